This design comes from an exercise in tuning for small area and a short achievable clock period on the open sky130 flow, not from production work.
Where RTL was checked, it was by simulation tests only, not by an equivalence proof against the original.
Runs are listed by start time; runs that overlapped did not see each other's results, and the first one shown may already differ from the original design.
The series may have gaps, and a smaller design here may also do less where the tests do not look.
Function not checked in runs 2, 4 to 6 and 13: the RTL went through the layout flow alone.

`design.v`:
```
module ConvolutionModule (
    input [199:0] matrix_a,      
    input [199:0] matrix_b,      
    input [1:0] matrix_size,     
    output reg signed [15:0] result_out
);
    function [7:0] get_pixel;
        input [199:0] matrix;
        input [4:0] index;
        begin
            get_pixel = matrix[(index*8) +: 8];
        end
    endfunction
    function signed [7:0] get_kernel;
        input [199:0] matrix;
        input [4:0] index;
        begin
            get_kernel = matrix[(index*8) +: 8];
        end
    endfunction
    function [4:0] get_index;
        input [2:0] row;
        input [2:0] col;
        begin
            get_index = row * 5 + col;  
        end
    endfunction
    function is_valid_coord;
        input [2:0] row;
        input [2:0] col;
        input [1:0] size;
        begin
            case (size)
                2'b00: is_valid_coord = (row < 2) && (col < 2);  
                2'b01: is_valid_coord = (row < 3) && (col < 3);  
                2'b10: is_valid_coord = (row < 4) && (col < 4);  
                2'b11: is_valid_coord = (row < 5) && (col < 5);  
                default: is_valid_coord = 0;
            endcase
        end
    endfunction
    function signed [15:0] optimized_convolution;
        input [199:0] pixels;
        input [199:0] kernel;
        input [1:0] size;
        reg signed [19:0] sum;  
        reg [7:0] pixel_val;
        reg signed [7:0] kernel_val;
        reg [2:0] row, col;
        reg [4:0] idx;
        begin
            sum = 20'sb0;
            for (row = 0; row < 5; row = row + 1) begin
                for (col = 0; col < 5; col = col + 1) begin
                    if (is_valid_coord(row, col, size)) begin
                        idx = get_index(row, col);
                        pixel_val = get_pixel(pixels, idx);
                        kernel_val = get_kernel(kernel, idx);
                        sum = sum + ($signed({1'b0, pixel_val}) * kernel_val);
                    end
                end
            end
            if (sum > 20'sd32767) 
                optimized_convolution = 16'sd32767;
            else if (sum < -20'sd32768)
                optimized_convolution = -16'sd32768;
            else
                optimized_convolution = sum[15:0];
        end
    endfunction
    always @(*) begin
        result_out = optimized_convolution(matrix_a, matrix_b, matrix_size);
    end
endmodule
module sqrt (
    input  wire [31:0] in,
    output reg  [15:0] out   
);
    integer i;
    reg [15:0] x;
    reg [31:0] temp;
    always @(*) begin
        x = 16'h0;
        for (i = 15; i >= 0; i = i - 1) begin
            temp = (x | (1 << i));
            if ((temp * temp) <= in) begin
                x = temp;
            end
        end
        out = x;
    end
endmodule
module Coprocessor (
    input [2:0] op_code,                     
    input [1:0] matrix_size,                 
    input [199:0] matrix_a,                  
    input [199:0] matrix_b,                  
    input [199:0] matrix_c,                  
    output reg process_Done,                
    output reg [199:0] result_final                                  
);
    wire signed [15:0] conv_gx, conv_gy;
    wire signed [15:0] conv_laplacian;
    ConvolutionModule conv_gx_unit (
        .matrix_a(matrix_a),
        .matrix_b(matrix_b),
        .matrix_size(matrix_size),
        .result_out(conv_gx)
    );
    ConvolutionModule conv_gy_unit (
        .matrix_a(matrix_a),
        .matrix_b(matrix_c),
        .matrix_size(matrix_size),
        .result_out(conv_gy)
    );
    ConvolutionModule conv_laplacian_unit (
        .matrix_a(matrix_a),
        .matrix_b(matrix_b),
        .matrix_size(matrix_size),
        .result_out(conv_laplacian)
    );
    wire signed [31:0] gx_squared, gy_squared, sum_squares;
    wire signed [15:0] sqrt_result;
    wire [7:0] saturated_result_gradient, saturated_result_laplacian;
    assign gx_squared = conv_gx * conv_gx;
    assign gy_squared = conv_gy * conv_gy; 
    assign sum_squares = gx_squared + gy_squared;
    sqrt sqrt_unit (
        .in(sum_squares),
        .out(sqrt_result)           
    );
    assign saturated_result_gradient = (sqrt_result > 16'd255) ? 8'd255 : 
                                      (sqrt_result < 16'd0) ? 8'd0 : 
                                      sqrt_result[7:0];
    assign saturated_result_laplacian = (conv_laplacian > 16'sd255) ? 8'd255 : 
                                       (conv_laplacian < -16'sd255) ? 8'd0 :
                                       (conv_laplacian < 16'sd0) ? 8'd0 :
                                       conv_laplacian[7:0];
    always @(*) begin
        case (op_code)
            3'b110: begin  
                result_final = {192'b0, saturated_result_laplacian};   
                process_Done = 1'b1;                     
            end
            3'b111: begin  
                result_final = {192'b0, saturated_result_gradient};   
                process_Done = 1'b1;                     
            end
            default: begin 
                result_final = 200'b0;
                process_Done = 1'b0;
            end
        endcase
    end
endmodule
module FilterPipe (
    input  wire         clk,
    input  wire         rst,
    input  wire         in_valid,
    input  wire [2:0]   op_code,
    input  wire [1:0]   matrix_size,
    input  wire [199:0] matrix_a,
    input  wire [199:0] matrix_b,
    input  wire [199:0] matrix_c,
    output reg          out_valid,
    output reg  [7:0]   result
);
    reg         v_r;
    reg [2:0]   op_r;
    reg [1:0]   size_r;
    reg [199:0] a_r, b_r, c_r;
    wire [199:0] result_final;
    wire         done;
    Coprocessor core (
        .op_code(op_r),
        .matrix_size(size_r),
        .matrix_a(a_r),
        .matrix_b(b_r),
        .matrix_c(c_r),
        .process_Done(done),
        .result_final(result_final)
    );
    always @(posedge clk) begin
        if (rst) begin
            v_r       <= 1'b0;
            out_valid <= 1'b0;
        end else begin
            v_r       <= in_valid;
            out_valid <= v_r;
        end
        op_r   <= op_code;
        size_r <= matrix_size;
        a_r    <= matrix_a;
        b_r    <= matrix_b;
        c_r    <= matrix_c;
        result <= result_final[7:0];
    end
endmodule
```
`constraint.sdc`:
```
create_clock -name core_clock -period 190.0 [get_ports {clk}]
set_input_delay 38.0000 -clock core_clock [delete_from_list [all_inputs] [get_ports {clk}]]
set_output_delay 38.0000 -clock core_clock [all_outputs]
set_load 0.01 [all_outputs]
```
`run.sh`:
```
#!/bin/bash
# synth_recipe.tcl (not shown) runs the flow's synth.tcl, then flattens the netlist and writes it again
# the make line also repeats each setting of config.mk as NAME=value (left out here)
make -C /OpenROAD-flow-scripts/flow DESIGN_CONFIG=/design/flow/config.mk WORK_HOME=/design/flow/orfs CLKGATE_MAP_FILE= SYNTH_SCRIPT=/design/flow/synth_recipe.tcl finish
```
`config.mk`:
```
export PLATFORM = sky130hd
export DESIGN_NAME = FilterPipe
export DESIGN_NICKNAME = FilterPipe
export VERILOG_FILES = /design/flow/design.v
export SDC_FILE = /design/flow/constraint.sdc
export NUM_CORES = 8
export LEC_CHECK = 0
export CAP_MARGIN = 20
export CORE_MARGIN = 2
export CORE_UTILIZATION = 40
export PLACE_DENSITY_LB_ADDON = 0.1
export SLEW_MARGIN = 20
```
==> impl_metrics.tcl, run 1 <==
set metrics [dict create \
    busiest_layer "met2" \
    setup_ws_ns 10.43 \
    drt_iter0_drc 9358 \
    reg2reg_to "result[4]" \
    hp-class "flip-flop to flip-flop" \
    path_delay_family "adder cells" \
    fin_setup_tns_ns 0 \
    rr_startpoint "a_r[3]" \
    boundaryPins 617 \
    crit_path_max_incr_delay_ns 0.74 \
    cts_tree "done" \
    die_y_microns 728 \
    finClkSkew_ns 0.132 \
    clk_latency_ns 0.94 \
    grt_first_pass_wirelength_mm 1060 \
    grt_pass1_vias 166000 \
    drive_above_1_share_pct 2.88 \
    reg2reg_depth 695 \
    netlist_area_sq_um 210000 \
    grt_setup_unrepaired "no" \
    max_freq_mhz 5.57 \
    track_usage_pct 26.8 \
    synthDominantCellAreaShare_pct 33.1 \
    coreArea_sq_um 522000 \
    relSlewSlack_pct 18.5 \
    syn_inst 23400 \
    pre_cts_slack_ns 7.88 \
    portBuffers 616 \
    wl_per_cell_microns 22.7 \
    synth_edf_count 0 \
    status "no timing/DRC/antenna violations" \
    grt_max_degree 110 \
    dr_total_vias 157000 \
    fin_crit_sh_pct 94.5 \
    required_ns 190.67 \
    seq_area_frac_synth_pct 5.87 \
    cts_root_buf "clkbuf_16" \
    use_met3_pct 2.87 \
    yosys.cell_count.top_type "inv_1" \
    ys_top_cells_by_area "fa_1 (33%), ha_1 (24%), inv_1 (9.3%)" \
    cp_num_cells 695 \
    clk_path_buf_depth 4 \
    numCtsBuffers 102 \
    hold_viol 0 \
    crit_top_cell "fa_1" \
    cts_sinks 615 \
    clk_pin_slew_ns 0.06 \
    setup_viol 0 \
    synthToLayoutAreaGrowth_pct 9.31 \
    min_from "v_r" \
    crit_path_end "result[4]" \
    dr.pass1.iters 9 \
    ys_seq_elements 615 \
    drv_slew 0 \
    ys_types 92 \
    drtAntennaViolNets 0 \
    die_w_microns 728 \
    viasPerCell 5.07 \
    cap_violations 0 \
    crit_type "flip-flop to flip-flop" \
    slowest_stage "fa_1" \
    post-dp-hpwl_mm 604 \
    drc_errors 0 \
    initial_core_util_pct 40.2 \
    holdPathStages 1 \
    worstSetupStartpoint "a_r[3]" \
    path_buf_inv 111 \
    yosysTopAreaCell "fa_1" \
    wirelength_mm 704 \
    dieArea_sq_um 530000 \
    end_kind "flip-flop" \
    ys_warn_count 4 \
    synthTopCellsByCount "inv_1 (5187), ha_1 (3962), fa_1 (3466)" \
    place_congestion 0.921 \
    min_to "out_valid" \
    antenna_found_initial 84 \
    cp.arrival_ns 180.24 \
    grtUsageMet1_pct 38.0 \
    syn_area_per_cell_sq_um 8.97 \
    async_flop_share_pct 0 \
    min_period_ns 179.57 \
    overflow 0 \
    path_max_fanout 27 \
    r2r_slack_ns 10.43 \
    h-tree-depth 3 \
    tightestPinTransition_ns 1.21 \
    layout.nets 32000 \
    start_kind "flip-flop" \
    num_rows 265 \
    synth_flop_cell "dfxtp_1" \
    use_met2_pct 43.2 \
]
-- layout make-up --
| cell class | count | area, sq um |
|---|---|---|
| fillers | 52000 | 292000 |
| multi-input cells | 17100 | 177000 |
| inverters | 5212 | 19600 |
| flip-flops and latches | 615 | 12300 |
| well taps | 6942 | 8690 |
| repair buffers | 896 | 8330 |
| clock buffers | 111 | 2650 |
| clock inverters | 72 | 847 |
| diodes | 73 | 183 |
-- placed cells by master, fill, tap and decap left out, types with 19 or more instances in the layout --
cell             synthesis  routed
inv_1                 5187    5185
ha_1                  3962    3962
fa_1                  3466    3466
nand2_1               1814    1812
and2_1                1801    1801
a21oi_1                929     917
nor2_1                 857     848
xnor2_1                765     758
o21ai_0                717     706
clkdlybuf4s50_1          0     616
dfxtp_1                615     605
a21o_1                 512     512
nand2b_1               422     422
xor2_1                 309     307
buf_4                    1     274
o21bai_1               193     193
nor3_1                 123     122
nor2b_1                121     120
o21a_1                 107     107
nand3_1                103     103
clkbuf_16                0     103
a21boi_0               102     101
diode_2                  0      73
a211oi_1                72      72
mux2_2                  69      69
nand4_1                 61      61
o31ai_1                 66      61
or3_1                   57      57
and3_1                  50      50
a31oi_1                 41      41
or2_2                   32      32
o211ai_1                22      22
a31o_2                  21      21
nor4_1                  21      21
inv_6                    0      19
nor3b_1                 19      19
mux2i_1                 19      19
-- stage by stage --
step,hold WS (ns),utilization [%],cells,area (sq um)
floorplan,0.414,-,23400,210000
global placement,0.421,43.2,30800,225000
detailed placement,0.436,43.2,30800,225000
CTS,0.452,43.9,31000,229000
global route,0.461,43.9,31000,229000
finish,0.441,43.9,31100,229000
-- logic make-up (layout without fill, tap and decap cells) --
| logic type | Yosys count | in the layout | share of synthesized area [%] |
|---|---|---|---|
| compound gates | 2993 | 2993 | 8.91 |
| xor+xnor | 1090 | 1090 | 4.65 |
| fa+ha+maj | 7428 | 7428 | 56.7 |
| buf+inv | 5624 | 6291 | 10.1 |
| flops | 615 | 615 | 5.87 |
| mux | 89 | 89 | 0.472 |
| other cells | 0 | 73 | 0 |
| simple gates | 5537 | 5537 | 13.3 |
-- per-layer routing --
layer / up-vias / wire length [microns]
li1: 74400 / -
met1: 78900 / 330000
met4: 22 / 22900
met2: 3434 / 317000
met5: - / 152
met3: 631 / 34100
-- flip-flops by register name (all words and copies together), names as in the netlist --
signal	flops
b_r	200
op_r	3
v_r	1
a_r	200
size_r	2
c_r	200
result	8
out_valid	1
-- timing repair --
item / in CTS / in global routing
resized for setup: 0 / 36
hold buffers: 0 / 0
setup endpoints to repair: 0 / 7
setup buffers: 0 / 2
Power of run 1 is not shown: the default activity estimate is doubtful for this run.
==> run 2: too many edits to list; what changed since run 1 <==
design.v: 198 -> 5278 lines; modules unchanged: 0
  ConvFront: new, 4712 lines, shown in part
  ConvBack: new, 215 lines
  FA: new, 4 lines
  HA: new, 4 lines
  sqrt: edited, 18 -> 233 lines
  Coprocessor: edited, 63 -> 32 lines
  Magnitudes: new, 22 lines
  FilterPipe: edited, 43 -> 56 lines
  removed: ConvolutionModule
==> module ConvFront as of run 2, first 61 of 4712 lines <==
module ConvFront (
    input  wire [199:0] am,    
    input  wire [199:0] k,     
    output wire [93:0]  p
);
  wire t0 = ~(am[0] & k[0]);
  wire t1 = ~(am[0] & k[1]);
  wire t2 = ~(am[0] & k[2]);
  wire t3 = ~(am[0] & k[3]);
  wire t4 = ~(am[0] & k[4]);
  wire t5 = ~(am[0] & k[5]);
  wire t6 = ~(am[0] & k[6]);
  wire t7 = ~(am[0] & k[7]);
  wire t8 = ~(am[1] & k[0]);
  wire t9 = ~(am[1] & k[1]);
  wire t10 = ~(am[1] & k[2]);
  wire t11 = ~(am[1] & k[3]);
  wire t12 = ~(am[1] & k[4]);
  wire t13 = ~(am[1] & k[5]);
  wire t14 = ~(am[1] & k[6]);
  wire t15 = ~(am[1] & k[7]);
  wire t16 = ~(am[2] & k[0]);
  wire t17 = ~(am[2] & k[1]);
  wire t18 = ~(am[2] & k[2]);
  wire t19 = ~(am[2] & k[3]);
  wire t20 = ~(am[2] & k[4]);
  wire t21 = ~(am[2] & k[5]);
  wire t22 = ~(am[2] & k[6]);
  wire t23 = ~(am[2] & k[7]);
  wire t24 = ~(am[3] & k[0]);
  wire t25 = ~(am[3] & k[1]);
  wire t26 = ~(am[3] & k[2]);
  wire t27 = ~(am[3] & k[3]);
  wire t28 = ~(am[3] & k[4]);
  wire t29 = ~(am[3] & k[5]);
  wire t30 = ~(am[3] & k[6]);
  wire t31 = ~(am[3] & k[7]);
  wire t32 = ~(am[4] & k[0]);
  wire t33 = ~(am[4] & k[1]);
  wire t34 = ~(am[4] & k[2]);
  wire t35 = ~(am[4] & k[3]);
  wire t36 = ~(am[4] & k[4]);
  wire t37 = ~(am[4] & k[5]);
  wire t38 = ~(am[4] & k[6]);
  wire t39 = ~(am[4] & k[7]);
  wire t40 = ~(am[5] & k[0]);
  wire t41 = ~(am[5] & k[1]);
  wire t42 = ~(am[5] & k[2]);
  wire t43 = ~(am[5] & k[3]);
  wire t44 = ~(am[5] & k[4]);
  wire t45 = ~(am[5] & k[5]);
  wire t46 = ~(am[5] & k[6]);
  wire t47 = ~(am[5] & k[7]);
  wire t48 = ~(am[6] & k[0]);
  wire t49 = ~(am[6] & k[1]);
  wire t50 = ~(am[6] & k[2]);
  wire t51 = ~(am[6] & k[3]);
  wire t52 = ~(am[6] & k[4]);
  wire t53 = ~(am[6] & k[5]);
  wire t54 = ~(am[6] & k[6]);
  wire t55 = ~(am[6] & k[7]);
==> module ConvBack as of run 2 <==
module ConvBack (
    input  wire [93:0] p,
    output wire [19:0]  s      
);
  wire u0, u1;
  FA u_u0 (.a(p[88]), .b(p[89]), .c(p[90]), .s(u0), .co(u1));
  wire u2, u3;
  FA u_u2 (.a(p[91]), .b(p[92]), .c(u1), .s(u2), .co(u3));
  wire u4 = ~p[75];
  wire u5 = ~p[76];
  wire u6 = ~p[77];
  wire u7 = ~p[78];
  wire u8 = ~p[79];
  wire u9 = ~p[80];
  wire u10 = ~p[81];
  wire u11 = ~p[82];
  wire u12 = ~p[83];
  wire u13 = ~p[84];
  wire u14 = ~p[85];
  wire u15 = ~p[86];
  wire u16 = ~p[87];
  wire u17 = ~u0;
  wire u18 = ~u2;
  wire u19 = ~p[93];
  wire u20 = ~u3;
  wire u21 = ~(p[1] ^ p[2]);
  wire u22 = p[1] | p[2];
  wire u23 = ~(p[3] ^ u22);
  wire u24 = p[3] | u22;
  wire u25, u26;
  FA u_u25 (.a(p[4]), .b(p[5]), .c(u24), .s(u25), .co(u26));
  wire u27, u28;
  FA u_u27 (.a(p[6]), .b(p[7]), .c(u26), .s(u27), .co(u28));
  wire u29 = ~(p[8] ^ p[9]);
  wire u30 = p[8] | p[9];
  wire u31, u32;
  FA u_u31 (.a(p[10]), .b(u29), .c(u28), .s(u31), .co(u32));
  wire u33 = ~(p[11] ^ p[12]);
  wire u34 = p[11] | p[12];
  wire u35, u36;
  FA u_u35 (.a(p[13]), .b(p[14]), .c(u30), .s(u35), .co(u36));
  wire u37, u38;
  FA u_u37 (.a(u33), .b(u35), .c(u32), .s(u37), .co(u38));
  wire u39, u40;
  FA u_u39 (.a(p[15]), .b(p[16]), .c(p[17]), .s(u39), .co(u40));
  wire u41, u42;
  FA u_u41 (.a(p[18]), .b(p[19]), .c(p[20]), .s(u41), .co(u42));
  wire u43, u44;
  FA u_u43 (.a(u4), .b(u34), .c(u39), .s(u43), .co(u44));
  wire u45, u46;
  FA u_u45 (.a(u41), .b(u36), .c(u43), .s(u45), .co(u46));
  wire u47, u48;
  HA u_u47 (.a(u45), .b(u38), .s(u47), .co(u48));
  wire u49 = ~(p[21] ^ p[22]);
  wire u50 = p[21] | p[22];
  wire u51, u52;
  FA u_u51 (.a(p[23]), .b(p[24]), .c(p[25]), .s(u51), .co(u52));
  wire u53, u54;
  FA u_u53 (.a(p[26]), .b(u5), .c(u40), .s(u53), .co(u54));
  wire u55, u56;
  FA u_u55 (.a(u42), .b(u49), .c(u51), .s(u55), .co(u56));
  wire u57, u58;
  FA u_u57 (.a(u44), .b(u53), .c(u55), .s(u57), .co(u58));
  wire u59, u60;
  FA u_u59 (.a(u46), .b(u57), .c(u48), .s(u59), .co(u60));
  wire u61, u62;
  FA u_u61 (.a(p[27]), .b(p[28]), .c(p[29]), .s(u61), .co(u62));
  wire u63, u64;
  FA u_u63 (.a(p[30]), .b(p[31]), .c(p[32]), .s(u63), .co(u64));
  wire u65, u66;
  FA u_u65 (.a(u6), .b(u50), .c(u52), .s(u65), .co(u66));
  wire u67, u68;
  FA u_u67 (.a(u61), .b(u63), .c(u54), .s(u67), .co(u68));
  wire u69, u70;
  FA u_u69 (.a(u56), .b(u65), .c(u67), .s(u69), .co(u70));
  wire u71, u72;
  FA u_u71 (.a(u58), .b(u69), .c(u60), .s(u71), .co(u72));
  wire u73, u74;
  FA u_u73 (.a(p[33]), .b(p[34]), .c(p[35]), .s(u73), .co(u74));
  wire u75, u76;
  FA u_u75 (.a(p[36]), .b(p[37]), .c(p[38]), .s(u75), .co(u76));
  wire u77, u78;
  FA u_u77 (.a(p[39]), .b(u7), .c(u8), .s(u77), .co(u78));
  wire u79, u80;
  FA u_u79 (.a(u62), .b(u64), .c(u73), .s(u79), .co(u80));
  wire u81, u82;
  FA u_u81 (.a(u75), .b(u77), .c(u66), .s(u81), .co(u82));
  wire u83, u84;
  FA u_u83 (.a(u79), .b(u68), .c(u81), .s(u83), .co(u84));
  wire u85, u86;
  FA u_u85 (.a(u70), .b(u83), .c(u72), .s(u85), .co(u86));
  wire u87 = ~u85;
  wire u88, u89;
  FA u_u88 (.a(p[40]), .b(p[41]), .c(p[42]), .s(u88), .co(u89));
  wire u90, u91;
  FA u_u90 (.a(p[43]), .b(p[44]), .c(p[45]), .s(u90), .co(u91));
  wire u92, u93;
  FA u_u92 (.a(p[46]), .b(u9), .c(u74), .s(u92), .co(u93));
  wire u94, u95;
  FA u_u94 (.a(u76), .b(u78), .c(u88), .s(u94), .co(u95));
  wire u96, u97;
  FA u_u96 (.a(u90), .b(u80), .c(u92), .s(u96), .co(u97));
  wire u98, u99;
  FA u_u98 (.a(u94), .b(u82), .c(u96), .s(u98), .co(u99));
  wire u100, u101;
  FA u_u100 (.a(u84), .b(u98), .c(u86), .s(u100), .co(u101));
  wire u102, u103;
  HA u_u102 (.a(u85), .b(u100), .s(u102), .co(u103));
  wire u104, u105;
  FA u_u104 (.a(p[47]), .b(p[48]), .c(p[49]), .s(u104), .co(u105));
  wire u106, u107;
  FA u_u106 (.a(p[50]), .b(p[51]), .c(p[52]), .s(u106), .co(u107));
  wire u108, u109;
  FA u_u108 (.a(p[53]), .b(u10), .c(u11), .s(u108), .co(u109));
  wire u110, u111;
  FA u_u110 (.a(u89), .b(u91), .c(u104), .s(u110), .co(u111));
  wire u112, u113;
  FA u_u112 (.a(u106), .b(u108), .c(u93), .s(u112), .co(u113));
  wire u114, u115;
  FA u_u114 (.a(u95), .b(u110), .c(u97), .s(u114), .co(u115));
  wire u116, u117;
  FA u_u116 (.a(u112), .b(u114), .c(u99), .s(u116), .co(u117));
  wire u118, u119;
  FA u_u118 (.a(u116), .b(u101), .c(u103), .s(u118), .co(u119));
  wire u120 = ~(p[54] ^ p[55]);
  wire u121 = p[54] | p[55];
  wire u122, u123;
  FA u_u122 (.a(p[56]), .b(p[57]), .c(p[58]), .s(u122), .co(u123));
  wire u124, u125;
  FA u_u124 (.a(p[59]), .b(u12), .c(u13), .s(u124), .co(u125));
  wire u126, u127;
  FA u_u126 (.a(u105), .b(u107), .c(u109), .s(u126), .co(u127));
  wire u128, u129;
  FA u_u128 (.a(u120), .b(u122), .c(u124), .s(u128), .co(u129));
  wire u130, u131;
  FA u_u130 (.a(u111), .b(u126), .c(u128), .s(u130), .co(u131));
  wire u132, u133;
  FA u_u132 (.a(u113), .b(u130), .c(u115), .s(u132), .co(u133));
  wire u134, u135;
  FA u_u134 (.a(u117), .b(u132), .c(u119), .s(u134), .co(u135));
  wire u136, u137;
  FA u_u136 (.a(p[60]), .b(p[61]), .c(p[62]), .s(u136), .co(u137));
  wire u138, u139;
  FA u_u138 (.a(p[63]), .b(p[64]), .c(u14), .s(u138), .co(u139));
  wire u140, u141;
  FA u_u140 (.a(u15), .b(u121), .c(u123), .s(u140), .co(u141));
  wire u142, u143;
  FA u_u142 (.a(u125), .b(u136), .c(u138), .s(u142), .co(u143));
  wire u144, u145;
  FA u_u144 (.a(u127), .b(u129), .c(u140), .s(u144), .co(u145));
  wire u146, u147;
  FA u_u146 (.a(u142), .b(u131), .c(u144), .s(u146), .co(u147));
  wire u148, u149;
  FA u_u148 (.a(u146), .b(u133), .c(u135), .s(u148), .co(u149));
  wire u150, u151;
  FA u_u150 (.a(p[65]), .b(p[66]), .c(p[67]), .s(u150), .co(u151));
  wire u152, u153;
  FA u_u152 (.a(p[68]), .b(p[69]), .c(u16), .s(u152), .co(u153));
  wire u154, u155;
  FA u_u154 (.a(u137), .b(u139), .c(u150), .s(u154), .co(u155));
  wire u156, u157;
  FA u_u156 (.a(u152), .b(u141), .c(u143), .s(u156), .co(u157));
  wire u158, u159;
  FA u_u158 (.a(u154), .b(u145), .c(u156), .s(u158), .co(u159));
  wire u160, u161;
  FA u_u160 (.a(u147), .b(u158), .c(u149), .s(u160), .co(u161));
  wire u162 = ~u160;
  wire u163, u164;
  FA u_u163 (.a(p[70]), .b(p[71]), .c(p[72]), .s(u163), .co(u164));
  wire u165, u166;
  FA u_u165 (.a(u17), .b(u151), .c(u153), .s(u165), .co(u166));
  wire u167, u168;
  FA u_u167 (.a(u163), .b(u155), .c(u165), .s(u167), .co(u168));
  wire u169, u170;
  FA u_u169 (.a(u157), .b(u167), .c(u159), .s(u169), .co(u170));
  wire u171, u172;
  FA u_u171 (.a(u169), .b(u161), .c(u160), .s(u171), .co(u172));
  wire u173 = ~u171;
  wire u174, u175;
  FA u_u174 (.a(p[73]), .b(p[74]), .c(u18), .s(u174), .co(u175));
  wire u176, u177;
  FA u_u176 (.a(u164), .b(u174), .c(u166), .s(u176), .co(u177));
  wire u178, u179;
  FA u_u178 (.a(u168), .b(u176), .c(u170), .s(u178), .co(u179));
  wire u180, u181;
  FA u_u180 (.a(u178), .b(u172), .c(u171), .s(u180), .co(u181));
  wire u182 = ~u180;
  wire u183, u184;
  FA u_u183 (.a(u19), .b(u20), .c(u175), .s(u183), .co(u184));
  wire u185, u186;
  FA u_u185 (.a(u183), .b(u177), .c(u179), .s(u185), .co(u186));
  wire u187, u188;
  FA u_u187 (.a(u185), .b(u181), .c(u180), .s(u187), .co(u188));
  wire u189 = u184 ^ u186 ^ u188;
  assign s[0] = ~p[0];
  assign s[1] = ~u21;
  assign s[2] = ~u23;
  assign s[3] = ~u25;
  assign s[4] = ~u27;
  assign s[5] = ~u31;
  assign s[6] = ~u37;
  assign s[7] = ~u47;
  assign s[8] = ~u59;
  assign s[9] = ~u71;
  assign s[10] = ~u87;
  assign s[11] = ~u102;
  assign s[12] = ~u118;
  assign s[13] = ~u134;
  assign s[14] = ~u148;
  assign s[15] = ~u162;
  assign s[16] = ~u173;
  assign s[17] = ~u182;
  assign s[18] = ~u187;
  assign s[19] = ~u189;
endmodule
==> module FA as of run 2 <==
module FA (input wire a, input wire b, input wire c, output wire s, output wire co);
    assign s  = a ^ b ^ c;
    assign co = (a & b) | (a & c) | (b & c);
endmodule
==> module HA as of run 2 <==
module HA (input wire a, input wire b, output wire s, output wire co);
    assign s  = a ^ b;
    assign co = a & b;
endmodule
==> module sqrt as of run 2 <==
module sqrt (
    input  wire [7:0] x,
    input  wire [7:0] y,
    output wire [7:0] out
);
  wire q0 = x[0] & x[1];
  wire q1 = x[0] & x[2];
  wire q2 = x[0] & x[3];
  wire q3 = x[0] & x[4];
  wire q4 = x[0] & x[5];
  wire q5 = x[0] & x[6];
  wire q6 = x[0] & x[7];
  wire q7 = x[1] & x[2];
  wire q8 = x[1] & x[3];
  wire q9 = x[1] & x[4];
  wire q10 = x[1] & x[5];
  wire q11 = x[1] & x[6];
  wire q12 = x[1] & x[7];
  wire q13 = x[2] & x[3];
  wire q14 = x[2] & x[4];
  wire q15 = x[2] & x[5];
  wire q16 = x[2] & x[6];
  wire q17 = x[2] & x[7];
  wire q18 = x[3] & x[4];
  wire q19 = x[3] & x[5];
  wire q20 = x[3] & x[6];
  wire q21 = x[3] & x[7];
  wire q22 = x[4] & x[5];
  wire q23 = x[4] & x[6];
  wire q24 = x[4] & x[7];
  wire q25 = x[5] & x[6];
  wire q26 = x[5] & x[7];
  wire q27 = x[6] & x[7];
  wire q28 = y[0] & y[1];
  wire q29 = y[0] & y[2];
  wire q30 = y[0] & y[3];
  wire q31 = y[0] & y[4];
  wire q32 = y[0] & y[5];
  wire q33 = y[0] & y[6];
  wire q34 = y[0] & y[7];
  wire q35 = y[1] & y[2];
  wire q36 = y[1] & y[3];
  wire q37 = y[1] & y[4];
  wire q38 = y[1] & y[5];
  wire q39 = y[1] & y[6];
  wire q40 = y[1] & y[7];
  wire q41 = y[2] & y[3];
  wire q42 = y[2] & y[4];
  wire q43 = y[2] & y[5];
  wire q44 = y[2] & y[6];
  wire q45 = y[2] & y[7];
  wire q46 = y[3] & y[4];
  wire q47 = y[3] & y[5];
  wire q48 = y[3] & y[6];
  wire q49 = y[3] & y[7];
  wire q50 = y[4] & y[5];
  wire q51 = y[4] & y[6];
  wire q52 = y[4] & y[7];
  wire q53 = y[5] & y[6];
  wire q54 = y[5] & y[7];
  wire q55 = y[6] & y[7];
  wire q56, q57;
  HA u_q56 (.a(x[0]), .b(y[0]), .s(q56), .co(q57));
  wire q58, q59;
  FA u_q58 (.a(q0), .b(x[1]), .c(q28), .s(q58), .co(q59));
  wire q60, q61;
  HA u_q60 (.a(y[1]), .b(q58), .s(q60), .co(q61));
  wire q62, q63;
  FA u_q62 (.a(q1), .b(q29), .c(q59), .s(q62), .co(q63));
  wire q64, q65;
  HA u_q64 (.a(q61), .b(q62), .s(q64), .co(q65));
  wire q66, q67;
  FA u_q66 (.a(q2), .b(q7), .c(x[2]), .s(q66), .co(q67));
  wire q68, q69;
  FA u_q68 (.a(q30), .b(q35), .c(y[2]), .s(q68), .co(q69));
  wire q70, q71;
  FA u_q70 (.a(q66), .b(q68), .c(q63), .s(q70), .co(q71));
  wire q72, q73;
  HA u_q72 (.a(q65), .b(q70), .s(q72), .co(q73));
  wire q74, q75;
  FA u_q74 (.a(q3), .b(q8), .c(q31), .s(q74), .co(q75));
  wire q76, q77;
  FA u_q76 (.a(q36), .b(q67), .c(q69), .s(q76), .co(q77));
  wire q78, q79;
  FA u_q78 (.a(q74), .b(q76), .c(q71), .s(q78), .co(q79));
  wire q80, q81;
  HA u_q80 (.a(q73), .b(q78), .s(q80), .co(q81));
  wire q82, q83;
  FA u_q82 (.a(q4), .b(q9), .c(q13), .s(q82), .co(q83));
  wire q84, q85;
  FA u_q84 (.a(x[3]), .b(q32), .c(q37), .s(q84), .co(q85));
  wire q86, q87;
  FA u_q86 (.a(q41), .b(y[3]), .c(q75), .s(q86), .co(q87));
  wire q88, q89;
  FA u_q88 (.a(q82), .b(q84), .c(q77), .s(q88), .co(q89));
  wire q90, q91;
  FA u_q90 (.a(q86), .b(q88), .c(q79), .s(q90), .co(q91));
  wire q92, q93;
  HA u_q92 (.a(q81), .b(q90), .s(q92), .co(q93));
  wire q94, q95;
  FA u_q94 (.a(q5), .b(q10), .c(q14), .s(q94), .co(q95));
  wire q96, q97;
  FA u_q96 (.a(q33), .b(q38), .c(q42), .s(q96), .co(q97));
  wire q98, q99;
  FA u_q98 (.a(q83), .b(q85), .c(q94), .s(q98), .co(q99));
  wire q100, q101;
  FA u_q100 (.a(q96), .b(q87), .c(q98), .s(q100), .co(q101));
  wire q102, q103;
  FA u_q102 (.a(q89), .b(q100), .c(q91), .s(q102), .co(q103));
  wire q104, q105;
  HA u_q104 (.a(q93), .b(q102), .s(q104), .co(q105));
  wire q106, q107;
  FA u_q106 (.a(q6), .b(q11), .c(q15), .s(q106), .co(q107));
  wire q108, q109;
  FA u_q108 (.a(q18), .b(x[4]), .c(q34), .s(q108), .co(q109));
  wire q110, q111;
  FA u_q110 (.a(q39), .b(q43), .c(q46), .s(q110), .co(q111));
  wire q112, q113;
  FA u_q112 (.a(y[4]), .b(q95), .c(q97), .s(q112), .co(q113));
  wire q114, q115;
  FA u_q114 (.a(q106), .b(q108), .c(q110), .s(q114), .co(q115));
  wire q116, q117;
  FA u_q116 (.a(q99), .b(q112), .c(q114), .s(q116), .co(q117));
  wire q118, q119;
  FA u_q118 (.a(q101), .b(q116), .c(q103), .s(q118), .co(q119));
  wire q120, q121;
  HA u_q120 (.a(q105), .b(q118), .s(q120), .co(q121));
  wire q122, q123;
  FA u_q122 (.a(q12), .b(q16), .c(q19), .s(q122), .co(q123));
  wire q124, q125;
  FA u_q124 (.a(q40), .b(q44), .c(q47), .s(q124), .co(q125));
  wire q126, q127;
  FA u_q126 (.a(q107), .b(q109), .c(q111), .s(q126), .co(q127));
  wire q128, q129;
  FA u_q128 (.a(q122), .b(q124), .c(q113), .s(q128), .co(q129));
  wire q130, q131;
  FA u_q130 (.a(q115), .b(q126), .c(q128), .s(q130), .co(q131));
  wire q132, q133;
  FA u_q132 (.a(q117), .b(q130), .c(q119), .s(q132), .co(q133));
  wire q134, q135;
  HA u_q134 (.a(q121), .b(q132), .s(q134), .co(q135));
  wire q136, q137;
  FA u_q136 (.a(q17), .b(q20), .c(q22), .s(q136), .co(q137));
  wire q138, q139;
  FA u_q138 (.a(x[5]), .b(q45), .c(q48), .s(q138), .co(q139));
  wire q140, q141;
  FA u_q140 (.a(q50), .b(y[5]), .c(q123), .s(q140), .co(q141));
  wire q142, q143;
  FA u_q142 (.a(q125), .b(q136), .c(q138), .s(q142), .co(q143));
  wire q144, q145;
  FA u_q144 (.a(q127), .b(q140), .c(q142), .s(q144), .co(q145));
  wire q146, q147;
  FA u_q146 (.a(q129), .b(q144), .c(q131), .s(q146), .co(q147));
  wire q148, q149;
  FA u_q148 (.a(q146), .b(q133), .c(q135), .s(q148), .co(q149));
  wire q150, q151;
  FA u_q150 (.a(q21), .b(q23), .c(q49), .s(q150), .co(q151));
  wire q152, q153;
  FA u_q152 (.a(q51), .b(q137), .c(q139), .s(q152), .co(q153));
  wire q154, q155;
  FA u_q154 (.a(q150), .b(q141), .c(q143), .s(q154), .co(q155));
  wire q156, q157;
  FA u_q156 (.a(q152), .b(q145), .c(q154), .s(q156), .co(q157));
  wire q158, q159;
  FA u_q158 (.a(q156), .b(q147), .c(q149), .s(q158), .co(q159));
  wire q160, q161;
  FA u_q160 (.a(q24), .b(q25), .c(x[6]), .s(q160), .co(q161));
  wire q162, q163;
  FA u_q162 (.a(q52), .b(q53), .c(y[6]), .s(q162), .co(q163));
  wire q164, q165;
  FA u_q164 (.a(q151), .b(q160), .c(q162), .s(q164), .co(q165));
  wire q166, q167;
  FA u_q166 (.a(q153), .b(q164), .c(q155), .s(q166), .co(q167));
  wire q168, q169;
  FA u_q168 (.a(q166), .b(q157), .c(q159), .s(q168), .co(q169));
  wire q170, q171;
  FA u_q170 (.a(q26), .b(q54), .c(q161), .s(q170), .co(q171));
  wire q172, q173;
  FA u_q172 (.a(q163), .b(q165), .c(q170), .s(q172), .co(q173));
  wire q174, q175;
  FA u_q174 (.a(q172), .b(q167), .c(q169), .s(q174), .co(q175));
  wire q176, q177;
  FA u_q176 (.a(q27), .b(x[7]), .c(q55), .s(q176), .co(q177));
  wire q178, q179;
  FA u_q178 (.a(y[7]), .b(q176), .c(q171), .s(q178), .co(q179));
  wire q180, q181;
  FA u_q180 (.a(q173), .b(q178), .c(q175), .s(q180), .co(q181));
  wire q182, q183;
  FA u_q182 (.a(q177), .b(q179), .c(q181), .s(q182), .co(q183));
  wire q184 = q183;
  wire [16:0] ss = {q184, q182, q180, q174, q168, q158, q148, q134, q120, q104, q92, q80, q72, q64, q60, q57, q56};
  wire [0:0] r0 = 1'b0;
  wire [2:0] ri1 = {1'b0, ss[15:14]};
  wire [2:0] tr1 = {1'b0, 2'b01};
  wire [2:0] df1 = ri1 - tr1;
  wire ge1 = ~df1[2];
  wire [1:0] rm1 = ge1 ? df1[1:0] : ri1[1:0];
  wire [3:0] ri2 = {rm1, ss[13:12]};
  wire [3:0] tr2 = {1'b0, ge1, 2'b01};
  wire [3:0] df2 = ri2 - tr2;
  wire ge2 = ~df2[3];
  wire [2:0] rm2 = ge2 ? df2[2:0] : ri2[2:0];
  wire [4:0] ri3 = {rm2, ss[11:10]};
  wire [4:0] tr3 = {1'b0, ge1, ge2, 2'b01};
  wire [4:0] df3 = ri3 - tr3;
  wire ge3 = ~df3[4];
  wire [3:0] rm3 = ge3 ? df3[3:0] : ri3[3:0];
  wire [5:0] ri4 = {rm3, ss[9:8]};
  wire [5:0] tr4 = {1'b0, ge1, ge2, ge3, 2'b01};
  wire [5:0] df4 = ri4 - tr4;
  wire ge4 = ~df4[5];
  wire [4:0] rm4 = ge4 ? df4[4:0] : ri4[4:0];
  wire [6:0] ri5 = {rm4, ss[7:6]};
  wire [6:0] tr5 = {1'b0, ge1, ge2, ge3, ge4, 2'b01};
  wire [6:0] df5 = ri5 - tr5;
  wire ge5 = ~df5[6];
  wire [5:0] rm5 = ge5 ? df5[5:0] : ri5[5:0];
  wire [7:0] ri6 = {rm5, ss[5:4]};
  wire [7:0] tr6 = {1'b0, ge1, ge2, ge3, ge4, ge5, 2'b01};
  wire [7:0] df6 = ri6 - tr6;
  wire ge6 = ~df6[7];
  wire [6:0] rm6 = ge6 ? df6[6:0] : ri6[6:0];
  wire [8:0] ri7 = {rm6, ss[3:2]};
  wire [8:0] tr7 = {1'b0, ge1, ge2, ge3, ge4, ge5, ge6, 2'b01};
  wire [8:0] df7 = ri7 - tr7;
  wire ge7 = ~df7[8];
  wire [7:0] rm7 = ge7 ? df7[7:0] : ri7[7:0];
  wire [9:0] ri8 = {rm7, ss[1:0]};
  wire [9:0] tr8 = {1'b0, ge1, ge2, ge3, ge4, ge5, ge6, ge7, 2'b01};
  wire [9:0] df8 = ri8 - tr8;
  wire ge8 = ~df8[9];
  assign out = ss[16] ? 8'd255 : {ge1, ge2, ge3, ge4, ge5, ge6, ge7, ge8};
endmodule
==> module Coprocessor as of run 2 <==
module Coprocessor (
    input  wire [1:0]   matrix_size,
    input  wire [199:0] matrix_a,
    input  wire [199:0] matrix_b,
    input  wire [199:0] matrix_c,
    output wire [93:0]   pb,
    output wire [93:0]   pc
);
    wire m2 = matrix_size[1] | matrix_size[0];
    wire m3 = matrix_size[1];
    wire m4 = matrix_size[1] & matrix_size[0];
    wire [199:0] am;
    genvar e;
    generate
        for (e = 0; e < 25; e = e + 1) begin : g_mask
            localparam integer R = e / 5;
            localparam integer C = e % 5;
            localparam integer MX = (R > C) ? R : C;
            if (MX <= 1) begin : g_all
                assign am[8*e +: 8] = matrix_a[8*e +: 8];
            end else if (MX == 2) begin : g_2
                assign am[8*e +: 8] = matrix_a[8*e +: 8] & {8{m2}};
            end else if (MX == 3) begin : g_3
                assign am[8*e +: 8] = matrix_a[8*e +: 8] & {8{m3}};
            end else begin : g_4
                assign am[8*e +: 8] = matrix_a[8*e +: 8] & {8{m4}};
            end
        end
    endgenerate
    ConvFront conv_b (.am(am), .k(matrix_b), .p(pb));
    ConvFront conv_c (.am(am), .k(matrix_c), .p(pc));
endmodule
==> module Magnitudes as of run 2 <==
module Magnitudes (
    input  wire [93:0]   pb,
    input  wire [93:0]   pc,
    output wire [7:0]   ax,       
    output wire [7:0]   ay,       
    output wire         satx,     
    output wire         saty,     
    output wire         negx      
);
    wire [19:0] sb, sc;
    ConvBack sum_b (.p(pb), .s(sb));
    ConvBack sum_c (.p(pc), .s(sc));
    wire bx_hi0 = ~|sb[19:8];
    wire bx_hi1 = &sb[19:8];
    wire by_hi0 = ~|sc[19:8];
    wire by_hi1 = &sc[19:8];
    assign negx = sb[19];
    assign satx = ~(bx_hi0 | (bx_hi1 & |sb[7:0]));
    assign saty = ~(by_hi0 | (by_hi1 & |sc[7:0]));
    assign ax = sb[19] ? (~sb[7:0] + 8'd1) : sb[7:0];
    assign ay = sc[19] ? (~sc[7:0] + 8'd1) : sc[7:0];
endmodule
==> module FilterPipe as of run 2 <==
module FilterPipe (
    input  wire         clk,
    input  wire         rst,
    input  wire         in_valid,
    input  wire [2:0]   op_code,
    input  wire [1:0]   matrix_size,
    input  wire [199:0] matrix_a,
    input  wire [199:0] matrix_b,
    input  wire [199:0] matrix_c,
    output reg          out_valid,
    output reg  [7:0]   result
);
    wire [93:0] pb, pc;
    Coprocessor core (
        .matrix_size(matrix_size), .matrix_a(matrix_a), .matrix_b(matrix_b),
        .matrix_c(matrix_c), .pb(pb), .pc(pc)
    );
    reg         v_r;
    reg [2:0]   op_r;
    reg [93:0] pb_r, pc_r;
    always @(posedge clk) begin
        if (rst) v_r <= 1'b0;
        else     v_r <= in_valid;
        op_r <= op_code;
        pb_r <= pb;
        pc_r <= pc;
    end
    wire [7:0] ax, ay;
    wire       satx, saty, negx;
    Magnitudes mag (
        .pb(pb_r), .pc(pc_r),
        .ax(ax), .ay(ay), .satx(satx), .saty(saty), .negx(negx)
    );
    reg        v_m, satx_m, saty_m, negx_m, is6_m, is7_m;
    reg [7:0]  ax_m, ay_m;
    always @(posedge clk) begin
        if (rst) v_m <= 1'b0;
        else     v_m <= v_r;
        satx_m <= satx;
        saty_m <= saty;
        negx_m <= negx;
        is6_m  <= (op_r == 3'd6);
        is7_m  <= (op_r == 3'd7);
        ax_m   <= ax;
        ay_m   <= ay;
    end
    wire [7:0] grad;
    sqrt sqrt_unit (.x(ax_m), .y(ay_m), .out(grad));
    wire [7:0] grad_s = (satx_m | saty_m) ? 8'd255 : grad;
    wire [7:0] lap    = negx_m ? 8'd0 : (satx_m ? 8'd255 : ax_m);
    always @(posedge clk) begin
        if (rst) out_valid <= 1'b0;
        else     out_valid <= v_m;
        result <= is6_m ? lap : (is7_m ? grad_s : 8'd0);
    end
endmodule
--- a/config.mk
+++ b/config.mk
@@ -6,4 +6,5 @@
 export NUM_CORES = 8
 export LEC_CHECK = 0
+export ABC_AREA = 1
 export CAP_MARGIN = 20
 export CORE_MARGIN = 2
@@ -11,2 +12,3 @@
 export PLACE_DENSITY_LB_ADDON = 0.1
 export SLEW_MARGIN = 20
+export SYNTH_HIERARCHICAL = 1
==> run 2 against run 1 <==
Net effect:
- maximum frequency increased to 4.0 times the previous value
- core utilization decreased by 2.6 points
- setup slack improved by 130 ns
- final cell count decreased by 62%
- routed wire length decreased by 21%
- critical path type is now input pin to flip-flop
==> impl_metrics.tcl, run 2 <==
set metrics [dict create \
    status "no timing/DRC/antenna violations" \
    clk_pin_slew_ns 0.06 \
    boundaryPins 617 \
    cp.arrival_ns 45.94 \
    async_flop_share_pct 0 \
    overflow 0 \
    dr.pass1.iters 8 \
    synthMuxAreaShare_pct 0 \
    netlist_area_sq_um 97000 \
    setup_viol 0 \
    yosysTopAreaCell "fa_1" \
    synth_edf_count 0 \
    grt_first_pass_wirelength_mm 727 \
    required_ns 190.50 \
    portBuffers 616 \
    synthToLayoutAreaGrowth_pct 2.53 \
    hp-class "flip-flop to flip-flop" \
    hold_viol 0 \
    crit_type "input pin to flip-flop" \
    cts_sinks 223 \
    end_kind "flip-flop" \
    syn_inst 8816 \
    ys_seq_elements 223 \
    drtAntennaViolNets 0 \
    fillers 23200 \
    track_usage_pct 45.7 \
    synthXorXnorAreaFrac_pct 0.190 \
    drt_iter0_drc 11200 \
    seq_area_frac_synth_pct 4.60 \
    ys_types 35 \
    grt_max_degree 45 \
    fin_crit_sh_pct 23.9 \
    layout_common_cells "nand2_1 (3468), fa_1 (3219), clkdlybuf4s50_1 (613), inv_1 (442), dfxtp_1 (223)" \
    grt_setup_unrepaired "no" \
    utilization_pct 41.3 \
    fin_setup_tns_ns 0 \
    die_w_microns 496 \
    synthDominantCellAreaShare_pct 66.4 \
    wl_per_cell_microns 47.3 \
    top_regs "pb_r (94), pc_r (94)" \
    syn_area_per_cell_sq_um 11.0 \
    numCtsBuffers 37 \
    worstSetupStartpoint "matrix_size[0]" \
    place_congestion 1.08 \
    viasPerCell 6.01 \
    coreArea_sq_um 241000 \
    cts_root_buf "clkbuf_16" \
    regArea_sq_um 4460 \
    synth_top_family_by_area "adder cells" \
    finClkSkew_ns 0.0476 \
    cts-resized-gates 0 \
    post_cts_buffers 0 \
    initial_core_util_pct 40.3 \
    ys_top_cells_by_area "fa_1 (66%), nand2_1 (13%), buf_6 (9.3%)" \
    grt_pass1_vias 74000 \
    post-dp-hpwl_mm 490 \
    cap_violations 0 \
    cts_hold_buf 0 \
    rr_startpoint "ax_m[1]" \
    drc_errors 0 \
    ys_warn_count 7 \
    layout.nets 12500 \
    synth_flop_cell "dfxtp_1" \
    wirelength_mm 559 \
    synth-simple-area-share_pct 15.2 \
    clk_latency_ns 0.66 \
    die_y_microns 496 \
    drv_slew 0 \
    synthTopCellsByCount "nand2_1 (3469), fa_1 (3219), buf_6 (803)" \
    min_period_ns 45.44 \
    dr_total_vias 71100 \
    yosys.cell_count.top_type "nand2_1" \
    drive_above_1_share_pct 4.93 \
    cts_tree "done" \
    clk_path_buf_depth 3 \
    h-tree-depth 2 \
    synth-compound-area-share_pct 0.280 \
    relSlewSlack_pct 14.8 \
    max_freq_mhz 22.0 \
    final_common_cell "nand2_1" \
    path_max_fanout 44 \
    multi_input_area_sq_um 80700 \
    dieArea_sq_um 247000 \
    tightestPinTransition_ns 1.27 \
    min_from "v_m" \
    start_kind "input pin" \
    synthAdderAreaFrac_pct 67.1 \
    antenna_found_initial 51 \
    num_rows 180 \
]
==> run 2: cell types whose count changed in the layout (fill, tap and decap cells not counted), sizes merged, moves of 512 or more <==
| cell | before | now |
|---|---|---|
| inv | 5226 | 458 |
| ha | 3962 | 52 |
| nand2 | 1814 | 3537 |
| a21o | 512 | 0 |
| and2 | 1802 | 0 |
| a21oi | 937 | 9 |
| nor2 | 864 | 161 |
| o21ai | 722 | 33 |
| xnor2 | 767 | 6 |
==> run 2: cell type report <==
type                       instances  share of cell area [%]
antenna                           18                  0.0453
multi-input combinational       7124                    81.1
sequential                       223                    4.49
clock buffer                      46                    1.04
timing repair buffer             753                    7.25
inverter                         451                    1.70
tap                             3185                    4.01
clock inverter                    22                   0.352
==> run 2: path summary, 6_finish.rpt <==
| check | slack [ns] | depth (start not counted) | endpoint |
|---|---|---|---|
| setup / recovery | 144.56 | 15 | pb_r[38] |
| hold / removal | 0.40 | 2 | out_valid |
| setup reg to reg | 173.65 | 70 | result[0] |
| hold reg to reg | 0.40 | 2 | out_valid |
==> run 2: Yosys stat by module, one instance, submodules excluded <==
module       cell area (sq um)  cells  copies in the design  flip-flops and latches
FA                        20.0      1                  3219                       0
sqrt                      2530    466                     1                       0
FilterPipe                4750    295                     1                     223
ConvBack                   328     69                     2                       0
Magnitudes                 631    142                     1                       0
ConvFront                11300   2094                     2                       0
HA                        12.5      1                    13                       0
Coprocessor               1350    355                     1                       0
==> run 2: layer usage <==
metal	GRT usage (%)	routed length [microns]	vias to the layer above
li1	-	-	24800
met1	63.3	225000	39300
met2	59.1	212000	6020
met3	28.1	102000	901
met4	12.3	19600	42
met5	0.772	525	-
==> run 2: kinds of logic after synthesis <==
group / count (synthesis)
AOI/OAI and AO/OA: 46
and+or+nand+nor: 3786
DFF: 223
xor gates and xnor gates: 21
adders and majority gates: 3271
buffers and inverters: 1469
==> run 2: per-stage QoR <==
step | area, sq um | std cells | worst slack [ns] | hold WS (ns)
after floorplan | 97000 | 8816 | 147.09 | 0.356
after global placement | 98000 | 11700 | 144.25 | 0.391
after detailed placement | 98000 | 11700 | 144.20 | 0.398
after CTS | 99400 | 11800 | 144.89 | 0.396
after global routing | 99500 | 11800 | 144.63 | 0.406
final | 99500 | 11800 | 144.56 | 0.396
==> run 2: worst max-delay path: stages <==
cell,delay [ns]
clkdlybuf4s50_1,0.57
nand2_4,0.25
buf_4,0.38
buf_4,0.46
nor2_2,0.65
buf_4,0.40
nand2_1,0.15
fa_1,0.58
fa_1,0.54
fa_1,0.78
fa_1,0.97
fa_1,0.52
fa_1,0.44
fa_1,0.63
fa_1,0.44
Power of run 2 is not shown: default switching activity piles up to over one toggle a cycle in this logic, so the estimate is an artifact.
==> run 3: too many edits to list; what changed since run 2 <==
design.v: 5278 -> 5168 lines; modules unchanged: 3
  ConvolutionModule: new, 4828 lines, shown in part
  Coprocessor: edited, 32 -> 45 lines
  FilterPipe: edited, 56 -> 54 lines
  removed: ConvFront, ConvBack, Magnitudes
==> module ConvolutionModule as of run 3, first 61 of 4828 lines <==
module ConvolutionModule (
    input  wire [199:0] am,    
    input  wire [199:0] k,     
    output wire [19:0]  s      
);
  wire t0 = ~(am[0] & k[0]);
  wire t1 = ~(am[0] & k[1]);
  wire t2 = ~(am[0] & k[2]);
  wire t3 = ~(am[0] & k[3]);
  wire t4 = ~(am[0] & k[4]);
  wire t5 = ~(am[0] & k[5]);
  wire t6 = ~(am[0] & k[6]);
  wire t7 = ~(am[0] & k[7]);
  wire t8 = ~(am[1] & k[0]);
  wire t9 = ~(am[1] & k[1]);
  wire t10 = ~(am[1] & k[2]);
  wire t11 = ~(am[1] & k[3]);
  wire t12 = ~(am[1] & k[4]);
  wire t13 = ~(am[1] & k[5]);
  wire t14 = ~(am[1] & k[6]);
  wire t15 = ~(am[1] & k[7]);
  wire t16 = ~(am[2] & k[0]);
  wire t17 = ~(am[2] & k[1]);
  wire t18 = ~(am[2] & k[2]);
  wire t19 = ~(am[2] & k[3]);
  wire t20 = ~(am[2] & k[4]);
  wire t21 = ~(am[2] & k[5]);
  wire t22 = ~(am[2] & k[6]);
  wire t23 = ~(am[2] & k[7]);
  wire t24 = ~(am[3] & k[0]);
  wire t25 = ~(am[3] & k[1]);
  wire t26 = ~(am[3] & k[2]);
  wire t27 = ~(am[3] & k[3]);
  wire t28 = ~(am[3] & k[4]);
  wire t29 = ~(am[3] & k[5]);
  wire t30 = ~(am[3] & k[6]);
  wire t31 = ~(am[3] & k[7]);
  wire t32 = ~(am[4] & k[0]);
  wire t33 = ~(am[4] & k[1]);
  wire t34 = ~(am[4] & k[2]);
  wire t35 = ~(am[4] & k[3]);
  wire t36 = ~(am[4] & k[4]);
  wire t37 = ~(am[4] & k[5]);
  wire t38 = ~(am[4] & k[6]);
  wire t39 = ~(am[4] & k[7]);
  wire t40 = ~(am[5] & k[0]);
  wire t41 = ~(am[5] & k[1]);
  wire t42 = ~(am[5] & k[2]);
  wire t43 = ~(am[5] & k[3]);
  wire t44 = ~(am[5] & k[4]);
  wire t45 = ~(am[5] & k[5]);
  wire t46 = ~(am[5] & k[6]);
  wire t47 = ~(am[5] & k[7]);
  wire t48 = ~(am[6] & k[0]);
  wire t49 = ~(am[6] & k[1]);
  wire t50 = ~(am[6] & k[2]);
  wire t51 = ~(am[6] & k[3]);
  wire t52 = ~(am[6] & k[4]);
  wire t53 = ~(am[6] & k[5]);
  wire t54 = ~(am[6] & k[6]);
  wire t55 = ~(am[6] & k[7]);
==> module Coprocessor, changes in run 3 <==
@@ -4,6 +4,9 @@
     input  wire [199:0] matrix_b,
     input  wire [199:0] matrix_c,
-    output wire [93:0]   pb,
-    output wire [93:0]   pc
+    output wire [7:0]   ax,       
+    output wire [7:0]   ay,       
+    output wire         satx,     
+    output wire         saty,     
+    output wire         negx      
 );
     wire m2 = matrix_size[1] | matrix_size[0];
@@ -28,5 +31,15 @@
         end
     endgenerate
-    ConvFront conv_b (.am(am), .k(matrix_b), .p(pb));
-    ConvFront conv_c (.am(am), .k(matrix_c), .p(pc));
+    wire [19:0] sb, sc;
+    ConvolutionModule conv_b (.am(am), .k(matrix_b), .s(sb));
+    ConvolutionModule conv_c (.am(am), .k(matrix_c), .s(sc));
+    wire bx_hi0 = ~|sb[19:8];
+    wire bx_hi1 = &sb[19:8];
+    wire by_hi0 = ~|sc[19:8];
+    wire by_hi1 = &sc[19:8];
+    assign negx = sb[19];
+    assign satx = ~(bx_hi0 | (bx_hi1 & |sb[7:0]));
+    assign saty = ~(by_hi0 | (by_hi1 & |sc[7:0]));
+    assign ax = sb[19] ? (~sb[7:0] + 8'd1) : sb[7:0];
+    assign ay = sc[19] ? (~sc[7:0] + 8'd1) : sc[7:0];
 endmodule
==> module FilterPipe, changes in run 3 <==
@@ -11,23 +11,21 @@
     output reg  [7:0]   result
 );
-    wire [93:0] pb, pc;
-    Coprocessor core (
-        .matrix_size(matrix_size), .matrix_a(matrix_a), .matrix_b(matrix_b),
-        .matrix_c(matrix_c), .pb(pb), .pc(pc)
-    );
     reg         v_r;
     reg [2:0]   op_r;
-    reg [93:0] pb_r, pc_r;
+    reg [1:0]   size_r;
+    reg [199:0] a_r, b_r, c_r;
     always @(posedge clk) begin
         if (rst) v_r <= 1'b0;
         else     v_r <= in_valid;
-        op_r <= op_code;
-        pb_r <= pb;
-        pc_r <= pc;
+        op_r   <= op_code;
+        size_r <= matrix_size;
+        a_r    <= matrix_a;
+        b_r    <= matrix_b;
+        c_r    <= matrix_c;
     end
     wire [7:0] ax, ay;
     wire       satx, saty, negx;
-    Magnitudes mag (
-        .pb(pb_r), .pc(pc_r),
+    Coprocessor core (
+        .matrix_size(size_r), .matrix_a(a_r), .matrix_b(b_r), .matrix_c(c_r),
         .ax(ax), .ay(ay), .satx(satx), .saty(saty), .negx(negx)
     );
==> run 3 against run 2 <==
Net effect:
- largest cell class unchanged
- design area grew 9.8%
- first-iteration DRC count grew 3.0%
- non-clock buffer count grew 83
- maximum frequency grew 15%
- setup slack gained 5.9 ns
- synthesized cell count grew 2.7%
- synthesized area grew 2.0%
- highest routed layer unchanged
- final cell count grew 5.1%
- still clean
- via count grew 3.6%
- critical endpoint is now result[5]
==> impl_metrics.tcl, run 3 <==
set metrics [dict create \
    path_max_fanout 1 \
    post_cts_buffers 0 \
    synthAdderAreaFrac_pct 65.8 \
    async_flop_share_pct 0 \
    cts_tree "done" \
    post-dp-hpwl_mm 496 \
    synth-simple-area-share_pct 14.8 \
    seq_area_frac_synth_pct 12.9 \
    end_kind "output port" \
    coreArea_sq_um 246000 \
    synthXorXnorAreaFrac_pct 0.186 \
    netlist_area_sq_um 98900 \
    synthDominantCellAreaShare_pct 65.1 \
    syn_area_per_cell_sq_um 10.9 \
    synthMuxAreaShare_pct 0 \
    path_buf_inv 1 \
    synthToLayoutAreaGrowth_pct 10.4 \
    die_y_microns 501 \
    num_rows 182 \
    drtAntennaViolNets 0 \
    min_period_ns 39.58 \
    route.met2.wl_mm 218 \
    grt_max_degree 46 \
    finClkSkew_ns 0.0599 \
    initial_core_util_pct 40.2 \
    crit_type "flip-flop to output port" \
    relSlewSlack_pct 33.6 \
    numCtsBuffers 71 \
    track_usage_pct 46.0 \
    ys_warn_count 7 \
    fin_crit_sh_pct 20.8 \
    path_cells "clkdlybuf4s50_1" \
    layout_common_cells "nand2_1 (3498), fa_1 (3219), dfxtp_1 (635), clkdlybuf4s50_1 (616), inv_1 (456)" \
    status "no timing/DRC/antenna violations" \
    setup_viol 0 \
    path_delay_family "buffers and inverters" \
    dr_total_vias 73600 \
    antenna_found_initial 41 \
    drive_above_1_share_pct 5.18 \
    grt_pass1_vias 77300 \
    portBuffers 616 \
    cts_root_buf "clkbuf_16" \
    clk_pin_slew_ns 0.06 \
    syn_inst 9054 \
    final_common_cell "nand2_1" \
    required_ns 152.00 \
    ys_seq_elements 637 \
    drv_slew 0 \
    max_freq_mhz 25.3 \
    clk_latency_ns 0.77 \
    top_layer "met5" \
    dieArea_sq_um 251000 \
    top_regs "a_r (200), b_r (200), c_r (200)" \
    cp.arrival_ns 1.58 \
    yosysTopAreaCell "fa_1" \
    place_congestion 1.08 \
    cts_sinks 637 \
    cts_hold_buf 0 \
    viasPerCell 5.92 \
    yosys.cell_count.top_type "nand2_1" \
    cap_violations 0 \
    hold_viol 0 \
    synthTopCellsByCount "nand2_1 (3499), fa_1 (3219), buf_2 (793)" \
    tightestPinTransition_ns 0.996 \
    grt_setup_unrepaired "no" \
    boundaryPins 617 \
    hp-class "flip-flop to flip-flop" \
    synth-compound-area-share_pct 0.274 \
    layout.nets 13000 \
    synth_top_family_by_area "adder cells" \
    wl_met1_mm 224 \
    die_w_microns 501 \
    synth_flop_cell "dfxtp_1" \
    wl_per_cell_microns 45.8 \
    ys_top_cells_by_area "fa_1 (65%), nand2_1 (13%), dfxtp_1 (13%)" \
    crit_path_max_incr_delay_ns 0.53 \
    overflow 0 \
    slowest_stage "clkdlybuf4s50_1" \
    synth_edf_count 0 \
    dr.pass1.iters 8 \
    cts-resized-gates 0 \
    met3_length_mm 99.3 \
    grt_first_pass_wirelength_mm 745 \
    wirelength_mm 569 \
    ys_types 36 \
    drt_iter0_drc 11600 \
    clk_path_buf_depth 3 \
    start_kind "flip-flop" \
    fin_setup_tns_ns 0 \
    h-tree-depth 3 \
    drc_errors 0 \
]
==> run 3: cell types whose count changed in the layout (fill, tap and decap cells not counted), moves of 6 or more <==
cell       change
nand2_2       -30
inv_1         +14
clkinv_2       +6
nor2_2        -23
nor2_1        +50
clkbuf_8      +12
buf_4         +85
nor2_4        -27
clkbuf_16     +33
clkbuf_1       +9
nand2_1       +30
dfxtp_1      +412
==> run 3: final cells by class <==
class | instances | area (sq um)
Sequential cell | 637 | 12800
Fill cell | 23000 | 137000
Inverter | 463 | 1740
Tap cell | 3220 | 4030
Antenna cell | 20 | 50.0
Clock inverter | 29 | 370
Multi-Input combinational cell | 7124 | 80400
Clock buffer | 100 | 2060
Timing Repair Buffer | 836 | 7820
==> run 3: final timing paths <==
| check | cells past startpoint | slack, ns | startpoint | end |
|---|---|---|---|---|
| min reg2reg | 2 | 0.40 | v_m | out_valid |
| max reg2reg | 45 | 171.35 | size_r[1] | saty_m |
| max | 1 | 150.42 | result[5] | result[5] |
| min | 2 | 0.40 | v_m | out_valid |
==> run 3: modules after synthesis (local to each module, per instance) <==
module / flip-flops and latches / cell area (sq um)
FilterPipe: 637 / 13000
ConvolutionModule: 0 / 8390
sqrt: 0 / 2530
Coprocessor: 0 / 1970
FA: 0 / 20.0
HA: 0 / 12.5
==> run 3: through the flow <==
stage	instances	setup slack (ns)	util, %	cell area (sq um)	hold WS, ns
floorplan	9054	151.67	-	98900	0.388
global placement	12300	151.18	43.4	107000	0.407
detailed placement	12300	151.15	43.4	107000	0.398
CTS	12400	150.35	44.4	109000	0.408
global route	12400	150.36	44.4	109000	0.424
finish	12400	150.42	44.4	109000	0.403
==> run 3: cells by family after synthesis <==
family,count (synthesis)
flip-flops,637
XOR/XNOR,21
AND/OR/NAND/NOR,3786
AO/OA/AOI/OAI,46
buffers and inverters,1293
adder cells (fa/ha/maj),3271
==> run 3: per-layer routing <==
metal / global-route usage (%) / vias up
met5: 0.752 / -
met1: 62.1 / 39900
met3: 26.9 / 1059
met2: 60.3 / 6260
li1: - / 26300
met4: 16.2 / 40
Power of run 3 is left out for the same reason.
==> run 4, diff against run 3 <==
--- a/design.v
+++ b/design.v
@@ -4840,242 +4840,364 @@
     output wire [7:0] out
 );
-  wire q0 = x[0] & x[1];
-  wire q1 = x[0] & x[2];
-  wire q2 = x[0] & x[3];
-  wire q3 = x[0] & x[4];
-  wire q4 = x[0] & x[5];
-  wire q5 = x[0] & x[6];
-  wire q6 = x[0] & x[7];
-  wire q7 = x[1] & x[2];
-  wire q8 = x[1] & x[3];
-  wire q9 = x[1] & x[4];
-  wire q10 = x[1] & x[5];
-  wire q11 = x[1] & x[6];
-  wire q12 = x[1] & x[7];
-  wire q13 = x[2] & x[3];
-  wire q14 = x[2] & x[4];
-  wire q15 = x[2] & x[5];
-  wire q16 = x[2] & x[6];
-  wire q17 = x[2] & x[7];
-  wire q18 = x[3] & x[4];
-  wire q19 = x[3] & x[5];
-  wire q20 = x[3] & x[6];
-  wire q21 = x[3] & x[7];
-  wire q22 = x[4] & x[5];
-  wire q23 = x[4] & x[6];
-  wire q24 = x[4] & x[7];
-  wire q25 = x[5] & x[6];
-  wire q26 = x[5] & x[7];
-  wire q27 = x[6] & x[7];
-  wire q28 = y[0] & y[1];
-  wire q29 = y[0] & y[2];
-  wire q30 = y[0] & y[3];
-  wire q31 = y[0] & y[4];
-  wire q32 = y[0] & y[5];
-  wire q33 = y[0] & y[6];
-  wire q34 = y[0] & y[7];
-  wire q35 = y[1] & y[2];
-  wire q36 = y[1] & y[3];
-  wire q37 = y[1] & y[4];
-  wire q38 = y[1] & y[5];
-  wire q39 = y[1] & y[6];
-  wire q40 = y[1] & y[7];
-  wire q41 = y[2] & y[3];
-  wire q42 = y[2] & y[4];
-  wire q43 = y[2] & y[5];
-  wire q44 = y[2] & y[6];
-  wire q45 = y[2] & y[7];
-  wire q46 = y[3] & y[4];
-  wire q47 = y[3] & y[5];
-  wire q48 = y[3] & y[6];
-  wire q49 = y[3] & y[7];
-  wire q50 = y[4] & y[5];
-  wire q51 = y[4] & y[6];
-  wire q52 = y[4] & y[7];
-  wire q53 = y[5] & y[6];
-  wire q54 = y[5] & y[7];
-  wire q55 = y[6] & y[7];
-  wire q56, q57;
-  HA u_q56 (.a(x[0]), .b(y[0]), .s(q56), .co(q57));
-  wire q58, q59;
-  FA u_q58 (.a(q0), .b(x[1]), .c(q28), .s(q58), .co(q59));
-  wire q60, q61;
-  HA u_q60 (.a(y[1]), .b(q58), .s(q60), .co(q61));
-  wire q62, q63;
-  FA u_q62 (.a(q1), .b(q29), .c(q59), .s(q62), .co(q63));
-  wire q64, q65;
-  HA u_q64 (.a(q61), .b(q62), .s(q64), .co(q65));
-  wire q66, q67;
-  FA u_q66 (.a(q2), .b(q7), .c(x[2]), .s(q66), .co(q67));
-  wire q68, q69;
-  FA u_q68 (.a(q30), .b(q35), .c(y[2]), .s(q68), .co(q69));
-  wire q70, q71;
-  FA u_q70 (.a(q66), .b(q68), .c(q63), .s(q70), .co(q71));
-  wire q72, q73;
-  HA u_q72 (.a(q65), .b(q70), .s(q72), .co(q73));
-  wire q74, q75;
-  FA u_q74 (.a(q3), .b(q8), .c(q31), .s(q74), .co(q75));
+  wire q0 = ~x[0];
+  wire q1 = ~(x[0] & x[1]);
+  wire q2 = ~(x[0] & x[2]);
+  wire q3 = ~(x[0] & x[3]);
+  wire q4 = ~(x[0] & x[4]);
+  wire q5 = ~(x[0] & x[5]);
+  wire q6 = ~(x[0] & x[6]);
+  wire q7 = ~(x[0] & x[7]);
+  wire q8 = ~x[1];
+  wire q9 = ~(x[1] & x[2]);
+  wire q10 = ~(x[1] & x[3]);
+  wire q11 = ~(x[1] & x[4]);
+  wire q12 = ~(x[1] & x[5]);
+  wire q13 = ~(x[1] & x[6]);
+  wire q14 = ~(x[1] & x[7]);
+  wire q15 = ~x[2];
+  wire q16 = ~(x[2] & x[3]);
+  wire q17 = ~(x[2] & x[4]);
+  wire q18 = ~(x[2] & x[5]);
+  wire q19 = ~(x[2] & x[6]);
+  wire q20 = ~(x[2] & x[7]);
+  wire q21 = ~x[3];
+  wire q22 = ~(x[3] & x[4]);
+  wire q23 = ~(x[3] & x[5]);
+  wire q24 = ~(x[3] & x[6]);
+  wire q25 = ~(x[3] & x[7]);
+  wire q26 = ~x[4];
+  wire q27 = ~(x[4] & x[5]);
+  wire q28 = ~(x[4] & x[6]);
+  wire q29 = ~(x[4] & x[7]);
+  wire q30 = ~x[5];
+  wire q31 = ~(x[5] & x[6]);
+  wire q32 = ~(x[5] & x[7]);
+  wire q33 = ~x[6];
+  wire q34 = ~(x[6] & x[7]);
+  wire q35 = ~x[7];
+  wire q36 = ~y[0];
+  wire q37 = ~(y[0] & y[1]);
+  wire q38 = ~(y[0] & y[2]);
+  wire q39 = ~(y[0] & y[3]);
+  wire q40 = ~(y[0] & y[4]);
+  wire q41 = ~(y[0] & y[5]);
+  wire q42 = ~(y[0] & y[6]);
+  wire q43 = ~(y[0] & y[7]);
+  wire q44 = ~y[1];
+  wire q45 = ~(y[1] & y[2]);
+  wire q46 = ~(y[1] & y[3]);
+  wire q47 = ~(y[1] & y[4]);
+  wire q48 = ~(y[1] & y[5]);
+  wire q49 = ~(y[1] & y[6]);
+  wire q50 = ~(y[1] & y[7]);
+  wire q51 = ~y[2];
+  wire q52 = ~(y[2] & y[3]);
+  wire q53 = ~(y[2] & y[4]);
+  wire q54 = ~(y[2] & y[5]);
+  wire q55 = ~(y[2] & y[6]);
+  wire q56 = ~(y[2] & y[7]);
+  wire q57 = ~y[3];
+  wire q58 = ~(y[3] & y[4]);
+  wire q59 = ~(y[3] & y[5]);
+  wire q60 = ~(y[3] & y[6]);
+  wire q61 = ~(y[3] & y[7]);
+  wire q62 = ~y[4];
+  wire q63 = ~(y[4] & y[5]);
+  wire q64 = ~(y[4] & y[6]);
+  wire q65 = ~(y[4] & y[7]);
+  wire q66 = ~y[5];
+  wire q67 = ~(y[5] & y[6]);
+  wire q68 = ~(y[5] & y[7]);
+  wire q69 = ~y[6];
+  wire q70 = ~(y[6] & y[7]);
+  wire q71 = ~y[7];
+  wire q72 = ~(q0 ^ q36);
+  wire q73 = q0 | q36;
+  wire q74 = ~(q1 ^ q8);
+  wire q75 = q1 | q8;
   wire q76, q77;
-  FA u_q76 (.a(q36), .b(q67), .c(q69), .s(q76), .co(q77));
-  wire q78, q79;
-  FA u_q78 (.a(q74), .b(q76), .c(q71), .s(q78), .co(q79));
+  FA u_q76 (.a(q37), .b(q44), .c(q74), .s(q76), .co(q77));
+  wire q78 = ~(q2 ^ q38);
+  wire q79 = q2 | q38;
   wire q80, q81;
-  HA u_q80 (.a(q73), .b(q78), .s(q80), .co(q81));
-  wire q82, q83;
-  FA u_q82 (.a(q4), .b(q9), .c(q13), .s(q82), .co(q83));
+  FA u_q80 (.a(q75), .b(q78), .c(q77), .s(q80), .co(q81));
+  wire q82 = ~(q3 ^ q9);
+  wire q83 = q3 | q9;
   wire q84, q85;
-  FA u_q84 (.a(x[3]), .b(q32), .c(q37), .s(q84), .co(q85));
+  FA u_q84 (.a(q15), .b(q39), .c(q45), .s(q84), .co(q85));
   wire q86, q87;
-  FA u_q86 (.a(q41), .b(y[3]), .c(q75), .s(q86), .co(q87));
+  FA u_q86 (.a(q51), .b(q79), .c(q82), .s(q86), .co(q87));
   wire q88, q89;
-  FA u_q88 (.a(q82), .b(q84), .c(q77), .s(q88), .co(q89));
-  wire q90, q91;
-  FA u_q90 (.a(q86), .b(q88), .c(q79), .s(q90), .co(q91));
+  FA u_q88 (.a(q84), .b(q86), .c(q81), .s(q88), .co(q89));
+  wire q90 = ~(q4 ^ q10);
+  wire q91 = q4 | q10;
   wire q92, q93;
-  HA u_q92 (.a(q81), .b(q90), .s(q92), .co(q93));
+  FA u_q92 (.a(q40), .b(q46), .c(q83), .s(q92), .co(q93));
   wire q94, q95;
-  FA u_q94 (.a(q5), .b(q10), .c(q14), .s(q94), .co(q95));
+  FA u_q94 (.a(q85), .b(q90), .c(q87), .s(q94), .co(q95));
   wire q96, q97;
-  FA u_q96 (.a(q33), .b(q38), .c(q42), .s(q96), .co(q97));
-  wire q98, q99;
-  FA u_q98 (.a(q83), .b(q85), .c(q94), .s(q98), .co(q99));
+  FA u_q96 (.a(q92), .b(q94), .c(q89), .s(q96), .co(q97));
+  wire q98 = ~(q5 ^ q11);
+  wire q99 = q5 | q11;
   wire q100, q101;
-  FA u_q100 (.a(q96), .b(q87), .c(q98), .s(q100), .co(q101));
+  FA u_q100 (.a(q16), .b(q21), .c(q41), .s(q100), .co(q101));
   wire q102, q103;
-  FA u_q102 (.a(q89), .b(q100), .c(q91), .s(q102), .co(q103));
+  FA u_q102 (.a(q47), .b(q52), .c(q57), .s(q102), .co(q103));
   wire q104, q105;
-  HA u_q104 (.a(q93), .b(q102), .s(q104), .co(q105));
+  FA u_q104 (.a(q91), .b(q98), .c(q100), .s(q104), .co(q105));
   wire q106, q107;
-  FA u_q106 (.a(q6), .b(q11), .c(q15), .s(q106), .co(q107));
+  FA u_q106 (.a(q102), .b(q93), .c(q104), .s(q106), .co(q107));
   wire q108, q109;
-  FA u_q108 (.a(q18), .b(x[4]), .c(q34), .s(q108), .co(q109));
-  wire q110, q111;
-  FA u_q110 (.a(q39), .b(q43), .c(q46), .s(q110), .co(q111));
+  FA u_q108 (.a(q95), .b(q106), .c(q97), .s(q108), .co(q109));
+  wire q110 = ~(q6 ^ q12);
+  wire q111 = q6 | q12;
   wire q112, q113;
-  FA u_q112 (.a(y[4]), .b(q95), .c(q97), .s(q112), .co(q113));
+  FA u_q112 (.a(q17), .b(q42), .c(q48), .s(q112), .co(q113));
   wire q114, q115;
-  FA u_q114 (.a(q106), .b(q108), .c(q110), .s(q114), .co(q115));
+  FA u_q114 (.a(q53), .b(q99), .c(q101), .s(q114), .co(q115));
   wire q116, q117;
-  FA u_q116 (.a(q99), .b(q112), .c(q114), .s(q116), .co(q117));
+  FA u_q116 (.a(q103), .b(q110), .c(q112), .s(q116), .co(q117));
   wire q118, q119;
-  FA u_q118 (.a(q101), .b(q116), .c(q103), .s(q118), .co(q119));
+  FA u_q118 (.a(q105), .b(q114), .c(q116), .s(q118), .co(q119));
   wire q120, q121;
-  HA u_q120 (.a(q105), .b(q118), .s(q120), .co(q121));
-  wire q122, q123;
-  FA u_q122 (.a(q12), .b(q16), .c(q19), .s(q122), .co(q123));
+  FA u_q120 (.a(q107), .b(q118), .c(q109), .s(q120), .co(q121));
+  wire q122 = ~(q7 ^ q13);
+  wire q123 = q7 | q13;
   wire q124, q125;
-  FA u_q124 (.a(q40), .b(q44), .c(q47), .s(q124), .co(q125));
+  FA u_q124 (.a(q18), .b(q22), .c(q26), .s(q124), .co(q125));
   wire q126, q127;
-  FA u_q126 (.a(q107), .b(q109), .c(q111), .s(q126), .co(q127));
+  FA u_q126 (.a(q43), .b(q49), .c(q54), .s(q126), .co(q127));
   wire q128, q129;
-  FA u_q128 (.a(q122), .b(q124), .c(q113), .s(q128), .co(q129));
+  FA u_q128 (.a(q58), .b(q62), .c(q111), .s(q128), .co(q129));
   wire q130, q131;
-  FA u_q130 (.a(q115), .b(q126), .c(q128), .s(q130), .co(q131));
+  FA u_q130 (.a(q113), .b(q122), .c(q124), .s(q130), .co(q131));
   wire q132, q133;
-  FA u_q132 (.a(q117), .b(q130), .c(q119), .s(q132), .co(q133));
+  FA u_q132 (.a(q126), .b(q115), .c(q117), .s(q132), .co(q133));
   wire q134, q135;
-  HA u_q134 (.a(q121), .b(q132), .s(q134), .co(q135));
+  FA u_q134 (.a(q128), .b(q130), .c(q119), .s(q134), .co(q135));
   wire q136, q137;
-  FA u_q136 (.a(q17), .b(q20), .c(q22), .s(q136), .co(q137));
-  wire q138, q139;
-  FA u_q138 (.a(x[5]), .b(q45), .c(q48), .s(q138), .co(q139));
+  FA u_q136 (.a(q132), .b(q134), .c(q121), .s(q136), .co(q137));
+  wire q138 = ~(q14 ^ q19);
+  wire q139 = q14 | q19;
   wire q140, q141;
-  FA u_q140 (.a(q50), .b(y[5]), .c(q123), .s(q140), .co(q141));
+  FA u_q140 (.a(q23), .b(q50), .c(q55), .s(q140), .co(q141));
   wire q142, q143;
-  FA u_q142 (.a(q125), .b(q136), .c(q138), .s(q142), .co(q143));
+  FA u_q142 (.a(q59), .b(q123), .c(q125), .s(q142), .co(q143));
   wire q144, q145;
-  FA u_q144 (.a(q127), .b(q140), .c(q142), .s(q144), .co(q145));
+  FA u_q144 (.a(q127), .b(q138), .c(q140), .s(q144), .co(q145));
   wire q146, q147;
-  FA u_q146 (.a(q129), .b(q144), .c(q131), .s(q146), .co(q147));
+  FA u_q146 (.a(q129), .b(q131), .c(q142), .s(q146), .co(q147));
   wire q148, q149;
-  FA u_q148 (.a(q146), .b(q133), .c(q135), .s(q148), .co(q149));
+  FA u_q148 (.a(q144), .b(q133), .c(q146), .s(q148), .co(q149));
   wire q150, q151;
-  FA u_q150 (.a(q21), .b(q23), .c(q49), .s(q150), .co(q151));
+  FA u_q150 (.a(q135), .b(q148), .c(q137), .s(q150), .co(q151));
   wire q152, q153;
-  FA u_q152 (.a(q51), .b(q137), .c(q139), .s(q152), .co(q153));
+  FA u_q152 (.a(q20), .b(q24), .c(q27), .s(q152), .co(q153));
   wire q154, q155;
-  FA u_q154 (.a(q150), .b(q141), .c(q143), .s(q154), .co(q155));
+  FA u_q154 (.a(q30), .b(q56), .c(q60), .s(q154), .co(q155));
   wire q156, q157;
-  FA u_q156 (.a(q152), .b(q145), .c(q154), .s(q156), .co(q157));
+  FA u_q156 (.a(q63), .b(q66), .c(q139), .s(q156), .co(q157));
   wire q158, q159;
-  FA u_q158 (.a(q156), .b(q147), .c(q149), .s(q158), .co(q159));
+  FA u_q158 (.a(q141), .b(q152), .c(q154), .s(q158), .co(q159));
   wire q160, q161;
-  FA u_q160 (.a(q24), .b(q25), .c(x[6]), .s(q160), .co(q161));
+  FA u_q160 (.a(q143), .b(q145), .c(q156), .s(q160), .co(q161));
   wire q162, q163;
-  FA u_q162 (.a(q52), .b(q53), .c(y[6]), .s(q162), .co(q163));
+  FA u_q162 (.a(q158), .b(q147), .c(q160), .s(q162), .co(q163));
   wire q164, q165;
-  FA u_q164 (.a(q151), .b(q160), .c(q162), .s(q164), .co(q165));
+  FA u_q164 (.a(q149), .b(q162), .c(q151), .s(q164), .co(q165));
   wire q166, q167;
-  FA u_q166 (.a(q153), .b(q164), .c(q155), .s(q166), .co(q167));
+  FA u_q166 (.a(q25), .b(q28), .c(q61), .s(q166), .co(q167));
   wire q168, q169;
-  FA u_q168 (.a(q166), .b(q157), .c(q159), .s(q168), .co(q169));
+  FA u_q168 (.a(q64), .b(q153), .c(q155), .s(q168), .co(q169));
   wire q170, q171;
-  FA u_q170 (.a(q26), .b(q54), .c(q161), .s(q170), .co(q171));
+  FA u_q170 (.a(q166), .b(q157), .c(q159), .s(q170), .co(q171));
   wire q172, q173;
-  FA u_q172 (.a(q163), .b(q165), .c(q170), .s(q172), .co(q173));
+  FA u_q172 (.a(q168), .b(q161), .c(q170), .s(q172), .co(q173));
   wire q174, q175;
-  FA u_q174 (.a(q172), .b(q167), .c(q169), .s(q174), .co(q175));
+  FA u_q174 (.a(q163), .b(q172), .c(q165), .s(q174), .co(q175));
   wire q176, q177;
-  FA u_q176 (.a(q27), .b(x[7]), .c(q55), .s(q176), .co(q177));
+  FA u_q176 (.a(q29), .b(q31), .c(q33), .s(q176), .co(q177));
   wire q178, q179;
-  FA u_q178 (.a(y[7]), .b(q176), .c(q171), .s(q178), .co(q179));
+  FA u_q178 (.a(q65), .b(q67), .c(q69), .s(q178), .co(q179));
   wire q180, q181;
-  FA u_q180 (.a(q173), .b(q178), .c(q175), .s(q180), .co(q181));
+  FA u_q180 (.a(q167), .b(q176), .c(q178), .s(q180), .co(q181));
   wire q182, q183;
-  FA u_q182 (.a(q177), .b(q179), .c(q181), .s(q182), .co(q183));
-  wire q184 = q183;
-  wire [16:0] ss = {q184, q182, q180, q174, q168, q158, q148, q134, q120, q104, q92, q80, q72, q64, q60, q57, q56};
-  wire [0:0] r0 = 1'b0;
-  wire [2:0] ri1 = {1'b0, ss[15:14]};
-  wire [2:0] tr1 = {1'b0, 2'b01};
-  wire [2:0] df1 = ri1 - tr1;
-  wire ge1 = ~df1[2];
-  wire [1:0] rm1 = ge1 ? df1[1:0] : ri1[1:0];
-  wire [3:0] ri2 = {rm1, ss[13:12]};
-  wire [3:0] tr2 = {1'b0, ge1, 2'b01};
-  wire [3:0] df2 = ri2 - tr2;
-  wire ge2 = ~df2[3];
-  wire [2:0] rm2 = ge2 ? df2[2:0] : ri2[2:0];
-  wire [4:0] ri3 = {rm2, ss[11:10]};
-  wire [4:0] tr3 = {1'b0, ge1, ge2, 2'b01};
-  wire [4:0] df3 = ri3 - tr3;
-  wire ge3 = ~df3[4];
-  wire [3:0] rm3 = ge3 ? df3[3:0] : ri3[3:0];
-  wire [5:0] ri4 = {rm3, ss[9:8]};
-  wire [5:0] tr4 = {1'b0, ge1, ge2, ge3, 2'b01};
-  wire [5:0] df4 = ri4 - tr4;
-  wire ge4 = ~df4[5];
-  wire [4:0] rm4 = ge4 ? df4[4:0] : ri4[4:0];
-  wire [6:0] ri5 = {rm4, ss[7:6]};
-  wire [6:0] tr5 = {1'b0, ge1, ge2, ge3, ge4, 2'b01};
-  wire [6:0] df5 = ri5 - tr5;
-  wire ge5 = ~df5[6];
-  wire [5:0] rm5 = ge5 ? df5[5:0] : ri5[5:0];
-  wire [7:0] ri6 = {rm5, ss[5:4]};
-  wire [7:0] tr6 = {1'b0, ge1, ge2, ge3, ge4, ge5, 2'b01};
-  wire [7:0] df6 = ri6 - tr6;
-  wire ge6 = ~df6[7];
-  wire [6:0] rm6 = ge6 ? df6[6:0] : ri6[6:0];
-  wire [8:0] ri7 = {rm6, ss[3:2]};
-  wire [8:0] tr7 = {1'b0, ge1, ge2, ge3, ge4, ge5, ge6, 2'b01};
-  wire [8:0] df7 = ri7 - tr7;
-  wire ge7 = ~df7[8];
-  wire [7:0] rm7 = ge7 ? df7[7:0] : ri7[7:0];
-  wire [9:0] ri8 = {rm7, ss[1:0]};
-  wire [9:0] tr8 = {1'b0, ge1, ge2, ge3, ge4, ge5, ge6, ge7, 2'b01};
-  wire [9:0] df8 = ri8 - tr8;
-  wire ge8 = ~df8[9];
-  assign out = ss[16] ? 8'd255 : {ge1, ge2, ge3, ge4, ge5, ge6, ge7, ge8};
+  FA u_q182 (.a(q169), .b(q180), .c(q171), .s(q182), .co(q183));
+  wire q184, q185;
+  FA u_q184 (.a(q182), .b(q173), .c(q175), .s(q184), .co(q185));
+  wire q186, q187;
+  FA u_q186 (.a(q32), .b(q68), .c(q177), .s(q186), .co(q187));
+  wire q188, q189;
+  FA u_q188 (.a(q179), .b(q181), .c(q186), .s(q188), .co(q189));
+  wire q190, q191;
+  FA u_q190 (.a(q188), .b(q183), .c(q185), .s(q190), .co(q191));
+  wire q192, q193;
+  FA u_q192 (.a(q34), .b(q35), .c(q70), .s(q192), .co(q193));
+  wire q194, q195;
+  FA u_q194 (.a(q71), .b(q192), .c(q187), .s(q194), .co(q195));
+  wire q196, q197;
+  FA u_q196 (.a(q189), .b(q194), .c(q191), .s(q196), .co(q197));
+  wire q198, q199;
+  FA u_q198 (.a(q193), .b(q195), .c(q197), .s(q198), .co(q199));
+  wire q200 = q199;
+  wire [16:0] ss = ~{q200, q198, q196, q190, q184, q174, q164, q150, q136, q120, q108, q96, q88, q80, q76, q73, q72};
+  wire q201 = ~ss[14];
+  wire q202 = ~(ss[15] ^ ss[14]);
+  wire q203 = ss[15] | ss[14];
+  wire q204 = ~q203;
+  wire q205 = ~q204;
+  wire q206 = q205 ? q201 : ss[14];
+  wire q207 = q205 ? q202 : ss[15];
+  wire q208 = ~ss[12];
+  wire q209 = ~(ss[13] ^ ss[12]);
+  wire q210 = ss[13] | ss[12];
+  wire q211, q212;
+  FA u_q211 (.a(q206), .b(q204), .c(q210), .s(q211), .co(q212));
+  wire q213 = ~(q207 ^ q212);
+  wire q214 = ~q213;
+  wire q215 = q214 ? q208 : ss[12];
+  wire q216 = q214 ? q209 : ss[13];
+  wire q217 = q214 ? q211 : q206;
+  wire q218 = ~ss[10];
+  wire q219 = ~(ss[11] ^ ss[10]);
+  wire q220 = ss[11] | ss[10];
+  wire q221, q222;
+  FA u_q221 (.a(q215), .b(q213), .c(q220), .s(q221), .co(q222));
+  wire q223, q224;
+  FA u_q223 (.a(q216), .b(q204), .c(q222), .s(q223), .co(q224));
+  wire q225 = ~(q217 ^ q224);
+  wire q226 = ~q225;
+  wire q227 = q226 ? q218 : ss[10];
+  wire q228 = q226 ? q219 : ss[11];
+  wire q229 = q226 ? q221 : q215;
+  wire q230 = q226 ? q223 : q216;
+  wire q231 = ~ss[8];
+  wire q232 = ~(ss[9] ^ ss[8]);
+  wire q233 = ss[9] | ss[8];
+  wire q234, q235;
+  FA u_q234 (.a(q227), .b(q225), .c(q233), .s(q234), .co(q235));
+  wire q236, q237;
+  FA u_q236 (.a(q228), .b(q213), .c(q235), .s(q236), .co(q237));
+  wire q238, q239;
+  FA u_q238 (.a(q229), .b(q204), .c(q237), .s(q238), .co(q239));
+  wire q240 = ~(q230 ^ q239);
+  wire q241 = ~q240;
+  wire q242 = q241 ? q231 : ss[8];
+  wire q243 = q241 ? q232 : ss[9];
+  wire q244 = q241 ? q234 : q227;
+  wire q245 = q241 ? q236 : q228;
+  wire q246 = q241 ? q238 : q229;
+  wire q247 = ~ss[6];
+  wire q248 = ~(ss[7] ^ ss[6]);
+  wire q249 = ss[7] | ss[6];
+  wire q250, q251;
+  FA u_q250 (.a(q242), .b(q240), .c(q249), .s(q250), .co(q251));
+  wire q252, q253;
+  FA u_q252 (.a(q243), .b(q225), .c(q251), .s(q252), .co(q253));
+  wire q254, q255;
+  FA u_q254 (.a(q244), .b(q213), .c(q253), .s(q254), .co(q255));
+  wire q256, q257;
+  FA u_q256 (.a(q245), .b(q204), .c(q255), .s(q256), .co(q257));
+  wire q258 = ~(q246 ^ q257);
+  wire q259 = ~q258;
+  wire q260 = q259 ? q247 : ss[6];
+  wire q261 = q259 ? q248 : ss[7];
+  wire q262 = q259 ? q250 : q242;
+  wire q263 = q259 ? q252 : q243;
+  wire q264 = q259 ? q254 : q244;
+  wire q265 = q259 ? q256 : q245;
+  wire q266 = ~ss[4];
+  wire q267 = ~(ss[5] ^ ss[4]);
+  wire q268 = ss[5] | ss[4];
+  wire q269, q270;
+  FA u_q269 (.a(q260), .b(q258), .c(q268), .s(q269), .co(q270));
+  wire q271, q272;
+  FA u_q271 (.a(q261), .b(q240), .c(q270), .s(q271), .co(q272));
+  wire q273, q274;
+  FA u_q273 (.a(q262), .b(q225), .c(q272), .s(q273), .co(q274));
+  wire q275, q276;
+  FA u_q275 (.a(q263), .b(q213), .c(q274), .s(q275), .co(q276));
+  wire q277, q278;
+  FA u_q277 (.a(q264), .b(q204), .c(q276), .s(q277), .co(q278));
+  wire q279 = ~(q265 ^ q278);
+  wire q280 = ~q279;
+  wire q281 = q280 ? q266 : ss[4];
+  wire q282 = q280 ? q267 : ss[5];
+  wire q283 = q280 ? q269 : q260;
+  wire q284 = q280 ? q271 : q261;
+  wire q285 = q280 ? q273 : q262;
+  wire q286 = q280 ? q275 : q263;
+  wire q287 = q280 ? q277 : q264;
+  wire q288 = ~ss[2];
+  wire q289 = ~(ss[3] ^ ss[2]);
+  wire q290 = ss[3] | ss[2];
+  wire q291, q292;
+  FA u_q291 (.a(q281), .b(q279), .c(q290), .s(q291), .co(q292));
+  wire q293, q294;
+  FA u_q293 (.a(q282), .b(q258), .c(q292), .s(q293), .co(q294));
+  wire q295, q296;
+  FA u_q295 (.a(q283), .b(q240), .c(q294), .s(q295), .co(q296));
+  wire q297, q298;
+  FA u_q297 (.a(q284), .b(q225), .c(q296), .s(q297), .co(q298));
+  wire q299, q300;
+  FA u_q299 (.a(q285), .b(q213), .c(q298), .s(q299), .co(q300));
+  wire q301, q302;
+  FA u_q301 (.a(q286), .b(q204), .c(q300), .s(q301), .co(q302));
+  wire q303 = ~(q287 ^ q302);
+  wire q304 = ~q303;
+  wire q305 = q304 ? q288 : ss[2];
+  wire q306 = q304 ? q289 : ss[3];
+  wire q307 = q304 ? q291 : q281;
+  wire q308 = q304 ? q293 : q282;
+  wire q309 = q304 ? q295 : q283;
+  wire q310 = q304 ? q297 : q284;
+  wire q311 = q304 ? q299 : q285;
+  wire q312 = q304 ? q301 : q286;
+  wire q313 = ~ss[0];
+  wire q314 = ~(ss[1] ^ ss[0]);
+  wire q315 = ss[1] | ss[0];
+  wire q316 = (q305 & q303) | (q305 & q315) | (q303 & q315);
+  wire q317 = (q306 & q279) | (q306 & q316) | (q279 & q316);
+  wire q318 = (q307 & q258) | (q307 & q317) | (q258 & q317);
+  wire q319 = (q308 & q240) | (q308 & q318) | (q240 & q318);
+  wire q320 = (q309 & q225) | (q309 & q319) | (q225 & q319);
+  wire q321 = (q310 & q213) | (q310 & q320) | (q213 & q320);
+  wire q322 = (q311 & q204) | (q311 & q321) | (q204 & q321);
+  wire q323 = ~(q312 ^ q322);
+  wire q324 = ~q323;
+  assign out = ss[16] ? 8'd255 : {q205, q214, q226, q241, q259, q280, q304, q324};
 endmodule
 module Coprocessor (
+    input  wire         is6,        
+    input  wire         is7,        
+    input  wire [199:0] am,         
+    input  wire [199:0] matrix_b,
+    input  wire [199:0] matrix_c,
+    output wire [7:0]   result
+);
+    wire [19:0] sb, sc;
+    ConvolutionModule conv_b (.am(am), .k(matrix_b), .s(sb));
+    ConvolutionModule conv_c (.am(am), .k(matrix_c), .s(sc));
+    wire satx = ~(~|sb[19:8] | (&sb[19:8] & |sb[7:0]));
+    wire saty = ~(~|sc[19:8] | (&sc[19:8] & |sc[7:0]));
+    wire [7:0] ax = sb[19] ? (~sb[7:0] + 8'd1) : sb[7:0];
+    wire [7:0] ay = sc[19] ? (~sc[7:0] + 8'd1) : sc[7:0];
+    wire [7:0] grad;
+    sqrt sqrt_unit (.x(ax), .y(ay), .out(grad));
+    wire [7:0] grad_s = (satx | saty) ? 8'd255 : grad;
+    wire [7:0] lap    = sb[19] ? 8'd0 : (satx ? 8'd255 : sb[7:0]);
+    assign result = is6 ? lap : (is7 ? grad_s : 8'd0);
+endmodule
+module FilterPipe (
+    input  wire         clk,
+    input  wire         rst,
+    input  wire         in_valid,
+    input  wire [2:0]   op_code,
     input  wire [1:0]   matrix_size,
     input  wire [199:0] matrix_a,
     input  wire [199:0] matrix_b,
     input  wire [199:0] matrix_c,
-    output wire [7:0]   ax,       
-    output wire [7:0]   ay,       
-    output wire         satx,     
-    output wire         saty,     
-    output wire         negx      
+    output reg          out_valid,
+    output reg  [7:0]   result
 );
     wire m2 = matrix_size[1] | matrix_size[0];
@@ -5100,69 +5222,24 @@
         end
     endgenerate
-    wire [19:0] sb, sc;
-    ConvolutionModule conv_b (.am(am), .k(matrix_b), .s(sb));
-    ConvolutionModule conv_c (.am(am), .k(matrix_c), .s(sc));
-    wire bx_hi0 = ~|sb[19:8];
-    wire bx_hi1 = &sb[19:8];
-    wire by_hi0 = ~|sc[19:8];
-    wire by_hi1 = &sc[19:8];
-    assign negx = sb[19];
-    assign satx = ~(bx_hi0 | (bx_hi1 & |sb[7:0]));
-    assign saty = ~(by_hi0 | (by_hi1 & |sc[7:0]));
-    assign ax = sb[19] ? (~sb[7:0] + 8'd1) : sb[7:0];
-    assign ay = sc[19] ? (~sc[7:0] + 8'd1) : sc[7:0];
-endmodule
-module FilterPipe (
-    input  wire         clk,
-    input  wire         rst,
-    input  wire         in_valid,
-    input  wire [2:0]   op_code,
-    input  wire [1:0]   matrix_size,
-    input  wire [199:0] matrix_a,
-    input  wire [199:0] matrix_b,
-    input  wire [199:0] matrix_c,
-    output reg          out_valid,
-    output reg  [7:0]   result
-);
-    reg         v_r;
-    reg [2:0]   op_r;
-    reg [1:0]   size_r;
+    reg         v_r, is6_r, is7_r;
     reg [199:0] a_r, b_r, c_r;
     always @(posedge clk) begin
         if (rst) v_r <= 1'b0;
         else     v_r <= in_valid;
-        op_r   <= op_code;
-        size_r <= matrix_size;
-        a_r    <= matrix_a;
-        b_r    <= matrix_b;
-        c_r    <= matrix_c;
+        is6_r <= (op_code == 3'd6);
+        is7_r <= (op_code == 3'd7);
+        a_r   <= am;
+        b_r   <= matrix_b;
+        c_r   <= matrix_c;
     end
-    wire [7:0] ax, ay;
-    wire       satx, saty, negx;
+    wire [7:0] res;
     Coprocessor core (
-        .matrix_size(size_r), .matrix_a(a_r), .matrix_b(b_r), .matrix_c(c_r),
-        .ax(ax), .ay(ay), .satx(satx), .saty(saty), .negx(negx)
+        .is6(is6_r), .is7(is7_r), .am(a_r), .matrix_b(b_r), .matrix_c(c_r),
+        .result(res)
     );
-    reg        v_m, satx_m, saty_m, negx_m, is6_m, is7_m;
-    reg [7:0]  ax_m, ay_m;
-    always @(posedge clk) begin
-        if (rst) v_m <= 1'b0;
-        else     v_m <= v_r;
-        satx_m <= satx;
-        saty_m <= saty;
-        negx_m <= negx;
-        is6_m  <= (op_r == 3'd6);
-        is7_m  <= (op_r == 3'd7);
-        ax_m   <= ax;
-        ay_m   <= ay;
-    end
-    wire [7:0] grad;
-    sqrt sqrt_unit (.x(ax_m), .y(ay_m), .out(grad));
-    wire [7:0] grad_s = (satx_m | saty_m) ? 8'd255 : grad;
-    wire [7:0] lap    = negx_m ? 8'd0 : (satx_m ? 8'd255 : ax_m);
     always @(posedge clk) begin
         if (rst) out_valid <= 1'b0;
-        else     out_valid <= v_m;
-        result <= is6_m ? lap : (is7_m ? grad_s : 8'd0);
+        else     out_valid <= v_r;
+        result <= res;
     end
 endmodule
--- a/config.mk
+++ b/config.mk
@@ -6,5 +6,4 @@
 export NUM_CORES = 8
 export LEC_CHECK = 0
-export ABC_AREA = 1
 export CAP_MARGIN = 20
 export CORE_MARGIN = 2
==> run 4 against run 3 <==
Net effect:
- still clean
- clock skew decreased by 0.014 ns
- final cell count decreased by 4.8%
- critical path type unchanged
- design area decreased by 1.8%
- sequential share of layout area decreased by 0.21 points
==> impl_metrics.tcl, run 4 <==
set metrics [dict create \
    track_usage_pct 46.3 \
    fin_setup_tns_ns 0 \
    cts_tree "done" \
    yosysTopAreaCell "fa_1" \
    drt_iter0_drc 11400 \
    top_regs "a_r (200), b_r (200), c_r (200)" \
    cts_root_buf "clkbuf_16" \
    layout.nets 12400 \
    r2r_slack_ns 151.01 \
    place_congestion 1.14 \
    antenna_found_initial 42 \
    synthTopCellsByCount "nand2_1 (3259), fa_1 (3240), dfxtp_1 (612)" \
    synth_flop_cell "dfxtp_1" \
    start_kind "flip-flop" \
    ys_seq_elements 612 \
    fin_crit_sh_pct 20.8 \
    hold_viol 0 \
    final_common_cell "nand2_1" \
    grt_max_degree 95 \
    grtUsageMet1_pct 64.6 \
    use_met3_pct 28.6 \
    initial_core_util_pct 40.1 \
    required_ns 152.00 \
    hp-class "flip-flop to flip-flop" \
    cap_violations 0 \
    boundaryPins 617 \
    min_from "v_r" \
    holdPathStages 1 \
    wl_per_cell_microns 47.8 \
    synthToLayoutAreaGrowth_pct 10.2 \
    finClkSkew_ns 0.0457 \
    cts-resized-gates 0 \
    netlist_area_sq_um 97300 \
    synth_edf_count 0 \
    relSlewSlack_pct 20.9 \
    die_y_microns 497 \
    h-tree-depth 3 \
    dr.pass1.iters 8 \
    crit_path_max_incr_delay_ns 0.53 \
    viasPerCell 6.09 \
    cp.arrival_ns 1.61 \
    coreArea_sq_um 243000 \
    syn_area_per_cell_sq_um 11.4 \
    ys_warn_count 7 \
    path_delay_family "buffers and inverters" \
    rr_startpoint "a_r[48]" \
    final_area_sq_um 107000 \
    dr_total_vias 72000 \
    path_max_fanout 1 \
    busiest_layer "met1" \
    setup_viol 0 \
    wirelength_mm 566 \
    overflow 0 \
    fillers 22700 \
    synthDominantCellAreaShare_pct 66.7 \
    layout_common_cells "nand2_1 (3259), fa_1 (3240), clkdlybuf4s50_1 (614), dfxtp_1 (572), buf_4 (193)" \
    clk_path_buf_depth 3 \
    status "no timing/DRC/antenna violations" \
    drv_slew 0 \
    post-dp-hpwl_mm 481 \
    multi_input_area_sq_um 80300 \
    syn_inst 8506 \
    clk_pin_slew_ns 0.05 \
    cts_sinks 612 \
    yosys.cell_count.top_type "nand2_1" \
    tightestPinTransition_ns 1.19 \
    post_cts_buffers 0 \
    clk_latency_ns 0.76 \
    grt_setup_unrepaired "no" \
    ys_top_cells_by_area "fa_1 (67%), dfxtp_1 (13%), nand2_1 (13%)" \
    use_met2_pct 57.4 \
    min_to "out_valid" \
    place_area_sq_um 105000 \
    grt_first_pass_wirelength_mm 742 \
    ys_types 72 \
    path_buf_inv 1 \
    dieArea_sq_um 247000 \
    reg2reg_to "result[0]" \
    slowest_stage "clkdlybuf4s50_1" \
    num_rows 181 \
    crit_type "flip-flop to output port" \
    portBuffers 616 \
    max_freq_mhz 25.2 \
    async_flop_share_pct 0 \
    end_kind "output port" \
    min_period_ns 39.61 \
    die_w_microns 497 \
    path_cells "clkdlybuf4s50_1" \
    regArea_sq_um 12300 \
    grt_pass1_vias 76500 \
    drc_errors 0 \
    reg2reg_depth 99 \
    cts_hold_buf 0 \
    seq_area_frac_synth_pct 12.6 \
    drive_above_1_share_pct 4.35 \
    drtAntennaViolNets 0 \
    numCtsBuffers 71 \
]
-- run 4: worst register-to-register path, delay by kind of cell (launching register included) --
family | cells | cell delay, ns
flip-flops | 1 | 1.10
adder cells (fa/ha/maj) | 60 | 27.73
buffers and inverters | 9 | 2.03
XOR/XNOR | 6 | 2.48
multiplexers | 1 | 0.11
AND/OR/NAND/NOR | 10 | 2.38
AO/OA/AOI/OAI | 13 | 3.04
-- run 4: worst max path at each step --
stage | startpoint | end | slack (ns) | cells after the start
after floorplan | matrix_size[0] | a_r[100] | 151.43 | 3
after global placement | matrix_size[1] | a_r[154] | 150.21 | 3
after detailed placement | matrix_size[1] | a_r[154] | 150.16 | 3
after CTS | out_valid | out_valid | 150.32 | 1
after global routing | a_r[48] | result[0] | 149.70 | 99
final | out_valid | out_valid | 150.39 | 1
-- run 4: area by class of cell --
cell class | count | area share (%)
Clock buffer | 98 | 1.92
Tap cell | 3202 | 3.74
Clock inverter | 28 | 0.300
Inverter | 134 | 0.469
Sequential cell | 612 | 11.5
Timing Repair Buffer | 809 | 7.11
Multi-Input combinational cell | 6923 | 74.9
Antenna cell | 23 | 0.0537
-- run 4: stage by stage --
stage,util [%],instances,hold WS [ns],setup slack [ns]
final,44.2,11800,0.432,150.39
after global placement,43.2,11700,0.444,150.21
after CTS,44.2,11800,0.438,150.32
after floorplan,-,8506,0.414,151.43
after global routing,44.2,11800,0.456,149.70
after detailed placement,43.2,11700,0.425,150.16
-- run 4: layer usage --
layer | vias up | part of all wire, % | routed length, microns
li1 | 25100 | - | -
met2 | 6282 | 37 | 208000
met1 | 39600 | 40 | 228000
met3 | 952 | 18 | 103000
met4 | 38 | 4.5 | 25700
met5 | - | 0.13 | 755
-- run 4: modules after synthesis (local to each module, per instance) --
module / cell area [sq um] / flip-flops and latches / times used / cells inside
ConvolutionModule: 8290 / 0 / 2 / 2046
Coprocessor: 601 / 0 / 1 / 88
FA: 20.0 / 0 / 3240 / 1
FilterPipe: 13600 / 612 / 1 / 814
HA: 12.5 / 0 / 4 / 1
sqrt: 1650 / 0 / 1 / 268
-- run 4: logic make-up after synthesis --
logic type	synth area share [%]
and+or+nand+nor	14.2
adders and majority gates	67.1
buffers and inverters	4.87
DFF	12.6
AOI/OAI and AO/OA	0.818
xor gates and xnor gates	0.265
muxes	0.204
Power of run 4 is left out for the same reason.
==> run 5, diff against run 4 <==
==> flow/run.sh (new file) <==
#!/bin/bash
# The standard layout (standard.sh: ORFS synthesis to finish), with the
# port buffers that global placement inserts made sky130_fd_sc_hd__buf_1 cells
# instead of the cell buffer_ports picks by default.
set -euo pipefail
export BUFFER_PORTS_ARGS="-buffer_cell sky130_fd_sc_hd__buf_1"
bash standard.sh finish > standard.log 2>&1
==> standard.sh (new file) <==
#!/bin/bash
# synth_recipe.tcl (not shown) runs the flow's synth.tcl, then flattens the netlist and writes it again
# the make line also repeats each setting of config.mk as NAME=value (left out here)
make -C /OpenROAD-flow-scripts/flow DESIGN_CONFIG=/design/flow/config.mk WORK_HOME=/design/flow/orfs CLKGATE_MAP_FILE= SYNTH_SCRIPT=/design/flow/synth_recipe.tcl "${@:-finish}"
removed: run.sh
==> run 5 against run 4 <==
Net effect:
- critical path type unchanged
- still clean
- clock skew fell by 0.017 ns
- global-route usage fell by 2.4 points
- flip-flop and latch count did not move
==> impl_metrics.tcl, run 5 <==
set metrics [dict create \
    status "no timing/DRC/antenna violations" \
    clk_pin_slew_ns 0.06 \
    path_cells "buf_1" \
    h-tree-depth 3 \
    cts_tree "done" \
    post-dp-hpwl_mm 459 \
    cp.arrival_ns 1.23 \
    async_flop_share_pct 0 \
    relSlewSlack_pct 15.4 \
    netlist_area_sq_um 97300 \
    min_period_ns 39.23 \
    synth_flop_cell "dfxtp_1" \
    ys_warn_count 7 \
    path_max_fanout 1 \
    viasPerCell 6.05 \
    finClkSkew_ns 0.0289 \
    layout.nets 12400 \
    synthTopCellsByCount "nand2_1 (3259), fa_1 (3240), dfxtp_1 (612)" \
    grt_setup_unrepaired "no" \
    drt_iter0_drc 10700 \
    max_freq_mhz 25.5 \
    ys_top_cells_by_area "fa_1 (67%), dfxtp_1 (13%), nand2_1 (13%)" \
    path_delay_family "flip-flops" \
    wirelength_mm 537 \
    coreArea_sq_um 243000 \
    start_kind "flip-flop" \
    die_y_microns 497 \
    die_w_microns 497 \
    syn_inst 8506 \
    grt_first_pass_wirelength_mm 709 \
    boundaryPins 617 \
    cap_violations 0 \
    synthDominantCellAreaShare_pct 66.7 \
    crit_type "flip-flop to output port" \
    syn_area_per_cell_sq_um 11.4 \
    dieArea_sq_um 247000 \
    drtAntennaViolNets 0 \
    place_congestion 1.07 \
    drc_errors 0 \
    hp-class "flip-flop to flip-flop" \
    portBuffers 616 \
    tightestPinTransition_ns 1.27 \
    grt_max_degree 79 \
    required_ns 152.00 \
    cts-resized-gates 0 \
    utilization_pct 42.6 \
    drv_slew 0 \
    top_regs "a_r (200), b_r (200), c_r (200)" \
    hold_viol 0 \
    initial_core_util_pct 40.1 \
    antenna_found_initial 42 \
    synth_edf_count 0 \
    cts_root_buf "clkbuf_16" \
    grt_pass1_vias 76500 \
    wl_per_cell_microns 45.4 \
    ys_types 72 \
    dr_total_vias 71600 \
    dr.pass1.iters 6 \
    clk_path_buf_depth 3 \
    cts_hold_buf 0 \
    yosysTopAreaCell "fa_1" \
    layout_common_cells "nand2_1 (3259), fa_1 (3240), buf_1 (614), dfxtp_1 (587), buf_4 (203)" \
    end_kind "output port" \
    path_buf_inv 1 \
    fin_setup_tns_ns 0 \
    overflow 0 \
    numCtsBuffers 69 \
    cts_sinks 612 \
    seq_area_frac_synth_pct 12.6 \
    yosys.cell_count.top_type "nand2_1" \
    setup_viol 0 \
    slowest_stage "dfxtp_1" \
    drive_above_1_share_pct 4.25 \
    post_cts_buffers 0 \
    ys_seq_elements 612 \
    num_rows 181 \
    track_usage_pct 43.9 \
    crit_path_max_incr_delay_ns 0.33 \
    clk_latency_ns 0.75 \
    fin_crit_sh_pct 20.6 \
    final_common_cell "nand2_1" \
    synthToLayoutAreaGrowth_pct 6.20 \
]
run 5: final timing paths:
| kind | to | slack, ns | cells after the start | start |
|---|---|---|---|---|
| max | result[0] | 150.77 | 1 | result[0] |
| min | out_valid | 0.46 | 1 | v_r |
| max reg2reg | result[0] | 150.78 | 94 | a_r[48] |
| min reg2reg | out_valid | 0.46 | 1 | v_r |
run 5: cells by family (layout without fill, tap and decap cells):
group | Yosys count | count (layout) | share of synthesized area [%]
fa+ha+maj | 3271 | 3271 | 67.1
simple gates | 3505 | 3505 | 14.2
mux | 18 | 18 | 0.204
xor+xnor | 23 | 23 | 0.265
buf+inv | 971 | 1077 | 4.87
flops | 612 | 612 | 12.6
compound gates | 106 | 106 | 0.818
other cells | 0 | 18 | 0
run 5: layout make-up:
class	instances	area, sq um
Sequential cell	612	12300
Multi-Input combinational cell	6923	80300
Inverter	134	503
Clock buffer	94	1970
Clock inverter	30	349
Antenna cell	18	45.0
Fill cell	23000	139000
Tap cell	3202	4010
Timing Repair Buffer	819	3840
run 5: per-module statistics from Yosys (local to each module, per instance):
module / cell area, sq um / copies in the design
HA: 12.5 / 4
ConvolutionModule: 8290 / 2
sqrt: 1650 / 1
FilterPipe: 13600 / 1
Coprocessor: 601 / 1
FA: 20.0 / 3240
run 5: routing by layer:
layer	vias up	global-route usage, %	part of all wire, %
met3	953	25.4	18
met1	39300	61.1	40
met5	-	0.772	0.094
met4	38	15.7	4.5
met2	6192	55.7	38
li1	25100	-	-
run 5: stage by stage:
stage	cell area (sq um)	setup WS [ns]	cells	hold WS, ns
finish	103000	150.77	11800	0.461
global route	103000	149.92	11800	0.480
CTS	103000	150.73	11800	0.474
detailed placement	101000	150.16	11700	0.466
global placement	101000	150.19	11700	0.470
floorplan	97300	151.43	8506	0.414
Power of run 5 is left out for the same reason.
==> run 6: too many edits to list; what changed since run 5 <==
design.v: 5245 -> 5396 lines; modules unchanged: 3
  ConvolutionModule: edited, 4828 -> 4299 lines, shown in part
  AOI22: new, 3 lines
  AOI222: new, 4 lines
  Coprocessor: edited, 21 -> 21 lines
  Triple: new, 655 lines
  FilterPipe: edited, 55 -> 73 lines
==> module ConvolutionModule as of run 6, first 42 of 4299 lines <==
module ConvolutionModule (
    input  wire [199:0] am,    
    input  wire [249:0] t,     
    input  wire [199:0] k,     
    output wire [19:0]  s      
);
  wire t0 = k[0] & ~k[1];
  wire t1 = ~k[0] & k[1];
  wire t2 = k[0] & k[1];
  wire t3 = ~(am[0] & k[0]);
  wire t4;
  AOI222 u_t4 (.a1(t0), .a2(am[1]), .b1(t1), .b2(am[0]), .c1(t2), .c2(t[1]), .y(t4));
  wire t5;
  AOI222 u_t5 (.a1(t0), .a2(am[2]), .b1(t1), .b2(am[1]), .c1(t2), .c2(t[2]), .y(t5));
  wire t6;
  AOI222 u_t6 (.a1(t0), .a2(am[3]), .b1(t1), .b2(am[2]), .c1(t2), .c2(t[3]), .y(t6));
  wire t7;
  AOI222 u_t7 (.a1(t0), .a2(am[4]), .b1(t1), .b2(am[3]), .c1(t2), .c2(t[4]), .y(t7));
  wire t8;
  AOI222 u_t8 (.a1(t0), .a2(am[5]), .b1(t1), .b2(am[4]), .c1(t2), .c2(t[5]), .y(t8));
  wire t9;
  AOI222 u_t9 (.a1(t0), .a2(am[6]), .b1(t1), .b2(am[5]), .c1(t2), .c2(t[6]), .y(t9));
  wire t10;
  AOI222 u_t10 (.a1(t0), .a2(am[7]), .b1(t1), .b2(am[6]), .c1(t2), .c2(t[7]), .y(t10));
  wire t11;
  AOI222 u_t11 (.a1(t0), .a2(1'b0), .b1(t1), .b2(am[7]), .c1(t2), .c2(t[8]), .y(t11));
  wire t12 = ~(t2 & t[9]);
  wire t13 = k[2] & ~k[3];
  wire t14 = ~k[2] & k[3];
  wire t15 = k[2] & k[3];
  wire t16 = ~(am[0] & k[2]);
  wire t17;
  AOI222 u_t17 (.a1(t13), .a2(am[1]), .b1(t14), .b2(am[0]), .c1(t15), .c2(t[1]), .y(t17));
  wire t18;
  AOI222 u_t18 (.a1(t13), .a2(am[2]), .b1(t14), .b2(am[1]), .c1(t15), .c2(t[2]), .y(t18));
  wire t19;
  AOI222 u_t19 (.a1(t13), .a2(am[3]), .b1(t14), .b2(am[2]), .c1(t15), .c2(t[3]), .y(t19));
  wire t20;
  AOI222 u_t20 (.a1(t13), .a2(am[4]), .b1(t14), .b2(am[3]), .c1(t15), .c2(t[4]), .y(t20));
  wire t21;
  AOI222 u_t21 (.a1(t13), .a2(am[5]), .b1(t14), .b2(am[4]), .c1(t15), .c2(t[5]), .y(t21));
  wire t22;
==> module AOI22 as of run 6 <==
module AOI22 (input wire a1, input wire a2, input wire b1, input wire b2, output wire y);
    assign y = ~((a1 & a2) | (b1 & b2));
endmodule
==> module AOI222 as of run 6 <==
module AOI222 (input wire a1, input wire a2, input wire b1, input wire b2,
               input wire c1, input wire c2, output wire y);
    assign y = ~((a1 & a2) | (b1 & b2) | (c1 & c2));
endmodule
==> module Coprocessor as of run 6 <==
module Coprocessor (
    input  wire [199:0] am,         
    input  wire [199:0] matrix_b,
    input  wire [199:0] matrix_c,
    output wire [7:0]   ax,         
    output wire [7:0]   ay,         
    output wire         satx,       
    output wire         saty,       
    output wire         negx        
);
    wire [249:0] t;
    Triple triple (.am(am), .t(t));
    wire [19:0] sb, sc;
    ConvolutionModule conv_b (.am(am), .t(t), .k(matrix_b), .s(sb));
    ConvolutionModule conv_c (.am(am), .t(t), .k(matrix_c), .s(sc));
    assign satx = ~(~|sb[19:8] | (&sb[19:8] & |sb[7:0]));
    assign saty = ~(~|sc[19:8] | (&sc[19:8] & |sc[7:0]));
    assign negx = sb[19];
    assign ax = sb[19] ? (~sb[7:0] + 8'd1) : sb[7:0];
    assign ay = sc[19] ? (~sc[7:0] + 8'd1) : sc[7:0];
endmodule
==> module Triple as of run 6 <==
module Triple (
    input  wire [199:0] am,
    output wire [249:0] t
);
  wire r0, r1;
  HA u_r0 (.a(am[1]), .b(am[0]), .s(r0), .co(r1));
  wire r2, r3;
  FA u_r2 (.a(am[2]), .b(am[1]), .c(r1), .s(r2), .co(r3));
  wire r4, r5;
  FA u_r4 (.a(am[3]), .b(am[2]), .c(r3), .s(r4), .co(r5));
  wire r6, r7;
  FA u_r6 (.a(am[4]), .b(am[3]), .c(r5), .s(r6), .co(r7));
  wire r8, r9;
  FA u_r8 (.a(am[5]), .b(am[4]), .c(r7), .s(r8), .co(r9));
  wire r10, r11;
  FA u_r10 (.a(am[6]), .b(am[5]), .c(r9), .s(r10), .co(r11));
  wire r12, r13;
  FA u_r12 (.a(am[7]), .b(am[6]), .c(r11), .s(r12), .co(r13));
  wire r14, r15;
  HA u_r14 (.a(am[7]), .b(r13), .s(r14), .co(r15));
  wire r16, r17;
  HA u_r16 (.a(am[9]), .b(am[8]), .s(r16), .co(r17));
  wire r18, r19;
  FA u_r18 (.a(am[10]), .b(am[9]), .c(r17), .s(r18), .co(r19));
  wire r20, r21;
  FA u_r20 (.a(am[11]), .b(am[10]), .c(r19), .s(r20), .co(r21));
  wire r22, r23;
  FA u_r22 (.a(am[12]), .b(am[11]), .c(r21), .s(r22), .co(r23));
  wire r24, r25;
  FA u_r24 (.a(am[13]), .b(am[12]), .c(r23), .s(r24), .co(r25));
  wire r26, r27;
  FA u_r26 (.a(am[14]), .b(am[13]), .c(r25), .s(r26), .co(r27));
  wire r28, r29;
  FA u_r28 (.a(am[15]), .b(am[14]), .c(r27), .s(r28), .co(r29));
  wire r30, r31;
  HA u_r30 (.a(am[15]), .b(r29), .s(r30), .co(r31));
  wire r32, r33;
  HA u_r32 (.a(am[17]), .b(am[16]), .s(r32), .co(r33));
  wire r34, r35;
  FA u_r34 (.a(am[18]), .b(am[17]), .c(r33), .s(r34), .co(r35));
  wire r36, r37;
  FA u_r36 (.a(am[19]), .b(am[18]), .c(r35), .s(r36), .co(r37));
  wire r38, r39;
  FA u_r38 (.a(am[20]), .b(am[19]), .c(r37), .s(r38), .co(r39));
  wire r40, r41;
  FA u_r40 (.a(am[21]), .b(am[20]), .c(r39), .s(r40), .co(r41));
  wire r42, r43;
  FA u_r42 (.a(am[22]), .b(am[21]), .c(r41), .s(r42), .co(r43));
  wire r44, r45;
  FA u_r44 (.a(am[23]), .b(am[22]), .c(r43), .s(r44), .co(r45));
  wire r46, r47;
  HA u_r46 (.a(am[23]), .b(r45), .s(r46), .co(r47));
  wire r48, r49;
  HA u_r48 (.a(am[25]), .b(am[24]), .s(r48), .co(r49));
  wire r50, r51;
  FA u_r50 (.a(am[26]), .b(am[25]), .c(r49), .s(r50), .co(r51));
  wire r52, r53;
  FA u_r52 (.a(am[27]), .b(am[26]), .c(r51), .s(r52), .co(r53));
  wire r54, r55;
  FA u_r54 (.a(am[28]), .b(am[27]), .c(r53), .s(r54), .co(r55));
  wire r56, r57;
  FA u_r56 (.a(am[29]), .b(am[28]), .c(r55), .s(r56), .co(r57));
  wire r58, r59;
  FA u_r58 (.a(am[30]), .b(am[29]), .c(r57), .s(r58), .co(r59));
  wire r60, r61;
  FA u_r60 (.a(am[31]), .b(am[30]), .c(r59), .s(r60), .co(r61));
  wire r62, r63;
  HA u_r62 (.a(am[31]), .b(r61), .s(r62), .co(r63));
  wire r64, r65;
  HA u_r64 (.a(am[33]), .b(am[32]), .s(r64), .co(r65));
  wire r66, r67;
  FA u_r66 (.a(am[34]), .b(am[33]), .c(r65), .s(r66), .co(r67));
  wire r68, r69;
  FA u_r68 (.a(am[35]), .b(am[34]), .c(r67), .s(r68), .co(r69));
  wire r70, r71;
  FA u_r70 (.a(am[36]), .b(am[35]), .c(r69), .s(r70), .co(r71));
  wire r72, r73;
  FA u_r72 (.a(am[37]), .b(am[36]), .c(r71), .s(r72), .co(r73));
  wire r74, r75;
  FA u_r74 (.a(am[38]), .b(am[37]), .c(r73), .s(r74), .co(r75));
  wire r76, r77;
  FA u_r76 (.a(am[39]), .b(am[38]), .c(r75), .s(r76), .co(r77));
  wire r78, r79;
  HA u_r78 (.a(am[39]), .b(r77), .s(r78), .co(r79));
  wire r80, r81;
  HA u_r80 (.a(am[41]), .b(am[40]), .s(r80), .co(r81));
  wire r82, r83;
  FA u_r82 (.a(am[42]), .b(am[41]), .c(r81), .s(r82), .co(r83));
  wire r84, r85;
  FA u_r84 (.a(am[43]), .b(am[42]), .c(r83), .s(r84), .co(r85));
  wire r86, r87;
  FA u_r86 (.a(am[44]), .b(am[43]), .c(r85), .s(r86), .co(r87));
  wire r88, r89;
  FA u_r88 (.a(am[45]), .b(am[44]), .c(r87), .s(r88), .co(r89));
  wire r90, r91;
  FA u_r90 (.a(am[46]), .b(am[45]), .c(r89), .s(r90), .co(r91));
  wire r92, r93;
  FA u_r92 (.a(am[47]), .b(am[46]), .c(r91), .s(r92), .co(r93));
  wire r94, r95;
  HA u_r94 (.a(am[47]), .b(r93), .s(r94), .co(r95));
  wire r96, r97;
  HA u_r96 (.a(am[49]), .b(am[48]), .s(r96), .co(r97));
  wire r98, r99;
  FA u_r98 (.a(am[50]), .b(am[49]), .c(r97), .s(r98), .co(r99));
  wire r100, r101;
  FA u_r100 (.a(am[51]), .b(am[50]), .c(r99), .s(r100), .co(r101));
  wire r102, r103;
  FA u_r102 (.a(am[52]), .b(am[51]), .c(r101), .s(r102), .co(r103));
  wire r104, r105;
  FA u_r104 (.a(am[53]), .b(am[52]), .c(r103), .s(r104), .co(r105));
  wire r106, r107;
  FA u_r106 (.a(am[54]), .b(am[53]), .c(r105), .s(r106), .co(r107));
  wire r108, r109;
  FA u_r108 (.a(am[55]), .b(am[54]), .c(r107), .s(r108), .co(r109));
  wire r110, r111;
  HA u_r110 (.a(am[55]), .b(r109), .s(r110), .co(r111));
  wire r112, r113;
  HA u_r112 (.a(am[57]), .b(am[56]), .s(r112), .co(r113));
  wire r114, r115;
  FA u_r114 (.a(am[58]), .b(am[57]), .c(r113), .s(r114), .co(r115));
  wire r116, r117;
  FA u_r116 (.a(am[59]), .b(am[58]), .c(r115), .s(r116), .co(r117));
  wire r118, r119;
  FA u_r118 (.a(am[60]), .b(am[59]), .c(r117), .s(r118), .co(r119));
  wire r120, r121;
  FA u_r120 (.a(am[61]), .b(am[60]), .c(r119), .s(r120), .co(r121));
  wire r122, r123;
  FA u_r122 (.a(am[62]), .b(am[61]), .c(r121), .s(r122), .co(r123));
  wire r124, r125;
  FA u_r124 (.a(am[63]), .b(am[62]), .c(r123), .s(r124), .co(r125));
  wire r126, r127;
  HA u_r126 (.a(am[63]), .b(r125), .s(r126), .co(r127));
  wire r128, r129;
  HA u_r128 (.a(am[65]), .b(am[64]), .s(r128), .co(r129));
  wire r130, r131;
  FA u_r130 (.a(am[66]), .b(am[65]), .c(r129), .s(r130), .co(r131));
  wire r132, r133;
  FA u_r132 (.a(am[67]), .b(am[66]), .c(r131), .s(r132), .co(r133));
  wire r134, r135;
  FA u_r134 (.a(am[68]), .b(am[67]), .c(r133), .s(r134), .co(r135));
  wire r136, r137;
  FA u_r136 (.a(am[69]), .b(am[68]), .c(r135), .s(r136), .co(r137));
  wire r138, r139;
  FA u_r138 (.a(am[70]), .b(am[69]), .c(r137), .s(r138), .co(r139));
  wire r140, r141;
  FA u_r140 (.a(am[71]), .b(am[70]), .c(r139), .s(r140), .co(r141));
  wire r142, r143;
  HA u_r142 (.a(am[71]), .b(r141), .s(r142), .co(r143));
  wire r144, r145;
  HA u_r144 (.a(am[73]), .b(am[72]), .s(r144), .co(r145));
  wire r146, r147;
  FA u_r146 (.a(am[74]), .b(am[73]), .c(r145), .s(r146), .co(r147));
  wire r148, r149;
  FA u_r148 (.a(am[75]), .b(am[74]), .c(r147), .s(r148), .co(r149));
  wire r150, r151;
  FA u_r150 (.a(am[76]), .b(am[75]), .c(r149), .s(r150), .co(r151));
  wire r152, r153;
  FA u_r152 (.a(am[77]), .b(am[76]), .c(r151), .s(r152), .co(r153));
  wire r154, r155;
  FA u_r154 (.a(am[78]), .b(am[77]), .c(r153), .s(r154), .co(r155));
  wire r156, r157;
  FA u_r156 (.a(am[79]), .b(am[78]), .c(r155), .s(r156), .co(r157));
  wire r158, r159;
  HA u_r158 (.a(am[79]), .b(r157), .s(r158), .co(r159));
  wire r160, r161;
  HA u_r160 (.a(am[81]), .b(am[80]), .s(r160), .co(r161));
  wire r162, r163;
  FA u_r162 (.a(am[82]), .b(am[81]), .c(r161), .s(r162), .co(r163));
  wire r164, r165;
  FA u_r164 (.a(am[83]), .b(am[82]), .c(r163), .s(r164), .co(r165));
  wire r166, r167;
  FA u_r166 (.a(am[84]), .b(am[83]), .c(r165), .s(r166), .co(r167));
  wire r168, r169;
  FA u_r168 (.a(am[85]), .b(am[84]), .c(r167), .s(r168), .co(r169));
  wire r170, r171;
  FA u_r170 (.a(am[86]), .b(am[85]), .c(r169), .s(r170), .co(r171));
  wire r172, r173;
  FA u_r172 (.a(am[87]), .b(am[86]), .c(r171), .s(r172), .co(r173));
  wire r174, r175;
  HA u_r174 (.a(am[87]), .b(r173), .s(r174), .co(r175));
  wire r176, r177;
  HA u_r176 (.a(am[89]), .b(am[88]), .s(r176), .co(r177));
  wire r178, r179;
  FA u_r178 (.a(am[90]), .b(am[89]), .c(r177), .s(r178), .co(r179));
  wire r180, r181;
  FA u_r180 (.a(am[91]), .b(am[90]), .c(r179), .s(r180), .co(r181));
  wire r182, r183;
  FA u_r182 (.a(am[92]), .b(am[91]), .c(r181), .s(r182), .co(r183));
  wire r184, r185;
  FA u_r184 (.a(am[93]), .b(am[92]), .c(r183), .s(r184), .co(r185));
  wire r186, r187;
  FA u_r186 (.a(am[94]), .b(am[93]), .c(r185), .s(r186), .co(r187));
  wire r188, r189;
  FA u_r188 (.a(am[95]), .b(am[94]), .c(r187), .s(r188), .co(r189));
  wire r190, r191;
  HA u_r190 (.a(am[95]), .b(r189), .s(r190), .co(r191));
  wire r192, r193;
  HA u_r192 (.a(am[97]), .b(am[96]), .s(r192), .co(r193));
  wire r194, r195;
  FA u_r194 (.a(am[98]), .b(am[97]), .c(r193), .s(r194), .co(r195));
  wire r196, r197;
  FA u_r196 (.a(am[99]), .b(am[98]), .c(r195), .s(r196), .co(r197));
  wire r198, r199;
  FA u_r198 (.a(am[100]), .b(am[99]), .c(r197), .s(r198), .co(r199));
  wire r200, r201;
  FA u_r200 (.a(am[101]), .b(am[100]), .c(r199), .s(r200), .co(r201));
  wire r202, r203;
  FA u_r202 (.a(am[102]), .b(am[101]), .c(r201), .s(r202), .co(r203));
  wire r204, r205;
  FA u_r204 (.a(am[103]), .b(am[102]), .c(r203), .s(r204), .co(r205));
  wire r206, r207;
  HA u_r206 (.a(am[103]), .b(r205), .s(r206), .co(r207));
  wire r208, r209;
  HA u_r208 (.a(am[105]), .b(am[104]), .s(r208), .co(r209));
  wire r210, r211;
  FA u_r210 (.a(am[106]), .b(am[105]), .c(r209), .s(r210), .co(r211));
  wire r212, r213;
  FA u_r212 (.a(am[107]), .b(am[106]), .c(r211), .s(r212), .co(r213));
  wire r214, r215;
  FA u_r214 (.a(am[108]), .b(am[107]), .c(r213), .s(r214), .co(r215));
  wire r216, r217;
  FA u_r216 (.a(am[109]), .b(am[108]), .c(r215), .s(r216), .co(r217));
  wire r218, r219;
  FA u_r218 (.a(am[110]), .b(am[109]), .c(r217), .s(r218), .co(r219));
  wire r220, r221;
  FA u_r220 (.a(am[111]), .b(am[110]), .c(r219), .s(r220), .co(r221));
  wire r222, r223;
  HA u_r222 (.a(am[111]), .b(r221), .s(r222), .co(r223));
  wire r224, r225;
  HA u_r224 (.a(am[113]), .b(am[112]), .s(r224), .co(r225));
  wire r226, r227;
  FA u_r226 (.a(am[114]), .b(am[113]), .c(r225), .s(r226), .co(r227));
  wire r228, r229;
  FA u_r228 (.a(am[115]), .b(am[114]), .c(r227), .s(r228), .co(r229));
  wire r230, r231;
  FA u_r230 (.a(am[116]), .b(am[115]), .c(r229), .s(r230), .co(r231));
  wire r232, r233;
  FA u_r232 (.a(am[117]), .b(am[116]), .c(r231), .s(r232), .co(r233));
  wire r234, r235;
  FA u_r234 (.a(am[118]), .b(am[117]), .c(r233), .s(r234), .co(r235));
  wire r236, r237;
  FA u_r236 (.a(am[119]), .b(am[118]), .c(r235), .s(r236), .co(r237));
  wire r238, r239;
  HA u_r238 (.a(am[119]), .b(r237), .s(r238), .co(r239));
  wire r240, r241;
  HA u_r240 (.a(am[121]), .b(am[120]), .s(r240), .co(r241));
  wire r242, r243;
  FA u_r242 (.a(am[122]), .b(am[121]), .c(r241), .s(r242), .co(r243));
  wire r244, r245;
  FA u_r244 (.a(am[123]), .b(am[122]), .c(r243), .s(r244), .co(r245));
  wire r246, r247;
  FA u_r246 (.a(am[124]), .b(am[123]), .c(r245), .s(r246), .co(r247));
  wire r248, r249;
  FA u_r248 (.a(am[125]), .b(am[124]), .c(r247), .s(r248), .co(r249));
  wire r250, r251;
  FA u_r250 (.a(am[126]), .b(am[125]), .c(r249), .s(r250), .co(r251));
  wire r252, r253;
  FA u_r252 (.a(am[127]), .b(am[126]), .c(r251), .s(r252), .co(r253));
  wire r254, r255;
  HA u_r254 (.a(am[127]), .b(r253), .s(r254), .co(r255));
  wire r256, r257;
  HA u_r256 (.a(am[129]), .b(am[128]), .s(r256), .co(r257));
  wire r258, r259;
  FA u_r258 (.a(am[130]), .b(am[129]), .c(r257), .s(r258), .co(r259));
  wire r260, r261;
  FA u_r260 (.a(am[131]), .b(am[130]), .c(r259), .s(r260), .co(r261));
  wire r262, r263;
  FA u_r262 (.a(am[132]), .b(am[131]), .c(r261), .s(r262), .co(r263));
  wire r264, r265;
  FA u_r264 (.a(am[133]), .b(am[132]), .c(r263), .s(r264), .co(r265));
  wire r266, r267;
  FA u_r266 (.a(am[134]), .b(am[133]), .c(r265), .s(r266), .co(r267));
  wire r268, r269;
  FA u_r268 (.a(am[135]), .b(am[134]), .c(r267), .s(r268), .co(r269));
  wire r270, r271;
  HA u_r270 (.a(am[135]), .b(r269), .s(r270), .co(r271));
  wire r272, r273;
  HA u_r272 (.a(am[137]), .b(am[136]), .s(r272), .co(r273));
  wire r274, r275;
  FA u_r274 (.a(am[138]), .b(am[137]), .c(r273), .s(r274), .co(r275));
  wire r276, r277;
  FA u_r276 (.a(am[139]), .b(am[138]), .c(r275), .s(r276), .co(r277));
  wire r278, r279;
  FA u_r278 (.a(am[140]), .b(am[139]), .c(r277), .s(r278), .co(r279));
  wire r280, r281;
  FA u_r280 (.a(am[141]), .b(am[140]), .c(r279), .s(r280), .co(r281));
  wire r282, r283;
  FA u_r282 (.a(am[142]), .b(am[141]), .c(r281), .s(r282), .co(r283));
  wire r284, r285;
  FA u_r284 (.a(am[143]), .b(am[142]), .c(r283), .s(r284), .co(r285));
  wire r286, r287;
  HA u_r286 (.a(am[143]), .b(r285), .s(r286), .co(r287));
  wire r288, r289;
  HA u_r288 (.a(am[145]), .b(am[144]), .s(r288), .co(r289));
  wire r290, r291;
  FA u_r290 (.a(am[146]), .b(am[145]), .c(r289), .s(r290), .co(r291));
  wire r292, r293;
  FA u_r292 (.a(am[147]), .b(am[146]), .c(r291), .s(r292), .co(r293));
  wire r294, r295;
  FA u_r294 (.a(am[148]), .b(am[147]), .c(r293), .s(r294), .co(r295));
  wire r296, r297;
  FA u_r296 (.a(am[149]), .b(am[148]), .c(r295), .s(r296), .co(r297));
  wire r298, r299;
  FA u_r298 (.a(am[150]), .b(am[149]), .c(r297), .s(r298), .co(r299));
  wire r300, r301;
  FA u_r300 (.a(am[151]), .b(am[150]), .c(r299), .s(r300), .co(r301));
  wire r302, r303;
  HA u_r302 (.a(am[151]), .b(r301), .s(r302), .co(r303));
  wire r304, r305;
  HA u_r304 (.a(am[153]), .b(am[152]), .s(r304), .co(r305));
  wire r306, r307;
  FA u_r306 (.a(am[154]), .b(am[153]), .c(r305), .s(r306), .co(r307));
  wire r308, r309;
  FA u_r308 (.a(am[155]), .b(am[154]), .c(r307), .s(r308), .co(r309));
  wire r310, r311;
  FA u_r310 (.a(am[156]), .b(am[155]), .c(r309), .s(r310), .co(r311));
  wire r312, r313;
  FA u_r312 (.a(am[157]), .b(am[156]), .c(r311), .s(r312), .co(r313));
  wire r314, r315;
  FA u_r314 (.a(am[158]), .b(am[157]), .c(r313), .s(r314), .co(r315));
  wire r316, r317;
  FA u_r316 (.a(am[159]), .b(am[158]), .c(r315), .s(r316), .co(r317));
  wire r318, r319;
  HA u_r318 (.a(am[159]), .b(r317), .s(r318), .co(r319));
  wire r320, r321;
  HA u_r320 (.a(am[161]), .b(am[160]), .s(r320), .co(r321));
  wire r322, r323;
  FA u_r322 (.a(am[162]), .b(am[161]), .c(r321), .s(r322), .co(r323));
  wire r324, r325;
  FA u_r324 (.a(am[163]), .b(am[162]), .c(r323), .s(r324), .co(r325));
  wire r326, r327;
  FA u_r326 (.a(am[164]), .b(am[163]), .c(r325), .s(r326), .co(r327));
  wire r328, r329;
  FA u_r328 (.a(am[165]), .b(am[164]), .c(r327), .s(r328), .co(r329));
  wire r330, r331;
  FA u_r330 (.a(am[166]), .b(am[165]), .c(r329), .s(r330), .co(r331));
  wire r332, r333;
  FA u_r332 (.a(am[167]), .b(am[166]), .c(r331), .s(r332), .co(r333));
  wire r334, r335;
  HA u_r334 (.a(am[167]), .b(r333), .s(r334), .co(r335));
  wire r336, r337;
  HA u_r336 (.a(am[169]), .b(am[168]), .s(r336), .co(r337));
  wire r338, r339;
  FA u_r338 (.a(am[170]), .b(am[169]), .c(r337), .s(r338), .co(r339));
  wire r340, r341;
  FA u_r340 (.a(am[171]), .b(am[170]), .c(r339), .s(r340), .co(r341));
  wire r342, r343;
  FA u_r342 (.a(am[172]), .b(am[171]), .c(r341), .s(r342), .co(r343));
  wire r344, r345;
  FA u_r344 (.a(am[173]), .b(am[172]), .c(r343), .s(r344), .co(r345));
  wire r346, r347;
  FA u_r346 (.a(am[174]), .b(am[173]), .c(r345), .s(r346), .co(r347));
  wire r348, r349;
  FA u_r348 (.a(am[175]), .b(am[174]), .c(r347), .s(r348), .co(r349));
  wire r350, r351;
  HA u_r350 (.a(am[175]), .b(r349), .s(r350), .co(r351));
  wire r352, r353;
  HA u_r352 (.a(am[177]), .b(am[176]), .s(r352), .co(r353));
  wire r354, r355;
  FA u_r354 (.a(am[178]), .b(am[177]), .c(r353), .s(r354), .co(r355));
  wire r356, r357;
  FA u_r356 (.a(am[179]), .b(am[178]), .c(r355), .s(r356), .co(r357));
  wire r358, r359;
  FA u_r358 (.a(am[180]), .b(am[179]), .c(r357), .s(r358), .co(r359));
  wire r360, r361;
  FA u_r360 (.a(am[181]), .b(am[180]), .c(r359), .s(r360), .co(r361));
  wire r362, r363;
  FA u_r362 (.a(am[182]), .b(am[181]), .c(r361), .s(r362), .co(r363));
  wire r364, r365;
  FA u_r364 (.a(am[183]), .b(am[182]), .c(r363), .s(r364), .co(r365));
  wire r366, r367;
  HA u_r366 (.a(am[183]), .b(r365), .s(r366), .co(r367));
  wire r368, r369;
  HA u_r368 (.a(am[185]), .b(am[184]), .s(r368), .co(r369));
  wire r370, r371;
  FA u_r370 (.a(am[186]), .b(am[185]), .c(r369), .s(r370), .co(r371));
  wire r372, r373;
  FA u_r372 (.a(am[187]), .b(am[186]), .c(r371), .s(r372), .co(r373));
  wire r374, r375;
  FA u_r374 (.a(am[188]), .b(am[187]), .c(r373), .s(r374), .co(r375));
  wire r376, r377;
  FA u_r376 (.a(am[189]), .b(am[188]), .c(r375), .s(r376), .co(r377));
  wire r378, r379;
  FA u_r378 (.a(am[190]), .b(am[189]), .c(r377), .s(r378), .co(r379));
  wire r380, r381;
  FA u_r380 (.a(am[191]), .b(am[190]), .c(r379), .s(r380), .co(r381));
  wire r382, r383;
  HA u_r382 (.a(am[191]), .b(r381), .s(r382), .co(r383));
  wire r384, r385;
  HA u_r384 (.a(am[193]), .b(am[192]), .s(r384), .co(r385));
  wire r386, r387;
  FA u_r386 (.a(am[194]), .b(am[193]), .c(r385), .s(r386), .co(r387));
  wire r388, r389;
  FA u_r388 (.a(am[195]), .b(am[194]), .c(r387), .s(r388), .co(r389));
  wire r390, r391;
  FA u_r390 (.a(am[196]), .b(am[195]), .c(r389), .s(r390), .co(r391));
  wire r392, r393;
  FA u_r392 (.a(am[197]), .b(am[196]), .c(r391), .s(r392), .co(r393));
  wire r394, r395;
  FA u_r394 (.a(am[198]), .b(am[197]), .c(r393), .s(r394), .co(r395));
  wire r396, r397;
  FA u_r396 (.a(am[199]), .b(am[198]), .c(r395), .s(r396), .co(r397));
  wire r398, r399;
  HA u_r398 (.a(am[199]), .b(r397), .s(r398), .co(r399));
  assign t[0] = am[0];
  assign t[1] = r0;
  assign t[2] = r2;
  assign t[3] = r4;
  assign t[4] = r6;
  assign t[5] = r8;
  assign t[6] = r10;
  assign t[7] = r12;
  assign t[8] = r14;
  assign t[9] = r15;
  assign t[10] = am[8];
  assign t[11] = r16;
  assign t[12] = r18;
  assign t[13] = r20;
  assign t[14] = r22;
  assign t[15] = r24;
  assign t[16] = r26;
  assign t[17] = r28;
  assign t[18] = r30;
  assign t[19] = r31;
  assign t[20] = am[16];
  assign t[21] = r32;
  assign t[22] = r34;
  assign t[23] = r36;
  assign t[24] = r38;
  assign t[25] = r40;
  assign t[26] = r42;
  assign t[27] = r44;
  assign t[28] = r46;
  assign t[29] = r47;
  assign t[30] = am[24];
  assign t[31] = r48;
  assign t[32] = r50;
  assign t[33] = r52;
  assign t[34] = r54;
  assign t[35] = r56;
  assign t[36] = r58;
  assign t[37] = r60;
  assign t[38] = r62;
  assign t[39] = r63;
  assign t[40] = am[32];
  assign t[41] = r64;
  assign t[42] = r66;
  assign t[43] = r68;
  assign t[44] = r70;
  assign t[45] = r72;
  assign t[46] = r74;
  assign t[47] = r76;
  assign t[48] = r78;
  assign t[49] = r79;
  assign t[50] = am[40];
  assign t[51] = r80;
  assign t[52] = r82;
  assign t[53] = r84;
  assign t[54] = r86;
  assign t[55] = r88;
  assign t[56] = r90;
  assign t[57] = r92;
  assign t[58] = r94;
  assign t[59] = r95;
  assign t[60] = am[48];
  assign t[61] = r96;
  assign t[62] = r98;
  assign t[63] = r100;
  assign t[64] = r102;
  assign t[65] = r104;
  assign t[66] = r106;
  assign t[67] = r108;
  assign t[68] = r110;
  assign t[69] = r111;
  assign t[70] = am[56];
  assign t[71] = r112;
  assign t[72] = r114;
  assign t[73] = r116;
  assign t[74] = r118;
  assign t[75] = r120;
  assign t[76] = r122;
  assign t[77] = r124;
  assign t[78] = r126;
  assign t[79] = r127;
  assign t[80] = am[64];
  assign t[81] = r128;
  assign t[82] = r130;
  assign t[83] = r132;
  assign t[84] = r134;
  assign t[85] = r136;
  assign t[86] = r138;
  assign t[87] = r140;
  assign t[88] = r142;
  assign t[89] = r143;
  assign t[90] = am[72];
  assign t[91] = r144;
  assign t[92] = r146;
  assign t[93] = r148;
  assign t[94] = r150;
  assign t[95] = r152;
  assign t[96] = r154;
  assign t[97] = r156;
  assign t[98] = r158;
  assign t[99] = r159;
  assign t[100] = am[80];
  assign t[101] = r160;
  assign t[102] = r162;
  assign t[103] = r164;
  assign t[104] = r166;
  assign t[105] = r168;
  assign t[106] = r170;
  assign t[107] = r172;
  assign t[108] = r174;
  assign t[109] = r175;
  assign t[110] = am[88];
  assign t[111] = r176;
  assign t[112] = r178;
  assign t[113] = r180;
  assign t[114] = r182;
  assign t[115] = r184;
  assign t[116] = r186;
  assign t[117] = r188;
  assign t[118] = r190;
  assign t[119] = r191;
  assign t[120] = am[96];
  assign t[121] = r192;
  assign t[122] = r194;
  assign t[123] = r196;
  assign t[124] = r198;
  assign t[125] = r200;
  assign t[126] = r202;
  assign t[127] = r204;
  assign t[128] = r206;
  assign t[129] = r207;
  assign t[130] = am[104];
  assign t[131] = r208;
  assign t[132] = r210;
  assign t[133] = r212;
  assign t[134] = r214;
  assign t[135] = r216;
  assign t[136] = r218;
  assign t[137] = r220;
  assign t[138] = r222;
  assign t[139] = r223;
  assign t[140] = am[112];
  assign t[141] = r224;
  assign t[142] = r226;
  assign t[143] = r228;
  assign t[144] = r230;
  assign t[145] = r232;
  assign t[146] = r234;
  assign t[147] = r236;
  assign t[148] = r238;
  assign t[149] = r239;
  assign t[150] = am[120];
  assign t[151] = r240;
  assign t[152] = r242;
  assign t[153] = r244;
  assign t[154] = r246;
  assign t[155] = r248;
  assign t[156] = r250;
  assign t[157] = r252;
  assign t[158] = r254;
  assign t[159] = r255;
  assign t[160] = am[128];
  assign t[161] = r256;
  assign t[162] = r258;
  assign t[163] = r260;
  assign t[164] = r262;
  assign t[165] = r264;
  assign t[166] = r266;
  assign t[167] = r268;
  assign t[168] = r270;
  assign t[169] = r271;
  assign t[170] = am[136];
  assign t[171] = r272;
  assign t[172] = r274;
  assign t[173] = r276;
  assign t[174] = r278;
  assign t[175] = r280;
  assign t[176] = r282;
  assign t[177] = r284;
  assign t[178] = r286;
  assign t[179] = r287;
  assign t[180] = am[144];
  assign t[181] = r288;
  assign t[182] = r290;
  assign t[183] = r292;
  assign t[184] = r294;
  assign t[185] = r296;
  assign t[186] = r298;
  assign t[187] = r300;
  assign t[188] = r302;
  assign t[189] = r303;
  assign t[190] = am[152];
  assign t[191] = r304;
  assign t[192] = r306;
  assign t[193] = r308;
  assign t[194] = r310;
  assign t[195] = r312;
  assign t[196] = r314;
  assign t[197] = r316;
  assign t[198] = r318;
  assign t[199] = r319;
  assign t[200] = am[160];
  assign t[201] = r320;
  assign t[202] = r322;
  assign t[203] = r324;
  assign t[204] = r326;
  assign t[205] = r328;
  assign t[206] = r330;
  assign t[207] = r332;
  assign t[208] = r334;
  assign t[209] = r335;
  assign t[210] = am[168];
  assign t[211] = r336;
  assign t[212] = r338;
  assign t[213] = r340;
  assign t[214] = r342;
  assign t[215] = r344;
  assign t[216] = r346;
  assign t[217] = r348;
  assign t[218] = r350;
  assign t[219] = r351;
  assign t[220] = am[176];
  assign t[221] = r352;
  assign t[222] = r354;
  assign t[223] = r356;
  assign t[224] = r358;
  assign t[225] = r360;
  assign t[226] = r362;
  assign t[227] = r364;
  assign t[228] = r366;
  assign t[229] = r367;
  assign t[230] = am[184];
  assign t[231] = r368;
  assign t[232] = r370;
  assign t[233] = r372;
  assign t[234] = r374;
  assign t[235] = r376;
  assign t[236] = r378;
  assign t[237] = r380;
  assign t[238] = r382;
  assign t[239] = r383;
  assign t[240] = am[192];
  assign t[241] = r384;
  assign t[242] = r386;
  assign t[243] = r388;
  assign t[244] = r390;
  assign t[245] = r392;
  assign t[246] = r394;
  assign t[247] = r396;
  assign t[248] = r398;
  assign t[249] = r399;
endmodule
==> module FilterPipe, changes in run 6 <==
@@ -43,13 +43,31 @@
         c_r   <= matrix_c;
     end
-    wire [7:0] res;
+    wire [7:0] ax, ay;
+    wire       satx, saty, negx;
     Coprocessor core (
-        .is6(is6_r), .is7(is7_r), .am(a_r), .matrix_b(b_r), .matrix_c(c_r),
-        .result(res)
+        .am(a_r), .matrix_b(b_r), .matrix_c(c_r),
+        .ax(ax), .ay(ay), .satx(satx), .saty(saty), .negx(negx)
     );
+    reg        v_m, satx_m, saty_m, negx_m, is6_m, is7_m;
+    reg [7:0]  ax_m, ay_m;
+    always @(posedge clk) begin
+        if (rst) v_m <= 1'b0;
+        else     v_m <= v_r;
+        satx_m <= satx;
+        saty_m <= saty;
+        negx_m <= negx;
+        is6_m  <= is6_r;
+        is7_m  <= is7_r;
+        ax_m   <= ax;
+        ay_m   <= ay;
+    end
+    wire [7:0] grad;
+    sqrt sqrt_unit (.x(ax_m), .y(ay_m), .out(grad));
+    wire [7:0] grad_s = (satx_m | saty_m) ? 8'd255 : grad;
+    wire [7:0] lap    = negx_m ? 8'd0 : (satx_m ? 8'd255 : ax_m);
     always @(posedge clk) begin
         if (rst) out_valid <= 1'b0;
-        else     out_valid <= v_r;
-        result <= res;
+        else     out_valid <= v_m;
+        result <= is6_m ? lap : (is7_m ? grad_s : 8'd0);
     end
 endmodule
removed: flow/run.sh
removed: standard.sh
==> run.sh (new file) <==
#!/bin/bash
# synth_recipe.tcl (not shown) runs the flow's synth.tcl, then flattens the netlist and writes it again
# the make line also repeats each setting of config.mk as NAME=value (left out here)
make -C /OpenROAD-flow-scripts/flow DESIGN_CONFIG=/design/flow/config.mk WORK_HOME=/design/flow/orfs CLKGATE_MAP_FILE= SYNTH_SCRIPT=/design/flow/synth_recipe.tcl finish
==> run 6 against run 5 <==
Net effect:
- critical path depth unchanged
- largest cell class unchanged
- die area decreased by 9.0%
- synthesized cell count decreased by 19%
- global-route usage increased by 3.0 points
- via count increased by 3.3%
- final cell count decreased by 11%
- worst hold slack got worse by 0.13 ns
==> impl_metrics.tcl, run 6 <==
set metrics [dict create \
    clk_latency_ns 0.74 \
    wirelength_mm 530 \
    clk_path_buf_depth 3 \
    finClkSkew_ns 0.0261 \
    die_w_microns 474 \
    setup_ws_ns 150.37 \
    wl_per_cell_microns 50.1 \
    drt_iter0_drc 22000 \
    grt_setup_unrepaired "no" \
    dp_cells 10400 \
    dieArea_sq_um 225000 \
    place_congestion 1.14 \
    path_delay_family "buffers and inverters" \
    cts-resized-gates 0 \
    setup_viol 0 \
    cts_hold_buf 0 \
    synthToLayoutAreaGrowth_pct 13.1 \
    slowest_stage "clkdlybuf4s50_1" \
    max_freq_mhz 25.2 \
    grt_max_degree 81 \
    top_regs "a_r (200), b_r (200), c_r (200)" \
    cts_tree "done" \
    ys_warn_count 7 \
    dr.pass1.iters 17 \
    tightestPinTransition_ns 1.22 \
    num_rows 172 \
    hold_viol 0 \
    dr_total_vias 74000 \
    required_ns 152.00 \
    path_cells "clkdlybuf4s50_1" \
    fillers 20200 \
    antenna_found_initial 21 \
    min_to "is6_m" \
    crit_type "flip-flop to output port" \
    reg2reg_to "result[0]" \
    regArea_sq_um 12700 \
    start_kind "flip-flop" \
    cp.arrival_ns 1.63 \
    holdPathStages 0 \
    grt_first_pass_wirelength_mm 689 \
    drc_errors 0 \
    relSlewSlack_pct 18.5 \
    layout_common_cells "fa_1 (2488), a222oi_1 (1200), nand2_1 (1028), dfxtp_1 (634), clkdlybuf4s50_1 (614)" \
    fin_setup_tns_ns 0 \
    layout.nets 10700 \
    path_buf_inv 1 \
    syn_inst 6924 \
    final_common_cell "fa_1" \
    boundaryPins 617 \
    coreArea_sq_um 220000 \
    fin_cells 10600 \
    min_from "is6_r" \
    portBuffers 616 \
    r2r_slack_ns 167.08 \
    pre_cts_slack_ns 150.16 \
    end_kind "output port" \
    hp-class "flip-flop to flip-flop" \
    crit_path_max_incr_delay_ns 0.58 \
    drive_above_1_share_pct 3.90 \
    die_y_microns 474 \
    h-tree-depth 3 \
    rr_startpoint "ax_m[3]" \
    drv_slew 0 \
    utilization_pct 45.5 \
    min_period_ns 39.63 \
    cap_violations 0 \
    cts_sinks 634 \
    grt_pass1_vias 73600 \
    syn_area_per_cell_sq_um 12.8 \
    overflow 0 \
    initial_core_util_pct 40.3 \
    status "no timing/DRC/antenna violations" \
    post_cts_buffers 0 \
    path_max_fanout 1 \
    post-dp-hpwl_mm 459 \
    fin_crit_sh_pct 20.9 \
    clk_pin_slew_ns 0.06 \
    reg2reg_depth 67 \
    track_usage_pct 46.9 \
    multi_input_area_sq_um 73400 \
    numCtsBuffers 68 \
    cts_root_buf "clkbuf_16" \
    viasPerCell 7.00 \
    netlist_area_sq_um 88500 \
    drtAntennaViolNets 0 \
]
[run 6: worst max-delay path by stage]
stage	startpoint	to	slack, ns	cells after the start
after detailed placement	matrix_size[1]	a_r[61]	150.16	5
after global placement	matrix_size[1]	a_r[100]	150.22	5
after floorplan	matrix_size[0]	a_r[100]	151.35	4
final	out_valid	out_valid	150.37	1
after global routing	out_valid	out_valid	150.35	1
after CTS	out_valid	out_valid	150.33	1
[run 6: layout make-up]
type | count | share of cell area, %
Clock inverter | 19 | 0.256
Clock buffer | 95 | 1.95
Timing Repair Buffer | 791 | 7.46
Tap cell | 2958 | 3.70
Sequential cell | 634 | 12.7
Inverter | 139 | 0.521
Multi-Input combinational cell | 5928 | 73.4
Antenna cell | 17 | 0.0425
[run 6: layer usage]
metal / part of all wire (%) / global-route usage, % / routed length [microns]
met1: 36 / 60.0 / 190000
met2: 40 / 64.6 / 214000
met3: 14 / 17.7 / 76000
met4: 9.5 / 34.0 / 50100
met5: 0.016 / 0 / 83
[run 6: per-stage QoR]
step / area (sq um) / hold slack, ns
after floorplan: 89100 / 0.310
after global placement: 97800 / 0.332
after detailed placement: 97800 / 0.323
after CTS: 100000 / 0.338
after global routing: 100000 / 0.343
final: 100000 / 0.332
Power of run 6 is left out for the same reason.
==> run 7, diff against run 6 <==
--- a/design.v
+++ b/design.v
@@ -3,5 +3,5 @@
     input  wire [249:0] t,     
     input  wire [199:0] k,     
-    output wire [19:0]  s      
+    output wire [19:0]  sn     
 );
   wire t0 = k[0] & ~k[1];
@@ -24,5 +24,5 @@
   AOI222 u_t10 (.a1(t0), .a2(am[7]), .b1(t1), .b2(am[6]), .c1(t2), .c2(t[7]), .y(t10));
   wire t11;
-  AOI222 u_t11 (.a1(t0), .a2(1'b0), .b1(t1), .b2(am[7]), .c1(t2), .c2(t[8]), .y(t11));
+  AOI22 u_t11 (.a1(t1), .a2(am[7]), .b1(t2), .b2(t[8]), .y(t11));
   wire t12 = ~(t2 & t[9]);
   wire t13 = k[2] & ~k[3];
@@ -45,5 +45,5 @@
   AOI222 u_t23 (.a1(t13), .a2(am[7]), .b1(t14), .b2(am[6]), .c1(t15), .c2(t[7]), .y(t23));
   wire t24;
-  AOI222 u_t24 (.a1(t13), .a2(1'b0), .b1(t14), .b2(am[7]), .c1(t15), .c2(t[8]), .y(t24));
+  AOI22 u_t24 (.a1(t14), .a2(am[7]), .b1(t15), .b2(t[8]), .y(t24));
   wire t25 = ~(t15 & t[9]);
   wire t26 = k[4] & ~k[5];
@@ -66,5 +66,5 @@
   AOI222 u_t36 (.a1(t26), .a2(am[7]), .b1(t27), .b2(am[6]), .c1(t28), .c2(t[7]), .y(t36));
   wire t37;
-  AOI222 u_t37 (.a1(t26), .a2(1'b0), .b1(t27), .b2(am[7]), .c1(t28), .c2(t[8]), .y(t37));
+  AOI22 u_t37 (.a1(t27), .a2(am[7]), .b1(t28), .b2(t[8]), .y(t37));
   wire t38 = ~(t28 & t[9]);
   wire t39 = ~(am[0] & k[6]);
@@ -103,5 +103,5 @@
   AOI222 u_t65 (.a1(t55), .a2(am[15]), .b1(t56), .b2(am[14]), .c1(t57), .c2(t[17]), .y(t65));
   wire t66;
-  AOI222 u_t66 (.a1(t55), .a2(1'b0), .b1(t56), .b2(am[15]), .c1(t57), .c2(t[18]), .y(t66));
+  AOI22 u_t66 (.a1(t56), .a2(am[15]), .b1(t57), .b2(t[18]), .y(t66));
   wire t67 = ~(t57 & t[19]);
   wire t68 = k[10] & ~k[11];
@@ -124,5 +124,5 @@
   AOI222 u_t78 (.a1(t68), .a2(am[15]), .b1(t69), .b2(am[14]), .c1(t70), .c2(t[17]), .y(t78));
   wire t79;
-  AOI222 u_t79 (.a1(t68), .a2(1'b0), .b1(t69), .b2(am[15]), .c1(t70), .c2(t[18]), .y(t79));
+  AOI22 u_t79 (.a1(t69), .a2(am[15]), .b1(t70), .b2(t[18]), .y(t79));
   wire t80 = ~(t70 & t[19]);
   wire t81 = k[12] & ~k[13];
@@ -145,5 +145,5 @@
   AOI222 u_t91 (.a1(t81), .a2(am[15]), .b1(t82), .b2(am[14]), .c1(t83), .c2(t[17]), .y(t91));
   wire t92;
-  AOI222 u_t92 (.a1(t81), .a2(1'b0), .b1(t82), .b2(am[15]), .c1(t83), .c2(t[18]), .y(t92));
+  AOI22 u_t92 (.a1(t82), .a2(am[15]), .b1(t83), .b2(t[18]), .y(t92));
   wire t93 = ~(t83 & t[19]);
   wire t94 = ~(am[8] & k[14]);
@@ -182,5 +182,5 @@
   AOI222 u_t120 (.a1(t110), .a2(am[23]), .b1(t111), .b2(am[22]), .c1(t112), .c2(t[27]), .y(t120));
   wire t121;
-  AOI222 u_t121 (.a1(t110), .a2(1'b0), .b1(t111), .b2(am[23]), .c1(t112), .c2(t[28]), .y(t121));
+  AOI22 u_t121 (.a1(t111), .a2(am[23]), .b1(t112), .b2(t[28]), .y(t121));
   wire t122 = ~(t112 & t[29]);
   wire t123 = k[18] & ~k[19];
@@ -203,5 +203,5 @@
   AOI222 u_t133 (.a1(t123), .a2(am[23]), .b1(t124), .b2(am[22]), .c1(t125), .c2(t[27]), .y(t133));
   wire t134;
-  AOI222 u_t134 (.a1(t123), .a2(1'b0), .b1(t124), .b2(am[23]), .c1(t125), .c2(t[28]), .y(t134));
+  AOI22 u_t134 (.a1(t124), .a2(am[23]), .b1(t125), .b2(t[28]), .y(t134));
   wire t135 = ~(t125 & t[29]);
   wire t136 = k[20] & ~k[21];
@@ -224,5 +224,5 @@
   AOI222 u_t146 (.a1(t136), .a2(am[23]), .b1(t137), .b2(am[22]), .c1(t138), .c2(t[27]), .y(t146));
   wire t147;
-  AOI222 u_t147 (.a1(t136), .a2(1'b0), .b1(t137), .b2(am[23]), .c1(t138), .c2(t[28]), .y(t147));
+  AOI22 u_t147 (.a1(t137), .a2(am[23]), .b1(t138), .b2(t[28]), .y(t147));
   wire t148 = ~(t138 & t[29]);
   wire t149 = ~(am[16] & k[22]);
@@ -261,5 +261,5 @@
   AOI222 u_t175 (.a1(t165), .a2(am[31]), .b1(t166), .b2(am[30]), .c1(t167), .c2(t[37]), .y(t175));
   wire t176;
-  AOI222 u_t176 (.a1(t165), .a2(1'b0), .b1(t166), .b2(am[31]), .c1(t167), .c2(t[38]), .y(t176));
+  AOI22 u_t176 (.a1(t166), .a2(am[31]), .b1(t167), .b2(t[38]), .y(t176));
   wire t177 = ~(t167 & t[39]);
   wire t178 = k[26] & ~k[27];
@@ -282,5 +282,5 @@
   AOI222 u_t188 (.a1(t178), .a2(am[31]), .b1(t179), .b2(am[30]), .c1(t180), .c2(t[37]), .y(t188));
   wire t189;
-  AOI222 u_t189 (.a1(t178), .a2(1'b0), .b1(t179), .b2(am[31]), .c1(t180), .c2(t[38]), .y(t189));
+  AOI22 u_t189 (.a1(t179), .a2(am[31]), .b1(t180), .b2(t[38]), .y(t189));
   wire t190 = ~(t180 & t[39]);
   wire t191 = k[28] & ~k[29];
@@ -303,5 +303,5 @@
   AOI222 u_t201 (.a1(t191), .a2(am[31]), .b1(t192), .b2(am[30]), .c1(t193), .c2(t[37]), .y(t201));
   wire t202;
-  AOI222 u_t202 (.a1(t191), .a2(1'b0), .b1(t192), .b2(am[31]), .c1(t193), .c2(t[38]), .y(t202));
+  AOI22 u_t202 (.a1(t192), .a2(am[31]), .b1(t193), .b2(t[38]), .y(t202));
   wire t203 = ~(t193 & t[39]);
   wire t204 = ~(am[24] & k[30]);
@@ -340,5 +340,5 @@
   AOI222 u_t230 (.a1(t220), .a2(am[39]), .b1(t221), .b2(am[38]), .c1(t222), .c2(t[47]), .y(t230));
   wire t231;
-  AOI222 u_t231 (.a1(t220), .a2(1'b0), .b1(t221), .b2(am[39]), .c1(t222), .c2(t[48]), .y(t231));
+  AOI22 u_t231 (.a1(t221), .a2(am[39]), .b1(t222), .b2(t[48]), .y(t231));
   wire t232 = ~(t222 & t[49]);
   wire t233 = k[34] & ~k[35];
@@ -361,5 +361,5 @@
   AOI222 u_t243 (.a1(t233), .a2(am[39]), .b1(t234), .b2(am[38]), .c1(t235), .c2(t[47]), .y(t243));
   wire t244;
-  AOI222 u_t244 (.a1(t233), .a2(1'b0), .b1(t234), .b2(am[39]), .c1(t235), .c2(t[48]), .y(t244));
+  AOI22 u_t244 (.a1(t234), .a2(am[39]), .b1(t235), .b2(t[48]), .y(t244));
   wire t245 = ~(t235 & t[49]);
   wire t246 = k[36] & ~k[37];
@@ -382,5 +382,5 @@
   AOI222 u_t256 (.a1(t246), .a2(am[39]), .b1(t247), .b2(am[38]), .c1(t248), .c2(t[47]), .y(t256));
   wire t257;
-  AOI222 u_t257 (.a1(t246), .a2(1'b0), .b1(t247), .b2(am[39]), .c1(t248), .c2(t[48]), .y(t257));
+  AOI22 u_t257 (.a1(t247), .a2(am[39]), .b1(t248), .b2(t[48]), .y(t257));
   wire t258 = ~(t248 & t[49]);
   wire t259 = ~(am[32] & k[38]);
@@ -419,5 +419,5 @@
   AOI222 u_t285 (.a1(t275), .a2(am[47]), .b1(t276), .b2(am[46]), .c1(t277), .c2(t[57]), .y(t285));
   wire t286;
-  AOI222 u_t286 (.a1(t275), .a2(1'b0), .b1(t276), .b2(am[47]), .c1(t277), .c2(t[58]), .y(t286));
+  AOI22 u_t286 (.a1(t276), .a2(am[47]), .b1(t277), .b2(t[58]), .y(t286));
   wire t287 = ~(t277 & t[59]);
   wire t288 = k[42] & ~k[43];
@@ -440,5 +440,5 @@
   AOI222 u_t298 (.a1(t288), .a2(am[47]), .b1(t289), .b2(am[46]), .c1(t290), .c2(t[57]), .y(t298));
   wire t299;
-  AOI222 u_t299 (.a1(t288), .a2(1'b0), .b1(t289), .b2(am[47]), .c1(t290), .c2(t[58]), .y(t299));
+  AOI22 u_t299 (.a1(t289), .a2(am[47]), .b1(t290), .b2(t[58]), .y(t299));
   wire t300 = ~(t290 & t[59]);
   wire t301 = k[44] & ~k[45];
@@ -461,5 +461,5 @@
   AOI222 u_t311 (.a1(t301), .a2(am[47]), .b1(t302), .b2(am[46]), .c1(t303), .c2(t[57]), .y(t311));
   wire t312;
-  AOI222 u_t312 (.a1(t301), .a2(1'b0), .b1(t302), .b2(am[47]), .c1(t303), .c2(t[58]), .y(t312));
+  AOI22 u_t312 (.a1(t302), .a2(am[47]), .b1(t303), .b2(t[58]), .y(t312));
   wire t313 = ~(t303 & t[59]);
   wire t314 = ~(am[40] & k[46]);
@@ -498,5 +498,5 @@
   AOI222 u_t340 (.a1(t330), .a2(am[55]), .b1(t331), .b2(am[54]), .c1(t332), .c2(t[67]), .y(t340));
   wire t341;
-  AOI222 u_t341 (.a1(t330), .a2(1'b0), .b1(t331), .b2(am[55]), .c1(t332), .c2(t[68]), .y(t341));
+  AOI22 u_t341 (.a1(t331), .a2(am[55]), .b1(t332), .b2(t[68]), .y(t341));
   wire t342 = ~(t332 & t[69]);
   wire t343 = k[50] & ~k[51];
@@ -519,5 +519,5 @@
   AOI222 u_t353 (.a1(t343), .a2(am[55]), .b1(t344), .b2(am[54]), .c1(t345), .c2(t[67]), .y(t353));
   wire t354;
-  AOI222 u_t354 (.a1(t343), .a2(1'b0), .b1(t344), .b2(am[55]), .c1(t345), .c2(t[68]), .y(t354));
+  AOI22 u_t354 (.a1(t344), .a2(am[55]), .b1(t345), .b2(t[68]), .y(t354));
   wire t355 = ~(t345 & t[69]);
   wire t356 = k[52] & ~k[53];
@@ -540,5 +540,5 @@
   AOI222 u_t366 (.a1(t356), .a2(am[55]), .b1(t357), .b2(am[54]), .c1(t358), .c2(t[67]), .y(t366));
   wire t367;
-  AOI222 u_t367 (.a1(t356), .a2(1'b0), .b1(t357), .b2(am[55]), .c1(t358), .c2(t[68]), .y(t367));
+  AOI22 u_t367 (.a1(t357), .a2(am[55]), .b1(t358), .b2(t[68]), .y(t367));
   wire t368 = ~(t358 & t[69]);
   wire t369 = ~(am[48] & k[54]);
@@ -577,5 +577,5 @@
   AOI222 u_t395 (.a1(t385), .a2(am[63]), .b1(t386), .b2(am[62]), .c1(t387), .c2(t[77]), .y(t395));
   wire t396;
-  AOI222 u_t396 (.a1(t385), .a2(1'b0), .b1(t386), .b2(am[63]), .c1(t387), .c2(t[78]), .y(t396));
+  AOI22 u_t396 (.a1(t386), .a2(am[63]), .b1(t387), .b2(t[78]), .y(t396));
   wire t397 = ~(t387 & t[79]);
   wire t398 = k[58] & ~k[59];
@@ -598,5 +598,5 @@
   AOI222 u_t408 (.a1(t398), .a2(am[63]), .b1(t399), .b2(am[62]), .c1(t400), .c2(t[77]), .y(t408));
   wire t409;
-  AOI222 u_t409 (.a1(t398), .a2(1'b0), .b1(t399), .b2(am[63]), .c1(t400), .c2(t[78]), .y(t409));
+  AOI22 u_t409 (.a1(t399), .a2(am[63]), .b1(t400), .b2(t[78]), .y(t409));
   wire t410 = ~(t400 & t[79]);
   wire t411 = k[60] & ~k[61];
@@ -619,5 +619,5 @@
   AOI222 u_t421 (.a1(t411), .a2(am[63]), .b1(t412), .b2(am[62]), .c1(t413), .c2(t[77]), .y(t421));
   wire t422;
-  AOI222 u_t422 (.a1(t411), .a2(1'b0), .b1(t412), .b2(am[63]), .c1(t413), .c2(t[78]), .y(t422));
+  AOI22 u_t422 (.a1(t412), .a2(am[63]), .b1(t413), .b2(t[78]), .y(t422));
   wire t423 = ~(t413 & t[79]);
   wire t424 = ~(am[56] & k[62]);
@@ -656,5 +656,5 @@
   AOI222 u_t450 (.a1(t440), .a2(am[71]), .b1(t441), .b2(am[70]), .c1(t442), .c2(t[87]), .y(t450));
   wire t451;
-  AOI222 u_t451 (.a1(t440), .a2(1'b0), .b1(t441), .b2(am[71]), .c1(t442), .c2(t[88]), .y(t451));
+  AOI22 u_t451 (.a1(t441), .a2(am[71]), .b1(t442), .b2(t[88]), .y(t451));
   wire t452 = ~(t442 & t[89]);
   wire t453 = k[66] & ~k[67];
@@ -677,5 +677,5 @@
   AOI222 u_t463 (.a1(t453), .a2(am[71]), .b1(t454), .b2(am[70]), .c1(t455), .c2(t[87]), .y(t463));
   wire t464;
-  AOI222 u_t464 (.a1(t453), .a2(1'b0), .b1(t454), .b2(am[71]), .c1(t455), .c2(t[88]), .y(t464));
+  AOI22 u_t464 (.a1(t454), .a2(am[71]), .b1(t455), .b2(t[88]), .y(t464));
   wire t465 = ~(t455 & t[89]);
   wire t466 = k[68] & ~k[69];
@@ -698,5 +698,5 @@
   AOI222 u_t476 (.a1(t466), .a2(am[71]), .b1(t467), .b2(am[70]), .c1(t468), .c2(t[87]), .y(t476));
   wire t477;
-  AOI222 u_t477 (.a1(t466), .a2(1'b0), .b1(t467), .b2(am[71]), .c1(t468), .c2(t[88]), .y(t477));
+  AOI22 u_t477 (.a1(t467), .a2(am[71]), .b1(t468), .b2(t[88]), .y(t477));
   wire t478 = ~(t468 & t[89]);
   wire t479 = ~(am[64] & k[70]);
@@ -735,5 +735,5 @@
   AOI222 u_t505 (.a1(t495), .a2(am[79]), .b1(t496), .b2(am[78]), .c1(t497), .c2(t[97]), .y(t505));
   wire t506;
-  AOI222 u_t506 (.a1(t495), .a2(1'b0), .b1(t496), .b2(am[79]), .c1(t497), .c2(t[98]), .y(t506));
+  AOI22 u_t506 (.a1(t496), .a2(am[79]), .b1(t497), .b2(t[98]), .y(t506));
   wire t507 = ~(t497 & t[99]);
   wire t508 = k[74] & ~k[75];
@@ -756,5 +756,5 @@
   AOI222 u_t518 (.a1(t508), .a2(am[79]), .b1(t509), .b2(am[78]), .c1(t510), .c2(t[97]), .y(t518));
   wire t519;
-  AOI222 u_t519 (.a1(t508), .a2(1'b0), .b1(t509), .b2(am[79]), .c1(t510), .c2(t[98]), .y(t519));
+  AOI22 u_t519 (.a1(t509), .a2(am[79]), .b1(t510), .b2(t[98]), .y(t519));
   wire t520 = ~(t510 & t[99]);
   wire t521 = k[76] & ~k[77];
@@ -777,5 +777,5 @@
   AOI222 u_t531 (.a1(t521), .a2(am[79]), .b1(t522), .b2(am[78]), .c1(t523), .c2(t[97]), .y(t531));
   wire t532;
-  AOI222 u_t532 (.a1(t521), .a2(1'b0), .b1(t522), .b2(am[79]), .c1(t523), .c2(t[98]), .y(t532));
+  AOI22 u_t532 (.a1(t522), .a2(am[79]), .b1(t523), .b2(t[98]), .y(t532));
   wire t533 = ~(t523 & t[99]);
   wire t534 = ~(am[72] & k[78]);
@@ -814,5 +814,5 @@
   AOI222 u_t560 (.a1(t550), .a2(am[87]), .b1(t551), .b2(am[86]), .c1(t552), .c2(t[107]), .y(t560));
   wire t561;
-  AOI222 u_t561 (.a1(t550), .a2(1'b0), .b1(t551), .b2(am[87]), .c1(t552), .c2(t[108]), .y(t561));
+  AOI22 u_t561 (.a1(t551), .a2(am[87]), .b1(t552), .b2(t[108]), .y(t561));
   wire t562 = ~(t552 & t[109]);
   wire t563 = k[82] & ~k[83];
@@ -835,5 +835,5 @@
   AOI222 u_t573 (.a1(t563), .a2(am[87]), .b1(t564), .b2(am[86]), .c1(t565), .c2(t[107]), .y(t573));
   wire t574;
-  AOI222 u_t574 (.a1(t563), .a2(1'b0), .b1(t564), .b2(am[87]), .c1(t565), .c2(t[108]), .y(t574));
+  AOI22 u_t574 (.a1(t564), .a2(am[87]), .b1(t565), .b2(t[108]), .y(t574));
   wire t575 = ~(t565 & t[109]);
   wire t576 = k[84] & ~k[85];
@@ -856,5 +856,5 @@
   AOI222 u_t586 (.a1(t576), .a2(am[87]), .b1(t577), .b2(am[86]), .c1(t578), .c2(t[107]), .y(t586));
   wire t587;
-  AOI222 u_t587 (.a1(t576), .a2(1'b0), .b1(t577), .b2(am[87]), .c1(t578), .c2(t[108]), .y(t587));
+  AOI22 u_t587 (.a1(t577), .a2(am[87]), .b1(t578), .b2(t[108]), .y(t587));
   wire t588 = ~(t578 & t[109]);
   wire t589 = ~(am[80] & k[86]);
@@ -893,5 +893,5 @@
   AOI222 u_t615 (.a1(t605), .a2(am[95]), .b1(t606), .b2(am[94]), .c1(t607), .c2(t[117]), .y(t615));
   wire t616;
-  AOI222 u_t616 (.a1(t605), .a2(1'b0), .b1(t606), .b2(am[95]), .c1(t607), .c2(t[118]), .y(t616));
+  AOI22 u_t616 (.a1(t606), .a2(am[95]), .b1(t607), .b2(t[118]), .y(t616));
   wire t617 = ~(t607 & t[119]);
   wire t618 = k[90] & ~k[91];
@@ -914,5 +914,5 @@
   AOI222 u_t628 (.a1(t618), .a2(am[95]), .b1(t619), .b2(am[94]), .c1(t620), .c2(t[117]), .y(t628));
   wire t629;
-  AOI222 u_t629 (.a1(t618), .a2(1'b0), .b1(t619), .b2(am[95]), .c1(t620), .c2(t[118]), .y(t629));
+  AOI22 u_t629 (.a1(t619), .a2(am[95]), .b1(t620), .b2(t[118]), .y(t629));
   wire t630 = ~(t620 & t[119]);
   wire t631 = k[92] & ~k[93];
@@ -935,5 +935,5 @@
   AOI222 u_t641 (.a1(t631), .a2(am[95]), .b1(t632), .b2(am[94]), .c1(t633), .c2(t[117]), .y(t641));
   wire t642;
-  AOI222 u_t642 (.a1(t631), .a2(1'b0), .b1(t632), .b2(am[95]), .c1(t633), .c2(t[118]), .y(t642));
+  AOI22 u_t642 (.a1(t632), .a2(am[95]), .b1(t633), .b2(t[118]), .y(t642));
   wire t643 = ~(t633 & t[119]);
   wire t644 = ~(am[88] & k[94]);
@@ -972,5 +972,5 @@
   AOI222 u_t670 (.a1(t660), .a2(am[103]), .b1(t661), .b2(am[102]), .c1(t662), .c2(t[127]), .y(t670));
   wire t671;
-  AOI222 u_t671 (.a1(t660), .a2(1'b0), .b1(t661), .b2(am[103]), .c1(t662), .c2(t[128]), .y(t671));
+  AOI22 u_t671 (.a1(t661), .a2(am[103]), .b1(t662), .b2(t[128]), .y(t671));
   wire t672 = ~(t662 & t[129]);
   wire t673 = k[98] & ~k[99];
@@ -993,5 +993,5 @@
   AOI222 u_t683 (.a1(t673), .a2(am[103]), .b1(t674), .b2(am[102]), .c1(t675), .c2(t[127]), .y(t683));
   wire t684;
-  AOI222 u_t684 (.a1(t673), .a2(1'b0), .b1(t674), .b2(am[103]), .c1(t675), .c2(t[128]), .y(t684));
+  AOI22 u_t684 (.a1(t674), .a2(am[103]), .b1(t675), .b2(t[128]), .y(t684));
   wire t685 = ~(t675 & t[129]);
   wire t686 = k[100] & ~k[101];
@@ -1014,5 +1014,5 @@
   AOI222 u_t696 (.a1(t686), .a2(am[103]), .b1(t687), .b2(am[102]), .c1(t688), .c2(t[127]), .y(t696));
   wire t697;
-  AOI222 u_t697 (.a1(t686), .a2(1'b0), .b1(t687), .b2(am[103]), .c1(t688), .c2(t[128]), .y(t697));
+  AOI22 u_t697 (.a1(t687), .a2(am[103]), .b1(t688), .b2(t[128]), .y(t697));
   wire t698 = ~(t688 & t[129]);
   wire t699 = ~(am[96] & k[102]);
@@ -1051,5 +1051,5 @@
   AOI222 u_t725 (.a1(t715), .a2(am[111]), .b1(t716), .b2(am[110]), .c1(t717), .c2(t[137]), .y(t725));
   wire t726;
-  AOI222 u_t726 (.a1(t715), .a2(1'b0), .b1(t716), .b2(am[111]), .c1(t717), .c2(t[138]), .y(t726));
+  AOI22 u_t726 (.a1(t716), .a2(am[111]), .b1(t717), .b2(t[138]), .y(t726));
   wire t727 = ~(t717 & t[139]);
   wire t728 = k[106] & ~k[107];
@@ -1072,5 +1072,5 @@
   AOI222 u_t738 (.a1(t728), .a2(am[111]), .b1(t729), .b2(am[110]), .c1(t730), .c2(t[137]), .y(t738));
   wire t739;
-  AOI222 u_t739 (.a1(t728), .a2(1'b0), .b1(t729), .b2(am[111]), .c1(t730), .c2(t[138]), .y(t739));
+  AOI22 u_t739 (.a1(t729), .a2(am[111]), .b1(t730), .b2(t[138]), .y(t739));
   wire t740 = ~(t730 & t[139]);
   wire t741 = k[108] & ~k[109];
@@ -1093,5 +1093,5 @@
   AOI222 u_t751 (.a1(t741), .a2(am[111]), .b1(t742), .b2(am[110]), .c1(t743), .c2(t[137]), .y(t751));
   wire t752;
-  AOI222 u_t752 (.a1(t741), .a2(1'b0), .b1(t742), .b2(am[111]), .c1(t743), .c2(t[138]), .y(t752));
+  AOI22 u_t752 (.a1(t742), .a2(am[111]), .b1(t743), .b2(t[138]), .y(t752));
   wire t753 = ~(t743 & t[139]);
   wire t754 = ~(am[104] & k[110]);
@@ -1130,5 +1130,5 @@
   AOI222 u_t780 (.a1(t770), .a2(am[119]), .b1(t771), .b2(am[118]), .c1(t772), .c2(t[147]), .y(t780));
   wire t781;
-  AOI222 u_t781 (.a1(t770), .a2(1'b0), .b1(t771), .b2(am[119]), .c1(t772), .c2(t[148]), .y(t781));
+  AOI22 u_t781 (.a1(t771), .a2(am[119]), .b1(t772), .b2(t[148]), .y(t781));
   wire t782 = ~(t772 & t[149]);
   wire t783 = k[114] & ~k[115];
@@ -1151,5 +1151,5 @@
   AOI222 u_t793 (.a1(t783), .a2(am[119]), .b1(t784), .b2(am[118]), .c1(t785), .c2(t[147]), .y(t793));
   wire t794;
-  AOI222 u_t794 (.a1(t783), .a2(1'b0), .b1(t784), .b2(am[119]), .c1(t785), .c2(t[148]), .y(t794));
+  AOI22 u_t794 (.a1(t784), .a2(am[119]), .b1(t785), .b2(t[148]), .y(t794));
   wire t795 = ~(t785 & t[149]);
   wire t796 = k[116] & ~k[117];
@@ -1172,5 +1172,5 @@
   AOI222 u_t806 (.a1(t796), .a2(am[119]), .b1(t797), .b2(am[118]), .c1(t798), .c2(t[147]), .y(t806));
   wire t807;
-  AOI222 u_t807 (.a1(t796), .a2(1'b0), .b1(t797), .b2(am[119]), .c1(t798), .c2(t[148]), .y(t807));
+  AOI22 u_t807 (.a1(t797), .a2(am[119]), .b1(t798), .b2(t[148]), .y(t807));
   wire t808 = ~(t798 & t[149]);
   wire t809 = ~(am[112] & k[118]);
@@ -1209,5 +1209,5 @@
   AOI222 u_t835 (.a1(t825), .a2(am[127]), .b1(t826), .b2(am[126]), .c1(t827), .c2(t[157]), .y(t835));
   wire t836;
-  AOI222 u_t836 (.a1(t825), .a2(1'b0), .b1(t826), .b2(am[127]), .c1(t827), .c2(t[158]), .y(t836));
+  AOI22 u_t836 (.a1(t826), .a2(am[127]), .b1(t827), .b2(t[158]), .y(t836));
   wire t837 = ~(t827 & t[159]);
   wire t838 = k[122] & ~k[123];
@@ -1230,5 +1230,5 @@
   AOI222 u_t848 (.a1(t838), .a2(am[127]), .b1(t839), .b2(am[126]), .c1(t840), .c2(t[157]), .y(t848));
   wire t849;
-  AOI222 u_t849 (.a1(t838), .a2(1'b0), .b1(t839), .b2(am[127]), .c1(t840), .c2(t[158]), .y(t849));
+  AOI22 u_t849 (.a1(t839), .a2(am[127]), .b1(t840), .b2(t[158]), .y(t849));
   wire t850 = ~(t840 & t[159]);
   wire t851 = k[124] & ~k[125];
@@ -1251,5 +1251,5 @@
   AOI222 u_t861 (.a1(t851), .a2(am[127]), .b1(t852), .b2(am[126]), .c1(t853), .c2(t[157]), .y(t861));
   wire t862;
-  AOI222 u_t862 (.a1(t851), .a2(1'b0), .b1(t852), .b2(am[127]), .c1(t853), .c2(t[158]), .y(t862));
+  AOI22 u_t862 (.a1(t852), .a2(am[127]), .b1(t853), .b2(t[158]), .y(t862));
   wire t863 = ~(t853 & t[159]);
   wire t864 = ~(am[120] & k[126]);
@@ -1288,5 +1288,5 @@
   AOI222 u_t890 (.a1(t880), .a2(am[135]), .b1(t881), .b2(am[134]), .c1(t882), .c2(t[167]), .y(t890));
   wire t891;
-  AOI222 u_t891 (.a1(t880), .a2(1'b0), .b1(t881), .b2(am[135]), .c1(t882), .c2(t[168]), .y(t891));
+  AOI22 u_t891 (.a1(t881), .a2(am[135]), .b1(t882), .b2(t[168]), .y(t891));
   wire t892 = ~(t882 & t[169]);
   wire t893 = k[130] & ~k[131];
@@ -1309,5 +1309,5 @@
   AOI222 u_t903 (.a1(t893), .a2(am[135]), .b1(t894), .b2(am[134]), .c1(t895), .c2(t[167]), .y(t903));
   wire t904;
-  AOI222 u_t904 (.a1(t893), .a2(1'b0), .b1(t894), .b2(am[135]), .c1(t895), .c2(t[168]), .y(t904));
+  AOI22 u_t904 (.a1(t894), .a2(am[135]), .b1(t895), .b2(t[168]), .y(t904));
   wire t905 = ~(t895 & t[169]);
   wire t906 = k[132] & ~k[133];
@@ -1330,5 +1330,5 @@
   AOI222 u_t916 (.a1(t906), .a2(am[135]), .b1(t907), .b2(am[134]), .c1(t908), .c2(t[167]), .y(t916));
   wire t917;
-  AOI222 u_t917 (.a1(t906), .a2(1'b0), .b1(t907), .b2(am[135]), .c1(t908), .c2(t[168]), .y(t917));
+  AOI22 u_t917 (.a1(t907), .a2(am[135]), .b1(t908), .b2(t[168]), .y(t917));
   wire t918 = ~(t908 & t[169]);
   wire t919 = ~(am[128] & k[134]);
@@ -1367,5 +1367,5 @@
   AOI222 u_t945 (.a1(t935), .a2(am[143]), .b1(t936), .b2(am[142]), .c1(t937), .c2(t[177]), .y(t945));
   wire t946;
-  AOI222 u_t946 (.a1(t935), .a2(1'b0), .b1(t936), .b2(am[143]), .c1(t937), .c2(t[178]), .y(t946));
+  AOI22 u_t946 (.a1(t936), .a2(am[143]), .b1(t937), .b2(t[178]), .y(t946));
   wire t947 = ~(t937 & t[179]);
   wire t948 = k[138] & ~k[139];
@@ -1388,5 +1388,5 @@
   AOI222 u_t958 (.a1(t948), .a2(am[143]), .b1(t949), .b2(am[142]), .c1(t950), .c2(t[177]), .y(t958));
   wire t959;
-  AOI222 u_t959 (.a1(t948), .a2(1'b0), .b1(t949), .b2(am[143]), .c1(t950), .c2(t[178]), .y(t959));
+  AOI22 u_t959 (.a1(t949), .a2(am[143]), .b1(t950), .b2(t[178]), .y(t959));
   wire t960 = ~(t950 & t[179]);
   wire t961 = k[140] & ~k[141];
@@ -1409,5 +1409,5 @@
   AOI222 u_t971 (.a1(t961), .a2(am[143]), .b1(t962), .b2(am[142]), .c1(t963), .c2(t[177]), .y(t971));
   wire t972;
-  AOI222 u_t972 (.a1(t961), .a2(1'b0), .b1(t962), .b2(am[143]), .c1(t963), .c2(t[178]), .y(t972));
+  AOI22 u_t972 (.a1(t962), .a2(am[143]), .b1(t963), .b2(t[178]), .y(t972));
   wire t973 = ~(t963 & t[179]);
   wire t974 = ~(am[136] & k[142]);
@@ -1446,5 +1446,5 @@
   AOI222 u_t1000 (.a1(t990), .a2(am[151]), .b1(t991), .b2(am[150]), .c1(t992), .c2(t[187]), .y(t1000));
   wire t1001;
-  AOI222 u_t1001 (.a1(t990), .a2(1'b0), .b1(t991), .b2(am[151]), .c1(t992), .c2(t[188]), .y(t1001));
+  AOI22 u_t1001 (.a1(t991), .a2(am[151]), .b1(t992), .b2(t[188]), .y(t1001));
   wire t1002 = ~(t992 & t[189]);
   wire t1003 = k[146] & ~k[147];
@@ -1467,5 +1467,5 @@
   AOI222 u_t1013 (.a1(t1003), .a2(am[151]), .b1(t1004), .b2(am[150]), .c1(t1005), .c2(t[187]), .y(t1013));
   wire t1014;
-  AOI222 u_t1014 (.a1(t1003), .a2(1'b0), .b1(t1004), .b2(am[151]), .c1(t1005), .c2(t[188]), .y(t1014));
+  AOI22 u_t1014 (.a1(t1004), .a2(am[151]), .b1(t1005), .b2(t[188]), .y(t1014));
   wire t1015 = ~(t1005 & t[189]);
   wire t1016 = k[148] & ~k[149];
@@ -1488,5 +1488,5 @@
   AOI222 u_t1026 (.a1(t1016), .a2(am[151]), .b1(t1017), .b2(am[150]), .c1(t1018), .c2(t[187]), .y(t1026));
   wire t1027;
-  AOI222 u_t1027 (.a1(t1016), .a2(1'b0), .b1(t1017), .b2(am[151]), .c1(t1018), .c2(t[188]), .y(t1027));
+  AOI22 u_t1027 (.a1(t1017), .a2(am[151]), .b1(t1018), .b2(t[188]), .y(t1027));
   wire t1028 = ~(t1018 & t[189]);
   wire t1029 = ~(am[144] & k[150]);
@@ -1525,5 +1525,5 @@
   AOI222 u_t1055 (.a1(t1045), .a2(am[159]), .b1(t1046), .b2(am[158]), .c1(t1047), .c2(t[197]), .y(t1055));
   wire t1056;
-  AOI222 u_t1056 (.a1(t1045), .a2(1'b0), .b1(t1046), .b2(am[159]), .c1(t1047), .c2(t[198]), .y(t1056));
+  AOI22 u_t1056 (.a1(t1046), .a2(am[159]), .b1(t1047), .b2(t[198]), .y(t1056));
   wire t1057 = ~(t1047 & t[199]);
   wire t1058 = k[154] & ~k[155];
@@ -1546,5 +1546,5 @@
   AOI222 u_t1068 (.a1(t1058), .a2(am[159]), .b1(t1059), .b2(am[158]), .c1(t1060), .c2(t[197]), .y(t1068));
   wire t1069;
-  AOI222 u_t1069 (.a1(t1058), .a2(1'b0), .b1(t1059), .b2(am[159]), .c1(t1060), .c2(t[198]), .y(t1069));
+  AOI22 u_t1069 (.a1(t1059), .a2(am[159]), .b1(t1060), .b2(t[198]), .y(t1069));
   wire t1070 = ~(t1060 & t[199]);
   wire t1071 = k[156] & ~k[157];
@@ -1567,5 +1567,5 @@
   AOI222 u_t1081 (.a1(t1071), .a2(am[159]), .b1(t1072), .b2(am[158]), .c1(t1073), .c2(t[197]), .y(t1081));
   wire t1082;
-  AOI222 u_t1082 (.a1(t1071), .a2(1'b0), .b1(t1072), .b2(am[159]), .c1(t1073), .c2(t[198]), .y(t1082));
+  AOI22 u_t1082 (.a1(t1072), .a2(am[159]), .b1(t1073), .b2(t[198]), .y(t1082));
   wire t1083 = ~(t1073 & t[199]);
   wire t1084 = ~(am[152] & k[158]);
@@ -1604,5 +1604,5 @@
   AOI222 u_t1110 (.a1(t1100), .a2(am[167]), .b1(t1101), .b2(am[166]), .c1(t1102), .c2(t[207]), .y(t1110));
   wire t1111;
-  AOI222 u_t1111 (.a1(t1100), .a2(1'b0), .b1(t1101), .b2(am[167]), .c1(t1102), .c2(t[208]), .y(t1111));
+  AOI22 u_t1111 (.a1(t1101), .a2(am[167]), .b1(t1102), .b2(t[208]), .y(t1111));
   wire t1112 = ~(t1102 & t[209]);
   wire t1113 = k[162] & ~k[163];
@@ -1625,5 +1625,5 @@
   AOI222 u_t1123 (.a1(t1113), .a2(am[167]), .b1(t1114), .b2(am[166]), .c1(t1115), .c2(t[207]), .y(t1123));
   wire t1124;
-  AOI222 u_t1124 (.a1(t1113), .a2(1'b0), .b1(t1114), .b2(am[167]), .c1(t1115), .c2(t[208]), .y(t1124));
+  AOI22 u_t1124 (.a1(t1114), .a2(am[167]), .b1(t1115), .b2(t[208]), .y(t1124));
   wire t1125 = ~(t1115 & t[209]);
   wire t1126 = k[164] & ~k[165];
@@ -1646,5 +1646,5 @@
   AOI222 u_t1136 (.a1(t1126), .a2(am[167]), .b1(t1127), .b2(am[166]), .c1(t1128), .c2(t[207]), .y(t1136));
   wire t1137;
-  AOI222 u_t1137 (.a1(t1126), .a2(1'b0), .b1(t1127), .b2(am[167]), .c1(t1128), .c2(t[208]), .y(t1137));
+  AOI22 u_t1137 (.a1(t1127), .a2(am[167]), .b1(t1128), .b2(t[208]), .y(t1137));
   wire t1138 = ~(t1128 & t[209]);
   wire t1139 = ~(am[160] & k[166]);
@@ -1683,5 +1683,5 @@
   AOI222 u_t1165 (.a1(t1155), .a2(am[175]), .b1(t1156), .b2(am[174]), .c1(t1157), .c2(t[217]), .y(t1165));
   wire t1166;
-  AOI222 u_t1166 (.a1(t1155), .a2(1'b0), .b1(t1156), .b2(am[175]), .c1(t1157), .c2(t[218]), .y(t1166));
+  AOI22 u_t1166 (.a1(t1156), .a2(am[175]), .b1(t1157), .b2(t[218]), .y(t1166));
   wire t1167 = ~(t1157 & t[219]);
   wire t1168 = k[170] & ~k[171];
@@ -1704,5 +1704,5 @@
   AOI222 u_t1178 (.a1(t1168), .a2(am[175]), .b1(t1169), .b2(am[174]), .c1(t1170), .c2(t[217]), .y(t1178));
   wire t1179;
-  AOI222 u_t1179 (.a1(t1168), .a2(1'b0), .b1(t1169), .b2(am[175]), .c1(t1170), .c2(t[218]), .y(t1179));
+  AOI22 u_t1179 (.a1(t1169), .a2(am[175]), .b1(t1170), .b2(t[218]), .y(t1179));
   wire t1180 = ~(t1170 & t[219]);
   wire t1181 = k[172] & ~k[173];
@@ -1725,5 +1725,5 @@
   AOI222 u_t1191 (.a1(t1181), .a2(am[175]), .b1(t1182), .b2(am[174]), .c1(t1183), .c2(t[217]), .y(t1191));
   wire t1192;
-  AOI222 u_t1192 (.a1(t1181), .a2(1'b0), .b1(t1182), .b2(am[175]), .c1(t1183), .c2(t[218]), .y(t1192));
+  AOI22 u_t1192 (.a1(t1182), .a2(am[175]), .b1(t1183), .b2(t[218]), .y(t1192));
   wire t1193 = ~(t1183 & t[219]);
   wire t1194 = ~(am[168] & k[174]);
@@ -1762,5 +1762,5 @@
   AOI222 u_t1220 (.a1(t1210), .a2(am[183]), .b1(t1211), .b2(am[182]), .c1(t1212), .c2(t[227]), .y(t1220));
   wire t1221;
-  AOI222 u_t1221 (.a1(t1210), .a2(1'b0), .b1(t1211), .b2(am[183]), .c1(t1212), .c2(t[228]), .y(t1221));
+  AOI22 u_t1221 (.a1(t1211), .a2(am[183]), .b1(t1212), .b2(t[228]), .y(t1221));
   wire t1222 = ~(t1212 & t[229]);
   wire t1223 = k[178] & ~k[179];
@@ -1783,5 +1783,5 @@
   AOI222 u_t1233 (.a1(t1223), .a2(am[183]), .b1(t1224), .b2(am[182]), .c1(t1225), .c2(t[227]), .y(t1233));
   wire t1234;
-  AOI222 u_t1234 (.a1(t1223), .a2(1'b0), .b1(t1224), .b2(am[183]), .c1(t1225), .c2(t[228]), .y(t1234));
+  AOI22 u_t1234 (.a1(t1224), .a2(am[183]), .b1(t1225), .b2(t[228]), .y(t1234));
   wire t1235 = ~(t1225 & t[229]);
   wire t1236 = k[180] & ~k[181];
@@ -1804,5 +1804,5 @@
   AOI222 u_t1246 (.a1(t1236), .a2(am[183]), .b1(t1237), .b2(am[182]), .c1(t1238), .c2(t[227]), .y(t1246));
   wire t1247;
-  AOI222 u_t1247 (.a1(t1236), .a2(1'b0), .b1(t1237), .b2(am[183]), .c1(t1238), .c2(t[228]), .y(t1247));
+  AOI22 u_t1247 (.a1(t1237), .a2(am[183]), .b1(t1238), .b2(t[228]), .y(t1247));
   wire t1248 = ~(t1238 & t[229]);
   wire t1249 = ~(am[176] & k[182]);
@@ -1841,5 +1841,5 @@
   AOI222 u_t1275 (.a1(t1265), .a2(am[191]), .b1(t1266), .b2(am[190]), .c1(t1267), .c2(t[237]), .y(t1275));
   wire t1276;
-  AOI222 u_t1276 (.a1(t1265), .a2(1'b0), .b1(t1266), .b2(am[191]), .c1(t1267), .c2(t[238]), .y(t1276));
+  AOI22 u_t1276 (.a1(t1266), .a2(am[191]), .b1(t1267), .b2(t[238]), .y(t1276));
   wire t1277 = ~(t1267 & t[239]);
   wire t1278 = k[186] & ~k[187];
@@ -1862,5 +1862,5 @@
   AOI222 u_t1288 (.a1(t1278), .a2(am[191]), .b1(t1279), .b2(am[190]), .c1(t1280), .c2(t[237]), .y(t1288));
   wire t1289;
-  AOI222 u_t1289 (.a1(t1278), .a2(1'b0), .b1(t1279), .b2(am[191]), .c1(t1280), .c2(t[238]), .y(t1289));
+  AOI22 u_t1289 (.a1(t1279), .a2(am[191]), .b1(t1280), .b2(t[238]), .y(t1289));
   wire t1290 = ~(t1280 & t[239]);
   wire t1291 = k[188] & ~k[189];
@@ -1883,5 +1883,5 @@
   AOI222 u_t1301 (.a1(t1291), .a2(am[191]), .b1(t1292), .b2(am[190]), .c1(t1293), .c2(t[237]), .y(t1301));
   wire t1302;
-  AOI222 u_t1302 (.a1(t1291), .a2(1'b0), .b1(t1292), .b2(am[191]), .c1(t1293), .c2(t[238]), .y(t1302));
+  AOI22 u_t1302 (.a1(t1292), .a2(am[191]), .b1(t1293), .b2(t[238]), .y(t1302));
   wire t1303 = ~(t1293 & t[239]);
   wire t1304 = ~(am[184] & k[190]);
@@ -1920,5 +1920,5 @@
   AOI222 u_t1330 (.a1(t1320), .a2(am[199]), .b1(t1321), .b2(am[198]), .c1(t1322), .c2(t[247]), .y(t1330));
   wire t1331;
-  AOI222 u_t1331 (.a1(t1320), .a2(1'b0), .b1(t1321), .b2(am[199]), .c1(t1322), .c2(t[248]), .y(t1331));
+  AOI22 u_t1331 (.a1(t1321), .a2(am[199]), .b1(t1322), .b2(t[248]), .y(t1331));
   wire t1332 = ~(t1322 & t[249]);
   wire t1333 = k[194] & ~k[195];
@@ -1941,5 +1941,5 @@
   AOI222 u_t1343 (.a1(t1333), .a2(am[199]), .b1(t1334), .b2(am[198]), .c1(t1335), .c2(t[247]), .y(t1343));
   wire t1344;
-  AOI222 u_t1344 (.a1(t1333), .a2(1'b0), .b1(t1334), .b2(am[199]), .c1(t1335), .c2(t[248]), .y(t1344));
+  AOI22 u_t1344 (.a1(t1334), .a2(am[199]), .b1(t1335), .b2(t[248]), .y(t1344));
   wire t1345 = ~(t1335 & t[249]);
   wire t1346 = k[196] & ~k[197];
@@ -1962,5 +1962,5 @@
   AOI222 u_t1356 (.a1(t1346), .a2(am[199]), .b1(t1347), .b2(am[198]), .c1(t1348), .c2(t[247]), .y(t1356));
   wire t1357;
-  AOI222 u_t1357 (.a1(t1346), .a2(1'b0), .b1(t1347), .b2(am[199]), .c1(t1348), .c2(t[248]), .y(t1357));
+  AOI22 u_t1357 (.a1(t1347), .a2(am[199]), .b1(t1348), .b2(t[248]), .y(t1357));
   wire t1358 = ~(t1348 & t[249]);
   wire t1359 = ~(am[192] & k[198]);
@@ -4277,24 +4277,24 @@
   FA u_t3669 (.a(t3667), .b(t3662), .c(t3664), .s(t3669), .co(t3670));
   wire t3671 = t3666 ^ t3668 ^ t3670;
-  assign s[0] = ~t1780;
-  assign s[1] = ~t1816;
-  assign s[2] = ~t1884;
-  assign s[3] = ~t1968;
-  assign s[4] = ~t2084;
-  assign s[5] = ~t2216;
-  assign s[6] = ~t2382;
-  assign s[7] = ~t2566;
-  assign s[8] = ~t2758;
-  assign s[9] = ~t2954;
-  assign s[10] = ~t3130;
-  assign s[11] = ~t3293;
-  assign s[12] = ~t3427;
-  assign s[13] = ~t3545;
-  assign s[14] = ~t3605;
-  assign s[15] = ~t3637;
-  assign s[16] = ~t3654;
-  assign s[17] = ~t3663;
-  assign s[18] = ~t3669;
-  assign s[19] = ~t3671;
+  assign sn[0] = t1780;
+  assign sn[1] = t1816;
+  assign sn[2] = t1884;
+  assign sn[3] = t1968;
+  assign sn[4] = t2084;
+  assign sn[5] = t2216;
+  assign sn[6] = t2382;
+  assign sn[7] = t2566;
+  assign sn[8] = t2758;
+  assign sn[9] = t2954;
+  assign sn[10] = t3130;
+  assign sn[11] = t3293;
+  assign sn[12] = t3427;
+  assign sn[13] = t3545;
+  assign sn[14] = t3605;
+  assign sn[15] = t3637;
+  assign sn[16] = t3654;
+  assign sn[17] = t3663;
+  assign sn[18] = t3669;
+  assign sn[19] = t3671;
 endmodule
 module FA (input wire a, input wire b, input wire c, output wire s, output wire co);
@@ -4658,7 +4658,9 @@
     wire [249:0] t;
     Triple triple (.am(am), .t(t));
-    wire [19:0] sb, sc;
-    ConvolutionModule conv_b (.am(am), .t(t), .k(matrix_b), .s(sb));
-    ConvolutionModule conv_c (.am(am), .t(t), .k(matrix_c), .s(sc));
+    wire [19:0] sbn, scn;
+    ConvolutionModule conv_b (.am(am), .t(t), .k(matrix_b), .sn(sbn));
+    ConvolutionModule conv_c (.am(am), .t(t), .k(matrix_c), .sn(scn));
+    wire [19:0] sb = ~sbn;
+    wire [19:0] sc = ~scn;
     assign satx = ~(~|sb[19:8] | (&sb[19:8] & |sb[7:0]));
     assign saty = ~(~|sc[19:8] | (&sc[19:8] & |sc[7:0]));
==> flow/run.sh (new file) <==
#!/bin/bash
# The standard layout (standard.sh: ORFS synthesis to finish), with the
# port buffers that global placement inserts made sky130_fd_sc_hd__buf_1 cells
# instead of the cell buffer_ports picks by default.
set -euo pipefail
export BUFFER_PORTS_ARGS="-buffer_cell sky130_fd_sc_hd__buf_1"
bash standard.sh finish > standard.log 2>&1
==> standard.sh (new file) <==
#!/bin/bash
# synth_recipe.tcl (not shown) runs the flow's synth.tcl, then flattens the netlist and writes it again
# the make line also repeats each setting of config.mk as NAME=value (left out here)
make -C /OpenROAD-flow-scripts/flow DESIGN_CONFIG=/design/flow/config.mk WORK_HOME=/design/flow/orfs CLKGATE_MAP_FILE= SYNTH_SCRIPT=/design/flow/synth_recipe.tcl "${@:-finish}"
--- a/config.mk
+++ b/config.mk
@@ -8,5 +8,7 @@
 export CAP_MARGIN = 20
 export CORE_MARGIN = 2
-export CORE_UTILIZATION = 40
+export CORE_UTILIZATION = 30
+export CTS_CLUSTER_DIAMETER = 60
+export CTS_CLUSTER_SIZE = 20
 export PLACE_DENSITY_LB_ADDON = 0.1
 export SLEW_MARGIN = 20
removed: run.sh
==> run 7 against run 6 <==
Net effect:
- sequential share of layout area is 0.40 points higher
- core utilization down 13 points
- flip-flop and latch count is the same
- register-to-register slack got worse by 0.73 ns
- largest cell class unchanged
- maximum frequency rose by 1.0%
- worst hold slack improved by 0.019 ns
- critical endpoint is now a_r[101]
- highest routed layer unchanged
==> impl_metrics.tcl, run 7 <==
set metrics [dict create \
    finClkSkew_ns 0.0283 \
    drtAntennaViolNets 0 \
    cts_hold_buf 0 \
    drive_above_1_share_pct 6.19 \
    boundaryPins 617 \
    clk_path_buf_depth 3 \
    place_congestion 1.09 \
    netlist_area_sq_um 89100 \
    grt_first_pass_wirelength_mm 722 \
    clk_pin_slew_ns 0.08 \
    max_freq_mhz 25.5 \
    drt_iter0_drc 17200 \
    grt_setup_unrepaired "no" \
    dr_total_vias 71300 \
    ys_warn_count 7 \
    start_kind "input pin" \
    top_regs "a_r (200), b_r (200), c_r (200)" \
    portBuffers 616 \
    syn_area_per_cell_sq_um 12.9 \
    min_period_ns 39.24 \
    path_max_fanout 54 \
    reg2reg_to "result[0]" \
    num_rows 200 \
    cts_sinks 634 \
    post_cts_buffers 0 \
    dp_cells 11300 \
    setup_viol 0 \
    syn_inst 6929 \
    antenna_found_initial 21 \
    multi_input_area_sq_um 73300 \
    dieArea_sq_um 301000 \
    status "no timing/DRC/antenna violations" \
    tightestPinTransition_ns 1.16 \
    layout.nets 10600 \
    numCtsBuffers 54 \
    layout_common_cells "fa_1 (2488), a222oi_1 (1050), nand2_1 (1025), dfxtp_1 (634), buf_1 (614)" \
    fin_crit_sh_pct 20.7 \
    utilization_pct 32.8 \
    final_common_cell "fa_1" \
    grt_pass1_vias 72400 \
    fin_cells 11400 \
    relSlewSlack_pct 22.9 \
    grt_max_degree 55 \
    place_area_sq_um 95100 \
    regArea_sq_um 12700 \
    reg2reg_depth 64 \
    dr.pass1.iters 15 \
    final_area_sq_um 97000 \
    post-dp-hpwl_mm 490 \
    hold_viol 0 \
    h-tree-depth 2 \
    holdPathStages 0 \
    die_y_microns 549 \
    cts_tree "done" \
    cts_root_buf "clkbuf_16" \
    hp-class "flip-flop to flip-flop" \
    initial_core_util_pct 30.1 \
    overflow 0 \
    track_usage_pct 36.8 \
    r2r_slack_ns 166.35 \
    crit_type "input pin to flip-flop" \
    wirelength_mm 559 \
    drc_errors 0 \
    cp.arrival_ns 39.85 \
    clk_latency_ns 0.76 \
    cts-resized-gates 0 \
    rr_startpoint "ax_m[3]" \
    cap_violations 0 \
    fin_setup_tns_ns 0 \
    coreArea_sq_um 296000 \
    fillers 29700 \
    wl_per_cell_microns 49.2 \
    die_w_microns 549 \
    min_from "is7_r" \
    min_to "is7_m" \
    viasPerCell 6.27 \
    drv_slew 0 \
    required_ns 190.62 \
    synthToLayoutAreaGrowth_pct 8.93 \
    end_kind "flip-flop" \
]
==> run 7: final cells by class <==
type	instances	area share [%]
inverters	113	0.437
clock buffers	62	1.49
flip-flops and latches	634	13.1
repair buffers	808	3.88
clock inverters	34	0.499
diodes	6	0.0155
multi-input cells	5777	75.5
well taps	3939	5.08
==> run 7: metrics by stage <==
stage | hold slack [ns] | setup WS [ns]
floorplan | 0.310 | 151.35
global placement | 0.347 | 149.97
detailed placement | 0.336 | 149.94
CTS | 0.348 | 150.69
global route | 0.359 | 150.70
finish | 0.352 | 150.76
==> run 7: critical path, cell delays in order <==
cell and delay [ns]:
clkbuf_4 0.45, nor2_4 0.64, buf_4 0.50, nor2b_1 0.12
==> run 7: worst max path at each step <==
stage                    from         to  slack (ns)  cells after the start
6_report       matrix_size[1]   a_r[101]      150.76                      4
5_1_grt        matrix_size[1]    a_r[97]      150.70                      4
4_1_cts             result[2]  result[2]      150.69                      1
3_5_place_dp   matrix_size[1]   a_r[101]      149.94                      4
3_3_place_gp   matrix_size[1]   a_r[100]      149.97                      4
2_1_floorplan  matrix_size[0]   a_r[100]      151.35                      4
==> run 7: routing by layer <==
| metal | share of wire (%) | routed length, microns | vias up | global-route usage [%] |
|---|---|---|---|---|
| li1 | - | - | 26300 | - |
| met1 | 40 | 221000 | 38700 | 49.6 |
| met2 | 43 | 238000 | 5493 | 53.7 |
| met3 | 10 | 56100 | 790 | 7.90 |
| met4 | 7.7 | 43300 | 12 | 22.9 |
| met5 | 0.014 | 81 | - | 0 |
Power of run 7 is left out for the same reason.
==> run 8, diff against run 7 <==
--- a/config.mk
+++ b/config.mk
@@ -7,6 +7,7 @@
 export LEC_CHECK = 0
 export CAP_MARGIN = 20
+export CELL_PAD_IN_SITES_DETAIL_PLACEMENT = 1
 export CORE_MARGIN = 2
-export CORE_UTILIZATION = 30
+export CORE_UTILIZATION = 40
 export CTS_CLUSTER_DIAMETER = 60
 export CTS_CLUSTER_SIZE = 20
==> run 8 against run 7 <==
Net effect:
- still clean
- global-route usage rose by 11 points
- design area down 1.3%
- first-iteration DRC count rose by 10%
- final cell count down 8.5%
- sequential share of layout area rose by 0.18 points
- die area shrank 25%
- worst hold slack better by 0.015 ns
- clock skew increased by 0.014 ns
- setup slack got worse by 0.021 ns
- non-clock buffer count is 2 lower
- flip-flop and latch count is the same
- critical path type is now flip-flop to output port
- largest cell class unchanged
==> impl_metrics.tcl, run 8 <==
set metrics [dict create \
    drc_errors 0 \
    ys_warn_count 7 \
    wirelength_mm 545 \
    cp.arrival_ns 1.26 \
    hold_viol 0 \
    cts_sinks 634 \
    slowest_stage "dfxtp_1" \
    cts-resized-gates 0 \
    crit_type "flip-flop to output port" \
    syn_area_per_cell_sq_um 12.9 \
    viasPerCell 7.04 \
    drt_iter0_drc 19000 \
    drtAntennaViolNets 0 \
    clk_path_buf_depth 3 \
    min_period_ns 39.26 \
    hp-class "flip-flop to flip-flop" \
    post-dp-hpwl_mm 475 \
    grt_first_pass_wirelength_mm 709 \
    start_kind "flip-flop" \
    cts_tree "done" \
    relSlewSlack_pct 28.4 \
    path_buf_inv 1 \
    grt_max_degree 80 \
    fin_setup_tns_ns 0 \
    grt_pass1_vias 75300 \
    end_kind "output port" \
    numCtsBuffers 52 \
    setup_viol 0 \
    antenna_found_initial 29 \
    num_rows 173 \
    cts_hold_buf 0 \
    final_common_cell "fa_1" \
    final_area_sq_um 95700 \
    netlist_area_sq_um 89100 \
    crit_path_max_incr_delay_ns 0.31 \
    timing.hold.ws_ns 0.366 \
    syn_inst 6929 \
    cts_root_buf "clkbuf_16" \
    top_regs "a_r (200), b_r (200), c_r (200)" \
    finClkSkew_ns 0.0426 \
    dieArea_sq_um 226000 \
    post_cts_buffers 0 \
    required_ns 152.00 \
    path_cells "buf_1" \
    path_delay_family "flip-flops" \
    die_w_microns 476 \
    cap_violations 0 \
    portBuffers 616 \
    die_y_microns 476 \
    fin_crit_sh_pct 20.7 \
    drive_above_1_share_pct 6.11 \
    tightestPinTransition_ns 1.07 \
    path_max_fanout 1 \
    drv_slew 0 \
    synthToLayoutAreaGrowth_pct 7.46 \
    dr.pass1.iters 15 \
    track_usage_pct 48.0 \
    initial_core_util_pct 40.1 \
    clk_latency_ns 0.76 \
    max_freq_mhz 25.5 \
    grt_setup_unrepaired "no" \
    clk_pin_slew_ns 0.08 \
    place_area_sq_um 93900 \
    layout.nets 10600 \
    boundaryPins 617 \
    overflow 0 \
    utilization_pct 43.1 \
    coreArea_sq_um 222000 \
    place_congestion 1.12 \
    layout_common_cells "fa_1 (2488), a222oi_1 (1050), nand2_1 (1025), dfxtp_1 (634), buf_1 (614)" \
    dr_total_vias 73300 \
    h-tree-depth 2 \
    status "no timing/DRC/antenna violations" \
    wl_per_cell_microns 52.4 \
]
==> run 8: changes by cell type in the layout (fill, tap and decap cells not counted) <==
cell,delta
clkbuf_1,-1
clkbuf_8,-3
inv_12,-2
inv_8,+3
clkinvlp_4,+1
buf_4,-3
clkbuf_16,-3
diode_2,+6
clkinv_2,-1
buf_16,+1
==> run 8: final timing paths <==
path,start,to,slack (ns),cells after the start
max,out_valid,out_valid,150.74,1
min,is7_r,is7_m,0.37,0
max reg2reg,ax_m[1],result[0],166.71,67
min reg2reg,is7_r,is7_m,0.37,0
==> run 8: layout make-up <==
| cell class | count | area [sq um] |
|---|---|---|
| Tap cell | 2975 | 3720 |
| Timing Repair Buffer | 806 | 3770 |
| Clock buffer | 55 | 1320 |
| Multi-Input combinational cell | 5777 | 73300 |
| Inverter | 113 | 424 |
| Antenna cell | 12 | 30.0 |
| Clock inverter | 35 | 488 |
| Sequential cell | 634 | 12700 |
| Fill cell | 23100 | 126000 |
==> run 8: through the flow <==
stage | worst slack [ns] | cells
2_1_floorplan | 151.35 | 6929
3_3_place_gp | 150.23 | 10300
3_5_place_dp | 150.16 | 10300
4_1_cts | 150.68 | 10400
5_1_grt | 150.68 | 10400
6_report | 150.74 | 10400
==> run 8: metal layers <==
layer / track usage (%) / vias up / wire (microns)
met2: 67.1 / 6379 / 223000
met1: 61.1 / 39300 / 197000
met3: 16.8 / 1256 / 73000
met4: 35.6 / 28 / 52500
li1: - / 26300 / -
met5: 0 / - / 183
Power of run 8 is left out for the same reason.
==> run 9, diff against run 8 <==
==> flow/run.sh (replaced) <==
#!/bin/bash
# The standard layout (standard.sh: ORFS from synthesis to finish) with
# two changes: the buffers that ABC inserted are removed at floorplan
# (REMOVE_ABC_BUFFERS=1, as global placement is not timing driven here), and
# the port buffers that global placement inserts are sky130_fd_sc_hd__buf_1.
# make's output goes to standard.log; ORFS keeps each step's log under orfs/logs.
set -euo pipefail
export BUFFER_PORTS_ARGS="-buffer_cell sky130_fd_sc_hd__buf_1"
bash standard.sh REMOVE_ABC_BUFFERS=1 finish > standard.log 2>&1
--- a/config.mk
+++ b/config.mk
@@ -10,6 +10,7 @@
 export CORE_MARGIN = 2
 export CORE_UTILIZATION = 40
-export CTS_CLUSTER_DIAMETER = 60
-export CTS_CLUSTER_SIZE = 20
+export CTS_CLUSTER_DIAMETER = 80
+export CTS_CLUSTER_SIZE = 30
+export GPL_TIMING_DRIVEN = 0
 export PLACE_DENSITY_LB_ADDON = 0.1
 export SLEW_MARGIN = 20
==> run 9 against run 8 <==
Net effect:
- synthesized cell count is the same
- clock skew shrank 0.012 ns
- critical endpoint is now result[2]
- die area is the same
- synthesized area is the same
- core utilization shrank 0.82 points
- design area shrank 1.9%
- routed wire length shrank 0.29%
- worst hold slack lost 0.022 ns
==> impl_metrics.tcl, run 9 <==
set metrics [dict create \
    status "no timing/DRC/antenna violations" \
    layout_common_cells "fa_1 (2488), a222oi_1 (1050), nand2_1 (1025), dfxtp_1 (625), buf_1 (614)" \
    final_common_cell "fa_1" \
    numCtsBuffers 34 \
    cts-resized-gates 0 \
    overflow 0 \
    antenna_found_initial 22 \
    netlist_area_sq_um 89100 \
    hp-class "flip-flop to flip-flop" \
    dr_total_vias 72800 \
    min_period_ns 39.20 \
    path_max_fanout 1 \
    num_rows 173 \
    boundaryPins 617 \
    drc_errors 0 \
    synthToLayoutAreaGrowth_pct 5.42 \
    tightestPinTransition_ns 1.27 \
    end_kind "output port" \
    viasPerCell 7.14 \
    cts_root_buf "clkbuf_16" \
    final_area_sq_um 93900 \
    cp.arrival_ns 1.20 \
    use_met2_pct 68.3 \
    clk_path_buf_depth 3 \
    post-dp-hpwl_mm 475 \
    die_y_microns 476 \
    hold_viol 0 \
    drive_above_1_share_pct 3.45 \
    pre_cts_slack_ns 150.36 \
    crit_path_max_incr_delay_ns 0.32 \
    cts_hold_buf 0 \
    grt_max_degree 55 \
    dr.pass1.iters 20 \
    initial_core_util_pct 40.1 \
    drtAntennaViolNets 0 \
    drt_iter0_drc 18000 \
    utilization_pct 42.3 \
    cts_sinks 634 \
    wirelength_mm 544 \
    post_cts_buffers 0 \
    top_regs "a_r (200), b_r (200), c_r (200)" \
    drv_slew 0 \
    die_w_microns 476 \
    busiest_layer "met2" \
    max_freq_mhz 25.5 \
    path_delay_family "flip-flops" \
    ys_warn_count 7 \
    coreArea_sq_um 222000 \
    place_congestion 1.12 \
    grt_first_pass_wirelength_mm 702 \
    clk_latency_ns 0.71 \
    portBuffers 616 \
    h-tree-depth 2 \
    cts_tree "done" \
    path_cells "buf_1" \
    wl_per_cell_microns 53.3 \
    fin_setup_tns_ns 0 \
    path_buf_inv 1 \
    finClkSkew_ns 0.0305 \
    place_area_sq_um 92500 \
    grt_setup_unrepaired "no" \
    syn_area_per_cell_sq_um 12.9 \
    layout.nets 10400 \
    setup_viol 0 \
    crit_type "flip-flop to output port" \
    required_ns 152.00 \
    grtUsageMet1_pct 61.4 \
    relSlewSlack_pct 15.4 \
    track_usage_pct 47.7 \
    dieArea_sq_um 226000 \
    slowest_stage "dfxtp_1" \
    clk_pin_slew_ns 0.09 \
    syn_inst 6929 \
    use_met3_pct 15.5 \
    setup_ws_ns 150.80 \
    grt_pass1_vias 73700 \
    fin_crit_sh_pct 20.6 \
    cap_violations 0 \
    start_kind "flip-flop" \
]
## run 9: cell count changes in the layout (fill, tap and decap cells not counted), moves of 5 or more
| cell | before | now |
|---|---|---|
| clkinvlp_4 | 5 | 0 |
| buf_4 | 189 | 1 |
| dfxtp_2 | 0 | 9 |
| dfxtp_1 | 634 | 625 |
| buf_12 | 0 | 5 |
| clkbuf_16 | 52 | 37 |
## run 9: final timing paths
kind / from / end / slack, ns / cells past startpoint
worst min register to register: is6_r / is6_m / 0.34 / 0
worst min-delay path: is6_r / is6_m / 0.34 / 0
worst max register to register: ay_m[0] / result[0] / 167.01 / 64
worst max-delay path: result[2] / result[2] / 150.80 / 1
## run 9: area by class of cell
type	instances	area, sq um
sequential	634	12700
antenna	14	35.0
clock buffer	39	933
multi-input combinational	5777	73300
fill	23300	128000
tap	2975	3720
clock inverter	20	343
inverter	113	424
timing repair buffer	624	2460
## run 9: stage by stage
| stage | instances | hold slack [ns] |
|---|---|---|
| after global routing | 10200 | 0.359 |
| after detailed placement | 10100 | 0.323 |
| after global placement | 10100 | 0.319 |
| after CTS | 10200 | 0.343 |
| after floorplan | 6524 | 0.310 |
| final | 10200 | 0.345 |
## run 9: routing by layer
metal,up-vias,routed length (microns)
li1,25900,-
met3,1142,70300
met4,18,47100
met5,-,120
met1,39400,198000
met2,6347,228000
Power of run 9 is left out for the same reason.
==> run 10, diff against run 9 <==
--- a/config.mk
+++ b/config.mk
@@ -10,6 +10,6 @@
 export CORE_MARGIN = 2
 export CORE_UTILIZATION = 40
-export CTS_CLUSTER_DIAMETER = 80
-export CTS_CLUSTER_SIZE = 30
+export CTS_CLUSTER_DIAMETER = 60
+export CTS_CLUSTER_SIZE = 20
 export GPL_TIMING_DRIVEN = 0
 export PLACE_DENSITY_LB_ADDON = 0.1
==> run 10 against run 9 <==
Net effect:
- non-clock buffer count stayed put
- still clean on timing, DRC and antenna
- core utilization is 0.14 points higher
- via count hardly changed
- synthesized area stayed put
- die area stayed put
- sequential share of layout area hardly changed
- global-route usage hardly changed
- critical path type unchanged
- maximum frequency hardly changed
==> impl_metrics.tcl, run 10 <==
set metrics [dict create \
    status "no timing/DRC/antenna violations" \
    fin_setup_tns_ns 0 \
    drv_slew 0 \
    layout.nets 10400 \
    drc_errors 0 \
    synthToLayoutAreaGrowth_pct 5.78 \
    path_delay_family "flip-flops" \
    final_common_cell "fa_1" \
    portBuffers 616 \
    crit_type "flip-flop to output port" \
    numCtsBuffers 48 \
    cts-resized-gates 0 \
    slowest_stage "dfxtp_1" \
    drtAntennaViolNets 0 \
    h-tree-depth 2 \
    place_congestion 1.12 \
    die_y_microns 476 \
    syn_area_per_cell_sq_um 12.9 \
    clk_pin_slew_ns 0.07 \
    netlist_area_sq_um 89100 \
    crit_path_max_incr_delay_ns 0.32 \
    overflow 0 \
    setup_viol 0 \
    grt_first_pass_wirelength_mm 702 \
    viasPerCell 7.13 \
    cts_tree "done" \
    finClkSkew_ns 0.0240 \
    end_kind "output port" \
    hp-class "flip-flop to flip-flop" \
    min_period_ns 39.22 \
    max_freq_mhz 25.5 \
    die_w_microns 476 \
    path_cells "buf_1" \
    post_cts_buffers 0 \
    drive_above_1_share_pct 3.69 \
    path_max_fanout 1 \
    clk_path_buf_depth 3 \
    timing.hold.ws_ns 0.342 \
    cts_hold_buf 0 \
    dr_total_vias 72800 \
    start_kind "flip-flop" \
    dp_cells 10100 \
    fin_cells 10200 \
    boundaryPins 617 \
    wirelength_mm 543 \
    num_rows 173 \
    grt_max_degree 55 \
    layout_common_cells "fa_1 (2488), a222oi_1 (1050), nand2_1 (1025), dfxtp_1 (626), buf_1 (614)" \
    wl_per_cell_microns 53.2 \
    top_regs "a_r (200), b_r (200), c_r (200)" \
    initial_core_util_pct 40.1 \
    hold_viol 0 \
    grt_setup_unrepaired "no" \
    cts_sinks 634 \
    antenna_found_initial 19 \
    cp.arrival_ns 1.21 \
    path_buf_inv 1 \
    required_ns 152.00 \
    dr.pass1.iters 17 \
    dieArea_sq_um 226000 \
    fin_crit_sh_pct 20.6 \
    post-dp-hpwl_mm 475 \
    coreArea_sq_um 222000 \
    ys_warn_count 7 \
    drt_iter0_drc 17600 \
    tightestPinTransition_ns 1.25 \
    cap_violations 0 \
    place_area_sq_um 92500 \
    clk_latency_ns 0.72 \
    grt_pass1_vias 73900 \
    track_usage_pct 47.7 \
    syn_inst 6929 \
    cts_root_buf "clkbuf_16" \
    final_area_sq_um 94200 \
    relSlewSlack_pct 16.7 \
]
run 10: final timing paths:
check | endpoint | slack, ns | cells after the start | start
setup / recovery | result[0] | 150.79 | 1 | result[0]
hold / removal | is6_m | 0.34 | 0 | is6_r
setup reg to reg | result[0] | 167.01 | 64 | ay_m[0]
hold reg to reg | is6_m | 0.34 | 0 | is6_r
run 10: layout make-up:
cell class	count	area, sq um
fillers	23300	128000
multi-input cells	5777	73300
flip-flops and latches	634	12700
well taps	2975	3720
repair buffers	624	2460
clock buffers	55	1260
inverters	113	424
clock inverters	26	343
diodes	11	27.5
run 10: per-stage QoR:
step | setup WS, ns | utilization [%]
after floorplan | 150.51 | -
after global placement | 142.47 | 41.6
after detailed placement | 150.36 | 41.7
after CTS | 150.73 | 42.4
after global routing | 150.72 | 42.4
final | 150.79 | 42.5
run 10: per-layer routing:
metal	track usage [%]	routed length, microns	vias up
met3	15.7	71500	1188
met4	33.1	49200	24
li1	-	-	25900
met2	67.9	226000	6323
met5	0	154	-
met1	61.3	197000	39300
Power of run 10 is left out for the same reason.
==> run 11, diff against run 10 <==
==> flow/run.sh (replaced) <==
#!/bin/bash
# The standard layout (standard.sh: ORFS from synthesis to finish) with
# three changes:
#  - ABC maps the logic for a load of 1 (ABC_LOAD_IN_FF=1) instead of the
#    platform's 5, so it does not upsize the small AOI cells it maps;
#  - the buffers that ABC inserted are removed at floorplan
#    (REMOVE_ABC_BUFFERS=1, as global placement is not timing driven here);
#  - the port buffers that global placement inserts are sky130_fd_sc_hd__buf_1.
# make's output goes to standard.log; ORFS keeps each step's log under orfs/logs.
set -euo pipefail
export BUFFER_PORTS_ARGS="-buffer_cell sky130_fd_sc_hd__buf_1"
bash standard.sh ABC_LOAD_IN_FF=1 REMOVE_ABC_BUFFERS=1 finish > standard.log 2>&1
--- a/config.mk
+++ b/config.mk
@@ -10,6 +10,6 @@
 export CORE_MARGIN = 2
 export CORE_UTILIZATION = 40
-export CTS_CLUSTER_DIAMETER = 60
-export CTS_CLUSTER_SIZE = 20
+export CTS_CLUSTER_DIAMETER = 80
+export CTS_CLUSTER_SIZE = 30
 export GPL_TIMING_DRIVEN = 0
 export PLACE_DENSITY_LB_ADDON = 0.1
==> run 11 against run 10 <==
Net effect:
- synthesized area down 0.87%
- flip-flop and latch count unchanged
- setup slack worse by 0.036 ns
- register-to-register slack better by 0.07 ns
- global-route usage up 0.82 points
- maximum frequency about the same
- design area down 1.3%
- first-iteration DRC count up 11%
- clock-buffer cell count down 16
- critical path depth unchanged
- critical path type unchanged
- highest routed layer unchanged
==> impl_metrics.tcl, run 11 <==
set metrics [dict create \
    cap_violations 0 \
    initial_core_util_pct 40.2 \
    fin_setup_tns_ns 0 \
    post-dp-hpwl_mm 477 \
    coreArea_sq_um 220000 \
    end_kind "output port" \
    post_cts_buffers 0 \
    drc_errors 0 \
    min_period_ns 39.25 \
    fillers 23100 \
    grt_setup_unrepaired "no" \
    dr_total_vias 72700 \
    path_cells "buf_1" \
    cts_sinks 634 \
    drtAntennaViolNets 0 \
    clk_pin_slew_ns 0.11 \
    dr.pass1.iters 17 \
    place_congestion 1.12 \
    dp_cells 10000 \
    syn_area_per_cell_sq_um 12.7 \
    grt_pass1_vias 73600 \
    grt_first_pass_wirelength_mm 709 \
    hold_viol 0 \
    clk_path_buf_depth 3 \
    drive_above_1_share_pct 1.44 \
    die_w_microns 474 \
    syn_inst 6928 \
    path_delay_family "flip-flops" \
    drt_iter0_drc 19500 \
    cts_tree "done" \
    tightestPinTransition_ns 1.27 \
    viasPerCell 7.20 \
    wl_per_cell_microns 54.2 \
    crit_path_max_incr_delay_ns 0.33 \
    start_kind "flip-flop" \
    ys_warn_count 7 \
    h-tree-depth 2 \
    fin_cells 10100 \
    grt_max_degree 48 \
    cts_root_buf "clkbuf_16" \
    cts-resized-gates 0 \
    synthToLayoutAreaGrowth_pct 5.32 \
    netlist_area_sq_um 88300 \
    num_rows 172 \
    setup_viol 0 \
    required_ns 152.00 \
    cts_hold_buf 0 \
    wirelength_mm 547 \
    drv_slew 0 \
    dieArea_sq_um 224000 \
    final_area_sq_um 93000 \
    layout.nets 10400 \
    crit_type "flip-flop to output port" \
    fin_crit_sh_pct 20.7 \
    finClkSkew_ns 0.0539 \
    path_max_fanout 1 \
    max_freq_mhz 25.5 \
    antenna_found_initial 28 \
    slowest_stage "dfxtp_1" \
    cp.arrival_ns 1.25 \
    track_usage_pct 48.5 \
    overflow 0 \
    status "no timing/DRC/antenna violations" \
    top_regs "a_r (200), b_r (200), c_r (200)" \
    place_area_sq_um 91600 \
    boundaryPins 617 \
    layout_common_cells "fa_1 (2488), a222oi_1 (1050), nand2_1 (1025), dfxtp_1 (624), buf_1 (614)" \
    numCtsBuffers 35 \
    die_y_microns 474 \
    path_buf_inv 1 \
    relSlewSlack_pct 14.9 \
    hp-class "flip-flop to flip-flop" \
    clk_latency_ns 0.70 \
    final_common_cell "fa_1" \
    portBuffers 616 \
]
-- run 11: final cells by class --
cell class | count | area, sq um | share of cell area, %
sequential | 634 | 12700 | 13.7
clock inverter | 21 | 338 | 0.363
clock buffer | 39 | 943 | 1.01
multi-input combinational | 5777 | 72500 | 78.0
timing repair buffer | 623 | 2440 | 2.62
antenna | 14 | 35.0 | 0.0377
inverter | 113 | 424 | 0.456
tap | 2871 | 3590 | 3.86
-- run 11: metrics by stage --
stage | utilization, % | worst slack, ns | hold slack, ns
finish | 42.4 | 150.75 | 0.367
global route | 42.3 | 150.69 | 0.389
CTS | 42.3 | 150.66 | 0.367
detailed placement | 41.8 | 150.33 | 0.314
global placement | 41.7 | 142.56 | 0.322
floorplan | - | 150.51 | 0.310
-- run 11: final timing paths --
kind	startpoint	slack, ns	end	cells after the start
worst max-delay path	result[4]	150.75	result[4]	1
worst max register to register	ay_m[1]	167.08	result[0]	65
worst min-delay path	is6_r	0.37	is6_m	0
worst min register to register	is6_r	0.37	is6_m	0
-- run 11: layer usage --
metal	GRT usage, %	part of all wire (%)	vias up
met5	0	0.022	-
met4	32.2	8.8	18
met3	16.2	13	1183
met2	68.7	41	6354
met1	63.0	37	39200
li1	-	-	25900
Power of run 11 is left out for the same reason.
==> run 12, diff against run 11 <==
--- a/design.v
+++ b/design.v
@@ -5374,17 +5374,7 @@
         .ax(ax), .ay(ay), .satx(satx), .saty(saty), .negx(negx)
     );
-    reg        v_m, satx_m, saty_m, negx_m, is6_m, is7_m;
-    reg [7:0]  ax_m, ay_m;
-    always @(posedge clk) begin
-        if (rst) v_m <= 1'b0;
-        else     v_m <= v_r;
-        satx_m <= satx;
-        saty_m <= saty;
-        negx_m <= negx;
-        is6_m  <= is6_r;
-        is7_m  <= is7_r;
-        ax_m   <= ax;
-        ay_m   <= ay;
-    end
+    wire       v_m = v_r, satx_m = satx, saty_m = saty, negx_m = negx;
+    wire       is6_m = is6_r, is7_m = is7_r;
+    wire [7:0] ax_m = ax, ay_m = ay;
     wire [7:0] grad;
     sqrt sqrt_unit (.x(ax_m), .y(ay_m), .out(grad));
==> run 12 against run 11 <==
Net effect:
- still clean on timing, DRC and antenna
- setup slack better by 0.021 ns
- clock-buffer cell count decreased by 6
- die area is 0.50% lower
- design area decreased by 0.77%
- highest routed layer unchanged
==> impl_metrics.tcl, run 12 <==
set metrics [dict create \
    numCtsBuffers 28 \
    clk_pin_slew_ns 0.10 \
    place_congestion 1.14 \
    grt_first_pass_wirelength_mm 698 \
    grt_pass1_vias 73700 \
    post-dp-hpwl_mm 472 \
    viasPerCell 7.19 \
    tightestPinTransition_ns 1.32 \
    drc_errors 0 \
    rr_startpoint "a_r[9]" \
    clk_path_buf_depth 3 \
    die_y_microns 473 \
    slowest_stage "dfxtp_1" \
    h-tree-depth 1 \
    wirelength_mm 539 \
    path_cells "buf_1" \
    crit_path_max_incr_delay_ns 0.32 \
    required_ns 152.00 \
    drtAntennaViolNets 0 \
    wl_per_cell_microns 53.5 \
    drv_slew 0 \
    drive_above_1_share_pct 1.31 \
    grt_setup_unrepaired "no" \
    portBuffers 616 \
    dieArea_sq_um 223000 \
    top_regs "a_r (200), b_r (200), c_r (200)" \
    initial_core_util_pct 40.1 \
    cts-resized-gates 0 \
    cts_hold_buf 0 \
    dr_total_vias 72400 \
    max_freq_mhz 25.5 \
    ys_warn_count 7 \
    status "no timing/DRC/antenna violations" \
    worstSetupStartpoint "result[5]" \
    cts_root_buf "clkbuf_16" \
    num_rows 172 \
    boundaryPins 617 \
    clk_latency_ns 0.75 \
    finClkSkew_ns 0.0331 \
    path_buf_inv 1 \
    layout.nets 10300 \
    cp.arrival_ns 1.23 \
    start_kind "flip-flop" \
    overflow 0 \
    cts_sinks 612 \
    syn_area_per_cell_sq_um 12.7 \
    synthToLayoutAreaGrowth_pct 5.03 \
    crit_type "flip-flop to output port" \
    dr.pass1.iters 17 \
    use_met2_pct 67.3 \
    drt_iter0_drc 18900 \
    hp-class "flip-flop to flip-flop" \
    setup_viol 0 \
    coreArea_sq_um 219000 \
    die_w_microns 473 \
    layout_common_cells "fa_1 (2488), a222oi_1 (1050), nand2_1 (1025), buf_1 (614), dfxtp_1 (606)" \
    end_kind "output port" \
    cts_tree "done" \
    min_period_ns 39.23 \
    cap_violations 0 \
    relSlewSlack_pct 11.9 \
    track_usage_pct 47.7 \
    path_delay_family "flip-flops" \
    final_common_cell "fa_1" \
    hold_viol 0 \
    antenna_found_initial 24 \
    grt_max_degree 53 \
    path_max_fanout 1 \
    post_cts_buffers 0 \
    min_from "v_r" \
    netlist_area_sq_um 87800 \
    busiest_layer "met2" \
    use_met3_pct 15.8 \
    syn_inst 6905 \
    fin_setup_tns_ns 0 \
    grtUsageMet1_pct 61.5 \
    fin_crit_sh_pct 20.6 \
]
-- run 12: worst paths after layout --
kind	end	slack, ns	depth (start not counted)
worst max-delay path	result[5]	150.77	1
worst max register to register	result[0]	151.53	97
worst min-delay path	out_valid	0.46	1
worst min register to register	out_valid	0.46	1
-- run 12: area by class of cell --
class                      count  area [sq um]
inverter                     113           424
multi-input combinational   5776         72500
timing repair buffer         623          2440
fill                       23000        127000
tap                         2871          3590
clock buffer                  33           771
clock inverter                16           201
sequential                   612         12300
antenna                       16          40.0
-- run 12: metal layers --
metal  vias to the layer above  routed length [microns]
met2                      6306                   221000
li1                      25800                        -
met1                     39100                   196000
met5                         -                      138
met4                        20                    49900
met3                      1160                    71200
-- run 12: through the flow --
stage | cell area (sq um) | setup slack, ns | utilization (%) | std cells | hold slack, ns
final | 92300 | 150.77 | 42.1 | 10100 | 0.461
after global routing | 92200 | 150.16 | 42.1 | 10100 | 0.486
after CTS | 92200 | 150.71 | 42.1 | 10000 | 0.464
after detailed placement | 91200 | 150.53 | 41.6 | 9995 | 0.445
after global placement | 91100 | 142.58 | 41.6 | 9988 | 0.418
after floorplan | 85200 | 150.51 | - | 6501 | 0.414
Power of run 12 is left out for the same reason.
==> run 13, diff against run 12 <==
--- a/design.v
+++ b/design.v
@@ -25,5 +25,6 @@
   wire t11;
   AOI22 u_t11 (.a1(t1), .a2(am[7]), .b1(t2), .b2(t[8]), .y(t11));
-  wire t12 = ~(t2 & t[9]);
+  wire t12;
+  NAND2 u_t12 (.a(t2), .b(t[9]), .y(t12));
   wire t13 = k[2] & ~k[3];
   wire t14 = ~k[2] & k[3];
@@ -46,5 +47,6 @@
   wire t24;
   AOI22 u_t24 (.a1(t14), .a2(am[7]), .b1(t15), .b2(t[8]), .y(t24));
-  wire t25 = ~(t15 & t[9]);
+  wire t25;
+  NAND2 u_t25 (.a(t15), .b(t[9]), .y(t25));
   wire t26 = k[4] & ~k[5];
   wire t27 = ~k[4] & k[5];
@@ -67,5 +69,6 @@
   wire t37;
   AOI22 u_t37 (.a1(t27), .a2(am[7]), .b1(t28), .b2(t[8]), .y(t37));
-  wire t38 = ~(t28 & t[9]);
+  wire t38;
+  NAND2 u_t38 (.a(t28), .b(t[9]), .y(t38));
   wire t39 = ~(am[0] & k[6]);
   wire t40 = ~(am[0] & k[7]);
@@ -104,5 +107,6 @@
   wire t66;
   AOI22 u_t66 (.a1(t56), .a2(am[15]), .b1(t57), .b2(t[18]), .y(t66));
-  wire t67 = ~(t57 & t[19]);
+  wire t67;
+  NAND2 u_t67 (.a(t57), .b(t[19]), .y(t67));
   wire t68 = k[10] & ~k[11];
   wire t69 = ~k[10] & k[11];
@@ -125,5 +129,6 @@
   wire t79;
   AOI22 u_t79 (.a1(t69), .a2(am[15]), .b1(t70), .b2(t[18]), .y(t79));
-  wire t80 = ~(t70 & t[19]);
+  wire t80;
+  NAND2 u_t80 (.a(t70), .b(t[19]), .y(t80));
   wire t81 = k[12] & ~k[13];
   wire t82 = ~k[12] & k[13];
@@ -146,5 +151,6 @@
   wire t92;
   AOI22 u_t92 (.a1(t82), .a2(am[15]), .b1(t83), .b2(t[18]), .y(t92));
-  wire t93 = ~(t83 & t[19]);
+  wire t93;
+  NAND2 u_t93 (.a(t83), .b(t[19]), .y(t93));
   wire t94 = ~(am[8] & k[14]);
   wire t95 = ~(am[8] & k[15]);
@@ -183,5 +189,6 @@
   wire t121;
   AOI22 u_t121 (.a1(t111), .a2(am[23]), .b1(t112), .b2(t[28]), .y(t121));
-  wire t122 = ~(t112 & t[29]);
+  wire t122;
+  NAND2 u_t122 (.a(t112), .b(t[29]), .y(t122));
   wire t123 = k[18] & ~k[19];
   wire t124 = ~k[18] & k[19];
@@ -204,5 +211,6 @@
   wire t134;
   AOI22 u_t134 (.a1(t124), .a2(am[23]), .b1(t125), .b2(t[28]), .y(t134));
-  wire t135 = ~(t125 & t[29]);
+  wire t135;
+  NAND2 u_t135 (.a(t125), .b(t[29]), .y(t135));
   wire t136 = k[20] & ~k[21];
   wire t137 = ~k[20] & k[21];
@@ -225,5 +233,6 @@
   wire t147;
   AOI22 u_t147 (.a1(t137), .a2(am[23]), .b1(t138), .b2(t[28]), .y(t147));
-  wire t148 = ~(t138 & t[29]);
+  wire t148;
+  NAND2 u_t148 (.a(t138), .b(t[29]), .y(t148));
   wire t149 = ~(am[16] & k[22]);
   wire t150 = ~(am[16] & k[23]);
@@ -262,5 +271,6 @@
   wire t176;
   AOI22 u_t176 (.a1(t166), .a2(am[31]), .b1(t167), .b2(t[38]), .y(t176));
-  wire t177 = ~(t167 & t[39]);
+  wire t177;
+  NAND2 u_t177 (.a(t167), .b(t[39]), .y(t177));
   wire t178 = k[26] & ~k[27];
   wire t179 = ~k[26] & k[27];
@@ -283,5 +293,6 @@
   wire t189;
   AOI22 u_t189 (.a1(t179), .a2(am[31]), .b1(t180), .b2(t[38]), .y(t189));
-  wire t190 = ~(t180 & t[39]);
+  wire t190;
+  NAND2 u_t190 (.a(t180), .b(t[39]), .y(t190));
   wire t191 = k[28] & ~k[29];
   wire t192 = ~k[28] & k[29];
@@ -304,5 +315,6 @@
   wire t202;
   AOI22 u_t202 (.a1(t192), .a2(am[31]), .b1(t193), .b2(t[38]), .y(t202));
-  wire t203 = ~(t193 & t[39]);
+  wire t203;
+  NAND2 u_t203 (.a(t193), .b(t[39]), .y(t203));
   wire t204 = ~(am[24] & k[30]);
   wire t205 = ~(am[24] & k[31]);
@@ -341,5 +353,6 @@
   wire t231;
   AOI22 u_t231 (.a1(t221), .a2(am[39]), .b1(t222), .b2(t[48]), .y(t231));
-  wire t232 = ~(t222 & t[49]);
+  wire t232;
+  NAND2 u_t232 (.a(t222), .b(t[49]), .y(t232));
   wire t233 = k[34] & ~k[35];
   wire t234 = ~k[34] & k[35];
@@ -362,5 +375,6 @@
   wire t244;
   AOI22 u_t244 (.a1(t234), .a2(am[39]), .b1(t235), .b2(t[48]), .y(t244));
-  wire t245 = ~(t235 & t[49]);
+  wire t245;
+  NAND2 u_t245 (.a(t235), .b(t[49]), .y(t245));
   wire t246 = k[36] & ~k[37];
   wire t247 = ~k[36] & k[37];
@@ -383,5 +397,6 @@
   wire t257;
   AOI22 u_t257 (.a1(t247), .a2(am[39]), .b1(t248), .b2(t[48]), .y(t257));
-  wire t258 = ~(t248 & t[49]);
+  wire t258;
+  NAND2 u_t258 (.a(t248), .b(t[49]), .y(t258));
   wire t259 = ~(am[32] & k[38]);
   wire t260 = ~(am[32] & k[39]);
@@ -420,5 +435,6 @@
   wire t286;
   AOI22 u_t286 (.a1(t276), .a2(am[47]), .b1(t277), .b2(t[58]), .y(t286));
-  wire t287 = ~(t277 & t[59]);
+  wire t287;
+  NAND2 u_t287 (.a(t277), .b(t[59]), .y(t287));
   wire t288 = k[42] & ~k[43];
   wire t289 = ~k[42] & k[43];
@@ -441,5 +457,6 @@
   wire t299;
   AOI22 u_t299 (.a1(t289), .a2(am[47]), .b1(t290), .b2(t[58]), .y(t299));
-  wire t300 = ~(t290 & t[59]);
+  wire t300;
+  NAND2 u_t300 (.a(t290), .b(t[59]), .y(t300));
   wire t301 = k[44] & ~k[45];
   wire t302 = ~k[44] & k[45];
@@ -462,5 +479,6 @@
   wire t312;
   AOI22 u_t312 (.a1(t302), .a2(am[47]), .b1(t303), .b2(t[58]), .y(t312));
-  wire t313 = ~(t303 & t[59]);
+  wire t313;
+  NAND2 u_t313 (.a(t303), .b(t[59]), .y(t313));
   wire t314 = ~(am[40] & k[46]);
   wire t315 = ~(am[40] & k[47]);
@@ -499,5 +517,6 @@
   wire t341;
   AOI22 u_t341 (.a1(t331), .a2(am[55]), .b1(t332), .b2(t[68]), .y(t341));
-  wire t342 = ~(t332 & t[69]);
+  wire t342;
+  NAND2 u_t342 (.a(t332), .b(t[69]), .y(t342));
   wire t343 = k[50] & ~k[51];
   wire t344 = ~k[50] & k[51];
@@ -520,5 +539,6 @@
   wire t354;
   AOI22 u_t354 (.a1(t344), .a2(am[55]), .b1(t345), .b2(t[68]), .y(t354));
-  wire t355 = ~(t345 & t[69]);
+  wire t355;
+  NAND2 u_t355 (.a(t345), .b(t[69]), .y(t355));
   wire t356 = k[52] & ~k[53];
   wire t357 = ~k[52] & k[53];
@@ -541,5 +561,6 @@
   wire t367;
   AOI22 u_t367 (.a1(t357), .a2(am[55]), .b1(t358), .b2(t[68]), .y(t367));
-  wire t368 = ~(t358 & t[69]);
+  wire t368;
+  NAND2 u_t368 (.a(t358), .b(t[69]), .y(t368));
   wire t369 = ~(am[48] & k[54]);
   wire t370 = ~(am[48] & k[55]);
@@ -578,5 +599,6 @@
   wire t396;
   AOI22 u_t396 (.a1(t386), .a2(am[63]), .b1(t387), .b2(t[78]), .y(t396));
-  wire t397 = ~(t387 & t[79]);
+  wire t397;
+  NAND2 u_t397 (.a(t387), .b(t[79]), .y(t397));
   wire t398 = k[58] & ~k[59];
   wire t399 = ~k[58] & k[59];
@@ -599,5 +621,6 @@
   wire t409;
   AOI22 u_t409 (.a1(t399), .a2(am[63]), .b1(t400), .b2(t[78]), .y(t409));
-  wire t410 = ~(t400 & t[79]);
+  wire t410;
+  NAND2 u_t410 (.a(t400), .b(t[79]), .y(t410));
   wire t411 = k[60] & ~k[61];
   wire t412 = ~k[60] & k[61];
@@ -620,5 +643,6 @@
   wire t422;
   AOI22 u_t422 (.a1(t412), .a2(am[63]), .b1(t413), .b2(t[78]), .y(t422));
-  wire t423 = ~(t413 & t[79]);
+  wire t423;
+  NAND2 u_t423 (.a(t413), .b(t[79]), .y(t423));
   wire t424 = ~(am[56] & k[62]);
   wire t425 = ~(am[56] & k[63]);
@@ -657,5 +681,6 @@
   wire t451;
   AOI22 u_t451 (.a1(t441), .a2(am[71]), .b1(t442), .b2(t[88]), .y(t451));
-  wire t452 = ~(t442 & t[89]);
+  wire t452;
+  NAND2 u_t452 (.a(t442), .b(t[89]), .y(t452));
   wire t453 = k[66] & ~k[67];
   wire t454 = ~k[66] & k[67];
@@ -678,5 +703,6 @@
   wire t464;
   AOI22 u_t464 (.a1(t454), .a2(am[71]), .b1(t455), .b2(t[88]), .y(t464));
-  wire t465 = ~(t455 & t[89]);
+  wire t465;
+  NAND2 u_t465 (.a(t455), .b(t[89]), .y(t465));
   wire t466 = k[68] & ~k[69];
   wire t467 = ~k[68] & k[69];
@@ -699,5 +725,6 @@
   wire t477;
   AOI22 u_t477 (.a1(t467), .a2(am[71]), .b1(t468), .b2(t[88]), .y(t477));
-  wire t478 = ~(t468 & t[89]);
+  wire t478;
+  NAND2 u_t478 (.a(t468), .b(t[89]), .y(t478));
   wire t479 = ~(am[64] & k[70]);
   wire t480 = ~(am[64] & k[71]);
@@ -736,5 +763,6 @@
   wire t506;
   AOI22 u_t506 (.a1(t496), .a2(am[79]), .b1(t497), .b2(t[98]), .y(t506));
-  wire t507 = ~(t497 & t[99]);
+  wire t507;
+  NAND2 u_t507 (.a(t497), .b(t[99]), .y(t507));
   wire t508 = k[74] & ~k[75];
   wire t509 = ~k[74] & k[75];
@@ -757,5 +785,6 @@
   wire t519;
   AOI22 u_t519 (.a1(t509), .a2(am[79]), .b1(t510), .b2(t[98]), .y(t519));
-  wire t520 = ~(t510 & t[99]);
+  wire t520;
+  NAND2 u_t520 (.a(t510), .b(t[99]), .y(t520));
   wire t521 = k[76] & ~k[77];
   wire t522 = ~k[76] & k[77];
@@ -778,5 +807,6 @@
   wire t532;
   AOI22 u_t532 (.a1(t522), .a2(am[79]), .b1(t523), .b2(t[98]), .y(t532));
-  wire t533 = ~(t523 & t[99]);
+  wire t533;
+  NAND2 u_t533 (.a(t523), .b(t[99]), .y(t533));
   wire t534 = ~(am[72] & k[78]);
   wire t535 = ~(am[72] & k[79]);
@@ -815,5 +845,6 @@
   wire t561;
   AOI22 u_t561 (.a1(t551), .a2(am[87]), .b1(t552), .b2(t[108]), .y(t561));
-  wire t562 = ~(t552 & t[109]);
+  wire t562;
+  NAND2 u_t562 (.a(t552), .b(t[109]), .y(t562));
   wire t563 = k[82] & ~k[83];
   wire t564 = ~k[82] & k[83];
@@ -836,5 +867,6 @@
   wire t574;
   AOI22 u_t574 (.a1(t564), .a2(am[87]), .b1(t565), .b2(t[108]), .y(t574));
-  wire t575 = ~(t565 & t[109]);
+  wire t575;
+  NAND2 u_t575 (.a(t565), .b(t[109]), .y(t575));
   wire t576 = k[84] & ~k[85];
   wire t577 = ~k[84] & k[85];
@@ -857,5 +889,6 @@
   wire t587;
   AOI22 u_t587 (.a1(t577), .a2(am[87]), .b1(t578), .b2(t[108]), .y(t587));
-  wire t588 = ~(t578 & t[109]);
+  wire t588;
+  NAND2 u_t588 (.a(t578), .b(t[109]), .y(t588));
   wire t589 = ~(am[80] & k[86]);
   wire t590 = ~(am[80] & k[87]);
@@ -894,5 +927,6 @@
   wire t616;
   AOI22 u_t616 (.a1(t606), .a2(am[95]), .b1(t607), .b2(t[118]), .y(t616));
-  wire t617 = ~(t607 & t[119]);
+  wire t617;
+  NAND2 u_t617 (.a(t607), .b(t[119]), .y(t617));
   wire t618 = k[90] & ~k[91];
   wire t619 = ~k[90] & k[91];
@@ -915,5 +949,6 @@
   wire t629;
   AOI22 u_t629 (.a1(t619), .a2(am[95]), .b1(t620), .b2(t[118]), .y(t629));
-  wire t630 = ~(t620 & t[119]);
+  wire t630;
+  NAND2 u_t630 (.a(t620), .b(t[119]), .y(t630));
   wire t631 = k[92] & ~k[93];
   wire t632 = ~k[92] & k[93];
@@ -936,5 +971,6 @@
   wire t642;
   AOI22 u_t642 (.a1(t632), .a2(am[95]), .b1(t633), .b2(t[118]), .y(t642));
-  wire t643 = ~(t633 & t[119]);
+  wire t643;
+  NAND2 u_t643 (.a(t633), .b(t[119]), .y(t643));
   wire t644 = ~(am[88] & k[94]);
   wire t645 = ~(am[88] & k[95]);
@@ -973,5 +1009,6 @@
   wire t671;
   AOI22 u_t671 (.a1(t661), .a2(am[103]), .b1(t662), .b2(t[128]), .y(t671));
-  wire t672 = ~(t662 & t[129]);
+  wire t672;
+  NAND2 u_t672 (.a(t662), .b(t[129]), .y(t672));
   wire t673 = k[98] & ~k[99];
   wire t674 = ~k[98] & k[99];
@@ -994,5 +1031,6 @@
   wire t684;
   AOI22 u_t684 (.a1(t674), .a2(am[103]), .b1(t675), .b2(t[128]), .y(t684));
-  wire t685 = ~(t675 & t[129]);
+  wire t685;
+  NAND2 u_t685 (.a(t675), .b(t[129]), .y(t685));
   wire t686 = k[100] & ~k[101];
   wire t687 = ~k[100] & k[101];
@@ -1015,5 +1053,6 @@
   wire t697;
   AOI22 u_t697 (.a1(t687), .a2(am[103]), .b1(t688), .b2(t[128]), .y(t697));
-  wire t698 = ~(t688 & t[129]);
+  wire t698;
+  NAND2 u_t698 (.a(t688), .b(t[129]), .y(t698));
   wire t699 = ~(am[96] & k[102]);
   wire t700 = ~(am[96] & k[103]);
@@ -1052,5 +1091,6 @@
   wire t726;
   AOI22 u_t726 (.a1(t716), .a2(am[111]), .b1(t717), .b2(t[138]), .y(t726));
-  wire t727 = ~(t717 & t[139]);
+  wire t727;
+  NAND2 u_t727 (.a(t717), .b(t[139]), .y(t727));
   wire t728 = k[106] & ~k[107];
   wire t729 = ~k[106] & k[107];
@@ -1073,5 +1113,6 @@
   wire t739;
   AOI22 u_t739 (.a1(t729), .a2(am[111]), .b1(t730), .b2(t[138]), .y(t739));
-  wire t740 = ~(t730 & t[139]);
+  wire t740;
+  NAND2 u_t740 (.a(t730), .b(t[139]), .y(t740));
   wire t741 = k[108] & ~k[109];
   wire t742 = ~k[108] & k[109];
@@ -1094,5 +1135,6 @@
   wire t752;
   AOI22 u_t752 (.a1(t742), .a2(am[111]), .b1(t743), .b2(t[138]), .y(t752));
-  wire t753 = ~(t743 & t[139]);
+  wire t753;
+  NAND2 u_t753 (.a(t743), .b(t[139]), .y(t753));
   wire t754 = ~(am[104] & k[110]);
   wire t755 = ~(am[104] & k[111]);
@@ -1131,5 +1173,6 @@
   wire t781;
   AOI22 u_t781 (.a1(t771), .a2(am[119]), .b1(t772), .b2(t[148]), .y(t781));
-  wire t782 = ~(t772 & t[149]);
+  wire t782;
+  NAND2 u_t782 (.a(t772), .b(t[149]), .y(t782));
   wire t783 = k[114] & ~k[115];
   wire t784 = ~k[114] & k[115];
@@ -1152,5 +1195,6 @@
   wire t794;
   AOI22 u_t794 (.a1(t784), .a2(am[119]), .b1(t785), .b2(t[148]), .y(t794));
-  wire t795 = ~(t785 & t[149]);
+  wire t795;
+  NAND2 u_t795 (.a(t785), .b(t[149]), .y(t795));
   wire t796 = k[116] & ~k[117];
   wire t797 = ~k[116] & k[117];
@@ -1173,5 +1217,6 @@
   wire t807;
   AOI22 u_t807 (.a1(t797), .a2(am[119]), .b1(t798), .b2(t[148]), .y(t807));
-  wire t808 = ~(t798 & t[149]);
+  wire t808;
+  NAND2 u_t808 (.a(t798), .b(t[149]), .y(t808));
   wire t809 = ~(am[112] & k[118]);
   wire t810 = ~(am[112] & k[119]);
@@ -1210,5 +1255,6 @@
   wire t836;
   AOI22 u_t836 (.a1(t826), .a2(am[127]), .b1(t827), .b2(t[158]), .y(t836));
-  wire t837 = ~(t827 & t[159]);
+  wire t837;
+  NAND2 u_t837 (.a(t827), .b(t[159]), .y(t837));
   wire t838 = k[122] & ~k[123];
   wire t839 = ~k[122] & k[123];
@@ -1231,5 +1277,6 @@
   wire t849;
   AOI22 u_t849 (.a1(t839), .a2(am[127]), .b1(t840), .b2(t[158]), .y(t849));
-  wire t850 = ~(t840 & t[159]);
+  wire t850;
+  NAND2 u_t850 (.a(t840), .b(t[159]), .y(t850));
   wire t851 = k[124] & ~k[125];
   wire t852 = ~k[124] & k[125];
@@ -1252,5 +1299,6 @@
   wire t862;
   AOI22 u_t862 (.a1(t852), .a2(am[127]), .b1(t853), .b2(t[158]), .y(t862));
-  wire t863 = ~(t853 & t[159]);
+  wire t863;
+  NAND2 u_t863 (.a(t853), .b(t[159]), .y(t863));
   wire t864 = ~(am[120] & k[126]);
   wire t865 = ~(am[120] & k[127]);
@@ -1289,5 +1337,6 @@
   wire t891;
   AOI22 u_t891 (.a1(t881), .a2(am[135]), .b1(t882), .b2(t[168]), .y(t891));
-  wire t892 = ~(t882 & t[169]);
+  wire t892;
+  NAND2 u_t892 (.a(t882), .b(t[169]), .y(t892));
   wire t893 = k[130] & ~k[131];
   wire t894 = ~k[130] & k[131];
@@ -1310,5 +1359,6 @@
   wire t904;
   AOI22 u_t904 (.a1(t894), .a2(am[135]), .b1(t895), .b2(t[168]), .y(t904));
-  wire t905 = ~(t895 & t[169]);
+  wire t905;
+  NAND2 u_t905 (.a(t895), .b(t[169]), .y(t905));
   wire t906 = k[132] & ~k[133];
   wire t907 = ~k[132] & k[133];
@@ -1331,5 +1381,6 @@
   wire t917;
   AOI22 u_t917 (.a1(t907), .a2(am[135]), .b1(t908), .b2(t[168]), .y(t917));
-  wire t918 = ~(t908 & t[169]);
+  wire t918;
+  NAND2 u_t918 (.a(t908), .b(t[169]), .y(t918));
   wire t919 = ~(am[128] & k[134]);
   wire t920 = ~(am[128] & k[135]);
@@ -1368,5 +1419,6 @@
   wire t946;
   AOI22 u_t946 (.a1(t936), .a2(am[143]), .b1(t937), .b2(t[178]), .y(t946));
-  wire t947 = ~(t937 & t[179]);
+  wire t947;
+  NAND2 u_t947 (.a(t937), .b(t[179]), .y(t947));
   wire t948 = k[138] & ~k[139];
   wire t949 = ~k[138] & k[139];
@@ -1389,5 +1441,6 @@
   wire t959;
   AOI22 u_t959 (.a1(t949), .a2(am[143]), .b1(t950), .b2(t[178]), .y(t959));
-  wire t960 = ~(t950 & t[179]);
+  wire t960;
+  NAND2 u_t960 (.a(t950), .b(t[179]), .y(t960));
   wire t961 = k[140] & ~k[141];
   wire t962 = ~k[140] & k[141];
@@ -1410,5 +1463,6 @@
   wire t972;
   AOI22 u_t972 (.a1(t962), .a2(am[143]), .b1(t963), .b2(t[178]), .y(t972));
-  wire t973 = ~(t963 & t[179]);
+  wire t973;
+  NAND2 u_t973 (.a(t963), .b(t[179]), .y(t973));
   wire t974 = ~(am[136] & k[142]);
   wire t975 = ~(am[136] & k[143]);
@@ -1447,5 +1501,6 @@
   wire t1001;
   AOI22 u_t1001 (.a1(t991), .a2(am[151]), .b1(t992), .b2(t[188]), .y(t1001));
-  wire t1002 = ~(t992 & t[189]);
+  wire t1002;
+  NAND2 u_t1002 (.a(t992), .b(t[189]), .y(t1002));
   wire t1003 = k[146] & ~k[147];
   wire t1004 = ~k[146] & k[147];
@@ -1468,5 +1523,6 @@
   wire t1014;
   AOI22 u_t1014 (.a1(t1004), .a2(am[151]), .b1(t1005), .b2(t[188]), .y(t1014));
-  wire t1015 = ~(t1005 & t[189]);
+  wire t1015;
+  NAND2 u_t1015 (.a(t1005), .b(t[189]), .y(t1015));
   wire t1016 = k[148] & ~k[149];
   wire t1017 = ~k[148] & k[149];
@@ -1489,5 +1545,6 @@
   wire t1027;
   AOI22 u_t1027 (.a1(t1017), .a2(am[151]), .b1(t1018), .b2(t[188]), .y(t1027));
-  wire t1028 = ~(t1018 & t[189]);
+  wire t1028;
+  NAND2 u_t1028 (.a(t1018), .b(t[189]), .y(t1028));
   wire t1029 = ~(am[144] & k[150]);
   wire t1030 = ~(am[144] & k[151]);
@@ -1526,5 +1583,6 @@
   wire t1056;
   AOI22 u_t1056 (.a1(t1046), .a2(am[159]), .b1(t1047), .b2(t[198]), .y(t1056));
-  wire t1057 = ~(t1047 & t[199]);
+  wire t1057;
+  NAND2 u_t1057 (.a(t1047), .b(t[199]), .y(t1057));
   wire t1058 = k[154] & ~k[155];
   wire t1059 = ~k[154] & k[155];
@@ -1547,5 +1605,6 @@
   wire t1069;
   AOI22 u_t1069 (.a1(t1059), .a2(am[159]), .b1(t1060), .b2(t[198]), .y(t1069));
-  wire t1070 = ~(t1060 & t[199]);
+  wire t1070;
+  NAND2 u_t1070 (.a(t1060), .b(t[199]), .y(t1070));
   wire t1071 = k[156] & ~k[157];
   wire t1072 = ~k[156] & k[157];
@@ -1568,5 +1627,6 @@
   wire t1082;
   AOI22 u_t1082 (.a1(t1072), .a2(am[159]), .b1(t1073), .b2(t[198]), .y(t1082));
-  wire t1083 = ~(t1073 & t[199]);
+  wire t1083;
+  NAND2 u_t1083 (.a(t1073), .b(t[199]), .y(t1083));
   wire t1084 = ~(am[152] & k[158]);
   wire t1085 = ~(am[152] & k[159]);
@@ -1605,5 +1665,6 @@
   wire t1111;
   AOI22 u_t1111 (.a1(t1101), .a2(am[167]), .b1(t1102), .b2(t[208]), .y(t1111));
-  wire t1112 = ~(t1102 & t[209]);
+  wire t1112;
+  NAND2 u_t1112 (.a(t1102), .b(t[209]), .y(t1112));
   wire t1113 = k[162] & ~k[163];
   wire t1114 = ~k[162] & k[163];
@@ -1626,5 +1687,6 @@
   wire t1124;
   AOI22 u_t1124 (.a1(t1114), .a2(am[167]), .b1(t1115), .b2(t[208]), .y(t1124));
-  wire t1125 = ~(t1115 & t[209]);
+  wire t1125;
+  NAND2 u_t1125 (.a(t1115), .b(t[209]), .y(t1125));
   wire t1126 = k[164] & ~k[165];
   wire t1127 = ~k[164] & k[165];
@@ -1647,5 +1709,6 @@
   wire t1137;
   AOI22 u_t1137 (.a1(t1127), .a2(am[167]), .b1(t1128), .b2(t[208]), .y(t1137));
-  wire t1138 = ~(t1128 & t[209]);
+  wire t1138;
+  NAND2 u_t1138 (.a(t1128), .b(t[209]), .y(t1138));
   wire t1139 = ~(am[160] & k[166]);
   wire t1140 = ~(am[160] & k[167]);
@@ -1684,5 +1747,6 @@
   wire t1166;
   AOI22 u_t1166 (.a1(t1156), .a2(am[175]), .b1(t1157), .b2(t[218]), .y(t1166));
-  wire t1167 = ~(t1157 & t[219]);
+  wire t1167;
+  NAND2 u_t1167 (.a(t1157), .b(t[219]), .y(t1167));
   wire t1168 = k[170] & ~k[171];
   wire t1169 = ~k[170] & k[171];
@@ -1705,5 +1769,6 @@
   wire t1179;
   AOI22 u_t1179 (.a1(t1169), .a2(am[175]), .b1(t1170), .b2(t[218]), .y(t1179));
-  wire t1180 = ~(t1170 & t[219]);
+  wire t1180;
+  NAND2 u_t1180 (.a(t1170), .b(t[219]), .y(t1180));
   wire t1181 = k[172] & ~k[173];
   wire t1182 = ~k[172] & k[173];
@@ -1726,5 +1791,6 @@
   wire t1192;
   AOI22 u_t1192 (.a1(t1182), .a2(am[175]), .b1(t1183), .b2(t[218]), .y(t1192));
-  wire t1193 = ~(t1183 & t[219]);
+  wire t1193;
+  NAND2 u_t1193 (.a(t1183), .b(t[219]), .y(t1193));
   wire t1194 = ~(am[168] & k[174]);
   wire t1195 = ~(am[168] & k[175]);
@@ -1763,5 +1829,6 @@
   wire t1221;
   AOI22 u_t1221 (.a1(t1211), .a2(am[183]), .b1(t1212), .b2(t[228]), .y(t1221));
-  wire t1222 = ~(t1212 & t[229]);
+  wire t1222;
+  NAND2 u_t1222 (.a(t1212), .b(t[229]), .y(t1222));
   wire t1223 = k[178] & ~k[179];
   wire t1224 = ~k[178] & k[179];
@@ -1784,5 +1851,6 @@
   wire t1234;
   AOI22 u_t1234 (.a1(t1224), .a2(am[183]), .b1(t1225), .b2(t[228]), .y(t1234));
-  wire t1235 = ~(t1225 & t[229]);
+  wire t1235;
+  NAND2 u_t1235 (.a(t1225), .b(t[229]), .y(t1235));
   wire t1236 = k[180] & ~k[181];
   wire t1237 = ~k[180] & k[181];
@@ -1805,5 +1873,6 @@
   wire t1247;
   AOI22 u_t1247 (.a1(t1237), .a2(am[183]), .b1(t1238), .b2(t[228]), .y(t1247));
-  wire t1248 = ~(t1238 & t[229]);
+  wire t1248;
+  NAND2 u_t1248 (.a(t1238), .b(t[229]), .y(t1248));
   wire t1249 = ~(am[176] & k[182]);
   wire t1250 = ~(am[176] & k[183]);
@@ -1842,5 +1911,6 @@
   wire t1276;
   AOI22 u_t1276 (.a1(t1266), .a2(am[191]), .b1(t1267), .b2(t[238]), .y(t1276));
-  wire t1277 = ~(t1267 & t[239]);
+  wire t1277;
+  NAND2 u_t1277 (.a(t1267), .b(t[239]), .y(t1277));
   wire t1278 = k[186] & ~k[187];
   wire t1279 = ~k[186] & k[187];
@@ -1863,5 +1933,6 @@
   wire t1289;
   AOI22 u_t1289 (.a1(t1279), .a2(am[191]), .b1(t1280), .b2(t[238]), .y(t1289));
-  wire t1290 = ~(t1280 & t[239]);
+  wire t1290;
+  NAND2 u_t1290 (.a(t1280), .b(t[239]), .y(t1290));
   wire t1291 = k[188] & ~k[189];
   wire t1292 = ~k[188] & k[189];
@@ -1884,5 +1955,6 @@
   wire t1302;
   AOI22 u_t1302 (.a1(t1292), .a2(am[191]), .b1(t1293), .b2(t[238]), .y(t1302));
-  wire t1303 = ~(t1293 & t[239]);
+  wire t1303;
+  NAND2 u_t1303 (.a(t1293), .b(t[239]), .y(t1303));
   wire t1304 = ~(am[184] & k[190]);
   wire t1305 = ~(am[184] & k[191]);
@@ -1921,5 +1993,6 @@
   wire t1331;
   AOI22 u_t1331 (.a1(t1321), .a2(am[199]), .b1(t1322), .b2(t[248]), .y(t1331));
-  wire t1332 = ~(t1322 & t[249]);
+  wire t1332;
+  NAND2 u_t1332 (.a(t1322), .b(t[249]), .y(t1332));
   wire t1333 = k[194] & ~k[195];
   wire t1334 = ~k[194] & k[195];
@@ -1942,5 +2015,6 @@
   wire t1344;
   AOI22 u_t1344 (.a1(t1334), .a2(am[199]), .b1(t1335), .b2(t[248]), .y(t1344));
-  wire t1345 = ~(t1335 & t[249]);
+  wire t1345;
+  NAND2 u_t1345 (.a(t1335), .b(t[249]), .y(t1345));
   wire t1346 = k[196] & ~k[197];
   wire t1347 = ~k[196] & k[197];
@@ -1963,5 +2037,6 @@
   wire t1357;
   AOI22 u_t1357 (.a1(t1347), .a2(am[199]), .b1(t1348), .b2(t[248]), .y(t1357));
-  wire t1358 = ~(t1348 & t[249]);
+  wire t1358;
+  NAND2 u_t1358 (.a(t1348), .b(t[249]), .y(t1358));
   wire t1359 = ~(am[192] & k[198]);
   wire t1360 = ~(am[192] & k[199]);
@@ -4306,4 +4381,7 @@
     assign co = a & b;
 endmodule
+module NAND2 (input wire a, input wire b, output wire y);
+    assign y = ~(a & b);
+endmodule
 module AOI22 (input wire a1, input wire a2, input wire b1, input wire b2, output wire y);
     assign y = ~((a1 & a2) | (b1 & b2));
==> run 13 against run 12 <==
Net effect:
- sequential share of layout area about the same
- worst hold slack better by 0.0060 ns
- maximum frequency is essentially flat
- register-to-register slack hardly changed
- still clean on timing, DRC and antenna
- core utilization up 0.33 points
==> impl_metrics.tcl, run 13 <==
set metrics [dict create \
    status "no timing/DRC/antenna violations" \
    overflow 0 \
    fin_setup_tns_ns 0 \
    cts_hold_buf 0 \
    regArea_sq_um 12300 \
    synthToLayoutAreaGrowth_pct 5.26 \
    place_congestion 1.15 \
    drt_iter0_drc 18200 \
    die_y_microns 472 \
    max_freq_mhz 25.5 \
    utilization_pct 42.4 \
    fillers 22800 \
    crit_path_max_incr_delay_ns 0.33 \
    cts-resized-gates 0 \
    grt_pass1_vias 73900 \
    clk_pin_slew_ns 0.10 \
    path_cells "buf_1" \
    end_kind "output port" \
    cp.arrival_ns 1.22 \
    multi_input_area_sq_um 72300 \
    numCtsBuffers 34 \
    cts_sinks 612 \
    drive_above_1_share_pct 1.34 \
    layout.nets 10300 \
    crit_type "flip-flop to output port" \
    tightestPinTransition_ns 1.30 \
    place_area_sq_um 91000 \
    dr.pass1.iters 17 \
    start_kind "flip-flop" \
    syn_inst 6905 \
    initial_core_util_pct 40.3 \
    post-dp-hpwl_mm 468 \
    layout_common_cells "fa_1 (2488), nand2_1 (1175), a222oi_1 (1050), buf_1 (614), dfxtp_1 (611)" \
    fin_crit_sh_pct 20.6 \
    h-tree-depth 2 \
    clk_latency_ns 0.68 \
    post_cts_buffers 0 \
    die_w_microns 472 \
    ys_warn_count 7 \
    cap_violations 0 \
    boundaryPins 617 \
    syn_area_per_cell_sq_um 12.7 \
    path_max_fanout 1 \
    finClkSkew_ns 0.0306 \
    portBuffers 616 \
    required_ns 152.00 \
    netlist_area_sq_um 87600 \
    cts_tree "done" \
    path_delay_family "flip-flops" \
    grt_first_pass_wirelength_mm 697 \
    wirelength_mm 536 \
    setup_viol 0 \
    drv_slew 0 \
    drtAntennaViolNets 0 \
    antenna_found_initial 20 \
    final_common_cell "fa_1" \
    num_rows 171 \
    min_period_ns 39.22 \
    dieArea_sq_um 223000 \
    clk_path_buf_depth 3 \
    viasPerCell 7.18 \
    hold_viol 0 \
    dr_total_vias 72100 \
    path_buf_inv 1 \
    drc_errors 0 \
    top_regs "a_r (200), b_r (200), c_r (200)" \
    grt_max_degree 45 \
    coreArea_sq_um 217000 \
    final_area_sq_um 92300 \
    relSlewSlack_pct 13.5 \
    slowest_stage "dfxtp_1" \
    grt_setup_unrepaired "no" \
    wl_per_cell_microns 53.3 \
    cts_root_buf "clkbuf_16" \
    track_usage_pct 47.6 \
    hp-class "flip-flop to flip-flop" \
]
## run 13: per-layer routing
metal	global-route usage [%]	share of wire, %	vias to the layer above
met3	15.3	13	1099
met4	33.9	9.1	20
li1	-	-	25700
met2	67.0	41	6398
met5	0	0.025	-
met1	61.9	37	38900
## run 13: final timing paths
kind	start	to	slack (ns)	depth (start not counted)
worst max-delay path	result[4]	result[4]	150.78	1
worst min-delay path	v_r	out_valid	0.47	1
worst max register to register	a_r[40]	result[0]	151.54	98
worst min register to register	v_r	out_valid	0.47	1
## run 13: cell type report
cell class / instances / share of cell area [%]
inverter: 113 / 0.460
tap: 2854 / 3.87
antenna: 11 / 0.0298
multi-input combinational: 5776 / 78.4
clock buffer: 38 / 1.01
sequential: 612 / 13.3
clock inverter: 23 / 0.334
timing repair buffer: 622 / 2.64
## run 13: through the flow
step           setup WS [ns]  instances  hold WS (ns)
2_1_floorplan         150.51       6501         0.414
3_3_place_gp          142.24       9971         0.419
3_5_place_dp          150.37       9977         0.444
4_1_cts               150.72      10000         0.464
5_1_grt               150.28      10000         0.481
6_report              150.78      10000         0.467
Power of run 13 is left out for the same reason.

separate check: timing with driven ports:
Ports are ideal in the flow. The routed layouts listed here were re-timed in OpenROAD. Step 1: set_driving_cell puts a clkbuf_16 on clk and a buf_2 on each other input, an assumption about the parent block. Step 2, shift: input delay + t, output delay - t, t = (earliest + latest rising clock arrival at the registers) / 2. This alone moves slack from input paths to output paths. Three values: ideal, step 1, step 2; two values: the first two.
run | t, ns | setup slack, ns | hold WS [ns]
run 1 | 0.992 | 10.431 / 10.431 / 10.431 | 0.441 / 0.441 / 0.441
run 2 | 0.702 | 144.564 / 144.609 / 143.907 | 0.396 / 0.396 / 0.396
run 3 | 0.831 | 150.417 / 150.318 / 151.148 | 0.403 / 0.403 / 0.403
run 4 | 0.827 | 150.392 / 150.295 / 150.097 | 0.432 / 0.432 / 0.432
run 5 | 0.833 | 150.768 / 150.668 / 150.076 | 0.461 / 0.461 / 0.461
run 6 | 0.828 | 150.367 / 150.262 / 150.168 | 0.332 / 0.332 / 0.332
run 7 | 0.853 | 150.762 / 150.663 / 149.996 | 0.352 / 0.352 / 0.352
run 8 | 0.851 | 150.741 / 150.633 / 150.163 | 0.366 / 0.366 / 0.366
run 9 | 0.802 | 150.800 / 150.695 / 150.351 | 0.345 / 0.345 / 0.345
run 10 | 0.813 | 150.785 / 150.679 / 150.358 | 0.342 / 0.342 / 0.342
run 11 | 0.776 | 150.749 / 150.643 / 150.344 | 0.367 / 0.367 / 0.367
run 12 | 0.831 | 150.770 / 150.666 / 150.543 | 0.461 / 0.461 / 0.461
run 13 | 0.778 | 150.777 / 150.669 / 150.419 | 0.467 / 0.467 / 0.467
After both steps setup and hold are still met in every run listed. For run 7, which loses most, drivers alone change the setup slack by -0.099 ns; drivers and shift together by -0.766 ns.
